From an optimization exercise on the open Yosys and OpenROAD flow, aimed at small area, a short achievable clock period and few clock cycles; shortcuts taken in it are not production practice. RTL that was checked went through simulation tests only; none was proved equivalent to the original. Order is by start time. A run may have started before the one above it ended, and the first run may already hold edits. Not every run is shown, and edits may drop behaviour that the tests do not exercise. For runs 1, 4, 5 and 24, only the layout was checked, not whether the RTL still works. No activity file was given, so power comes from the tool's default toggle rates.

**flow/config.mk**
```make
export PLATFORM = sky130hd
export DESIGN_NAME = wisc_cache
export DESIGN_NICKNAME = wisc_cache
export VERILOG_FILES = /design/flow/design.v
export SDC_FILE = /design/flow/constraint.sdc
export NUM_CORES = 4
export LEC_CHECK = 0
export CAP_MARGIN = 20
export CORE_MARGIN = 2
export CORE_UTILIZATION = 40
export PLACE_DENSITY = 0.6
export SLEW_MARGIN = 20
```
**flow/constraint.sdc**
```tcl
create_clock -name core_clock -period 12.0 [get_ports {clk}]
set_input_delay 2.4000 -clock core_clock [delete_from_list [all_inputs] [get_ports {clk}]]
set_output_delay 2.4000 -clock core_clock [all_outputs]
set_load 0.01 [all_outputs]
```
**flow/design.v**
```verilog
module wisc_cache (
   input         clk,
   input         rst,
   input  [15:0] Addr,
   input  [15:0] DataIn,
   input         Rd,
   input         Wr,
   output [15:0] DataOut,
   output        Done,
   output        Stall,
   output        CacheHit,
   output        err,
   output [51:0] bank_addr,     
   output [63:0] bank_wdata,    
   output [3:0]  bank_we,       
   input  [63:0] bank_rdata     
);
   wire [15:0] M_addr, M_data_in, M_data_out;
   wire M_wr, M_rd, M_stall, M_err;
   wire [3:0] M_busy;
   mem_system #(1) cache0 (
      .DataOut(DataOut), .Done(Done), .Stall(Stall), .CacheHit(CacheHit), .err(err),
      .Addr(Addr), .DataIn(DataIn), .Rd(Rd), .Wr(Wr), .createdump(1'b0),
      .clk(clk), .rst(rst),
      .M_addr(M_addr), .M_data_in(M_data_in), .M_wr(M_wr), .M_rd(M_rd),
      .M_data_out(M_data_out), .M_stall(M_stall), .M_busy(M_busy), .err_mem(M_err));
   wisc_fbm mem (
      .clk(clk), .rst(rst), .addr(M_addr), .data_in(M_data_in), .wr(M_wr), .rd(M_rd),
      .data_out(M_data_out), .stall(M_stall), .busy(M_busy), .err(M_err),
      .bank_addr(bank_addr), .bank_wdata(bank_wdata), .bank_we(bank_we),
      .bank_rdata(bank_rdata));
endmodule
module wisc_fbm (
   input         clk,
   input         rst,
   input  [15:0] addr,
   input  [15:0] data_in,
   input         wr,
   input         rd,
   output [15:0] data_out,
   output        stall,
   output [3:0]  busy,
   output        err,
   output [51:0] bank_addr,
   output [63:0] bank_wdata,
   output [3:0]  bank_we,
   input  [63:0] bank_rdata
);
   wire [3:0] sel;
   assign sel[0] = (addr[2:1] == 2'd0);
   assign sel[1] = (addr[2:1] == 2'd1);
   assign sel[2] = (addr[2:1] == 2'd2);
   assign sel[3] = (addr[2:1] == 2'd3);
   wire [3:0] en = sel & ~busy & {4{wr | rd}};
   assign stall = (wr | rd) & ~rst & (|(sel & busy));
   wire [15:0] d0, d1, d2, d3;
   wire [3:0] berr;
   wisc_bank m0 (.clk(clk), .rst(rst), .data_in(data_in), .addr(addr[15:3]), .wr(wr), .rd(rd), .enable(en[0]),
                 .data_out(d0), .err(berr[0]), .st_addr(bank_addr[12:0]), .st_wdata(bank_wdata[15:0]),
                 .st_we(bank_we[0]), .st_rdata(bank_rdata[15:0]));
   wisc_bank m1 (.clk(clk), .rst(rst), .data_in(data_in), .addr(addr[15:3]), .wr(wr), .rd(rd), .enable(en[1]),
                 .data_out(d1), .err(berr[1]), .st_addr(bank_addr[25:13]), .st_wdata(bank_wdata[31:16]),
                 .st_we(bank_we[1]), .st_rdata(bank_rdata[31:16]));
   wisc_bank m2 (.clk(clk), .rst(rst), .data_in(data_in), .addr(addr[15:3]), .wr(wr), .rd(rd), .enable(en[2]),
                 .data_out(d2), .err(berr[2]), .st_addr(bank_addr[38:26]), .st_wdata(bank_wdata[47:32]),
                 .st_we(bank_we[2]), .st_rdata(bank_rdata[47:32]));
   wisc_bank m3 (.clk(clk), .rst(rst), .data_in(data_in), .addr(addr[15:3]), .wr(wr), .rd(rd), .enable(en[3]),
                 .data_out(d3), .err(berr[3]), .st_addr(bank_addr[51:39]), .st_wdata(bank_wdata[63:48]),
                 .st_we(bank_we[3]), .st_rdata(bank_rdata[63:48]));
   assign data_out = d0 | d1 | d2 | d3;
   assign err = (wr | rd) & ((|berr) | addr[0]);
   reg [3:0] bsy0, bsy1, bsy2;
   always @(posedge clk) begin
      bsy0 <= rst ? 4'd0 : en;
      bsy1 <= rst ? 4'd0 : bsy0;
      bsy2 <= rst ? 4'd0 : bsy1;
   end
   assign busy = bsy0 | bsy1 | bsy2;
endmodule
module wisc_bank (
   input         clk,
   input         rst,
   input  [15:0] data_in,
   input  [12:0] addr,
   input         wr,
   input         rd,
   input         enable,
   output [15:0] data_out,
   output        err,
   output [12:0] st_addr,
   output [15:0] st_wdata,
   output        st_we,
   input  [15:0] st_rdata
);
   wire rd0 = rd & ~wr & enable & ~rst;
   wire wr0 = ~rd & wr & enable & ~rst;
   reg rd1, wr1, rd2, wr2, rd3, wr3;
   reg [12:0] addr_1c;
   reg [15:0] data_in_1c, dout;
   always @(posedge clk) begin
      rd1 <= rst ? 1'b0 : rd0;
      wr1 <= rst ? 1'b0 : wr0;
      rd2 <= rst ? 1'b0 : rd1;
      wr2 <= rst ? 1'b0 : wr1;
      rd3 <= rst ? 1'b0 : rd2;
      wr3 <= rst ? 1'b0 : wr2;
      addr_1c <= rst ? 13'd0 : addr;
      data_in_1c <= rst ? 16'd0 : data_in;
      dout <= rst ? 16'd0 : (rd1 ? st_rdata : 16'd0);
   end
   wire busy = rd1 | rd2 | rd3 | wr1 | wr2 | wr3;
   assign err = ((rd0 | wr0) & busy) | (rd & wr & enable & ~rst);
   assign data_out = dout;
   assign st_addr = addr_1c;
   assign st_wdata = data_in_1c;
   assign st_we = wr1 & ~rst;
endmodule

module mem_system(
   output [15:0] DataOut,
   output        Done,
   output        Stall,
   output        CacheHit,
   output        err,
   input  [15:0] Addr,
   input  [15:0] DataIn,
   input         Rd,
   input         Wr,
   input         createdump,
   input         clk,
   input         rst,
   output [15:0] M_addr,
   output [15:0] M_data_in,
   output        M_wr,
   output        M_rd,
   input  [15:0] M_data_out,
   input         M_stall,
   input  [3:0]  M_busy,
   input         err_mem
   );
   parameter memtype = 0;
   reg rd1, rd2;      
   reg wait_q;        
   wire bank_free = ~M_busy[Addr[2:1]];
   assign M_rd = Rd & bank_free & ~rd1 & ~rd2;
   assign M_wr = Wr & bank_free;
   assign M_addr = Addr;
   assign M_data_in = DataIn;
   assign Done = rd2 | M_wr;
   assign DataOut = M_data_out;
   assign CacheHit = Done & ~wait_q;
   assign Stall = Rd | Wr;
   assign err = err_mem | Addr[0];
   always @(posedge clk) begin
      rd1 <= rst ? 1'b0 : M_rd;
      rd2 <= rst ? 1'b0 : rd1;
      wait_q <= rst ? 1'b0 : (Rd | Wr) & ~Done;
   end
endmodule
```
**flow/run.sh**
```bash
#!/bin/bash
# synth_recipe.tcl (not shown) runs the flow's synth.tcl, then flattens the netlist and writes it again
# the make line also repeats each setting of config.mk as NAME=value (left out here)
make -C /OpenROAD-flow-scripts/flow DESIGN_CONFIG=/design/flow/config.mk WORK_HOME=/design/flow/orfs CLKGATE_MAP_FILE= SYNTH_SCRIPT=/design/flow/synth_recipe.tcl finish
```
==> impl_metrics.ini, run 1 <==
[sta]
worst_pin_slew_ns = 0.737
rsz0062_at_grt = false
setup_viol = 0
hold_ws_ns = 0.464
slew_headroom_pct = 50.4
max_freq_ghz = 0.140
fin_crit_sh_pct = 59.4
min_period_ns = 7.13
slew_violations = 0
tns_ns = 0
skew_ns = 0.0109
hold_violations = 0
worst_slack_ns = 4.87

[setup_path]
cp-end-kind = output port
ff2ff_setup_slack_ns = 10.41
cp.arrival_ns = 4.73
crit_type = in -> out
critPathSlowestCell = nor4_1
critPathTopFamily = buffers and inverters
crit_buf_inv = 2
critPathMaxFanout = 5
slowest_delay_ns = 0.70
required_ns = 9.60
reg2reg_depth = 5
r2r-end = cache0.wait_q
startpoint = Addr[2]
r2r-start = mem.bsy2[1]
path_cells = clkdlybuf4s50_1 -> nor4_1 -> o21ai_0 -> o21ai_0 -> a21o_1 -> nor2b_1 -> clkdlybuf4s50_1
startpoint_type = primary input

[logic_synthesis]
synth_seq_cells = 132
netlist_area_um2 = 4540
avgSynthCellArea_um2 = 10.8
synth_top_area_cell = dfxtp_1
synthArstFlopShare_pct = 0
synth_area_leaders = dfxtp_1 58%, buf_4 15%, and2_1 8.8%
ys_types = 26
synth_ff_type = dfxtp_1
synth_edf_count = 0
yosysTopAreaCellShare_pct = 58.2
seq_area_frac_synth_pct = 58.2
synthesis.instances = 422
synth_fp_nets = 522
yosysWarnings = 3

[placement]
place_ws_ns = 4.88
hpwl_mm = 7.99
gp_congestion = 0.835
port_buffers = 239

[drt]
met2_length_mm = 5.38
wire_per_inst_um = 14.5
maxUsedRoutingLayer = met4
firstDrtPassIters = 4
drc = 0
m1WireLength_mm = 4.21
routed_wl_mm = 10.7
drt_iter0_drc = 71
wl_met3_um = 927
ant_nets = 0
vias = 3209
vias_per_cell = 4.35

[pwr]
powerDensity_nw_per_um2 = 154
p_clk_share_pct = 48.2
internal_power_uw = 867
vdd_drop_max_mv = 0.100
switching_share_pct = 19.9
p_leak_uw = 0.00285
comb_power_share_pct = 9.9
totalPowerFinal_uw = 1080
switchingPower_uw = 215
p_seq_share_pct = 42.0

[floorplan]
fp.dieH_um = 111
rows = 38
dieArea_um2 = 12200
die_x_um = 111
pin_count = 240
core_area_um2 = 10900
start_util_pct = 41.5

[cts]
path_clk_slew_ns = 0.05
clock-sinks = 132
cts_resized = 0
clk_path_buf_depth = 2
clk_latency_ns = 0.40
htree_levels = 4
root_buffer = clkbuf_16
cts_setup_buffers = 0
cts_tree = yes
postCtsHoldBufs = 0
numCtsBuffers = 17

[global_route]
grt_max_degree = 63
grt_overflow = 0
track_usage_pct = 17.2
grt_antenna_before_repair = 1
grt_pass1_wl_mm = 16.4
grt_pass1_vias = 3091

[status]
status = no timing/DRC/antenna violations

[layout]
final_common_cell = clkdlybuf4s50_1
drive_gt1_share_pct = 6.53
layout_common_cells = 238 x clkdlybuf4s50_1, 132 x dfxtp_1, 64 x and2_1
area_growth_pct = 55.0
nNetsFinal = 684

[run]
drv_cap = 0

[min_path]
hold_depth = 1
min_to = cache0.rd2
hold_start = cache0.rd1
hp-class = reg -> reg
## worst max path at each step
| stage | endpoint | cells after the start |
|---|---|---|
| final | CacheHit | 7 |
| after global routing | CacheHit | 7 |
| after CTS | CacheHit | 7 |
| after detailed placement | CacheHit | 7 |
| after global placement | CacheHit | 7 |
| after floorplan | CacheHit | 5 |
## area by class of cell
cell class / count / area (um2)
flip-flops and latches: 132 / 2640
clock inverters: 9 / 125
multi-input cells: 189 / 1180
fillers: 908 / 3900
repair buffers: 244 / 2420
well taps: 140 / 175
clock buffers: 23 / 488
diodes: 1 / 2.50
## state kept, by name, summed over array words and instances (netlist names), 13 cells and up
| signal | flops |
|---|---|
| mem.m0.dout | 16 |
| mem.m1.addr_1c | 13 |
| mem.m3.dout | 16 |
| mem.m1.dout | 16 |
| mem.m1.data_in_1c | 16 |
| mem.m2.dout | 16 |
## power groups by stage
stage / clock network [uW] / logic [uW] / registers, uW
after floorplan: 0 / 45.9 / 465
after global placement: 0 / 108 / 463
after detailed placement: 0 / 108 / 464
after CTS: 534 / 108 / 454
after global routing: 554 / 113 / 455
final: 522 / 107 / 454
## cells by family after synthesis
logic type | share of synthesized area (%)
flip-flops | 58.2
AO/OA/AOI/OAI | 1.85
multiplexers | 0.221
buffers and inverters | 15.9
AND/OR/NAND/NOR | 23.8
## worst register-to-register path, stage by stage (launching register included)
cell,delay [ns]
dfxtp_1,0.29
nor4_1,0.65
o21ai_0,0.15
o21ai_0,0.13
a21o_1,0.18
nor3b_1,0.05
## routing by layer
metal / up-vias / track usage [%]
met5: - / 0
met4: 0 / 5.67
met3: 10 / 7.35
met2: 140 / 29.9
met1: 1483 / 18.8
li1: 1576 / -
## Yosys cell counts (all sizes together), types with 2 or more instances
master and number:
dfxtp 132, buf 91, and2 64, nor2b 60, or4 18, nor2 17
clkbuf 10, nand2 4, a21oi 3, nor4 3, o21ai 3, nand2b 2
nor3 2, nor3b 2, o31ai 2
## per-stage QoR
step	std cells	cell area [um2]	util, %
6_report	738	7030	64.3
5_1_grt	738	7030	64.3
4_1_cts	737	7030	64.3
3_5_place_dp	705	6420	58.7
3_3_place_gp	705	6420	58.7
2_1_floorplan	422	4540	-
==> run 2, diff against run 1 <==
--- a/flow/design.v
+++ b/flow/design.v
@@ -139,21 +139,30 @@
    input         err_mem
    );
    parameter memtype = 0;
-   reg rd1, rd2;      
-   reg wait_q;        
+   reg [1:0] st;
    wire bank_free = ~M_busy[Addr[2:1]];
-   assign M_rd = Rd & bank_free & ~rd1 & ~rd2;
+   wire can_send = ~(st[1] ^ st[0]);
+   assign M_rd = Rd & bank_free & can_send;
    assign M_wr = Wr & bank_free;
    assign M_addr = Addr;
    assign M_data_in = DataIn;
-   assign Done = rd2 | M_wr;
+   assign Done = (st == 2'b10) | M_wr;
    assign DataOut = M_data_out;
-   assign CacheHit = Done & ~wait_q;
+   assign CacheHit = M_wr & ~st[0];
    assign Stall = Rd | Wr;
-   assign err = err_mem | Addr[0];
+   assign err = Addr[0] | (Rd & Wr);
    always @(posedge clk) begin
-      rd1 <= rst ? 1'b0 : M_rd;
-      rd2 <= rst ? 1'b0 : rd1;
-      wait_q <= rst ? 1'b0 : (Rd | Wr) & ~Done;
+      if (rst)
+         st <= 2'b00;
+      else if (st == 2'b01)
+         st <= 2'b10;
+      else if (st == 2'b10)
+         st <= 2'b00;
+      else if (M_rd)
+         st <= 2'b01;
+      else if ((Rd | Wr) & ~Done)
+         st <= 2'b11;
+      else
+         st <= 2'b00;
    end
 endmodule
==> flow/flow/run.sh (new file) <==
#!/bin/bash
# The standard layout, with the port buffers made of buf_1 cells instead of
# the resizer's default choice (clkdlybuf4s50_1).
cp standard.sh standard_sh_copy.txt
export BUFFER_PORTS_ARGS="-buffer_cell sky130_fd_sc_hd__buf_1"
bash standard.sh > standard.log 2>&1
==> flow/standard.sh (new file) <==
#!/bin/bash
# synth_recipe.tcl (not shown) runs the flow's synth.tcl, then flattens the netlist and writes it again
# the make line also repeats each setting of config.mk as NAME=value (left out here)
make -C /OpenROAD-flow-scripts/flow DESIGN_CONFIG=/design/flow/config.mk WORK_HOME=/design/flow/orfs CLKGATE_MAP_FILE= SYNTH_SCRIPT=/design/flow/synth_recipe.tcl "${@:-finish}"
removed: flow/run.sh
==> run 2 against run 1 <==
- still clean on timing, DRC and antenna
- clock power is 7.9% lower
- area after synthesis is 10% lower
- worst hold slack worse by 0.0059 ns
- global-route usage is 2.6 points lower
- die area is 9.9% lower
- combinational power is 39% lower
- setup slack better by 1.3 ns
- critical endpoint is now Done
- highest routed layer unchanged
==> impl_metrics.ini, run 2 <==
[status]
status = no timing/DRC/antenna violations

[layout]
num-fill-cells = 965
layout_common_cells = 238 x buf_1, 115 x dfxtp_1, 64 x and2_1
final_common_cell = buf_1
nNetsFinal = 648
drive_gt1_share_pct = 6.63
final_util_pct = 51.1
area_growth_pct = 23.3
antenna_cells = 0

[sta]
hold_ws_ns = 0.459
skew_ns = 0.0166
max_freq_ghz = 0.171
slew_violations = 0
worst_pin_slew_ns = 0.971
fin_crit_sh_pct = 48.9
slew_headroom_pct = 35.2
setup_viol = 0
tns_ns = 0
min_period_ns = 5.86
rsz0062_at_grt = false
hold_violations = 0

[cts]
cts_tree = yes
path_clk_slew_ns = 0.05
root_buffer = clkbuf_8
htree_levels = 4
clock-sinks = 115
cts_setup_buffers = 0
postCtsHoldBufs = 0
cts_resized = 0
numCtsBuffers = 17
clk_path_buf_depth = 2
clk_latency_ns = 0.51

[floorplan]
rows = 36
core_area_um2 = 9820
pin_count = 240
start_util_pct = 41.5
fp.dieH_um = 105
dieArea_um2 = 11000
die_x_um = 105

[logic_synthesis]
synth_edf_count = 0
synth_ff_type = dfxtp_1
synth_commonest_cells = 115 x dfxtp_1, 91 x buf_4, 64 x and2_1
avgSynthCellArea_um2 = 10.6
seq_area_frac_synth_pct = 56.5
synth_top_area_cell = dfxtp_1
ys_types = 21
yosysWarnings = 3
synth_fp_nets = 487
synthesis.instances = 385
netlist_area_um2 = 4070
yosysTopAreaCellShare_pct = 56.5
yosysMostFrequentCell = dfxtp_1
synth_area_leaders = dfxtp_1 57%, buf_4 17%, and2_1 9.8%
synthArstFlopShare_pct = 0
synth_seq_cells = 115

[drt]
vias_per_cell = 4.21
drt_iter0_drc = 119
vias = 2908
wl_met3_um = 615
drc = 0
maxUsedRoutingLayer = met4
firstDrtPassIters = 4
wire_per_inst_um = 11.8
m1WireLength_mm = 3.14
routed_wl_mm = 8.13
met2_length_mm = 4.25
ant_nets = 0

[global_route]
grt_overflow = 0
grt_max_degree = 51
grt_antenna_before_repair = 0
grt_pass1_wl_mm = 12.4
grt_pass1_vias = 2618
track_usage_pct = 14.6

[setup_path]
r2r-end = cache0.st[0]
r2r-start = mem.bsy0[3]
reg2reg_depth = 4
required_ns = 9.60
crit_buf_inv = 2
crit_top_cell = buf_1
critPathMaxFanout = 7
cp.arrival_ns = 3.46
critPathTopFamily = multiplexers
cp-end-kind = output port
critPathSlowestCell = mux4_2
slowest_delay_ns = 0.60
startpoint_type = primary input
ff2ff_setup_slack_ns = 10.24
path_cells = buf_1 -> mux4_2 -> nand2_1 -> nand2b_1 -> buf_1
crit_type = in -> out

[min_path]
hold_depth = 1
hold_start = mem.bsy0[0]
hp-class = reg -> reg
min_to = mem.bsy1[0]

[placement]
port_buffers = 239
hpwl_mm = 5.77
gp_congestion = 0.765

[pwr]
vdd_drop_max_mv = 0.0900
p_leak_uw = 0.00203
powerDensity_nw_per_um2 = 188

[run]
drv_cap = 0
## run 2: cell types whose count changed in the layout (fill, tap and decap cells not counted), moves of 3 or more
cell             previous run  this run
nor2b_1                    60        45
inv_1                       0         5
inv_6                       0         3
a21oi_1                     3         0
clkinv_2                    4         1
clkdlybuf4s50_1           238         0
dfxtp_1                   132       115
clkinv_4                    0         3
buf_1                       0       238
nor4_1                      3         0
## run 2: worst reg2reg max path, cell delays in order, from the launching register on
cell       delay [ns]
dfxtp_1          0.34
nor3_1           0.07
mux4_2           0.54
a211o_1          0.35
a2111oi_2        0.36
## run 2: through the flow
step,total power [uW],instance area [um2],cells,worst slack (ns)
global placement,472,4440,660,6.16
global route,987,5020,691,6.06
detailed placement,473,4440,660,6.13
floorplan,461,4070,385,6.44
finish,946,5020,691,6.14
CTS,960,5020,691,6.13
## run 2: metal layers
metal | vias up | GRT usage, %
met5 | - | 0
met4 | 0 | 6.19
met3 | 10 | 4.80
met2 | 141 | 26.4
met1 | 1309 | 15.4
li1 | 1448 | -
## run 2: worst max-delay path by stage
stage,from,endpoint,slack (ns),depth (start not counted)
6_report,Addr[1],Done,6.14,5
5_1_grt,rst,bank_we[3],6.06,3
4_1_cts,Addr[1],Done,6.13,5
3_5_place_dp,Addr[1],Done,6.13,5
3_3_place_gp,Addr[1],Done,6.16,5
2_1_floorplan,rst,bank_we[0],6.44,4
## run 2: where the power goes
| group | switching [uW] | leakage, uW | total, uW | internal, uW |
|---|---|---|---|---|
| Clock | 178 | 0.000276 | 481 | 303 |
| Combinational | 38.5 | 0.000816 | 65.6 | 27.1 |
| Sequential | 6.72 | 0.000936 | 399 | 392 |
| Total | 224 | 0.00203 | 946 | 722 |
## run 2: cells by family (layout without fill, tap and decap cells)
group | Yosys count | count (layout) | synth area share (%)
AOI/OAI and AO/OA | 5 | 5 | 1.11
and+or+nand+nor | 157 | 157 | 23.1
adders and majority gates | 2 | 2 | 0.614
buffers and inverters | 105 | 278 | 18.1
DFF | 115 | 115 | 56.5
muxes | 1 | 1 | 0.553
## run 2: area by class of cell
| cell class | count | area [um2] | share of cell area (%) |
|---|---|---|---|
| flip-flops and latches | 115 | 2300 | 45.8 |
| repair buffers | 242 | 921 | 18.3 |
| clock buffers | 18 | 428 | 8.52 |
| multi-input cells | 165 | 1030 | 20.6 |
| well taps | 133 | 166 | 3.31 |
| clock inverters | 13 | 151 | 3.01 |
| inverters | 5 | 18.8 | 0.374 |
Testbench counts for the RTL of run 2, summed over its fixed seeds: cycles 54,679.
==> run 3, diff against run 2 <==
==> flow/flow/run.sh (replaced) <==
#!/bin/bash
# The standard layout, with the port buffers made of buf_1 cells instead of
# the resizer's default choice (clkdlybuf4s50_1), and timing repair aiming
# for more setup slack than the standard flow.
export BUFFER_PORTS_ARGS="-buffer_cell sky130_fd_sc_hd__buf_1"
export SETUP_SLACK_MARGIN=6.6
bash standard.sh > standard.log 2>&1
--- a/flow/config.mk
+++ b/flow/config.mk
@@ -5,8 +5,12 @@
 export SDC_FILE = /design/flow/constraint.sdc
 export NUM_CORES = 4
 export LEC_CHECK = 0
+export ABC_CLOCK_PERIOD_IN_PS = 1000
 export CAP_MARGIN = 20
 export CORE_MARGIN = 2
 export CORE_UTILIZATION = 40
+export CTS_BUF_LIST = sky130_fd_sc_hd__clkbuf_8
+export CTS_CLUSTER_DIAMETER = 60
+export CTS_CLUSTER_SIZE = 30
 export PLACE_DENSITY = 0.6
 export SLEW_MARGIN = 20
==> run 3 against run 2 <==
- still clean
- sequential share of layout area up 0.057 points
- flip-flop and latch count is the same
- critical path depth stayed put
- core utilization shrank 0.064 points
- synthesized cell count unchanged
- critical path type unchanged
- largest cell class unchanged
- largest power group is now sequential cells
==> impl_metrics.ini, run 3 <==
[logic_synthesis]
yosysMostFrequentCell = dfxtp_1
synthesis.instances = 385
yosysTopAreaCellShare_pct = 56.5
seq_area_frac_synth_pct = 56.5
synth_area_leaders = dfxtp_1 57%, buf_4 17%, and2_1 9.8%
synth_commonest_cells = 115 x dfxtp_1, 91 x buf_4, 64 x and2_1
synth_edf_count = 0
synth_top_area_cell = dfxtp_1
synth_ff_type = dfxtp_1
synth_fp_nets = 487
netlist_area_um2 = 4070
synth_seq_cells = 115
avgSynthCellArea_um2 = 10.6
yosysWarnings = 3
synthArstFlopShare_pct = 0
ys_types = 21

[floorplan]
core_area_um2 = 9820
rows = 36
die_x_um = 105
start_util_pct = 41.5
pin_count = 240
fp.dieH_um = 105
dieArea_um2 = 11000

[cts]
path_clk_slew_ns = 0.07
clk_path_buf_depth = 2
htree_levels = 4
clk_latency_ns = 0.41
clock-sinks = 115
postCtsHoldBufs = 0
root_buffer = clkbuf_8
numCtsBuffers = 17
cts_tree = yes

[sta]
rsz0062_at_grt = true
hold_violations = 0
worst_pin_slew_ns = 0.658
skew_ns = 0.00775
setup_viol = 0
max_freq_ghz = 0.177
slew_headroom_pct = 55.9
min_period_ns = 5.64
tns_ns = 0
fin_crit_sh_pct = 47.0
slew_violations = 0

[drt]
vias_per_cell = 4.19
firstDrtPassIters = 4
drt_iter0_drc = 58
routed_wl_mm = 8.69
vias = 2931
ant_nets = 0
drc = 0
wire_per_inst_um = 12.4

[global_route]
grt_overflow = 0
track_usage_pct = 14.8
grt_antenna_before_repair = 0
grt_max_degree = 51
grt_pass1_wl_mm = 12.5
grt_pass1_vias = 2655

[placement]
port_buffers = 239
place_area_um2 = 4450
gp_congestion = 0.791
dp_cells = 660
hpwl_mm = 6.05

[setup_path]
slowest_delay_ns = 0.51
required_ns = 9.60
critPathSlowestCell = mux4_2
path_cells = buf_8 -> mux4_2 -> nand2_2 -> nand2b_1 -> buf_2
critPathMaxFanout = 2
crit_type = in -> out
crit_buf_inv = 2
cp.arrival_ns = 3.24
startpoint_type = primary input
cp-end-kind = output port
critPathTopFamily = multiplexers

[layout]
nNetsFinal = 656
layout_common_cells = 231 x buf_1, 115 x dfxtp_1, 64 x and2_1
area_growth_pct = 23.2
antenna_cells = 0
design_area_um2 = 5020
fin_cells = 700
drive_gt1_share_pct = 9.88
final_util_pct = 51.1
final_common_cell = buf_1

[pwr]
p_leak_uw = 0.00205
powerDensity_nw_per_um2 = 170
vdd_drop_max_mv = 0.0595

[min_path]
hp-class = reg -> reg

[run]
drv_cap = 0

[status]
status = no timing/DRC/antenna violations
-- run 3: cell count changes in the layout (fill, tap and decap cells not counted), moves of 3 or more --
| cell | previous run | this run |
|---|---|---|
| clkbuf_8 | 2 | 18 |
| clkbuf_16 | 16 | 2 |
| buf_1 | 238 | 231 |
| buf_4 | 3 | 8 |
| buf_2 | 0 | 3 |
| nor2b_1 | 45 | 42 |
| nor2b_2 | 0 | 3 |
-- run 3: power by group --
part,total (uW),switching [uW],internal [uW]
Combinational,71.9,40.2,31.7
Clock,384,153,231
Sequential,398,6.62,392
-- run 3: path summary, 6_finish.rpt --
path | from | end | slack (ns) | depth (start not counted)
worst max-delay path | Addr[1] | Done | 6.36 | 5
worst min-delay path | mem.bsy0[0] | mem.bsy1[0] | 0.46 | 1
worst max register to register | mem.bsy0[2] | cache0.st[0] | 10.05 | 6
worst min register to register | mem.bsy0[0] | mem.bsy1[0] | 0.46 | 1
-- run 3: layer usage --
metal	share of wire [%]	routed length [um]	up-vias	global-route usage [%]
li1	-	-	1459	-
met1	39	3350	1308	15.3
met2	51	4450	152	26.1
met3	8.6	744	12	5.86
met4	1.6	143	0	7.05
met5	0	0	-	0
-- run 3: kinds of logic (layout without fill, tap and decap cells) --
| logic type | count (synthesis) | count (layout) | synth area share [%] |
|---|---|---|---|
| AO/OA/AOI/OAI | 5 | 5 | 1.11 |
| adder cells (fa/ha/maj) | 2 | 2 | 0.614 |
| buffers and inverters | 105 | 287 | 18.1 |
| flip-flops | 115 | 115 | 56.5 |
| multiplexers | 1 | 1 | 0.553 |
| AND/OR/NAND/NOR | 157 | 157 | 23.1 |
-- run 3: timing repair --
item | CTS | global route
setup endpoints to repair | 6 | 6
setup buffers | 2 | 4
pin swaps | 1 | 0
resized for setup | 10 | 8
gates cloned | 0 | 2
-- run 3: metrics by stage --
| stage | power, uW | setup slack (ns) | hold WS [ns] |
|---|---|---|---|
| 5_1_grt | 892 | 6.34 | 0.481 |
| 6_report | 854 | 6.36 | 0.458 |
| 4_1_cts | 862 | 6.35 | 0.459 |
| 3_5_place_dp | 473 | 6.15 | 0.458 |
| 2_1_floorplan | 461 | 6.47 | 0.439 |
| 3_3_place_gp | 473 | 6.17 | 0.451 |
-- run 3: area by class of cell --
type | instances | area, um2
clock buffer | 18 | 248
clock inverter | 14 | 186
fill | 935 | 4800
inverter | 5 | 18.8
multi-input combinational | 165 | 1040
sequential | 115 | 2300
tap | 133 | 166
timing repair buffer | 250 | 1050
==> run 4, diff against run 3 <==
--- a/flow/design.v
+++ b/flow/design.v
@@ -140,7 +140,9 @@
    );
    parameter memtype = 0;
    reg [1:0] st;
-   wire bank_free = ~M_busy[Addr[2:1]];
+   wire free01 = Addr[1] ? ~M_busy[1] : ~M_busy[0];
+   wire free23 = Addr[1] ? ~M_busy[3] : ~M_busy[2];
+   wire bank_free = Addr[2] ? free23 : free01;
    wire can_send = ~(st[1] ^ st[0]);
    assign M_rd = Rd & bank_free & can_send;
    assign M_wr = Wr & bank_free;
==> flow/flow/run.sh (replaced) <==
#!/bin/bash
# The standard layout, with the port buffers made of buf_1 cells instead of
# the resizer's default choice (clkdlybuf4s50_1).
cp standard.sh standard_sh_copy.txt
export BUFFER_PORTS_ARGS="-buffer_cell sky130_fd_sc_hd__buf_1"
bash standard.sh > standard.log 2>&1
==> run 4 against run 3 <==
- core utilization decreased by 2.1 points
- worst hold slack got worse by 0.0050 ns
- cell count down 1.4%
==> impl_metrics.ini, run 4 <==
[status]
status = no timing/DRC/antenna violations

[setup_path]
critPathSlowestCell = mux4_2
crit_type = in -> out
crit_top_cell = buf_1
cp.arrival_ns = 3.47
cp-end-kind = output port
slowest_delay_ns = 0.60
critPathMaxFanout = 7
required_ns = 9.60
ff2ff_setup_slack_ns = 10.24
startpoint_type = primary input
path_cells = buf_1 -> mux4_2 -> nand2_1 -> nand2b_1 -> buf_1

[sta]
skew_ns = 0.0116
worst_slack_ns = 6.13
hold_violations = 0
min_period_ns = 5.87
slew_violations = 0
worst_pin_slew_ns = 0.978
setup_viol = 0
rsz0062_at_grt = false
max_freq_ghz = 0.170
slew_headroom_pct = 34.8
fin_crit_sh_pct = 48.9
tns_ns = 0

[placement]
hpwl_mm = 6.12
port_buffers = 239
gp_congestion = 0.730
place_ws_ns = 6.13
place_area_um2 = 4440
dp_cells = 658

[logic_synthesis]
synth_commonest_cells = 115 x dfxtp_1, 91 x buf_4, 64 x and2_1
synthesis.instances = 385
synth_area_leaders = dfxtp_1 57%, buf_4 17%, and2_1 9.8%
avgSynthCellArea_um2 = 10.6
synth_top_area_cell = dfxtp_1
yosysTopAreaCellShare_pct = 56.5
seq_area_frac_synth_pct = 56.5
netlist_area_um2 = 4070
ys_types = 21
synthArstFlopShare_pct = 0
synth_fp_nets = 487
synth_ff_type = dfxtp_1
synth_edf_count = 0
yosysMostFrequentCell = dfxtp_1
synth_seq_cells = 115
yosysWarnings = 3

[layout]
area_growth_pct = 18.1
nNetsFinal = 646
antenna_cells = 0
drive_gt1_share_pct = 6.64
layout_common_cells = 238 x buf_1, 115 x dfxtp_1, 64 x and2_1
num-fill-cells = 977
design_area_um2 = 4810
fin_cells = 690
final_common_cell = buf_1

[global_route]
grt_pass1_vias = 2758
grt_pass1_wl_mm = 12.8
grt_antenna_before_repair = 0
grt_overflow = 0
grt_max_degree = 51
track_usage_pct = 15.0

[floorplan]
rows = 36
fp.dieH_um = 105
pin_count = 240
core_area_um2 = 9820
die_x_um = 105
start_util_pct = 41.5
dieArea_um2 = 11000

[drt]
routed_wl_mm = 8.16
drt_iter0_drc = 48
ant_nets = 0
firstDrtPassIters = 4
vias_per_cell = 4.23
drc = 0
vias = 2918
wire_per_inst_um = 11.8

[cts]
clk_latency_ns = 0.41
root_buffer = clkbuf_8
cts_tree = yes
numCtsBuffers = 17
clock-sinks = 115
clk_path_buf_depth = 2
cts_resized = 0
path_clk_slew_ns = 0.07
postCtsHoldBufs = 0
htree_levels = 4
cts_setup_buffers = 0

[min_path]
hp-class = reg -> reg

[pwr]
p_leak_uw = 0.00194
vdd_drop_max_mv = 0.0639
powerDensity_nw_per_um2 = 165

[run]
drv_cap = 0
## run 4: final cells by class
type                       count  area (um2)  area share (%)
timing repair buffer         240         906            18.8
clock inverter                11        86.3            1.79
sequential                   115        2300            47.9
clock buffer                  21         289            6.01
multi-input combinational    165        1040            21.7
tap                          133         166            3.46
inverter                       5        18.8           0.390
## run 4: logic make-up (layout without fill, tap and decap cells)
family,after synthesis,in the layout,share of synthesized area (%)
simple gates,157,157,23.1
flops,115,115,56.5
buf+inv,105,277,18.1
compound gates,5,5,1.11
fa+ha+maj,2,2,0.614
mux,1,1,0.553
## run 4: worst paths after layout
check	end	cells past startpoint	from
hold / removal	mem.bsy1[3]	1	mem.bsy0[3]
setup reg to reg	cache0.st[0]	4	mem.bsy1[3]
hold reg to reg	mem.bsy1[3]	1	mem.bsy0[3]
setup / recovery	Done	5	Addr[1]
## run 4: report_power, final
part | switching (uW) | internal [uW]
clock network | 146 | 183
logic | 38.6 | 27.0
registers | 6.31 | 392
## run 4: metrics by stage
stage	hold slack, ns	util [%]	total power (uW)
global placement	0.451	45.1	472
floorplan	0.439	-	461
global route	0.463	49.0	834
detailed placement	0.461	45.2	473
finish	0.453	49.0	792
CTS	0.453	49.0	805
## run 4: worst max-delay path: cells and delay by family
family | cells | cell delay, ns
buffers and inverters | 2 | 0.29
multiplexers | 1 | 0.60
AND/OR/NAND/NOR | 2 | 0.18
## run 4: metal layers
layer	routed length (um)	up-vias	global-route usage [%]
li1	-	1439	-
met1	3170	1333	16.1
met2	4290	134	26.5
met3	585	12	5.05
met4	119	0	6.95
met5	0	-	0
==> run 5, diff against run 4 <==
--- a/flow/design.v
+++ b/flow/design.v
@@ -140,9 +140,8 @@
    );
    parameter memtype = 0;
    reg [1:0] st;
-   wire free01 = Addr[1] ? ~M_busy[1] : ~M_busy[0];
-   wire free23 = Addr[1] ? ~M_busy[3] : ~M_busy[2];
-   wire bank_free = Addr[2] ? free23 : free01;
+   wire [3:0] sel = {Addr[2] & Addr[1], Addr[2] & ~Addr[1], ~Addr[2] & Addr[1], ~Addr[2] & ~Addr[1]};
+   wire bank_free = |(sel & ~M_busy);
    wire can_send = ~(st[1] ^ st[0]);
    assign M_rd = Rd & bank_free & can_send;
    assign M_wr = Wr & bank_free;
==> run 5 against run 4 <==
- sequential power about the same
- design area increased by 0.70%
- critical path depth unchanged
- still clean
- clock power up 5%
- area after synthesis is essentially flat
- critical path type unchanged
- via count shrank 2.7%
- sequential share of layout area is 0.33 points lower
- total power grew 1.7%
- register-to-register slack improved by 0.43 ns
- synthesized cell count down 0.26%
==> impl_metrics.ini, run 5 <==
[layout]
final_common_cell = buf_1
nNetsFinal = 648
num-fill-cells = 956
multi_input_area_um2 = 1030
antenna_cells = 0
register_area_um2 = 2300
fin_cells = 692
drive_gt1_share_pct = 7.51
area_growth_pct = 18.9
layout_common_cells = 238 x buf_1, 115 x dfxtp_1, 64 x and2_1

[floorplan]
pin_count = 240
start_util_pct = 41.5
dieArea_um2 = 11000
fp.dieH_um = 105
core_area_um2 = 9820
rows = 36
die_x_um = 105

[drt]
vias = 2838
firstDrtPassIters = 4
routed_wl_mm = 8.29
drc = 0
drt_iter0_drc = 57
wire_per_inst_um = 12.0
vias_per_cell = 4.10
ant_nets = 0

[logic_synthesis]
synth_fp_nets = 486
synth_edf_count = 0
synth_seq_cells = 115
synthArstFlopShare_pct = 0
synth_area_leaders = dfxtp_1 57%, buf_4 17%, and2_1 9.8%
ys_types = 25
yosysMostFrequentCell = dfxtp_1
synth_commonest_cells = 115 x dfxtp_1, 91 x buf_4, 64 x and2_1
avgSynthCellArea_um2 = 10.6
synth_top_area_cell = dfxtp_1
netlist_area_um2 = 4070
synthesis.instances = 384
synth_ff_type = dfxtp_1
yosysTopAreaCellShare_pct = 56.5
seq_area_frac_synth_pct = 56.5
yosysWarnings = 3

[global_route]
grt_max_degree = 49
grt_overflow = 0
grt_pass1_wl_mm = 12.5
grt_pass1_vias = 2639
grt_antenna_before_repair = 0
track_usage_pct = 14.9

[setup_path]
critPathMaxFanout = 4
cp.arrival_ns = 3.58
r2r-end = mem.bsy0[3]
r2r-start = cache0.st[0]
reg2reg_depth = 5
crit_type = in -> out
required_ns = 9.60
ff2ff_setup_slack_ns = 10.67
cp-end-kind = output port
startpoint_type = primary input

[sta]
tns_ns = 0
min_period_ns = 5.98
hold_ws_ns = 0.465
max_freq_ghz = 0.167
setup_viol = 0
worst_pin_slew_ns = 0.934
fin_crit_sh_pct = 49.8
slew_headroom_pct = 37.8
rsz0062_at_grt = false
skew_ns = 0.0107
slew_violations = 0
hold_violations = 0

[pwr]
powerDensity_nw_per_um2 = 166
vdd_drop_max_mv = 0.112
p_leak_uw = 0.00195

[cts]
numCtsBuffers = 17
cts_resized = 0
clk_latency_ns = 0.41
clock-sinks = 115
htree_levels = 4
root_buffer = clkbuf_8
path_clk_slew_ns = 0.08
postCtsHoldBufs = 0
clk_path_buf_depth = 2
cts_tree = yes
cts_setup_buffers = 0

[placement]
dp_cells = 660
gp_congestion = 0.781
port_buffers = 239
hpwl_mm = 6.09

[min_path]
hp-class = reg -> reg
hold_start = mem.bsy0[2]
hold_depth = 1
min_to = mem.bsy1[2]

[run]
drv_cap = 0

[status]
status = no timing/DRC/antenna violations
-- run 5: layout make-up --
class	instances	share of cell area [%]
Clock buffer	17	4.83
Clock inverter	15	3.31
Inverter	5	0.387
Multi-Input combinational cell	164	21.4
Sequential cell	115	47.5
Tap cell	133	3.43
Timing Repair Buffer	243	19.2
-- run 5: worst max path at each step --
stage               slack (ns)    start       end  depth (start not counted)
floorplan                 6.32  Addr[1]  CacheHit                          3
global placement          6.06  Addr[1]  CacheHit                          5
detailed placement        6.02  Addr[1]  CacheHit                          5
CTS                       6.02  Addr[1]  CacheHit                          5
global route              5.95  Addr[2]  CacheHit                          6
finish                    6.02  Addr[1]  CacheHit                          5
-- run 5: where the power goes --
group          switching (uW)  internal (uW)  leakage [uW]  total [uW]
combinational            36.1           26.1      0.000826        62.2
sequential               6.21            391      0.000936         397
clock                     160            186      0.000190         346
-- run 5: worst max-delay path: stages --
cell and delay, ns:
buf_1 0.11, or4_4 0.58, nand4_2 0.16, and3_1 0.17, buf_1 0.15
-- run 5: metal layers --
| metal | vias to the layer above | GRT usage (%) | share of wire (%) |
|---|---|---|---|
| met5 | - | 0 | 0 |
| met4 | 0 | 7.05 | 1.4 |
| met3 | 10 | 5.24 | 6.8 |
| met2 | 120 | 25.5 | 51 |
| met1 | 1263 | 16.4 | 41 |
| li1 | 1445 | - | - |
-- run 5: logic make-up (layout without fill, tap and decap cells) --
| logic type | count (synthesis) | count (layout) | share of synthesized area, % |
|---|---|---|---|
| compound gates | 8 | 8 | 1.44 |
| fa+ha+maj | 2 | 2 | 0.614 |
| buf+inv | 105 | 280 | 18.1 |
| flops | 115 | 115 | 56.5 |
| simple gates | 154 | 154 | 23.3 |
-- run 5: metrics by stage --
step / setup WS [ns] / instance area, um2 / power [uW] / util [%]
6_report: 6.02 / 4840 / 806 / 49.3
5_1_grt: 5.95 / 4840 / 844 / 49.3
4_1_cts: 6.02 / 4840 / 817 / 49.3
3_5_place_dp: 6.02 / 4450 / 469 / 45.3
3_3_place_gp: 6.06 / 4450 / 468 / 45.3
2_1_floorplan: 6.32 / 4070 / 457 / -
==> run 6, diff against run 5 <==
--- a/flow/design.v
+++ b/flow/design.v
@@ -140,8 +140,7 @@
    );
    parameter memtype = 0;
    reg [1:0] st;
-   wire [3:0] sel = {Addr[2] & Addr[1], Addr[2] & ~Addr[1], ~Addr[2] & Addr[1], ~Addr[2] & ~Addr[1]};
-   wire bank_free = |(sel & ~M_busy);
+   wire bank_free = ~M_busy[Addr[2:1]];
    wire can_send = ~(st[1] ^ st[0]);
    assign M_rd = Rd & bank_free & can_send;
    assign M_wr = Wr & bank_free;
--- a/flow/config.mk
+++ b/flow/config.mk
@@ -5,7 +5,7 @@
 export SDC_FILE = /design/flow/constraint.sdc
 export NUM_CORES = 4
 export LEC_CHECK = 0
-export ABC_CLOCK_PERIOD_IN_PS = 1000
+export ABC_CLOCK_PERIOD_IN_PS = 10
 export CAP_MARGIN = 20
 export CORE_MARGIN = 2
 export CORE_UTILIZATION = 40
==> run 6 against run 5 <==
- largest cell class unchanged
- clock-buffer cell count grew 1
- via count grew 1.6%
- non-clock buffer count shrank 1
- core utilization is essentially flat
- global-route usage shrank 0.81 points
- synthesized cell count grew 0.26%
- worst hold slack gained 0.00086 ns
==> impl_metrics.ini, run 6 <==
[setup_path]
critPathSlowestCell = mux4_2
cp.arrival_ns = 3.47
slowest_delay_ns = 0.60
crit_type = in -> out
cp-end-kind = output port
required_ns = 9.60
startpoint_type = primary input
crit_top_cell = buf_1
path_cells = buf_1 -> mux4_2 -> nand2_1 -> nand2b_1 -> buf_1
critPathMaxFanout = 7

[cts]
cts_resized = 0
clock-sinks = 115
root_buffer = clkbuf_8
cts_setup_buffers = 0
numCtsBuffers = 17
path_clk_slew_ns = 0.08
htree_levels = 4
clk_latency_ns = 0.41
postCtsHoldBufs = 0
cts_tree = yes
clk_path_buf_depth = 2

[sta]
hold_ws_ns = 0.466
tns_ns = 0
setup_viol = 0
min_period_ns = 5.87
slew_headroom_pct = 33.9
fin_crit_sh_pct = 48.9
max_freq_ghz = 0.170
rsz0062_at_grt = false
hold_violations = 0
worst_pin_slew_ns = 0.990
worst_slack_ns = 6.13
slew_violations = 0
skew_ns = 0.0119

[logic_synthesis]
synthArstFlopShare_pct = 0
ys_types = 21
seq_area_frac_synth_pct = 56.5
synthesis.instances = 385
synth_edf_count = 0
synth_ff_type = dfxtp_1
yosysTopAreaCellShare_pct = 56.5
synth_seq_cells = 115
yosysMostFrequentCell = dfxtp_1
synth_commonest_cells = 115 x dfxtp_1, 91 x buf_4, 64 x and2_1
netlist_area_um2 = 4070
avgSynthCellArea_um2 = 10.6
yosysWarnings = 3
synth_area_leaders = dfxtp_1 57%, buf_4 17%, and2_1 9.8%
synth_top_area_cell = dfxtp_1
synth_fp_nets = 487

[layout]
nNetsFinal = 648
layout_common_cells = 238 x buf_1, 115 x dfxtp_1, 64 x and2_1
final_util_pct = 49.3
multi_input_area_um2 = 1030
num-fill-cells = 978
register_area_um2 = 2300
area_growth_pct = 18.9
final_common_cell = buf_1
fin_cells = 691
antenna_cells = 0
drive_gt1_share_pct = 6.63

[drt]
wire_per_inst_um = 11.6
vias = 2884
wl_met3_um = 616
routed_wl_mm = 8.02
firstDrtPassIters = 4
maxUsedRoutingLayer = met4
vias_per_cell = 4.17
m1WireLength_mm = 3.09
drc = 0
drt_iter0_drc = 84
met2_length_mm = 4.23
ant_nets = 0

[placement]
hpwl_mm = 5.77
dp_cells = 660
gp_congestion = 0.765
port_buffers = 239
place_ws_ns = 6.13

[pwr]
vdd_drop_max_mv = 0.0665
p_leak_uw = 0.00195
powerDensity_nw_per_um2 = 169

[floorplan]
die_x_um = 105
start_util_pct = 41.5
fp.dieH_um = 105
rows = 36
core_area_um2 = 9820
pin_count = 240
dieArea_um2 = 11000

[min_path]
hp-class = reg -> reg

[global_route]
grt_pass1_vias = 2607
grt_max_degree = 51
grt_antenna_before_repair = 0
grt_overflow = 0
track_usage_pct = 14.1
grt_pass1_wl_mm = 12.1

[status]
status = no timing/DRC/antenna violations

[run]
drv_cap = 0
[run 6: changes by cell type after synthesis, sizes merged, moves of 2 or more]
cell,change
a21o,-2
a21oi,-2
nand3,+3
nand4,-2
nor2,+3
nor3,+3
or2,-2
or4,-2
[run 6: layout make-up]
type | count | share of cell area (%)
Clock buffer | 18 | 5.12
Sequential cell | 115 | 47.5
Timing Repair Buffer | 242 | 19.0
Tap cell | 133 | 3.44
Inverter | 5 | 0.388
Multi-Input combinational cell | 165 | 21.4
Clock inverter | 13 | 3.13
[run 6: cell families after synthesis]
kind of cell / after synthesis / share of synthesized area (%)
buffers and inverters: 105 / 18.1
AOI/OAI and AO/OA: 5 / 1.11
DFF: 115 / 56.5
muxes: 1 / 0.553
adders and majority gates: 2 / 0.614
and+or+nand+nor: 157 / 23.1
[run 6: report_power, final]
group | leakage (uW) | internal, uW | switching [uW] | total, uW
clock | 0.000194 | 193 | 160 | 353
combinational | 0.000816 | 27.1 | 38.3 | 65.4
sequential | 0.000936 | 391 | 6.67 | 398
total | 0.00195 | 611 | 205 | 817
[run 6: final timing paths]
kind	startpoint	to	slack, ns	depth (start not counted)
worst min-delay path	mem.bsy0[2]	mem.bsy1[2]	0.47	1
worst min register to register	mem.bsy0[2]	mem.bsy1[2]	0.47	1
worst max register to register	mem.bsy0[3]	cache0.st[0]	10.24	4
worst max-delay path	Addr[1]	Done	6.13	5
[run 6: through the flow]
stage,instance area (um2),power [uW]
after detailed placement,4440,473
after global placement,4440,472
after global routing,4840,854
final,4840,817
after floorplan,4070,461
after CTS,4840,831
[run 6: layer usage]
metal / vias to the layer above / global-route usage, %
li1: 1446 / -
met1: 1293 / 15.0
met2: 137 / 25.8
met3: 8 / 4.43
met4: 0 / 5.33
met5: - / 0
[run 6: critical path: cells and delay by family]
family | cells | cell delay (ns)
mux | 1 | 0.60
buf+inv | 2 | 0.29
simple gates | 2 | 0.18
Testbench counts for the RTL of run 6, summed over its fixed seeds: cycles 54,679.
==> run 7, diff against run 6 <==
--- a/flow/config.mk
+++ b/flow/config.mk
@@ -5,7 +5,7 @@
 export SDC_FILE = /design/flow/constraint.sdc
 export NUM_CORES = 4
 export LEC_CHECK = 0
-export ABC_CLOCK_PERIOD_IN_PS = 10
+export ABC_AREA = 1
 export CAP_MARGIN = 20
 export CORE_MARGIN = 2
 export CORE_UTILIZATION = 40
==> run 7 against run 6 <==
- total power up 3.3%
- sequential share of layout area down 2.2 points
- via count up 16%
- clock skew about the same
==> impl_metrics.ini, run 7 <==
[sta]
worst_pin_slew_ns = 0.866
max_freq_ghz = 0.174
hold_violations = 0
slew_violations = 0
hold_ws_ns = 0.426
worst_slack_ns = 6.25
skew_ns = 0.0114
tns_ns = 0
slew_headroom_pct = 42.2
rsz0062_at_grt = false
setup_viol = 0
min_period_ns = 5.75
fin_crit_sh_pct = 47.9

[logic_synthesis]
ys_types = 21
synthArstFlopShare_pct = 0
avgSynthCellArea_um2 = 8.49
synth_area_leaders = dfxtp_1 53%, buf_4 16%, nor2_1 10%
synthesis.instances = 509
synth_ff_type = dfxtp_1
yosysWarnings = 3
synth_commonest_cells = 117 x nor2_1, 115 x dfxtp_1, 114 x inv_1
synth_seq_cells = 115
netlist_area_um2 = 4320
synth_fp_nets = 611
yosysMostFrequentCell = nor2_1
synth_top_area_cell = dfxtp_1
yosysTopAreaCellShare_pct = 53.3
synth_edf_count = 0
seq_area_frac_synth_pct = 53.3

[setup_path]
cp.arrival_ns = 3.35
crit_type = in -> out
ff2ff_setup_slack_ns = 10.67
slowest_delay_ns = 0.64
startpoint = rst
crit_end = bank_we[1]
r2r-start = cache0.st[0]
reg2reg_depth = 8
required_ns = 9.60
path_cells = clkbuf_2 -> nor2_1 -> buf_1
critPathSlowestCell = clkbuf_2
r2r-end = mem.bsy0[2]
startpoint_type = primary input
critPathMaxFanout = 43
cp-end-kind = output port

[floorplan]
rows = 37
dieArea_um2 = 11600
start_util_pct = 41.5
core_area_um2 = 10400
die_x_um = 108
fp.dieH_um = 108
pin_count = 240

[placement]
gp_congestion = 0.756
place_ws_ns = 6.22
place_area_um2 = 4660
port_buffers = 239
hpwl_mm = 6.64

[pwr]
internal_power_uw = 626
powerDensity_nw_per_um2 = 166
p_seq_share_pct = 47.2
totalPowerFinal_uw = 843
comb_power_share_pct = 9.0
vdd_drop_max_mv = 0.0779
p_leak_uw = 0.00247
switching_share_pct = 25.7
p_clk_share_pct = 43.8
switchingPower_uw = 217

[cts]
path_clk_slew_ns = 0.06
htree_levels = 4
cts_setup_buffers = 0
cts_resized = 0
clock-sinks = 115
clk_path_buf_depth = 2
postCtsHoldBufs = 0
cts_tree = yes
root_buffer = clkbuf_8
numCtsBuffers = 17
clk_latency_ns = 0.41

[global_route]
grt_pass1_wl_mm = 13.6
grt_max_degree = 44
grt_antenna_before_repair = 0
track_usage_pct = 15.3
grt_overflow = 0
grt_pass1_vias = 3109

[layout]
design_area_um2 = 5080
layout_common_cells = 238 x buf_1, 117 x nor2_1, 115 x inv_1, 115 x dfxtp_1, 17 x clkbuf_8
drive_gt1_share_pct = 8.09
antenna_cells = 0
area_growth_pct = 17.6
nNetsFinal = 769
final_common_cell = buf_1

[status]
status = no timing/DRC/antenna violations

[drt]
drc = 0
ant_nets = 0
drt_iter0_drc = 137
vias = 3332
routed_wl_mm = 8.82
vias_per_cell = 4.08
firstDrtPassIters = 4
wire_per_inst_um = 10.8

[min_path]
hp-class = reg -> reg

[run]
drv_cap = 0
## run 7: cell count changes after synthesis, sizes merged, moves of 2 or more
| cell | before | now |
|---|---|---|
| a21oi | 0 | 2 |
| nand2 | 4 | 21 |
| nor2b | 45 | 0 |
| inv | 5 | 117 |
| and2 | 64 | 0 |
| nor3 | 4 | 0 |
| clkbuf | 9 | 4 |
| buf | 91 | 96 |
| nand4 | 0 | 5 |
| nor2 | 18 | 126 |
## run 7: how the worst min path moves through the flow
| stage | start | endpoint | cells past startpoint |
|---|---|---|---|
| finish | mem.bsy0[2] | mem.bsy1[2] | 2 |
| global route | mem.bsy0[2] | mem.bsy1[2] | 2 |
| CTS | mem.bsy0[2] | mem.bsy1[2] | 2 |
| detailed placement | mem.bsy1[3] | mem.bsy2[3] | 2 |
| global placement | mem.bsy1[3] | mem.bsy2[3] | 2 |
| floorplan | mem.bsy0[2] | mem.bsy1[2] | 2 |
## run 7: power by group through the flow
stage                     sequential [uW]  combinational, uW  clock (uW)
after floorplan                       408               61.0           0
after global placement                406               77.3           0
after detailed placement              407               77.0           0
after CTS                             398               77.4         380
after global routing                  399               86.7         397
final                                 398               76.0         370
## run 7: metal layers
layer / global-route usage (%) / routed length (um) / up-vias
li1: - / - / 1693
met1: 16.0 / 3460 / 1495
met2: 27.7 / 4720 / 134
met3: 5.33 / 500 / 10
met4: 6.78 / 132 / 0
met5: 0 / 0 / -
## run 7: cells by family after synthesis
logic type / synth area share (%)
buffers and inverters: 26.9
AND/OR/NAND/NOR: 18.7
flip-flops: 53.3
AO/OA/AOI/OAI: 0.492
adder cells (fa/ha/maj): 0.579
## run 7: worst max-delay path, delay by kind of cell
family	cells	cell delay (ns)
simple gates	1	0.13
buf+inv	2	0.80
## run 7: final cells by class
type | instances | area (um2)
Inverter | 117 | 439
Fill cell | 1056 | 5340
Clock inverter | 15 | 181
Timing Repair Buffer | 239 | 898
Multi-Input combinational cell | 177 | 855
Sequential cell | 115 | 2300
Clock buffer | 17 | 234
Tap cell | 136 | 170
## run 7: stage by stage
step | util (%) | std cells
6_report | 48.8 | 816
5_1_grt | 48.8 | 816
4_1_cts | 48.8 | 816
3_5_place_dp | 44.8 | 784
3_3_place_gp | 44.8 | 784
2_1_floorplan | - | 509
==> run 8, diff against run 7 <==
--- a/flow/config.mk
+++ b/flow/config.mk
@@ -5,7 +5,7 @@
 export SDC_FILE = /design/flow/constraint.sdc
 export NUM_CORES = 4
 export LEC_CHECK = 0
-export ABC_AREA = 1
+export ABC_CLOCK_PERIOD_IN_PS = 1000
 export CAP_MARGIN = 20
 export CORE_MARGIN = 2
 export CORE_UTILIZATION = 40
==> run 8 against run 7 <==
- still clean
- flip-flop and latch count stayed put
- setup slack worse by 0.12 ns
- core utilization is 0.54 points higher
- critical path depth is 2 higher
- die area is 5.5% lower
==> impl_metrics.ini, run 8 <==
[global_route]
grt_pass1_vias = 2607
grt_max_degree = 51
grt_antenna_before_repair = 0
grt_overflow = 0
grt_pass1_wl_mm = 12.1
track_usage_pct = 14.1

[min_path]
hold_depth = 1
hp-class = reg -> reg

[layout]
final_util_pct = 49.3
register_area_um2 = 2300
antenna_cells = 0
drive_gt1_share_pct = 6.63
area_growth_pct = 18.9
fin_cells = 691
num-fill-cells = 978
final_common_cell = buf_1
layout_common_cells = 238 x buf_1, 115 x dfxtp_1, 64 x and2_1
nNetsFinal = 648
multi_input_area_um2 = 1030

[cts]
htree_levels = 4
postCtsHoldBufs = 0
clk_latency_ns = 0.41
clk_path_buf_depth = 2
cts_resized = 0
cts_tree = yes
cts_setup_buffers = 0
root_buffer = clkbuf_8
path_clk_slew_ns = 0.08
clock-sinks = 115
numCtsBuffers = 17

[drt]
wire_per_inst_um = 11.6
drt_iter0_drc = 84
routed_wl_mm = 8.02
vias = 2884
firstDrtPassIters = 4
ant_nets = 0
vias_per_cell = 4.17
drc = 0

[logic_synthesis]
avgSynthCellArea_um2 = 10.6
ys_types = 21
netlist_area_um2 = 4070
seq_area_frac_synth_pct = 56.5
synth_top_area_cell = dfxtp_1
synth_seq_cells = 115
synthArstFlopShare_pct = 0
synth_commonest_cells = 115 x dfxtp_1, 91 x buf_4, 64 x and2_1
synth_fp_nets = 487
synth_area_leaders = dfxtp_1 57%, buf_4 17%, and2_1 9.8%
yosysMostFrequentCell = dfxtp_1
yosysTopAreaCellShare_pct = 56.5
synth_edf_count = 0
synth_ff_type = dfxtp_1
synthesis.instances = 385
yosysWarnings = 3

[setup_path]
crit_type = in -> out
startpoint_type = primary input
r2r-start = mem.bsy0[3]
critPathMaxFanout = 7
cp.arrival_ns = 3.47
r2r-end = cache0.st[0]
ff2ff_setup_slack_ns = 10.24
crit_end = Done
cp-end-kind = output port
startpoint = Addr[1]
required_ns = 9.60
reg2reg_depth = 4

[floorplan]
die_x_um = 105
fp.dieH_um = 105
dieArea_um2 = 11000
pin_count = 240
start_util_pct = 41.5
core_area_um2 = 9820
rows = 36

[pwr]
totalPowerFinal_uw = 817
powerDensity_nw_per_um2 = 169
vdd_drop_max_mv = 0.0665
p_leak_uw = 0.00195

[sta]
fin_crit_sh_pct = 48.9
rsz0062_at_grt = false
tns_ns = 0
hold_ws_ns = 0.466
max_freq_ghz = 0.170
slew_violations = 0
min_period_ns = 5.87
slew_headroom_pct = 33.9
hold_violations = 0
setup_viol = 0
worst_pin_slew_ns = 0.990
skew_ns = 0.0119

[placement]
hpwl_mm = 5.77
dp_cells = 660
gp_congestion = 0.765
port_buffers = 239

[run]
drv_cap = 0

[status]
status = no timing/DRC/antenna violations
==> run 8: cell types whose count changed in the layout (fill, tap and decap cells not counted), moves of 4 or more <==
cell | previous run | this run
nor2_1 | 117 | 18
nor3_1 | 0 | 4
inv_1 | 115 | 5
and2_1 | 0 | 64
nand2_1 | 14 | 4
nor2b_1 | 0 | 45
nor2_2 | 8 | 0
nand4_1 | 4 | 0
nand2_2 | 4 | 0
==> run 8: final cells by class <==
type,count,share of cell area (%)
repair buffers,242,19.0
well taps,133,3.44
inverters,5,0.388
clock buffers,18,5.12
clock inverters,13,3.13
flip-flops and latches,115,47.5
multi-input cells,165,21.4
==> run 8: critical path, stage by stage <==
cell and delay, ns:
buf_1 0.17, mux4_2 0.60, nand2_1 0.12, nand2b_1 0.06, buf_1 0.12
==> run 8: worst min-delay path by stage <==
stage | startpoint | endpoint | slack, ns
final | mem.bsy0[2] | mem.bsy1[2] | 0.47
after global routing | mem.bsy0[2] | mem.bsy1[2] | 0.48
after CTS | mem.bsy0[2] | mem.bsy1[2] | 0.46
after detailed placement | mem.bsy1[3] | mem.bsy2[3] | 0.45
after global placement | mem.bsy0[0] | mem.bsy1[0] | 0.45
after floorplan | mem.bsy1[1] | mem.bsy2[1] | 0.44
==> run 8: layer usage <==
layer | up-vias | GRT usage [%] | wire [um]
met5 | - | 0 | 0
met4 | 0 | 5.33 | 87
met3 | 8 | 4.43 | 616
met2 | 137 | 25.8 | 4230
met1 | 1293 | 15.0 | 3090
li1 | 1446 | - | -
==> run 8: stage by stage <==
stage / cell area [um2] / setup slack [ns]
2_1_floorplan: 4070 / 6.44
3_3_place_gp: 4440 / 6.16
3_5_place_dp: 4440 / 6.13
4_1_cts: 4840 / 6.13
5_1_grt: 4840 / 6.06
6_report: 4840 / 6.13
==> run 8: cells by family after synthesis <==
| family | share of synthesized area (%) |
|---|---|
| compound gates | 1.11 |
| simple gates | 23.1 |
| flops | 56.5 |
| fa+ha+maj | 0.614 |
| buf+inv | 18.1 |
| mux | 0.553 |
==> run 8: power breakdown <==
| part | internal (uW) | leakage, uW | total (uW) | switching, uW |
|---|---|---|---|---|
| clock | 193 | 0.000194 | 353 | 160 |
| sequential | 391 | 0.000936 | 398 | 6.67 |
| combinational | 27.1 | 0.000816 | 65.4 | 38.3 |
==> run 9, diff against run 8 <==
==> flow/flow/run.sh (replaced) <==
#!/bin/bash
# The standard layout, with the port buffers made of buf_1 cells instead of
# the resizer's default choice (clkdlybuf4s50_1), and larger clock-tree sink
# clusters.
export BUFFER_PORTS_ARGS="-buffer_cell sky130_fd_sc_hd__buf_1"
export CTS_ARGS="-sink_clustering_enable -repair_clock_nets -sink_clustering_size 40 -sink_clustering_max_diameter 200 -buf_list sky130_fd_sc_hd__clkbuf_8"
bash standard.sh > standard.log 2>&1
==> run 9 against run 8 <==
- still clean
- routed wire length stayed put
- clock-buffer cell count did not move
- synthesized cell count stayed put
- area after synthesis did not move
- total power did not move
- sequential power about the same
- global-route usage unchanged
- setup slack unchanged
- die area stayed put
- cell count did not move
- highest routed layer unchanged
==> impl_metrics.ini, run 9 <==
[sta]
skew_ns = 0.0119
fin_crit_sh_pct = 48.9
setup_viol = 0
rsz0062_at_grt = false
max_freq_ghz = 0.170
slew_headroom_pct = 33.9
tns_ns = 0
worst_pin_slew_ns = 0.990
slew_violations = 0
min_period_ns = 5.87
hold_violations = 0

[logic_synthesis]
synth_edf_count = 0
synth_fp_nets = 487
synthesis.instances = 385
synthArstFlopShare_pct = 0
synth_area_leaders = dfxtp_1 57%, buf_4 17%, and2_1 9.8%
netlist_area_um2 = 4070
synth_commonest_cells = 115 x dfxtp_1, 91 x buf_4, 64 x and2_1
synth_ff_type = dfxtp_1
avgSynthCellArea_um2 = 10.6
synth_top_area_cell = dfxtp_1
yosysTopAreaCellShare_pct = 56.5
yosysMostFrequentCell = dfxtp_1
synth_seq_cells = 115
seq_area_frac_synth_pct = 56.5
ys_types = 21
yosysWarnings = 3

[min_path]
hold_depth = 1
hold_start = mem.bsy0[2]
hp-class = reg -> reg
min_to = mem.bsy1[2]

[floorplan]
pin_count = 240
fp.dieH_um = 105
rows = 36
core_area_um2 = 9820
dieArea_um2 = 11000
die_x_um = 105
start_util_pct = 41.5

[pwr]
p_seq_share_pct = 48.8
comb_power_share_pct = 8.0
vdd_drop_max_mv = 0.0665
switching_share_pct = 25.2
internal_power_uw = 611
powerDensity_nw_per_um2 = 169
p_leak_uw = 0.00195
switchingPower_uw = 205
p_clk_share_pct = 43.2

[drt]
wire_per_inst_um = 11.6
drt_iter0_drc = 84
vias = 2884
drc = 0
ant_nets = 0
firstDrtPassIters = 4
routed_wl_mm = 8.02
vias_per_cell = 4.17

[cts]
root_buffer = clkbuf_8
clk_path_buf_depth = 2
cts_setup_buffers = 0
numCtsBuffers = 17
path_clk_slew_ns = 0.08
clock-sinks = 115
htree_levels = 4
cts_tree = yes
postCtsHoldBufs = 0
clk_latency_ns = 0.41
cts_resized = 0

[run]
drv_cap = 0

[setup_path]
startpoint_type = primary input
r2r-start = mem.bsy0[3]
required_ns = 9.60
cp-end-kind = output port
ff2ff_setup_slack_ns = 10.24
critPathTopFamily = multiplexers
reg2reg_depth = 4
crit_top_cell = buf_1
slowest_delay_ns = 0.60
path_cells = buf_1 -> mux4_2 -> nand2_1 -> nand2b_1 -> buf_1
cp.arrival_ns = 3.47
startpoint = Addr[1]
r2r-end = cache0.st[0]
critPathSlowestCell = mux4_2
crit_buf_inv = 2
crit_type = in -> out
cp.depth = 5
critPathMaxFanout = 7

[global_route]
grt_pass1_wl_mm = 12.1
track_usage_pct = 14.1
grt_max_degree = 51
grt_overflow = 0
grt_antenna_before_repair = 0
grt_pass1_vias = 2607

[layout]
area_growth_pct = 18.9
final_common_cell = buf_1
design_area_um2 = 4840
nNetsFinal = 648
layout_common_cells = 238 x buf_1, 115 x dfxtp_1, 64 x and2_1
drive_gt1_share_pct = 6.63
antenna_cells = 0

[placement]
port_buffers = 239
place_area_um2 = 4440
hpwl_mm = 5.77
gp_congestion = 0.765

[status]
status = no timing/DRC/antenna violations
[run 9: cell counts after synthesis]
No cell type changed its count.
[run 9: power by group through the flow]
stage	logic, uW	registers [uW]	clock network [uW]
2_1_floorplan	52.3	408	0
3_3_place_gp	65.9	406	0
3_5_place_dp	66.2	407	0
4_1_cts	66.5	398	366
5_1_grt	72.6	399	382
6_report	65.4	398	353
[run 9: kinds of logic (layout without fill, tap and decap cells)]
logic type	Yosys count	in the layout	synth area share [%]
AO/OA/AOI/OAI	5	5	1.11
AND/OR/NAND/NOR	157	157	23.1
multiplexers	1	1	0.553
buffers and inverters	105	278	18.1
adder cells (fa/ha/maj)	2	2	0.614
flip-flops	115	115	56.5
[run 9: area by class of cell]
class	count	area, um2
clock buffer	18	248
inverter	5	18.8
sequential	115	2300
clock inverter	13	151
multi-input combinational	165	1030
tap	133	166
timing repair buffer	242	921
fill	978	4980
[run 9: how the worst max path moves through the flow]
| stage | endpoint | slack, ns |
|---|---|---|
| 2_1_floorplan | bank_we[0] | 6.44 |
| 3_3_place_gp | Done | 6.16 |
| 3_5_place_dp | Done | 6.13 |
| 4_1_cts | Done | 6.13 |
| 5_1_grt | bank_we[3] | 6.06 |
| 6_report | Done | 6.13 |
[run 9: per-layer routing]
| metal | wire, um | vias to the layer above | part of all wire [%] | track usage, % |
|---|---|---|---|---|
| met5 | 0 | - | 0 | 0 |
| met4 | 87 | 0 | 1.1 | 5.33 |
| met3 | 616 | 8 | 7.7 | 4.43 |
| met2 | 4230 | 137 | 53 | 25.8 |
| met1 | 3090 | 1293 | 39 | 15.0 |
| li1 | - | 1446 | - | - |
[run 9: metrics by stage]
step	utilization [%]	instances	power, uW	worst slack (ns)	hold slack [ns]
global placement	45.2	660	472	6.16	0.450
detailed placement	45.2	660	473	6.13	0.454
floorplan	-	385	461	6.44	0.439
finish	49.3	691	817	6.13	0.466
global route	49.3	691	854	6.06	0.475
CTS	49.3	691	831	6.13	0.461
==> run 10, diff against run 9 <==
==> flow/flow/run.sh (replaced) <==
#!/bin/bash
# The standard layout, with the port buffers made of buf_1 cells instead of
# the resizer's default choice (clkdlybuf4s50_1), and timing repair aiming
# for more setup slack than the standard flow.
export BUFFER_PORTS_ARGS="-buffer_cell sky130_fd_sc_hd__buf_1"
export SETUP_SLACK_MARGIN=7.0
bash standard.sh > standard.log 2>&1
==> run 10 against run 9 <==
- routed wire length grew 9.2%
- sequential power is essentially flat
- sequential share of layout area fell by 1.4 points
- clock-buffer cell count did not move
- design area grew 3.1%
- die area did not move
- largest cell class unchanged
- critical path depth did not move
- cell count up 1.6%
- maximum frequency increased by 3.6%
- clock skew increased by 0.0021 ns
- highest routed layer unchanged
- core utilization rose by 1.5 points
- register-to-register slack worse by 0.25 ns
==> impl_metrics.ini, run 10 <==
[logic_synthesis]
ys_types = 21
synth_top_area_cell = dfxtp_1
synth_edf_count = 0
seq_area_frac_synth_pct = 56.5
synth_commonest_cells = 115 x dfxtp_1, 91 x buf_4, 64 x and2_1
synth_fp_nets = 487
yosysWarnings = 3
synthesis.instances = 385
synth_ff_type = dfxtp_1
synth_area_leaders = dfxtp_1 57%, buf_4 17%, and2_1 9.8%
netlist_area_um2 = 4070
avgSynthCellArea_um2 = 10.6
synthArstFlopShare_pct = 0
synth_seq_cells = 115
yosysTopAreaCellShare_pct = 56.5
yosysMostFrequentCell = dfxtp_1

[sta]
rsz0062_at_grt = true
min_period_ns = 5.66
hold_violations = 0
slew_violations = 0
setup_viol = 0
hold_ws_ns = 0.466
fin_crit_sh_pct = 47.2
tns_ns = 0
max_freq_ghz = 0.177
worst_pin_slew_ns = 0.507
slew_headroom_pct = 65.8
skew_ns = 0.0140

[drt]
drt_iter0_drc = 110
wire_per_inst_um = 12.5
firstDrtPassIters = 4
ant_nets = 0
drc = 0
routed_wl_mm = 8.75
vias = 2922
vias_per_cell = 4.16

[status]
status = no timing/DRC/antenna violations

[placement]
hpwl_mm = 6.06
place_area_um2 = 4450
port_buffers = 239
gp_congestion = 0.754

[setup_path]
required_ns = 9.60
startpoint_type = primary input
cp-end-kind = output port
cp.arrival_ns = 3.26
slowest_delay_ns = 0.51
critPathSlowestCell = mux4_2
crit_type = in -> out
path_cells = buf_8 -> mux4_2 -> nand2_2 -> nand2b_1 -> buf_2
critPathMaxFanout = 2

[global_route]
grt_max_degree = 26
grt_pass1_vias = 2669
track_usage_pct = 15.8
grt_pass1_wl_mm = 13.1
grt_overflow = 0
grt_antenna_before_repair = 0

[layout]
area_growth_pct = 22.6
num-fill-cells = 969
design_area_um2 = 4990
antenna_cells = 0
layout_common_cells = 227 x buf_1, 115 x dfxtp_1, 64 x and2_1
drive_gt1_share_pct = 10.9
nNetsFinal = 658
final_common_cell = buf_1

[floorplan]
rows = 36
core_area_um2 = 9820
fp.dieH_um = 105
dieArea_um2 = 11000
pin_count = 240
die_x_um = 105
start_util_pct = 41.5

[cts]
path_clk_slew_ns = 0.06
htree_levels = 4
cts_tree = yes
clk_latency_ns = 0.41
postCtsHoldBufs = 0
numCtsBuffers = 17
clk_path_buf_depth = 2
clock-sinks = 115
root_buffer = clkbuf_8

[pwr]
powerDensity_nw_per_um2 = 160
p_leak_uw = 0.00204
vdd_drop_max_mv = 0.0719

[min_path]
hp-class = reg -> reg

[run]
drv_cap = 0
-- run 10: cell counts after synthesis --
No cell type changed its count.
-- run 10: final cells by class --
class / instances / area [um2] / area share [%]
inverter: 5 / 18.8 / 0.376
tap: 133 / 166 / 3.33
sequential: 115 / 2300 / 46.1
timing repair buffer: 252 / 1080 / 21.7
clock inverter: 14 / 130 / 2.61
multi-input combinational: 165 / 1040 / 20.9
clock buffer: 18 / 248 / 4.96
-- run 10: worst max-delay path: cells and delay by family --
kind | cells | cell delay [ns]
mux | 1 | 0.51
buf+inv | 2 | 0.21
simple gates | 2 | 0.14
-- run 10: power by group --
part	switching, uW	total, uW	internal [uW]
Sequential	6.77	398	392
Clock	159	330	171
Combinational	40.1	72.6	32.5
-- run 10: per-stage QoR --
step           instances  power [uW]  utilization (%)  setup slack (ns)
2_1_floorplan        385         462                -              6.47
3_3_place_gp         661         474             45.3              6.15
3_5_place_dp         661         473             45.3              6.13
4_1_cts              699         812             50.4              6.33
5_1_grt              702         839             50.9              6.30
6_report             702         801             50.9              6.34
-- run 10: routing by layer --
| metal | track usage (%) | share of wire, % |
|---|---|---|
| met5 | 0 | 0 |
| met4 | 6.48 | 1.4 |
| met3 | 6.05 | 7.5 |
| met2 | 26.9 | 49 |
| met1 | 17.6 | 42 |
-- run 10: path summary, 6_finish.rpt --
kind,from,endpoint,depth (start not counted),slack (ns)
min reg2reg,mem.bsy1[0],mem.bsy2[0],1,0.47
max,Addr[1],Done,5,6.34
min,mem.bsy1[0],mem.bsy2[0],1,0.47
max reg2reg,mem.bsy1[3],cache0.st[0],6,9.99
-- run 10: what timing repair did --
item                       CTS  global route
gates cloned                 2             0
buffers inserted             4             3
gates resized for setup     23             6
setup endpoints to repair    8             8
pin swaps                    1             1
-- run 10: cell families after synthesis --
| kind of cell | Yosys count | share of synthesized area (%) |
|---|---|---|
| AOI/OAI and AO/OA | 5 | 1.11 |
| adders and majority gates | 2 | 0.614 |
| buffers and inverters | 105 | 18.1 |
| DFF | 115 | 56.5 |
| muxes | 1 | 0.553 |
| and+or+nand+nor | 157 | 23.1 |
==> run 11, diff against run 10 <==
==> flow/flow/run.sh (replaced) <==
#!/bin/bash
# The standard layout, with the port buffers made of buf_1 cells instead of
# the resizer's default choice (clkdlybuf4s50_1), and timing repair aiming
# for more setup slack than the standard flow.
export BUFFER_PORTS_ARGS="-buffer_cell sky130_fd_sc_hd__buf_1"
export SETUP_SLACK_MARGIN=6.4
bash standard.sh > standard.log 2>&1
==> run 11 against run 10 <==
- worst hold slack about the same
- non-clock buffer count is 8 lower
- design area fell by 2.4%
- setup slack better by 0.023 ns
- core utilization shrank 1.2 points
- critical path depth is the same
- critical endpoint unchanged
- highest routed layer unchanged
==> impl_metrics.ini, run 11 <==
[min_path]
hp-class = reg -> reg
min_to = mem.bsy1[2]
hold_depth = 1
hold_start = mem.bsy0[2]

[cts]
cts_tree = yes
postCtsHoldBufs = 0
clock-sinks = 115
numCtsBuffers = 17
clk_path_buf_depth = 2
htree_levels = 4
root_buffer = clkbuf_8
path_clk_slew_ns = 0.08
clk_latency_ns = 0.41

[logic_synthesis]
avgSynthCellArea_um2 = 10.6
netlist_area_um2 = 4070
synthArstFlopShare_pct = 0
seq_area_frac_synth_pct = 56.5
synth_commonest_cells = 115 x dfxtp_1, 91 x buf_4, 64 x and2_1
synth_edf_count = 0
ys_types = 21
synth_ff_type = dfxtp_1
synthesis.instances = 385
synth_area_leaders = dfxtp_1 57%, buf_4 17%, and2_1 9.8%
yosysMostFrequentCell = dfxtp_1
synth_seq_cells = 115
synth_fp_nets = 487
yosysWarnings = 3
yosysTopAreaCellShare_pct = 56.5
synth_top_area_cell = dfxtp_1

[drt]
vias_per_cell = 4.17
drt_iter0_drc = 98
vias = 2892
firstDrtPassIters = 4
ant_nets = 0
routed_wl_mm = 8.05
drc = 0
wire_per_inst_um = 11.6

[run]
drv_cap = 0

[placement]
gp_congestion = 0.765
port_buffers = 239
place_ws_ns = 6.13
hpwl_mm = 5.77

[setup_path]
cp-end-kind = output port
reg2reg_depth = 5
startpoint_type = primary input
slowest_delay_ns = 0.51
r2r-start = mem.bsy0[3]
crit_type = in -> out
required_ns = 9.60
critPathTopFamily = multiplexers
path_cells = buf_8 -> mux4_2 -> nand2_2 -> nand2b_1 -> clkbuf_2
crit_buf_inv = 2
r2r-end = cache0.st[0]
cp.arrival_ns = 3.24
critPathSlowestCell = mux4_2
critPathMaxFanout = 2
ff2ff_setup_slack_ns = 10.17
cp.depth = 5

[pwr]
p_leak_uw = 0.00197
vdd_drop_max_mv = 0.0665
powerDensity_nw_per_um2 = 168

[sta]
fin_crit_sh_pct = 47.0
setup_viol = 0
rsz0062_at_grt = true
tns_ns = 0
worst_slack_ns = 6.36
slew_violations = 0
max_freq_ghz = 0.177
skew_ns = 0.0119
worst_pin_slew_ns = 0.984
hold_violations = 0
min_period_ns = 5.64
slew_headroom_pct = 34.2

[layout]
layout_common_cells = 235 x buf_1, 115 x dfxtp_1, 64 x and2_1
final_util_pct = 49.7
antenna_cells = 0
drive_gt1_share_pct = 7.68
nNetsFinal = 650
final_common_cell = buf_1
num-fill-cells = 978
area_growth_pct = 19.7

[global_route]
grt_antenna_before_repair = 0
grt_max_degree = 51
grt_pass1_wl_mm = 12.2
track_usage_pct = 14.2
grt_overflow = 0
grt_pass1_vias = 2626

[floorplan]
die_x_um = 105
core_area_um2 = 9820
start_util_pct = 41.5
pin_count = 240
rows = 36
fp.dieH_um = 105
dieArea_um2 = 11000

[status]
status = no timing/DRC/antenna violations
-- run 11: cell counts after synthesis --
Identical to the previous run, type by type.
-- run 11: cells by family after synthesis --
family	share of synthesized area [%]
simple gates	23.1
mux	0.553
buf+inv	18.1
flops	56.5
fa+ha+maj	0.614
compound gates	1.11
-- run 11: power by group --
| part | switching [uW] | internal, uW | leakage [uW] |
|---|---|---|---|
| combinational | 38.6 | 28.6 | 0.000838 |
| sequential | 6.69 | 391 | 0.000936 |
| clock | 160 | 193 | 0.000194 |
| total | 206 | 613 | 0.00197 |
-- run 11: final cells by class --
| class | count | area, um2 | area share, % |
|---|---|---|---|
| Clock buffer | 18 | 248 | 5.08 |
| Clock inverter | 13 | 151 | 3.10 |
| Inverter | 5 | 18.8 | 0.385 |
| Multi-Input combinational cell | 165 | 1040 | 21.3 |
| Sequential cell | 115 | 2300 | 47.2 |
| Tap cell | 133 | 166 | 3.41 |
| Timing Repair Buffer | 244 | 952 | 19.5 |
-- run 11: worst register-to-register path, delay by kind of cell, from the launching register on --
kind	cells	cell delay, ns
DFF	1	0.33
buffers and inverters	1	0.17
and+or+nand+nor	1	0.06
AOI/OAI and AO/OA	2	0.68
muxes	1	0.49
-- run 11: worst max-delay path by stage --
| stage | startpoint | endpoint | slack, ns |
|---|---|---|---|
| 6_report | Addr[1] | Done | 6.36 |
| 4_1_cts | Addr[1] | Done | 6.35 |
| 5_1_grt | Addr[1] | Done | 6.32 |
| 3_3_place_gp | Addr[1] | Done | 6.16 |
| 2_1_floorplan | rst | bank_we[0] | 6.44 |
| 3_5_place_dp | Addr[1] | Done | 6.13 |
-- run 11: per-stage QoR --
stage | total power, uW | hold slack (ns) | area [um2] | instances
final | 818 | 0.466 | 4880 | 693
after global routing | 856 | 0.475 | 4880 | 693
after CTS | 832 | 0.461 | 4870 | 693
after detailed placement | 473 | 0.454 | 4440 | 660
after global placement | 472 | 0.450 | 4440 | 660
after floorplan | 461 | 0.439 | 4070 | 385
-- run 11: per-layer routing --
metal | up-vias | routed length (um) | global-route usage [%]
li1 | 1449 | - | -
met1 | 1299 | 3090 | 15.0
met2 | 136 | 4260 | 26.0
met3 | 8 | 609 | 4.43
met4 | 0 | 87 | 5.33
met5 | - | 0 | 0
-- run 11: timing repair --
| action | in CTS | in global routing |
|---|---|---|
| setup buffers | 2 | 0 |
| gates resized for setup | 7 | 2 |
| setup endpoints to repair | 6 | 3 |
| pin swaps | 2 | 1 |
==> run 12, diff against run 11 <==
==> flow/config.mk (replaced) <==
export PLATFORM = sky130hd
export DESIGN_NAME = wisc_cache
export DESIGN_NICKNAME = wisc_cache
export VERILOG_FILES = /design/flow/design.v
export SDC_FILE = /design/flow/constraint.sdc
export NUM_CORES = 4
export LEC_CHECK = 0
export ABC_CLOCK_PERIOD_IN_PS = 1000
export CAP_MARGIN = 0
export CORE_MARGIN = 2
export CORE_UTILIZATION = 40
export CTS_BUF_LIST = sky130_fd_sc_hd__clkbuf_4
export PLACE_DENSITY = 0.6
export SLEW_MARGIN = 0
==> run 12 against run 11 <==
- non-clock buffer count stayed put
- maximum frequency is essentially flat
- clock power down 22%
- critical path depth stayed put
- clock-buffer cell count fell by 1
- first-iteration DRC count fell by 32%
- critical endpoint unchanged
==> impl_metrics.ini, run 12 <==
[sta]
slew_headroom_pct = 34.3
slew_violations = 0
hold_violations = 0
tns_ns = 0
worst_pin_slew_ns = 0.983
skew_ns = 0.0176
max_freq_ghz = 0.177
fin_crit_sh_pct = 47.0
min_period_ns = 5.64
rsz0062_at_grt = true
setup_viol = 0

[layout]
drive_gt1_share_pct = 7.50
nNetsFinal = 650
design_area_um2 = 4760
final_common_cell = buf_1
area_growth_pct = 16.9
layout_common_cells = 235 x buf_1, 115 x dfxtp_1, 64 x and2_1
antenna_cells = 0

[setup_path]
r2r-start = mem.bsy0[3]
ff2ff_setup_slack_ns = 10.15
r2r-end = cache0.st[0]
required_ns = 9.60
startpoint_type = primary input
cp-end-kind = output port
crit_type = in -> out
reg2reg_depth = 5
cp.arrival_ns = 3.24
critPathMaxFanout = 2

[logic_synthesis]
synth_ff_type = dfxtp_1
avgSynthCellArea_um2 = 10.6
synth_top_area_cell = dfxtp_1
yosysMostFrequentCell = dfxtp_1
synthArstFlopShare_pct = 0
synth_commonest_cells = 115 x dfxtp_1, 91 x buf_4, 64 x and2_1
netlist_area_um2 = 4070
synth_seq_cells = 115
synth_area_leaders = dfxtp_1 57%, buf_4 17%, and2_1 9.8%
yosysWarnings = 3
ys_types = 21
synth_edf_count = 0
seq_area_frac_synth_pct = 56.5
synth_fp_nets = 487
synthesis.instances = 385
yosysTopAreaCellShare_pct = 56.5

[pwr]
p_leak_uw = 0.00192
powerDensity_nw_per_um2 = 156
vdd_drop_max_mv = 0.0571

[cts]
clk_latency_ns = 0.47
clock-sinks = 115
numCtsBuffers = 17
path_clk_slew_ns = 0.11
htree_levels = 4
root_buffer = clkbuf_4
clk_path_buf_depth = 2
cts_tree = yes

[floorplan]
start_util_pct = 41.5
rows = 36
die_x_um = 105
fp.dieH_um = 105
dieArea_um2 = 11000
pin_count = 240
core_area_um2 = 9820

[global_route]
grt_max_degree = 51
grt_antenna_before_repair = 0
grt_overflow = 0
grt_pass1_wl_mm = 12.2
grt_pass1_vias = 2628
track_usage_pct = 14.2

[drt]
firstDrtPassIters = 4
drt_iter0_drc = 67
vias = 2891
routed_wl_mm = 8.01
wire_per_inst_um = 11.6
drc = 0
vias_per_cell = 4.17
ant_nets = 0

[min_path]
hold_start = mem.bsy0[2]
hold_depth = 1
hp-class = reg -> reg
min_to = mem.bsy1[2]

[placement]
port_buffers = 239
place_area_um2 = 4440
hpwl_mm = 5.77
gp_congestion = 0.765

[status]
status = no timing/DRC/antenna violations

[run]
drv_cap = 0
run 12: cell counts after synthesis:
No cell type changed its count.
run 12: cells by family after synthesis:
logic type      after synthesis  share of synthesized area, %
simple gates                157                          23.1
buf+inv                     105                          18.1
mux                           1                         0.553
flops                       115                          56.5
compound gates                5                          1.11
fa+ha+maj                     2                         0.614
run 12: how the worst max path moves through the flow:
stage                       start          to  slack, ns
after floorplan               rst  bank_we[0]       6.44
after global placement    Addr[1]        Done       6.16
after detailed placement  Addr[1]        Done       6.13
after CTS                 Addr[1]        Done       6.35
after global routing      Addr[1]        Done       6.32
final                     Addr[1]        Done       6.36
run 12: timing repair:
| item | 4_1_cts | 5_1_grt |
|---|---|---|
| hold endpoints to repair | 0 | 0 |
| pin swaps | 2 | 1 |
| buffers inserted | 2 | 0 |
| hold buffers | 0 | 0 |
| resized for setup | 7 | 2 |
| endpoints found under the setup margin | 6 | 3 |
run 12: metrics by stage:
stage               total power, uW  setup WS (ns)  instances  utilization (%)  hold slack [ns]
finish                          741           6.36        693             48.5            0.468
floorplan                       461           6.44        385                -            0.439
CTS                             756           6.35        693             48.5            0.462
global placement                472           6.16        660             45.2            0.450
detailed placement              473           6.13        660             45.2            0.454
global route                    779           6.32        693             48.5            0.477
run 12: per-layer routing:
metal,share of wire (%),up-vias,track usage (%)
met5,0,-,0
li1,-,1452,-
met3,7.4,4,4.43
met4,0.75,0,5.90
met2,53,139,25.8
met1,39,1296,15.1
run 12: power by group:
group | total, uW | switching (uW) | internal (uW)
clock network | 275 | 150 | 126
registers | 398 | 6.74 | 391
logic | 67.2 | 38.6 | 28.6
run 12: area by class of cell:
type / count / area [um2]
Clock buffer: 17 / 128
Clock inverter: 14 / 155
Fill cell: 1001 / 5060
Inverter: 5 / 18.8
Multi-Input combinational cell: 165 / 1040
Sequential cell: 115 / 2300
Tap cell: 133 / 166
Timing Repair Buffer: 244 / 952
run 12: critical path: stages:
cell	delay, ns
buf_8	0.07
mux4_2	0.51
nand2_2	0.08
nand2b_1	0.06
clkbuf_2	0.12
==> run 13, diff against run 12 <==
--- a/flow/config.mk
+++ b/flow/config.mk
@@ -6,9 +6,9 @@
 export NUM_CORES = 4
 export LEC_CHECK = 0
 export ABC_CLOCK_PERIOD_IN_PS = 1000
-export CAP_MARGIN = 0
+export CAP_MARGIN = 20
 export CORE_MARGIN = 2
 export CORE_UTILIZATION = 40
 export CTS_BUF_LIST = sky130_fd_sc_hd__clkbuf_4
 export PLACE_DENSITY = 0.6
-export SLEW_MARGIN = 0
+export SLEW_MARGIN = 20
==> run 13 against run 12 <==
- critical endpoint unchanged
- critical path type unchanged
- sequential share of layout area unchanged
- sequential power about the same
- largest cell class unchanged
- clock skew unchanged
- cell count unchanged
- non-clock buffer count unchanged
==> impl_metrics.ini, run 13 <==
[status]
status = no timing/DRC/antenna violations

[cts]
path_clk_slew_ns = 0.11
cts_tree = yes
clk_path_buf_depth = 2
root_buffer = clkbuf_4
numCtsBuffers = 17
clk_latency_ns = 0.47
htree_levels = 4
clock-sinks = 115
postCtsHoldBufs = 0

[floorplan]
dieArea_um2 = 11000
fp.dieH_um = 105
core_area_um2 = 9820
die_x_um = 105
pin_count = 240
rows = 36
start_util_pct = 41.5

[sta]
slew_violations = 0
fin_crit_sh_pct = 47.0
skew_ns = 0.0176
hold_ws_ns = 0.468
tns_ns = 0
rsz0062_at_grt = true
setup_viol = 0
worst_pin_slew_ns = 0.983
max_freq_ghz = 0.177
slew_headroom_pct = 34.3
hold_violations = 0
min_period_ns = 5.64

[logic_synthesis]
synthesis.instances = 385
synthArstFlopShare_pct = 0
synth_area_leaders = dfxtp_1 57%, buf_4 17%, and2_1 9.8%
synth_ff_type = dfxtp_1
yosysTopAreaCellShare_pct = 56.5
netlist_area_um2 = 4070
yosysWarnings = 3
synth_top_area_cell = dfxtp_1
synth_edf_count = 0
synth_commonest_cells = 115 x dfxtp_1, 91 x buf_4, 64 x and2_1
yosysMostFrequentCell = dfxtp_1
avgSynthCellArea_um2 = 10.6
synth_fp_nets = 487
synth_seq_cells = 115
seq_area_frac_synth_pct = 56.5
ys_types = 21

[setup_path]
reg2reg_depth = 5
critPathMaxFanout = 2
r2r-end = cache0.st[0]
startpoint_type = primary input
path_cells = buf_8 -> mux4_2 -> nand2_2 -> nand2b_1 -> clkbuf_2
critPathSlowestCell = mux4_2
cp.arrival_ns = 3.24
r2r-start = mem.bsy0[3]
slowest_delay_ns = 0.51
startpoint = Addr[1]
cp-end-kind = output port
critPathTopFamily = multiplexers
required_ns = 9.60
ff2ff_setup_slack_ns = 10.15
crit_buf_inv = 2
crit_type = in -> out
cp.depth = 5
crit_end = Done

[drt]
routed_wl_mm = 8.01
wire_per_inst_um = 11.6
drt_iter0_drc = 67
firstDrtPassIters = 4
vias = 2891
drc = 0
ant_nets = 0
vias_per_cell = 4.17

[global_route]
grt_pass1_vias = 2628
grt_overflow = 0
grt_antenna_before_repair = 0
grt_max_degree = 51
grt_pass1_wl_mm = 12.2
track_usage_pct = 14.2

[pwr]
vdd_drop_max_mv = 0.0571
p_seq_share_pct = 53.8
internal_power_uw = 546
switching_share_pct = 26.3
p_leak_uw = 0.00192
switchingPower_uw = 195
p_clk_share_pct = 37.2
powerDensity_nw_per_um2 = 156
comb_power_share_pct = 9.1

[layout]
design_area_um2 = 4760
num-fill-cells = 1001
antenna_cells = 0
area_growth_pct = 16.9
drive_gt1_share_pct = 7.50
layout_common_cells = 235 x buf_1, 115 x dfxtp_1, 64 x and2_1
final_util_pct = 48.5
final_common_cell = buf_1
nNetsFinal = 650

[min_path]
hp-class = reg -> reg
hold_depth = 1

[placement]
place_area_um2 = 4440
hpwl_mm = 5.77
port_buffers = 239
gp_congestion = 0.765

[run]
drv_cap = 0
[run 13: per-stage QoR]
step / setup WS [ns] / power, uW / std cells
after floorplan: 6.44 / 461 / 385
after global placement: 6.16 / 472 / 660
after detailed placement: 6.13 / 473 / 660
after CTS: 6.35 / 756 / 693
after global routing: 6.32 / 779 / 693
final: 6.36 / 741 / 693
[run 13: cell families (layout without fill, tap and decap cells)]
kind of cell | count (synthesis) | count (layout) | synth area share [%]
DFF | 115 | 115 | 56.5
muxes | 1 | 1 | 0.553
buffers and inverters | 105 | 280 | 18.1
and+or+nand+nor | 157 | 157 | 23.1
adders and majority gates | 2 | 2 | 0.614
AOI/OAI and AO/OA | 5 | 5 | 1.11
[run 13: layout make-up]
type / count / area [um2] / share of cell area [%]
clock buffer: 17 / 128 / 2.68
sequential: 115 / 2300 / 48.4
clock inverter: 14 / 155 / 3.26
inverter: 5 / 18.8 / 0.394
multi-input combinational: 165 / 1040 / 21.8
tap: 133 / 166 / 3.50
timing repair buffer: 244 / 952 / 20.0
[run 13: timing repair]
item | CTS | global route
resized for setup | 7 | 2
pin swaps | 2 | 1
setup endpoints to repair | 6 | 3
hold endpoints to repair | 0 | 0
buffers inserted | 2 | 0
[run 13: power by group through the flow]
stage	clock, uW	sequential, uW	combinational, uW
2_1_floorplan	0	408	52.3
3_3_place_gp	0	406	65.9
3_5_place_dp	0	407	66.2
4_1_cts	289	398	68.0
5_1_grt	305	400	74.3
6_report	275	398	67.2
[run 13: worst min-delay path by stage]
stage,start,to,slack [ns]
2_1_floorplan,mem.bsy1[1],mem.bsy2[1],0.44
3_3_place_gp,mem.bsy0[0],mem.bsy1[0],0.45
5_1_grt,mem.bsy0[2],mem.bsy1[2],0.48
4_1_cts,mem.bsy0[2],mem.bsy1[2],0.46
6_report,mem.bsy0[2],mem.bsy1[2],0.47
3_5_place_dp,mem.bsy1[3],mem.bsy2[3],0.45
[run 13: layer usage]
layer,wire [um],GRT usage (%),vias up
li1,-,-,1452
met1,3100,15.1,1296
met2,4250,25.8,139
met3,595,4.43,4
met4,60,5.90,0
met5,0,0,-
==> run 14, diff against run 13 <==
--- a/flow/design.v
+++ b/flow/design.v
@@ -139,30 +139,61 @@
    input         err_mem
    );
    parameter memtype = 0;
-   reg [1:0] st;
-   wire bank_free = ~M_busy[Addr[2:1]];
+   reg         line_v;           
+   reg  [15:3] line_tag;
+   reg  [3:0]  word_v;           
+   reg  [15:0] w0, w1, w2, w3;
+   reg  [1:0]  st;
+   wire [1:0] wd = Addr[2:1];
+   wire tag_hit = line_v & (line_tag == Addr[15:3]);
+   wire [15:0] cword = wd[1] ? (wd[0] ? w3 : w2) : (wd[0] ? w1 : w0);
+   wire bank_free = ~M_busy[wd];
    wire can_send = ~(st[1] ^ st[0]);
-   assign M_rd = Rd & bank_free & can_send;
+   wire rd_hit = Rd & tag_hit & word_v[wd] & can_send;
+   wire rd_arr = (st == 2'b10);
+   assign M_rd = Rd & ~rd_hit & bank_free & can_send;
    assign M_wr = Wr & bank_free;
    assign M_addr = Addr;
    assign M_data_in = DataIn;
-   assign Done = (st == 2'b10) | M_wr;
-   assign DataOut = M_data_out;
-   assign CacheHit = M_wr & ~st[0];
+   assign Done = rd_hit | rd_arr | M_wr;
+   assign DataOut = rd_arr ? M_data_out : cword;
+   assign CacheHit = (rd_hit | M_wr) & ~st[0];
    assign Stall = Rd | Wr;
    assign err = Addr[0] | (Rd & Wr);
+   wire put = (M_wr & tag_hit) | rd_arr;
+   wire [15:0] put_d = rd_arr ? M_data_out : DataIn;
    always @(posedge clk) begin
-      if (rst)
+      if (rst) begin
          st <= 2'b00;
-      else if (st == 2'b01)
-         st <= 2'b10;
-      else if (st == 2'b10)
-         st <= 2'b00;
-      else if (M_rd)
-         st <= 2'b01;
-      else if ((Rd | Wr) & ~Done)
-         st <= 2'b11;
-      else
-         st <= 2'b00;
+         line_v <= 1'b0;
+         word_v <= 4'b0000;
+      end else begin
+         if (st == 2'b01)
+            st <= 2'b10;
+         else if (st == 2'b10)
+            st <= 2'b00;
+         else if (M_rd)
+            st <= 2'b01;
+         else if ((Rd | Wr) & ~Done)
+            st <= 2'b11;
+         else
+            st <= 2'b00;
+         if (M_rd & ~tag_hit) begin
+            line_v <= 1'b1;
+            word_v <= 4'b0000;
+         end else if (put) begin
+            word_v[wd] <= 1'b1;
+         end
+      end
+      if (M_rd & ~tag_hit)
+         line_tag <= Addr[15:3];
+      if (put) begin
+         case (wd)
+            2'd0: w0 <= put_d;
+            2'd1: w1 <= put_d;
+            2'd2: w2 <= put_d;
+            2'd3: w3 <= put_d;
+         endcase
+      end
    end
 endmodule
--- a/flow/config.mk
+++ b/flow/config.mk
@@ -9,6 +9,8 @@
 export CAP_MARGIN = 20
 export CORE_MARGIN = 2
 export CORE_UTILIZATION = 40
-export CTS_BUF_LIST = sky130_fd_sc_hd__clkbuf_4
+export CTS_BUF_LIST = sky130_fd_sc_hd__clkbuf_8
+export CTS_CLUSTER_DIAMETER = 60
+export CTS_CLUSTER_SIZE = 30
 export PLACE_DENSITY = 0.6
 export SLEW_MARGIN = 20
==> run 14 against run 13 <==
- total power rose by 86%
- area after synthesis rose by 85%
- synthesized cell count rose by 54%
- worst hold slack got worse by 0.0032 ns
- setup slack got worse by 0.55 ns
- clock-buffer cell count did not move
- via count rose by 60%
- critical endpoint is now CacheHit
- largest cell class unchanged
==> impl_metrics.ini, run 14 <==
[setup_path]
crit_end = CacheHit
path_cells = clkbuf_2 -> xnor2_1 -> nand4_1 -> or4_4 -> o21ai_4 -> and2_4 -> buf_6
required_ns = 9.60
critPathMaxFanout = 3
startpoint = Addr[11]
r2r-start = cache0.line_tag[12]
ff2ff_setup_slack_ns = 9.10
cp.arrival_ns = 3.80
cp-end-kind = output port
slowest_delay_ns = 0.54
r2r-end = cache0.w0[14]
critPathSlowestCell = or4_4
reg2reg_depth = 7
crit_type = in -> out
startpoint_type = primary input

[sta]
min_period_ns = 6.20
slew_violations = 0
rsz0062_at_grt = true
hold_ws_ns = 0.465
worst_pin_slew_ns = 1.02
hold_violations = 0
setup_viol = 0
skew_ns = 0.0143
tns_ns = 0
slew_headroom_pct = 31.2
max_freq_ghz = 0.161
fin_crit_sh_pct = 51.6

[logic_synthesis]
synth_fp_nets = 694
synth_commonest_cells = 120 x dfxtp_1, 91 x buf_4, 77 x edfxtp_1
yosys.area_share.simple_pct = 15.0
synthesis.instances = 592
avgSynthCellArea_um2 = 12.8
netlist_area_um2 = 7550
synth_top_family_by_area = simple AND/OR/NAND/NOR gates
synthMuxAreaShare_pct = 5.07
synth_xor_area_share_pct = 1.51
synthArstFlopShare_pct = 0
yosysWarnings = 3
synthAdderAreaFrac_pct = 0.332
synth_seq_cells = 197
synth_top_area_cell = dfxtp_1
synth_area_leaders = dfxtp_1 32%, edfxtp_1 31%, buf_4 9.1%
synth_ff_type = dfxtp_1
seq_area_frac_synth_pct = 62.5
yosysTopAreaCellShare_pct = 31.8
ys_types = 39
synth-compound-area-share_pct = 5.11
synth_edf_count = 77
yosysMostFrequentCell = dfxtp_1

[floorplan]
start_util_pct = 40.6
rows = 50
dieArea_um2 = 20000
pin_count = 240
die_x_um = 141
fp.dieH_um = 141
core_area_um2 = 18600

[layout]
final_util_pct = 47.2
antenna_cells = 0
layout_common_cells = 213 x buf_1, 120 x dfxtp_1, 77 x edfxtp_1
area_growth_pct = 16.2
final_common_cell = buf_1
drive_gt1_share_pct = 15.1
nNetsFinal = 856
fin_cells = 1001

[cts]
postCtsHoldBufs = 0
path_clk_slew_ns = 0.10
root_buffer = clkbuf_8
numCtsBuffers = 17
clock-sinks = 197
cts_tree = yes
clk_latency_ns = 0.47
htree_levels = 4
clk_path_buf_depth = 2

[drt]
drc = 0
vias = 4623
routed_wl_mm = 15.7
drt_iter0_drc = 177
firstDrtPassIters = 4
vias_per_cell = 4.62
wire_per_inst_um = 15.7
ant_nets = 0

[pwr]
vdd_drop_max_mv = 0.0708
p_leak_uw = 0.00312
powerDensity_nw_per_um2 = 157

[min_path]
hp-class = reg -> reg

[global_route]
grt_antenna_before_repair = 0
track_usage_pct = 16.0
grt_max_degree = 57
grt_pass1_vias = 4666
grt_pass1_wl_mm = 24.2
grt_overflow = 0

[placement]
port_buffers = 239
dp_cells = 957
hpwl_mm = 10.5
gp_congestion = 0.771

[run]
drv_cap = 0

[status]
status = no timing/DRC/antenna violations
==> run 14: cell types whose count changed after synthesis, sizes merged, moves of 9 or more <==
cell	before	now
or4	16	2
mux4	1	17
edfxtp	0	77
xnor2	0	13
nand2	4	18
a21oi	0	13
nor4	0	17
o21a	0	30
buf	91	100
==> run 14: how the worst min path moves through the flow <==
stage	endpoint	cells past startpoint	start	slack, ns
2_1_floorplan	cache0.line_v	2	cache0.line_v	0.43
3_3_place_gp	cache0.line_v	2	cache0.line_v	0.44
4_1_cts	mem.bsy1[0]	1	mem.bsy0[0]	0.47
6_report	cache0.line_v	2	cache0.line_v	0.46
3_5_place_dp	mem.bsy1[0]	1	mem.bsy0[0]	0.45
5_1_grt	mem.bsy1[0]	1	mem.bsy0[0]	0.47
==> run 14: timing repair <==
item | CTS | global route
gates resized for setup | 28 | 20
gates cloned | 3 | 0
setup endpoints to repair | 22 | 18
pin swaps | 6 | 11
setup buffers | 8 | 1
==> run 14: cell type report <==
cell class / instances / area, um2
clock buffer: 17 / 234
inverter: 4 / 15.0
timing repair buffer: 257 / 1200
fill: 1705 / 9810
multi-input combinational: 277 / 2130
sequential: 197 / 4710
clock inverter: 15 / 184
tap: 234 / 293
==> run 14: routing by layer <==
layer / wire, um / up-vias / track usage [%]
li1: - / 2274 / -
met1: 6940 / 2174 / 20.3
met2: 7710 / 157 / 26.6
met3: 807 / 18 / 3.68
met4: 288 / 0 / 6.47
met5: 0 / - / 0
==> run 14: logic make-up after synthesis <==
| group | after synthesis |
|---|---|
| AO/OA/AOI/OAI | 53 |
| XOR/XNOR | 13 |
| adder cells (fa/ha/maj) | 2 |
| buffers and inverters | 118 |
| flip-flops | 197 |
| multiplexers | 17 |
| AND/OR/NAND/NOR | 192 |
==> run 14: critical path, delay by kind of cell <==
family | cells | cell delay (ns)
compound gates | 1 | 0.16
buf+inv | 2 | 0.20
xor+xnor | 1 | 0.18
simple gates | 3 | 0.86
==> run 14: stage by stage <==
step / setup WS, ns / instance area, um2 / power (uW)
2_1_floorplan: 6.10 / 7670 / 901
3_3_place_gp: 5.23 / 8070 / 939
3_5_place_dp: 5.14 / 8070 / 944
4_1_cts: 5.77 / 8710 / 1390
5_1_grt: 5.74 / 8770 / 1440
6_report: 5.80 / 8770 / 1380
==> run 14: report_power, final <==
part           switching (uW)  total, uW  leakage [uW]  internal [uW]
clock network             256        435      0.000211            178
logic                     111        195       0.00123           83.6
registers                11.6        747       0.00168            736
Testbench counts for the RTL of run 14, summed over its fixed seeds: cycles 54,441.
==> run 15, diff against run 14 <==
--- a/flow/design.v
+++ b/flow/design.v
@@ -139,61 +139,30 @@
    input         err_mem
    );
    parameter memtype = 0;
-   reg         line_v;           
-   reg  [15:3] line_tag;
-   reg  [3:0]  word_v;           
-   reg  [15:0] w0, w1, w2, w3;
-   reg  [1:0]  st;
-   wire [1:0] wd = Addr[2:1];
-   wire tag_hit = line_v & (line_tag == Addr[15:3]);
-   wire [15:0] cword = wd[1] ? (wd[0] ? w3 : w2) : (wd[0] ? w1 : w0);
-   wire bank_free = ~M_busy[wd];
+   reg [1:0] st;
+   wire bank_free = ~M_busy[Addr[2:1]];
    wire can_send = ~(st[1] ^ st[0]);
-   wire rd_hit = Rd & tag_hit & word_v[wd] & can_send;
-   wire rd_arr = (st == 2'b10);
-   assign M_rd = Rd & ~rd_hit & bank_free & can_send;
+   assign M_rd = Rd & bank_free & can_send;
    assign M_wr = Wr & bank_free;
    assign M_addr = Addr;
    assign M_data_in = DataIn;
-   assign Done = rd_hit | rd_arr | M_wr;
-   assign DataOut = rd_arr ? M_data_out : cword;
-   assign CacheHit = (rd_hit | M_wr) & ~st[0];
+   assign Done = (st == 2'b10) | M_wr;
+   assign DataOut = M_data_out;
+   assign CacheHit = M_wr & ~st[0];
    assign Stall = Rd | Wr;
    assign err = Addr[0] | (Rd & Wr);
-   wire put = (M_wr & tag_hit) | rd_arr;
-   wire [15:0] put_d = rd_arr ? M_data_out : DataIn;
    always @(posedge clk) begin
-      if (rst) begin
+      if (rst)
          st <= 2'b00;
-         line_v <= 1'b0;
-         word_v <= 4'b0000;
-      end else begin
-         if (st == 2'b01)
-            st <= 2'b10;
-         else if (st == 2'b10)
-            st <= 2'b00;
-         else if (M_rd)
-            st <= 2'b01;
-         else if ((Rd | Wr) & ~Done)
-            st <= 2'b11;
-         else
-            st <= 2'b00;
-         if (M_rd & ~tag_hit) begin
-            line_v <= 1'b1;
-            word_v <= 4'b0000;
-         end else if (put) begin
-            word_v[wd] <= 1'b1;
-         end
-      end
-      if (M_rd & ~tag_hit)
-         line_tag <= Addr[15:3];
-      if (put) begin
-         case (wd)
-            2'd0: w0 <= put_d;
-            2'd1: w1 <= put_d;
-            2'd2: w2 <= put_d;
-            2'd3: w3 <= put_d;
-         endcase
-      end
+      else if (st == 2'b01)
+         st <= 2'b10;
+      else if (st == 2'b10)
+         st <= 2'b00;
+      else if (M_rd)
+         st <= 2'b01;
+      else if ((Rd | Wr) & ~Done)
+         st <= 2'b11;
+      else
+         st <= 2'b00;
    end
 endmodule
==> flow/flow/run.sh (replaced) <==
#!/bin/bash
# The standard layout with three changes:
#  - the port buffers are buf_1 cells instead of the resizer's default
#    choice (clkdlybuf4s50_1);
#  - timing repair aims for more setup slack than the standard flow;
#  - after the standard synthesis, each mux4 cell is rebuilt from NAND gates
#    (flow/eco.tcl), which is faster from its select inputs.
set -euo pipefail
export BUFFER_PORTS_ARGS="-buffer_cell sky130_fd_sc_hd__buf_1"
export SETUP_SLACK_MARGIN=6.7
bash standard.sh synth > synth.log 2>&1
R=$PWD/orfs/results/$FLOW_PLATFORM/wisc_cache/base
cat > eco_run.tcl <<EOT
read_db $R/1_synth.odb
source $PWD/flow/eco.tcl
write_db $R/1_synth.odb
EOT
openroad -no_init -exit eco_run.tcl > eco.log 2>&1
touch $R/1_synth.sdc
bash standard.sh > standard.log 2>&1
==> flow/flow/eco.tcl (new file) <==
# Replace each mux4 cell of the synthesized netlist with the same function
# built from NAND gates (two inverters, four nand3, one nand4), which is
# faster from the select inputs.
set db [ord::get_db]
set block [ord::get_db_block]
proc master {name} {
  set m [[ord::get_db] findMaster $name]
  if {$m eq "NULL" || $m eq ""} { error "no master $name" }
  return $m
}
proc pin_net {inst pin} { return [[$inst findITerm $pin] getNet] }
set n 0
foreach inst [$block getInsts] {
  set mname [[$inst getMaster] getName]
  if {![string match sky130_fd_sc_hd__mux4_* $mname]} { continue }
  set name [$inst getName]
  set a0 [pin_net $inst A0]; set a1 [pin_net $inst A1]
  set a2 [pin_net $inst A2]; set a3 [pin_net $inst A3]
  set s0 [pin_net $inst S0]; set s1 [pin_net $inst S1]
  set x  [pin_net $inst X]
  foreach it [$inst getITerms] { $it disconnect }
  odb::dbInst_destroy $inst
  set s0n [odb::dbNet_create $block ${name}_eco_s0n]
  set s1n [odb::dbNet_create $block ${name}_eco_s1n]
  set i0 [odb::dbInst_create $block [master sky130_fd_sc_hd__inv_1] ${name}_eco_i0]
  [$i0 findITerm A] connect $s0; [$i0 findITerm Y] connect $s0n
  set i1 [odb::dbInst_create $block [master sky130_fd_sc_hd__inv_1] ${name}_eco_i1]
  [$i1 findITerm A] connect $s1; [$i1 findITerm Y] connect $s1n
  set ts {}
  foreach {k sa sb d} [list 0 $s1n $s0n $a0 1 $s1n $s0 $a1 2 $s1 $s0n $a2 3 $s1 $s0 $a3] {
    set t [odb::dbNet_create $block ${name}_eco_t$k]
    set g [odb::dbInst_create $block [master sky130_fd_sc_hd__nand3_1] ${name}_eco_g$k]
    [$g findITerm A] connect $sa; [$g findITerm B] connect $sb; [$g findITerm C] connect $d
    [$g findITerm Y] connect $t
    lappend ts $t
  }
  set o [odb::dbInst_create $block [master sky130_fd_sc_hd__nand4_1] ${name}_eco_o]
  foreach p {A B C D} t $ts { [$o findITerm $p] connect $t }
  [$o findITerm Y] connect $x
  incr n
}
puts "ECO replaced $n mux4 cells"
--- a/flow/config.mk
+++ b/flow/config.mk
@@ -9,8 +9,6 @@
 export CAP_MARGIN = 20
 export CORE_MARGIN = 2
 export CORE_UTILIZATION = 40
-export CTS_BUF_LIST = sky130_fd_sc_hd__clkbuf_8
-export CTS_CLUSTER_DIAMETER = 60
-export CTS_CLUSTER_SIZE = 30
+export CTS_BUF_LIST = sky130_fd_sc_hd__clkbuf_4
 export PLACE_DENSITY = 0.6
 export SLEW_MARGIN = 20
==> run 15 against run 14 <==
- highest routed layer unchanged
- register-to-register slack improved by 1.3 ns
- first-iteration DRC count decreased by 72%
- sequential power decreased by 47%
- clock skew increased by 0.0066 ns
- still clean
- routed wire length decreased by 44%
- non-clock buffer count decreased by 6
- setup slack improved by 0.74 ns
- sequential share of layout area decreased by 7.2 points
==> impl_metrics.ini, run 15 <==
[status]
status = no timing/DRC/antenna violations

[drt]
routed_wl_mm = 8.77
ant_nets = 0
drt_iter0_drc = 49
firstDrtPassIters = 4
wire_per_inst_um = 12.4
vias_per_cell = 4.15
drc = 0
vias = 2937

[placement]
place_ws_ns = 5.99
port_buffers = 239
hpwl_mm = 6.15
gp_congestion = 0.795

[global_route]
grt_pass1_vias = 2721
track_usage_pct = 16.2
grt_max_degree = 26
grt_pass1_wl_mm = 13.5
grt_antenna_before_repair = 1
grt_overflow = 0

[cts]
numCtsBuffers = 17
clock-sinks = 115
cts_tree = yes
clk_latency_ns = 0.50
root_buffer = clkbuf_4
htree_levels = 4
postCtsHoldBufs = 0
clk_path_buf_depth = 2
path_clk_slew_ns = 0.11

[floorplan]
start_util_pct = 41.4
dieArea_um2 = 11000
fp.dieH_um = 105
die_x_um = 105
rows = 36
pin_count = 240
core_area_um2 = 9860

[setup_path]
critPathMaxFanout = 4
cp.arrival_ns = 3.06
crit_type = in -> out
cp-end-kind = output port
required_ns = 9.60
startpoint_type = primary input

[sta]
skew_ns = 0.0209
worst_pin_slew_ns = 0.711
rsz0062_at_grt = true
tns_ns = 0
setup_viol = 0
slew_violations = 0
fin_crit_sh_pct = 45.5
worst_slack_ns = 6.54
min_period_ns = 5.46
slew_headroom_pct = 52.4
max_freq_ghz = 0.183
hold_violations = 0

[min_path]
hp-class = reg -> reg

[layout]
nNetsFinal = 663
final_common_cell = buf_1
drive_gt1_share_pct = 11.1
area_growth_pct = 21.1
layout_common_cells = 229 x buf_1, 115 x dfxtp_1, 64 x and2_1

[logic_synthesis]
avgSynthCellArea_um2 = 10.4
netlist_area_um2 = 4080
yosysWarnings = 3
synth_fp_nets = 493
synthesis.instances = 391

[pwr]
p_leak_uw = 0.00203
vdd_drop_max_mv = 0.0564
powerDensity_nw_per_um2 = 146

[run]
drv_cap = 0
## run 15: area by class of cell
| type | instances | area (um2) |
|---|---|---|
| diodes | 1 | 2.50 |
| repair buffers | 251 | 1100 |
| flip-flops and latches | 115 | 2300 |
| multi-input cells | 169 | 1070 |
| clock inverters | 15 | 134 |
| inverters | 7 | 43.8 |
| well taps | 133 | 166 |
| clock buffers | 17 | 128 |
| fillers | 979 | 4920 |
## run 15: path summary, 6_finish.rpt
check | slack, ns | from | to | cells past startpoint
worst max register to register | 10.36 | mem.bsy1[3] | cache0.st[0] | 6
worst min-delay path | 0.47 | mem.bsy0[3] | mem.bsy1[3] | 1
worst min register to register | 0.47 | mem.bsy0[3] | mem.bsy1[3] | 1
worst max-delay path | 6.54 | Addr[2] | CacheHit | 7
## run 15: power by group
group          leakage (uW)  internal (uW)  switching [uW]
clock network      0.000139            104             151
logic              0.000960           32.8            39.9
registers          0.000935            391            6.33
## run 15: stage by stage
step / std cells / cell area, um2 / hold slack, ns / total power, uW / util, %
global route: 708 / 4940 / 0.479 / 764 / 50.1
finish: 708 / 4940 / 0.472 / 724 / 50.1
floorplan: 391 / 4140 / 0.439 / 459 / -
global placement: 667 / 4500 / 0.450 / 471 / 45.6
detailed placement: 667 / 4500 / 0.458 / 471 / 45.6
CTS: 706 / 4930 / 0.472 / 736 / 50.0
## run 15: repair_timing
| item | 4_1_cts | 5_1_grt |
|---|---|---|
| gates resized for setup | 23 | 2 |
| pin swaps | 3 | 1 |
| buffers inserted | 5 | 1 |
| setup endpoints to repair | 8 | 6 |
| cloned | 2 | 0 |
| hold endpoints to repair | 0 | 0 |
## run 15: routing by layer
| metal | global-route usage (%) | vias up | part of all wire (%) |
|---|---|---|---|
| met4 | 8.00 | 0 | 1.8 |
| met2 | 26.9 | 122 | 51 |
| li1 | - | 1484 | - |
| met1 | 18.5 | 1318 | 41 |
| met3 | 5.43 | 13 | 6.3 |
| met5 | 0 | - | 0 |
## run 15: worst max-delay path, cell delays in order
cell     delay [ns]
buf_12         0.12
inv_12         0.04
nand3_2        0.06
nand4_1        0.16
nand2_2        0.08
nor2_2         0.07
buf_2          0.12
Testbench counts for the RTL of run 15, summed over its fixed seeds: cycles 54,679.
==> run 16, diff against run 15 <==
--- a/flow/flow/run.sh
+++ b/flow/flow/run.sh
@@ -7,7 +7,7 @@
 #    (flow/eco.tcl), which is faster from its select inputs.
 set -euo pipefail
 export BUFFER_PORTS_ARGS="-buffer_cell sky130_fd_sc_hd__buf_1"
-export SETUP_SLACK_MARGIN=6.7
+export SETUP_SLACK_MARGIN=6.55
 bash standard.sh synth > synth.log 2>&1
 R=$PWD/orfs/results/$FLOW_PLATFORM/wisc_cache/base
 cat > eco_run.tcl <<EOT
==> run 16 against run 15 <==
- first-iteration DRC count up 110%
- total power increased by 7.2%
- area after synthesis unchanged
- cell count is 0.85% lower
- largest cell class unchanged
- design area decreased by 1.6%
- clock skew is 0.0043 ns lower
- worst hold slack got worse by 0.0056 ns
- non-clock buffer count fell by 5
- setup slack got worse by 0.012 ns
- synthesized cell count stayed put
- core utilization fell by 0.79 points
- flip-flop and latch count did not move
==> impl_metrics.ini, run 16 <==
[status]
status = no timing/DRC/antenna violations

[drt]
vias_per_cell = 4.21
drc = 0
firstDrtPassIters = 4
ant_nets = 0
wire_per_inst_um = 12.5
vias = 2956
routed_wl_mm = 8.80
drt_iter0_drc = 102

[setup_path]
startpoint_type = primary input
required_ns = 9.60
path_cells = buf_8 -> inv_4 -> nand3_2 -> nand4_1 -> nand2_2 -> nor2_1 -> buf_2
r2r-end = cache0.st[0]
startpoint = Addr[2]
critPathSlowestCell = nand4_1
cp.arrival_ns = 3.07
r2r-start = mem.bsy0[3]
ff2ff_setup_slack_ns = 10.41
cp-end-kind = output port
crit_end = CacheHit
reg2reg_depth = 6
slowest_delay_ns = 0.14
critPathMaxFanout = 4
crit_type = in -> out

[cts]
root_buffer = clkbuf_4
clock-sinks = 115
clk_latency_ns = 0.48
path_clk_slew_ns = 0.12
htree_levels = 4
numCtsBuffers = 17
clk_path_buf_depth = 2
cts_tree = yes

[layout]
nNetsFinal = 658
num-fill-cells = 956
final_util_pct = 49.3
layout_common_cells = 234 x buf_1, 115 x dfxtp_1, 64 x and2_1
area_growth_pct = 19.2
drive_gt1_share_pct = 8.96
fin_cells = 702
final_common_cell = buf_1
antenna_cells = 0

[sta]
rsz0062_at_grt = true
max_freq_ghz = 0.183
tns_ns = 0
slew_violations = 0
hold_violations = 0
setup_viol = 0
worst_pin_slew_ns = 0.456
min_period_ns = 5.47
fin_crit_sh_pct = 45.6
skew_ns = 0.0166
slew_headroom_pct = 69.3

[global_route]
grt.busiest_layer = met2
grt_util_met2_pct = 28.1
grt_antenna_before_repair = 0
track_usage_pct = 15.9
grtUsageMet1_pct = 17.0
grt_pass1_wl_mm = 13.4
grt_overflow = 0
grt_max_degree = 51
grt_use_met3_pct = 6.92
grt_pass1_vias = 2728

[placement]
hpwl_mm = 6.51
gp_congestion = 0.765
dp_cells = 668
port_buffers = 239

[floorplan]
start_util_pct = 41.4
dieArea_um2 = 11000
fp.dieH_um = 105
core_area_um2 = 9860
die_x_um = 105
pin_count = 240
rows = 36

[pwr]
powerDensity_nw_per_um2 = 160
p_leak_uw = 0.00198
vdd_drop_max_mv = 0.0931

[logic_synthesis]
yosysWarnings = 3
avgSynthCellArea_um2 = 10.4
synthesis.instances = 391
synth_fp_nets = 493
netlist_area_um2 = 4080

[min_path]
hp-class = reg -> reg
hold_depth = 1

[run]
drv_cap = 0
-- run 16: per-stage QoR --
stage / hold slack, ns / worst slack (ns) / power (uW) / cell area [um2]
floorplan: 0.439 / 6.63 / 458 / 4090
global placement: 0.452 / 6.25 / 470 / 4470
detailed placement: 0.459 / 6.19 / 471 / 4470
CTS: 0.461 / 6.50 / 787 / 4850
global route: 0.470 / 6.48 / 814 / 4870
finish: 0.467 / 6.53 / 776 / 4870
-- run 16: power by group --
group	switching, uW	total, uW	internal (uW)
combinational	38.9	67.4	28.4
sequential	6.66	397	391
clock	161	312	151
-- run 16: worst min-delay path by stage --
stage / slack, ns / from / end
global placement: 0.45 / mem.bsy1[1] / mem.bsy2[1]
floorplan: 0.44 / mem.bsy1[1] / mem.bsy2[1]
global route: 0.47 / mem.bsy0[1] / mem.bsy1[1]
finish: 0.47 / mem.bsy1[2] / mem.bsy2[2]
CTS: 0.46 / mem.bsy1[3] / mem.bsy2[3]
detailed placement: 0.46 / mem.bsy0[3] / mem.bsy1[3]
-- run 16: what timing repair did --
action,CTS,global route
buffers inserted,2,0
endpoints found under the setup margin,6,6
gates resized for setup,18,3
hold buffers,0,0
cloned,0,0
pin swaps,4,3
-- run 16: critical path, delay by kind of cell --
| kind | cells | cell delay (ns) |
|---|---|---|
| simple gates | 4 | 0.37 |
| buf+inv | 3 | 0.30 |
-- run 16: layout make-up --
| class | instances | area, um2 | area share, % |
|---|---|---|---|
| inverters | 7 | 31.3 | 0.643 |
| clock inverters | 15 | 195 | 4.01 |
| repair buffers | 246 | 988 | 20.3 |
| flip-flops and latches | 115 | 2300 | 47.3 |
| multi-input cells | 169 | 1060 | 21.7 |
| clock buffers | 17 | 128 | 2.62 |
| well taps | 133 | 166 | 3.42 |
-- run 16: layer usage --
metal | vias to the layer above | share of wire [%]
met1 | 1331 | 38
met2 | 147 | 52
met5 | - | 0
met4 | 0 | 0.77
li1 | 1472 | -
met3 | 6 | 8.7
==> run 17, diff against run 16 <==
--- a/flow/flow/run.sh
+++ b/flow/flow/run.sh
@@ -7,7 +7,7 @@
 #    (flow/eco.tcl), which is faster from its select inputs.
 set -euo pipefail
 export BUFFER_PORTS_ARGS="-buffer_cell sky130_fd_sc_hd__buf_1"
-export SETUP_SLACK_MARGIN=6.55
+export SETUP_SLACK_MARGIN=6.3
 bash standard.sh synth > synth.log 2>&1
 R=$PWD/orfs/results/$FLOW_PLATFORM/wisc_cache/base
 cat > eco_run.tcl <<EOT
==> run 17 against run 16 <==
- still clean on timing, DRC and antenna
- sequential power hardly changed
- register-to-register slack lost 0.02 ns
- clock power fell by 25%
- flip-flop and latch count unchanged
- synthesized cell count unchanged
- global-route usage down 0.72 points
- sequential share of layout area increased by 1.4 points
- total power shrank 11%
- setup slack got worse by 0.096 ns
- critical path type unchanged
- critical endpoint unchanged
- highest routed layer unchanged
==> impl_metrics.ini, run 17 <==
[sta]
fin_crit_sh_pct = 46.4
worst_slack_ns = 6.44
rsz0062_at_grt = false
skew_ns = 0.0162
slew_headroom_pct = 65.2
slew_violations = 0
setup_viol = 0
worst_pin_slew_ns = 0.517
max_freq_ghz = 0.180
hold_violations = 0
min_period_ns = 5.56
tns_ns = 0

[placement]
hpwl_mm = 6.17
gp_congestion = 0.709
port_buffers = 239
place_area_um2 = 4470
dp_cells = 668
place_ws_ns = 6.18

[setup_path]
startpoint = Addr[2]
critPathTopFamily = simple AND/OR/NAND/NOR gates
crit_buf_inv = 3
startpoint_type = primary input
ff2ff_setup_slack_ns = 10.39
crit_end = CacheHit
cp.depth = 7
crit_type = in -> out
r2r-end = cache0.st[0]
slowest_delay_ns = 0.14
critPathSlowestCell = buf_2
crit_top_cell = buf_2
cp.arrival_ns = 3.16
required_ns = 9.60
cp-end-kind = output port
critPathMaxFanout = 7
r2r-start = mem.bsy0[2]
reg2reg_depth = 6
path_cells = buf_2 -> inv_1 -> nand3_1 -> nand4_1 -> nand2_1 -> nor2_1 -> buf_2

[floorplan]
dieArea_um2 = 11000
pin_count = 240
fp.dieH_um = 105
rows = 36
die_x_um = 105
core_area_um2 = 9860
start_util_pct = 41.4

[layout]
num-fill-cells = 1003
fin_cells = 702
final_common_cell = buf_1
register_area_um2 = 2300
drive_gt1_share_pct = 7.92
design_area_um2 = 4730
nNetsFinal = 657
final_util_pct = 47.9
area_growth_pct = 15.7
multi_input_area_um2 = 1040
layout_common_cells = 235 x buf_1, 115 x dfxtp_1, 64 x and2_1

[global_route]
track_usage_pct = 15.2
grt_antenna_before_repair = 0
grt_pass1_vias = 2665
grt_pass1_wl_mm = 12.7
grt_overflow = 0
grt_max_degree = 51

[logic_synthesis]
netlist_area_um2 = 4080
synth_fp_nets = 493
synthesis.instances = 391
yosysWarnings = 3
avgSynthCellArea_um2 = 10.4

[drt]
drt_iter0_drc = 72
vias_per_cell = 4.14
drc = 0
routed_wl_mm = 8.34
firstDrtPassIters = 4
wire_per_inst_um = 11.9
ant_nets = 0
vias = 2904

[pwr]
p_leak_uw = 0.00191
vdd_drop_max_mv = 0.0568
powerDensity_nw_per_um2 = 147

[cts]
clk_latency_ns = 0.50
clk_path_buf_depth = 2
root_buffer = clkbuf_4
clock-sinks = 115
cts_tree = yes
path_clk_slew_ns = 0.10
htree_levels = 4
numCtsBuffers = 17

[min_path]
hp-class = reg -> reg

[run]
drv_cap = 0

[status]
status = no timing/DRC/antenna violations
run 17: cell types whose count changed in the layout (fill, tap and decap cells not counted), moves of 2 or more:
cell        delta
buf_8          -2
bufinv_16      -3
clkinv_2       +4
clkinvlp_4     +3
inv_4          -2
inv_6          -4
nand3_1        +2
nand3_2        -2
run 17: per-layer routing:
layer,GRT usage (%),wire length (um),up-vias,share of wire [%]
met5,0,0,-,0
met3,6.67,606,11,7.3
met1,16.8,3480,1289,42
met2,25.4,4120,128,49
met4,6.38,129,0,1.5
li1,-,-,1476,-
run 17: worst min-delay path by stage:
stage | startpoint | endpoint | depth (start not counted) | slack (ns)
floorplan | mem.bsy1[1] | mem.bsy2[1] | 1 | 0.44
global placement | mem.bsy0[3] | mem.bsy1[3] | 1 | 0.45
detailed placement | mem.bsy0[3] | mem.bsy1[3] | 1 | 0.46
CTS | mem.bsy0[3] | mem.bsy1[3] | 1 | 0.47
global route | mem.bsy0[2] | mem.bsy1[2] | 1 | 0.48
finish | mem.bsy1[3] | mem.bsy2[3] | 1 | 0.47
run 17: per-stage QoR:
stage / hold slack (ns) / total power, uW
2_1_floorplan: 0.439 / 458
6_report: 0.468 / 694
5_1_grt: 0.480 / 735
3_5_place_dp: 0.456 / 470
4_1_cts: 0.465 / 705
3_3_place_gp: 0.448 / 470
run 17: layout make-up:
class / count / area share [%]
Clock buffer: 17 / 2.70
Clock inverter: 15 / 2.33
Inverter: 7 / 0.556
Sequential cell: 115 / 48.7
Multi-Input combinational cell: 169 / 22.1
Timing Repair Buffer: 245 / 20.0
Antenna cell: 1 / 0.0530
Tap cell: 133 / 3.52
run 17: report_power, final:
group | leakage, uW | total [uW] | switching, uW | internal [uW]
registers | 0.000935 | 397 | 6.56 | 390
logic | 0.000852 | 64.4 | 37.9 | 26.5
clock network | 0.000121 | 233 | 150 | 82.6
run 17: what timing repair did:
action | 4_1_cts | 5_1_grt
endpoints found under the setup margin | 2 | 2
hold buffers | 0 | 0
gates cloned | 0 | 0
buffers inserted | 1 | 0
hold endpoints to repair | 0 | 0
resized for setup | 0 | 8
pin swaps | 1 | 3
==> run 18, diff against run 17 <==
--- a/flow/flow/run.sh
+++ b/flow/flow/run.sh
@@ -7,7 +7,7 @@
 #    (flow/eco.tcl), which is faster from its select inputs.
 set -euo pipefail
 export BUFFER_PORTS_ARGS="-buffer_cell sky130_fd_sc_hd__buf_1"
-export SETUP_SLACK_MARGIN=6.3
+export SETUP_SLACK_MARGIN=6.0
 bash standard.sh synth > synth.log 2>&1
 R=$PWD/orfs/results/$FLOW_PLATFORM/wisc_cache/base
 cat > eco_run.tcl <<EOT
==> run 18 against run 17 <==
- still clean
- area after synthesis stayed put
- clock power hardly changed
- highest routed layer unchanged
- total power hardly changed
- critical endpoint is now Done
- global-route usage is 0.053 points lower
==> impl_metrics.ini, run 18 <==
[status]
status = no timing/DRC/antenna violations

[sta]
rsz0062_at_grt = false
setup_viol = 0
slew_headroom_pct = 65.0
max_freq_ghz = 0.175
hold_violations = 0
min_period_ns = 5.71
fin_crit_sh_pct = 47.6
worst_pin_slew_ns = 0.519
slew_violations = 0
tns_ns = 0
skew_ns = 0.0173

[floorplan]
start_util_pct = 41.4
core_area_um2 = 9860
fp.dieH_um = 105
die_x_um = 105
rows = 36
dieArea_um2 = 11000
pin_count = 240

[setup_path]
cp-end-kind = output port
crit_type = in -> out
critPathMaxFanout = 6
cp.arrival_ns = 3.31
crit_buf_inv = 3
critPathSlowestCell = nand4_1
path_cells = buf_1 -> inv_1 -> nand3_1 -> nand4_1 -> nand2_1 -> nand2b_1 -> buf_1
startpoint_type = primary input
critPathTopFamily = simple AND/OR/NAND/NOR gates
required_ns = 9.60
crit_top_cell = buf_1
slowest_delay_ns = 0.20

[layout]
final_util_pct = 47.9
design_area_um2 = 4720
drive_gt1_share_pct = 7.21
area_growth_pct = 15.7
nNetsFinal = 658
layout_common_cells = 238 x buf_1, 115 x dfxtp_1, 64 x and2_1
final_common_cell = buf_1

[global_route]
track_usage_pct = 15.1
grt_antenna_before_repair = 0
grt_overflow = 0
grt_max_degree = 51
grt_pass1_wl_mm = 12.7
grt_pass1_vias = 2666

[cts]
numCtsBuffers = 17
clk_path_buf_depth = 2
cts_resized = 0
clock-sinks = 115
cts_tree = yes
path_clk_slew_ns = 0.10
clk_latency_ns = 0.50
root_buffer = clkbuf_4
htree_levels = 4

[logic_synthesis]
yosysWarnings = 3
synthesis.instances = 391
netlist_area_um2 = 4080
synth_fp_nets = 493
avgSynthCellArea_um2 = 10.4

[drt]
drc = 0
routed_wl_mm = 8.34
ant_nets = 0
vias_per_cell = 4.13
firstDrtPassIters = 4
vias = 2904
drt_iter0_drc = 55
wire_per_inst_um = 11.9

[run]
drv_cap = 0

[pwr]
p_leak_uw = 0.00190
vdd_drop_max_mv = 0.0569
powerDensity_nw_per_um2 = 147

[placement]
hpwl_mm = 6.17
gp_congestion = 0.709
port_buffers = 239
place_area_um2 = 4470

[min_path]
hp-class = reg -> reg
run 18: cell type report:
| type | count | area (um2) |
|---|---|---|
| diodes | 1 | 2.50 |
| clock buffers | 17 | 128 |
| clock inverters | 15 | 110 |
| fillers | 1000 | 5140 |
| inverters | 7 | 26.3 |
| multi-input cells | 169 | 1040 |
| flip-flops and latches | 115 | 2300 |
| well taps | 133 | 166 |
| repair buffers | 246 | 951 |
run 18: metal layers:
layer | vias to the layer above | share of wire (%) | GRT usage [%]
li1 | 1475 | - | -
met1 | 1295 | 41 | 16.6
met2 | 122 | 50 | 25.4
met3 | 12 | 7.3 | 6.67
met4 | 0 | 1.6 | 6.38
met5 | - | 0 | 0
run 18: final timing paths:
kind	startpoint	endpoint	slack, ns	depth (start not counted)
setup / recovery	Addr[1]	Done	6.29	7
hold / removal	mem.bsy0[3]	mem.bsy1[3]	0.47	1
setup reg to reg	mem.bsy0[1]	cache0.st[0]	10.33	6
hold reg to reg	mem.bsy0[3]	mem.bsy1[3]	0.47	1
run 18: where the power goes:
part | total (uW) | switching (uW) | internal [uW]
clock network | 233 | 150 | 82.6
logic | 64.5 | 37.8 | 26.7
registers | 397 | 6.52 | 390
total | 694 | 195 | 500
run 18: worst reg2reg max path, cell delays in order (launching register included):
cell	delay, ns
dfxtp_1	0.34
nor3_1	0.07
nand3_1	0.08
nand4_1	0.20
buf_4	0.21
a211o_1	0.33
a2111oi_2	0.35
run 18: stage by stage:
stage | hold slack (ns) | worst slack [ns] | cells | total power, uW
global route | 0.480 | 6.11 | 702 | 735
CTS | 0.465 | 6.17 | 700 | 704
detailed placement | 0.456 | 6.18 | 668 | 470
global placement | 0.448 | 6.23 | 668 | 470
floorplan | 0.439 | 6.44 | 391 | 458
finish | 0.468 | 6.29 | 703 | 694
run 18: what timing repair did:
item                       in CTS  in global routing
setup buffers                   0                  2
hold buffers                    0                  0
setup endpoints to repair       0                  2
==> run 19, diff against run 18 <==
--- a/flow/flow/run.sh
+++ b/flow/flow/run.sh
@@ -7,7 +7,7 @@
 #    (flow/eco.tcl), which is faster from its select inputs.
 set -euo pipefail
 export BUFFER_PORTS_ARGS="-buffer_cell sky130_fd_sc_hd__buf_1"
-export SETUP_SLACK_MARGIN=6.0
+export SETUP_SLACK_MARGIN=6.4
 bash standard.sh synth > synth.log 2>&1
 R=$PWD/orfs/results/$FLOW_PLATFORM/wisc_cache/base
 cat > eco_run.tcl <<EOT
==> run 19 against run 18 <==
- clock-buffer cell count unchanged
- core utilization up 0.20 points
- die area unchanged
- clock power about the same
- non-clock buffer count down 1
- sequential power about the same
- maximum frequency up 3.9%
- still clean on timing, DRC and antenna
- setup slack better by 0.21 ns
- routed wire length about the same
- area after synthesis unchanged
==> impl_metrics.ini, run 19 <==
[status]
status = no timing/DRC/antenna violations

[sta]
hold_violations = 0
setup_viol = 0
max_freq_ghz = 0.182
fin_crit_sh_pct = 45.8
hold_ws_ns = 0.469
slew_headroom_pct = 65.2
worst_pin_slew_ns = 0.517
min_period_ns = 5.50
rsz0062_at_grt = true
tns_ns = 0
skew_ns = 0.0161
slew_violations = 0

[setup_path]
crit_type = in -> out
critPathMaxFanout = 7
crit_end = CacheHit
r2r-start = mem.bsy0[2]
cp.arrival_ns = 3.10
slowest_delay_ns = 0.14
r2r-end = cache0.st[0]
startpoint = Addr[2]
reg2reg_depth = 6
startpoint_type = primary input
path_cells = buf_6 -> inv_2 -> nand3_1 -> nand4_1 -> nand2_1 -> nor2_1 -> buf_2
cp-end-kind = output port
required_ns = 9.60
ff2ff_setup_slack_ns = 10.39
critPathSlowestCell = nand4_1

[placement]
place_area_um2 = 4470
gp_congestion = 0.709
port_buffers = 239
hpwl_mm = 6.17

[logic_synthesis]
synth_fp_nets = 493
synthesis.instances = 391
avgSynthCellArea_um2 = 10.4
netlist_area_um2 = 4080
yosysWarnings = 3

[global_route]
grt_pass1_vias = 2665
track_usage_pct = 15.2
grt.busiest_layer = met2
grt_antenna_before_repair = 0
grt_util_met2_pct = 25.4
grt_max_degree = 51
grtUsageMet1_pct = 16.8
grt_pass1_wl_mm = 12.7
grt_overflow = 0
grt_use_met3_pct = 6.67

[cts]
htree_levels = 4
clk_latency_ns = 0.50
postCtsHoldBufs = 0
clk_path_buf_depth = 2
clock-sinks = 115
numCtsBuffers = 17
root_buffer = clkbuf_4
path_clk_slew_ns = 0.10
cts_tree = yes

[layout]
layout_common_cells = 235 x buf_1, 115 x dfxtp_1, 64 x and2_1
design_area_um2 = 4740
drive_gt1_share_pct = 8.10
num-fill-cells = 1005
final_common_cell = buf_1
final_util_pct = 48.1
multi_input_area_um2 = 1040
area_growth_pct = 16.2
nNetsFinal = 657
register_area_um2 = 2300

[floorplan]
dieArea_um2 = 11000
start_util_pct = 41.4
die_x_um = 105
rows = 36
fp.dieH_um = 105
core_area_um2 = 9860
pin_count = 240

[min_path]
hp-class = reg -> reg
hold_start = mem.bsy1[3]

[pwr]
powerDensity_nw_per_um2 = 146
switching_share_pct = 28.0
vdd_drop_max_mv = 0.0568
p_seq_share_pct = 57.2
internal_power_uw = 500
p_clk_share_pct = 33.5
comb_power_share_pct = 9.4
p_leak_uw = 0.00191
switchingPower_uw = 195

[drt]
vias = 2915
vias_per_cell = 4.15
drt_iter0_drc = 58
routed_wl_mm = 8.35
drc = 0
firstDrtPassIters = 4
wire_per_inst_um = 11.9
ant_nets = 0

[run]
drv_cap = 0
run 19: stage by stage:
stage | power, uW | instances | setup WS (ns)
5_1_grt | 736 | 701 | 6.38
2_1_floorplan | 458 | 391 | 6.44
4_1_cts | 705 | 701 | 6.41
3_3_place_gp | 470 | 668 | 6.23
6_report | 695 | 702 | 6.50
3_5_place_dp | 470 | 668 | 6.18
run 19: worst max-delay path, delay by kind of cell:
| family | cells | cell delay, ns |
|---|---|---|
| simple gates | 4 | 0.40 |
| buf+inv | 3 | 0.30 |
run 19: worst min path at each step:
stage / endpoint / cells after the start / slack, ns
after floorplan: mem.bsy2[1] / 1 / 0.44
after global placement: mem.bsy1[3] / 1 / 0.45
after detailed placement: mem.bsy1[3] / 1 / 0.46
after CTS: mem.bsy1[3] / 1 / 0.47
after global routing: mem.bsy1[2] / 1 / 0.48
final: mem.bsy2[3] / 1 / 0.47
run 19: layout make-up:
cell class / count / area share, %
Sequential cell: 115 / 48.5
Multi-Input combinational cell: 169 / 22.0
Timing Repair Buffer: 245 / 20.3
Tap cell: 133 / 3.51
Clock buffer: 17 / 2.69
Clock inverter: 15 / 2.32
Inverter: 7 / 0.607
Antenna cell: 1 / 0.0527
run 19: repair_timing:
action	4_1_cts	5_1_grt
pin swaps	1	4
resized for setup	3	10
setup endpoints to repair	2	6
buffers inserted	1	0
run 19: routing by layer:
| layer | wire length [um] | part of all wire, % | vias to the layer above |
|---|---|---|---|
| met1 | 3480 | 42 | 1296 |
| met5 | 0 | 0 | - |
| li1 | - | - | 1478 |
| met4 | 131 | 1.6 | 0 |
| met2 | 4130 | 49 | 128 |
| met3 | 614 | 7.4 | 13 |
run 19: power groups by stage:
stage,registers [uW],logic [uW],clock network [uW]
4_1_cts,397,65.4,242
3_5_place_dp,406,64.2,0
5_1_grt,399,72.9,264
2_1_floorplan,407,50.3,0
3_3_place_gp,406,64.2,0
6_report,397,65.1,233
==> run 20, diff against run 19 <==
--- a/flow/config.mk
+++ b/flow/config.mk
@@ -8,7 +8,7 @@
 export ABC_CLOCK_PERIOD_IN_PS = 1000
 export CAP_MARGIN = 20
 export CORE_MARGIN = 2
-export CORE_UTILIZATION = 40
+export CORE_UTILIZATION = 80
 export CTS_BUF_LIST = sky130_fd_sc_hd__clkbuf_4
-export PLACE_DENSITY = 0.6
+export PLACE_DENSITY = 0.9
 export SLEW_MARGIN = 20
==> run 20 against run 19 <==
- the run now fails in 5_1_grt
- synthesized cell count did not move
- area after synthesis did not move
==> impl_metrics.ini, run 20 <==
[floorplan]
rows = 26
fp.dieH_um = 75.5
die_x_um = 75.5
pin_count = 240
start_util_pct = 81.5

[sta]
grt_worst_setup_endpoint = bank_we[3]
worstEndpointType = top-level output

[status]
haltStage = 5_1_grt
status = aborted with a tool error
toolErrorMsg = [ERROR DPL-0033] detailed placement checks failed during check placement.

[cts]
numCtsBuffers = 17
postCtsHoldBufs = 0
htree_levels = 4
clk_path_buf_depth = 2
root_buffer = clkbuf_4
clock-sinks = 115

[global_route]
grt_max_degree = 51
grt_antenna_before_repair = 0

[logic_synthesis]
yosysWarnings = 3
netlist_area_um2 = 4080
avgSynthCellArea_um2 = 10.4
synthesis.instances = 391
synth_fp_nets = 493

[placement]
gp_congestion = 0.806
hpwl_mm = 6.51
port_buffers = 239
[run 20: through the flow]
stage	setup slack [ns]	instances	hold slack [ns]	instance area (um2)	utilization, %
2_1_floorplan	6.44	391	0.439	4080	-
3_3_place_gp	6.24	600	0.446	4350	86.9
3_5_place_dp	6.17	600	0.460	4350	86.9
4_1_cts	6.41	633	0.462	4650	92.8
[run 20: power by group through the flow]
stage          sequential (uW)  clock, uW  combinational [uW]
4_1_cts                    397        281                66.7
3_5_place_dp               406          0                63.5
3_3_place_gp               405          0                62.4
2_1_floorplan              407          0                50.3
[run 20: what timing repair did]
action	in CTS
endpoints found under the setup margin	6
endpoints found under the hold margin	0
gates resized for setup	4
buffers inserted	1
pin swaps	1
[run 20: worst min path at each step]
stage,slack (ns),endpoint
2_1_floorplan,0.44,mem.bsy2[1]
3_5_place_dp,0.46,mem.bsy1[0]
4_1_cts,0.46,mem.bsy1[0]
3_3_place_gp,0.45,mem.bsy2[2]
==> run 21, diff against run 20 <==
--- a/flow/config.mk
+++ b/flow/config.mk
@@ -8,7 +8,7 @@
 export ABC_CLOCK_PERIOD_IN_PS = 1000
 export CAP_MARGIN = 20
 export CORE_MARGIN = 2
-export CORE_UTILIZATION = 80
+export CORE_UTILIZATION = 65
 export CTS_BUF_LIST = sky130_fd_sc_hd__clkbuf_4
-export PLACE_DENSITY = 0.9
+export PLACE_DENSITY = 0.75
 export SLEW_MARGIN = 20
==> run 21 against run 20 <==
- area after synthesis unchanged
- now clean on timing, DRC and antenna
- synthesized cell count unchanged
==> impl_metrics.ini, run 21 <==
[sta]
min_period_ns = 5.55
skew_ns = 0.0142
worst_pin_slew_ns = 1.01
hold_violations = 0
max_freq_ghz = 0.180
slew_headroom_pct = 32.3
setup_viol = 0
tns_ns = 0
slew_violations = 0
rsz0062_at_grt = true
hold_ws_ns = 0.463
fin_crit_sh_pct = 46.2

[floorplan]
dieArea_um2 = 6930
start_util_pct = 68.2
rows = 28
die_x_um = 83.3
core_area_um2 = 5990
fp.dieH_um = 83.3
pin_count = 240

[layout]
layout_common_cells = 234 x buf_1, 115 x dfxtp_1, 64 x and2_1
final_common_cell = buf_1
multi_input_area_um2 = 1060
antenna_cells = 0
drive_gt1_share_pct = 7.64
num-fill-cells = 443
nNetsFinal = 652
area_growth_pct = 14.9
register_area_um2 = 2300

[setup_path]
cp-end-kind = output port
critPathMaxFanout = 6
startpoint_type = primary input
crit_type = in -> out
reg2reg_depth = 6
r2r-start = mem.bsy1[2]
cp.arrival_ns = 3.15
required_ns = 9.60
ff2ff_setup_slack_ns = 10.38
r2r-end = cache0.st[0]

[placement]
port_buffers = 239
hpwl_mm = 5.77
gp_congestion = 0.743

[drt]
ant_nets = 0
vias_per_cell = 4.56
vias = 2907
routed_wl_mm = 7.76
drc = 0
wire_per_inst_um = 12.2
drt_iter0_drc = 105
firstDrtPassIters = 4

[global_route]
grt_pass1_wl_mm = 11.9
grt_use_met3_pct = 7.95
grt_util_met2_pct = 36.8
grtUsageMet1_pct = 25.0
grt_max_degree = 51
grt_antenna_before_repair = 0
grt_overflow = 0
track_usage_pct = 21.9
grt_pass1_vias = 2553
grt.busiest_layer = met2

[min_path]
hp-class = reg -> reg
hold_start = mem.bsy1[0]
hold_depth = 1
min_to = mem.bsy2[0]

[cts]
clk_latency_ns = 0.47
postCtsHoldBufs = 0
path_clk_slew_ns = 0.09
root_buffer = clkbuf_4
numCtsBuffers = 17
htree_levels = 4
cts_tree = yes
clock-sinks = 115
clk_path_buf_depth = 2

[pwr]
vdd_drop_max_mv = 0.0902
switching_share_pct = 23.7
p_leak_uw = 0.00192
comb_power_share_pct = 9.0
switchingPower_uw = 174
p_seq_share_pct = 54.0
internal_power_uw = 560
p_clk_share_pct = 37.0
powerDensity_nw_per_um2 = 156

[logic_synthesis]
synthesis.instances = 391
avgSynthCellArea_um2 = 10.4
synth_fp_nets = 493
netlist_area_um2 = 4080
yosysWarnings = 3

[status]
status = no timing/DRC/antenna violations

[run]
drv_cap = 0
-- run 21: per-stage QoR --
step / util (%) / total power (uW) / setup WS [ns] / area, um2 / std cells
2_1_floorplan: - / 458 / 6.44 / 4080 / 391
3_3_place_gp: 72.8 / 468 / 6.23 / 4360 / 605
3_5_place_dp: 72.8 / 469 / 6.18 / 4360 / 605
4_1_cts: 77.7 / 739 / 6.42 / 4650 / 638
5_1_grt: 78.3 / 766 / 6.39 / 4690 / 638
6_report: 78.3 / 734 / 6.45 / 4690 / 638
-- run 21: what timing repair did --
item                                    in CTS  in global routing
endpoints found under the setup margin       6                  4
pin swaps                                    1                  3
setup buffers                                1                  0
gates resized for setup                      4                 15
-- run 21: worst max-delay path: stages --
cell and delay, ns:
buf_6 0.11, inv_2 0.06, nand3_2 0.07, nand4_1 0.17
nand2_2 0.09, nor2_2 0.11, buf_2 0.13
-- run 21: layer usage --
metal,part of all wire [%],routed length (um),vias to the layer above
met5,0,0,-
met4,1.4,109,0
met3,8.2,636,10
met2,51,3960,132
met1,39,3060,1294
li1,-,-,1471
-- run 21: worst max-delay path by stage --
stage | from | slack [ns] | end
CTS | Addr[1] | 6.42 | CacheHit
global placement | rst | 6.23 | bank_we[1]
floorplan | rst | 6.44 | bank_we[0]
global route | Addr[1] | 6.39 | CacheHit
finish | Addr[1] | 6.45 | CacheHit
detailed placement | rst | 6.18 | bank_we[0]
-- run 21: power by group through the flow --
| stage | clock (uW) | combinational (uW) | sequential (uW) |
|---|---|---|---|
| 2_1_floorplan | 0 | 50.3 | 407 |
| 3_3_place_gp | 0 | 62.8 | 405 |
| 3_5_place_dp | 0 | 63.4 | 405 |
| 4_1_cts | 278 | 64.7 | 396 |
| 5_1_grt | 296 | 72.9 | 398 |
| 6_report | 271 | 66.0 | 396 |
-- run 21: cell type report --
class | count | share of cell area, %
well taps | 75 | 2.00
flip-flops and latches | 115 | 49.1
multi-input cells | 169 | 22.7
clock buffers | 18 | 2.88
inverters | 7 | 0.613
repair buffers | 240 | 19.7
clock inverters | 14 | 3.07
==> run 22, diff against run 21 <==
--- a/flow/flow/run.sh
+++ b/flow/flow/run.sh
@@ -3,11 +3,13 @@
 #  - the port buffers are buf_1 cells instead of the resizer's default
 #    choice (clkdlybuf4s50_1);
 #  - timing repair aims for more setup slack than the standard flow;
+#  - clock tree synthesis adds no dummy loads;
 #  - after the standard synthesis, each mux4 cell is rebuilt from NAND gates
 #    (flow/eco.tcl), which is faster from its select inputs.
 set -euo pipefail
 export BUFFER_PORTS_ARGS="-buffer_cell sky130_fd_sc_hd__buf_1"
 export SETUP_SLACK_MARGIN=6.4
+export CTS_ARGS="-sink_clustering_enable -repair_clock_nets -buf_list sky130_fd_sc_hd__clkbuf_4 -dont_use_dummy_load"
 bash standard.sh synth > synth.log 2>&1
 R=$PWD/orfs/results/$FLOW_PLATFORM/wisc_cache/base
 cat > eco_run.tcl <<EOT
--- a/flow/config.mk
+++ b/flow/config.mk
@@ -8,7 +8,7 @@
 export ABC_CLOCK_PERIOD_IN_PS = 1000
 export CAP_MARGIN = 20
 export CORE_MARGIN = 2
-export CORE_UTILIZATION = 65
+export CORE_UTILIZATION = 40
 export CTS_BUF_LIST = sky130_fd_sc_hd__clkbuf_4
-export PLACE_DENSITY = 0.75
+export PLACE_DENSITY = 0.6
 export SLEW_MARGIN = 20
==> run 22 against run 21 <==
- clock skew up 0.028 ns
- sequential power hardly changed
- clock-buffer cell count is 1 lower
- critical path depth unchanged
- die area up 59%
- sequential share of layout area grew 0.65 points
- routed wire length grew 6.6%
- area after synthesis unchanged
- worst hold slack lost 0.014 ns
- critical path type unchanged
- critical endpoint unchanged
- largest cell class unchanged
==> impl_metrics.ini, run 22 <==
[logic_synthesis]
avgSynthCellArea_um2 = 10.4
synthesis.instances = 391
yosysWarnings = 3
netlist_area_um2 = 4080
synth_fp_nets = 493

[cts]
htree_levels = 4
path_clk_slew_ns = 0.07
numCtsBuffers = 17
clock-sinks = 115
postCtsHoldBufs = 0
cts_tree = yes
clk_latency_ns = 0.47
clk_path_buf_depth = 2
root_buffer = clkbuf_4

[drt]
vias_per_cell = 4.22
wire_per_inst_um = 12.1
drt_iter0_drc = 55
ant_nets = 0
firstDrtPassIters = 6
vias = 2898
routed_wl_mm = 8.27
drc = 0

[floorplan]
rows = 36
pin_count = 240
start_util_pct = 41.4
dieArea_um2 = 11000
die_x_um = 105
core_area_um2 = 9860
fp.dieH_um = 105

[setup_path]
critPathMaxFanout = 7
crit_type = in -> out
critPathSlowestCell = nand4_1
cp-end-kind = output port
reg2reg_depth = 6
required_ns = 9.60
critPathTopFamily = simple AND/OR/NAND/NOR gates
startpoint_type = primary input
path_cells = buf_6 -> inv_2 -> nand3_1 -> nand4_1 -> nand2_1 -> nor2_1 -> buf_2
cp.depth = 7
cp.arrival_ns = 3.09
crit_buf_inv = 3
slowest_delay_ns = 0.14

[sta]
rsz0062_at_grt = true
min_period_ns = 5.49
setup_viol = 0
worst_pin_slew_ns = 0.542
slew_headroom_pct = 63.5
tns_ns = 0
worst_slack_ns = 6.51
fin_crit_sh_pct = 45.8
hold_violations = 0
slew_violations = 0
skew_ns = 0.0421
max_freq_ghz = 0.182

[min_path]
hp-class = reg -> reg
hold_depth = 1

[global_route]
grt_pass1_vias = 2629
grt_pass1_wl_mm = 12.6
grt_max_degree = 51
grt_antenna_before_repair = 0
grt_overflow = 0
track_usage_pct = 14.9

[placement]
port_buffers = 239
gp_congestion = 0.709
place_area_um2 = 4470
hpwl_mm = 6.17
place_ws_ns = 6.18

[pwr]
vdd_drop_max_mv = 0.0689
powerDensity_nw_per_um2 = 137
p_leak_uw = 0.00187

[layout]
nNetsFinal = 657
design_area_um2 = 4630
final_common_cell = buf_1
antenna_cells = 0
drive_gt1_share_pct = 5.61
layout_common_cells = 235 x buf_1, 115 x dfxtp_1, 64 x and2_1
area_growth_pct = 13.4

[run]
drv_cap = 0

[status]
status = no timing/DRC/antenna violations
run 22: area by class of cell:
cell class,count,area [um2]
tap,133,166
multi-input combinational,169,1040
timing repair buffer,245,963
inverter,7,28.8
fill,1006,5230
sequential,115,2300
clock buffer,17,128
run 22: worst reg2reg max path, cell delays in order (launching register included):
cell	delay [ns]
dfxtp_1	0.34
nor3_1	0.07
nand3_1	0.08
nand4_1	0.14
buf_4	0.20
a211o_1	0.33
a2111oi_2	0.34
run 22: what timing repair did:
item,in CTS,in global routing
pin swaps,1,4
endpoints found under the setup margin,2,6
setup buffers,1,0
gates resized for setup,3,10
run 22: per-stage QoR:
| step | hold slack [ns] | total power [uW] | std cells | utilization (%) |
|---|---|---|---|---|
| detailed placement | 0.456 | 470 | 668 | 45.3 |
| CTS | 0.452 | 645 | 686 | 46.7 |
| global route | 0.464 | 674 | 686 | 47.0 |
| floorplan | 0.439 | 458 | 391 | - |
| global placement | 0.448 | 470 | 668 | 45.3 |
| finish | 0.449 | 635 | 686 | 47.0 |
run 22: final timing paths:
path / from / end / slack, ns
max: Addr[2] / CacheHit / 6.51
min: mem.bsy0[3] / mem.bsy1[3] / 0.45
max reg2reg: mem.bsy0[1] / cache0.st[0] / 10.39
min reg2reg: mem.bsy0[3] / mem.bsy1[3] / 0.45
run 22: layer usage:
metal / GRT usage [%] / wire length [um] / part of all wire [%]
met2: 25.3 / 4120 / 50
met1: 16.6 / 3440 / 42
met3: 6.30 / 599 / 7.2
met4: 5.52 / 108 / 1.3
met5: 0 / 0 / 0
run 22: power by group:
| part | internal [uW] | switching (uW) |
|---|---|---|
| Clock | 64.8 | 108 |
| Sequential | 390 | 6.53 |
| Combinational | 27.1 | 38.1 |
==> run 23, diff against run 22 <==
--- a/flow/flow/run.sh
+++ b/flow/flow/run.sh
@@ -1,5 +1,5 @@
 #!/bin/bash
-# The standard layout with three changes:
+# The standard layout with four changes:
 #  - the port buffers are buf_1 cells instead of the resizer's default
 #    choice (clkdlybuf4s50_1);
 #  - timing repair aims for more setup slack than the standard flow;
==> run 23 against run 22 <==
- routed wire length unchanged
- clock power hardly changed
- core utilization stayed put
- sequential power about the same
- combinational power about the same
- die area is the same
- cell count unchanged
- maximum frequency is the same
- design area unchanged
- setup slack is the same
==> impl_metrics.ini, run 23 <==
[placement]
gp_congestion = 0.709
port_buffers = 239
hpwl_mm = 6.17
dp_cells = 668

[layout]
fin_cells = 686
final_util_pct = 47.0
area_growth_pct = 13.4
drive_gt1_share_pct = 5.61
multi_input_area_um2 = 1040
register_area_um2 = 2300
final_common_cell = buf_1
num-fill-cells = 1006
antenna_cells = 0
layout_common_cells = 235 x buf_1, 115 x dfxtp_1, 64 x and2_1
nNetsFinal = 657

[cts]
numCtsBuffers = 17
root_buffer = clkbuf_4
cts_tree = yes
clock-sinks = 115
clk_latency_ns = 0.47
clk_path_buf_depth = 2
path_clk_slew_ns = 0.07
postCtsHoldBufs = 0
htree_levels = 4

[setup_path]
cp.arrival_ns = 3.09
startpoint_type = primary input
critPathMaxFanout = 7
required_ns = 9.60
cp-end-kind = output port
crit_type = in -> out

[sta]
min_period_ns = 5.49
fin_crit_sh_pct = 45.8
rsz0062_at_grt = true
setup_viol = 0
hold_violations = 0
slew_violations = 0
slew_headroom_pct = 63.5
max_freq_ghz = 0.182
tns_ns = 0
worst_pin_slew_ns = 0.542
skew_ns = 0.0421

[floorplan]
start_util_pct = 41.4
pin_count = 240
core_area_um2 = 9860
rows = 36
fp.dieH_um = 105
dieArea_um2 = 11000
die_x_um = 105

[pwr]
totalPowerFinal_uw = 635
p_leak_uw = 0.00187
vdd_drop_max_mv = 0.0689
powerDensity_nw_per_um2 = 137

[logic_synthesis]
netlist_area_um2 = 4080
yosysWarnings = 3
synth_fp_nets = 493
avgSynthCellArea_um2 = 10.4
synthesis.instances = 391

[drt]
routed_wl_mm = 8.27
wire_per_inst_um = 12.1
drt_iter0_drc = 55
firstDrtPassIters = 6
drc = 0
vias_per_cell = 4.22
ant_nets = 0
vias = 2898

[global_route]
grt_max_degree = 51
grt_antenna_before_repair = 0
grt_overflow = 0
track_usage_pct = 14.9
grt_pass1_wl_mm = 12.6
grt_pass1_vias = 2629

[run]
drv_cap = 0

[status]
status = no timing/DRC/antenna violations

[min_path]
hp-class = reg -> reg
[run 23: worst paths after layout]
path	from	slack, ns	cells after the start	endpoint
max	Addr[2]	6.51	7	CacheHit
min	mem.bsy0[3]	0.45	1	mem.bsy1[3]
max reg2reg	mem.bsy0[1]	10.39	6	cache0.st[0]
min reg2reg	mem.bsy0[3]	0.45	1	mem.bsy1[3]
[run 23: worst max-delay path, cell delays in order]
cell     delay (ns)
buf_6          0.11
inv_2          0.05
nand3_1        0.06
nand4_1        0.14
nand2_1        0.08
nor2_1         0.12
buf_2          0.14
[run 23: layout make-up]
cell class / instances / area share [%]
inverters: 7 / 0.621
repair buffers: 245 / 20.8
flip-flops and latches: 115 / 49.7
well taps: 133 / 3.59
multi-input cells: 169 / 22.5
clock buffers: 17 / 2.76
[run 23: report_power, final]
| part | switching (uW) | internal [uW] | total, uW |
|---|---|---|---|
| logic | 38.1 | 27.1 | 65.2 |
| clock network | 108 | 64.8 | 173 |
| registers | 6.53 | 390 | 397 |
[run 23: per-layer routing]
| metal | GRT usage, % | routed length, um | up-vias |
|---|---|---|---|
| li1 | - | - | 1458 |
| met1 | 16.6 | 3440 | 1302 |
| met2 | 25.3 | 4120 | 127 |
| met3 | 6.30 | 599 | 11 |
| met4 | 5.52 | 108 | 0 |
| met5 | 0 | 0 | - |
[run 23: through the flow]
step / hold WS (ns) / cell area, um2 / setup WS, ns
floorplan: 0.439 / 4080 / 6.44
global placement: 0.448 / 4470 / 6.23
detailed placement: 0.456 / 4470 / 6.18
CTS: 0.452 / 4610 / 6.41
global route: 0.464 / 4630 / 6.38
finish: 0.449 / 4630 / 6.51
[run 23: timing repair]
item,CTS,global route
setup buffers,1,0
resized for setup,3,10
hold endpoints to repair,0,0
pin swaps,1,4
setup endpoints to repair,2,6
==> run 24, diff against run 23 <==
--- a/flow/design.v
+++ b/flow/design.v
@@ -141,12 +141,11 @@
    parameter memtype = 0;
    reg [1:0] st;
    wire bank_free = ~M_busy[Addr[2:1]];
-   wire can_send = ~(st[1] ^ st[0]);
-   assign M_rd = Rd & bank_free & can_send;
+   assign M_rd = Rd & bank_free & ~st[1];
    assign M_wr = Wr & bank_free;
    assign M_addr = Addr;
    assign M_data_in = DataIn;
-   assign Done = (st == 2'b10) | M_wr;
+   assign Done = (st[1] & st[0]) | M_wr;
    assign DataOut = M_data_out;
    assign CacheHit = M_wr & ~st[0];
    assign Stall = Rd | Wr;
@@ -154,14 +153,14 @@
    always @(posedge clk) begin
       if (rst)
          st <= 2'b00;
-      else if (st == 2'b01)
-         st <= 2'b10;
       else if (st == 2'b10)
+         st <= 2'b11;
+      else if (st == 2'b11)
          st <= 2'b00;
       else if (M_rd)
+         st <= 2'b10;
+      else if ((Rd | Wr) & ~M_wr)
          st <= 2'b01;
-      else if ((Rd | Wr) & ~Done)
-         st <= 2'b11;
       else
          st <= 2'b00;
    end
==> run 24 against run 23 <==
- synthesized cell count is 2.3% lower
- sequential power barely moved
- combinational power fell by 4.4%
- non-clock buffer count up 5
- largest power group unchanged
==> impl_metrics.ini, run 24 <==
[layout]
area_growth_pct = 14.6
layout_common_cells = 234 x buf_1, 115 x dfxtp_1, 64 x and2_1
drive_gt1_share_pct = 7.66
final_util_pct = 47.5
design_area_um2 = 4680
fin_cells = 681
final_common_cell = buf_1
num-fill-cells = 965
antenna_cells = 0
nNetsFinal = 650

[drt]
vias = 2900
vias_per_cell = 4.26
wire_per_inst_um = 12.9
routed_wl_mm = 8.79
drt_iter0_drc = 67
firstDrtPassIters = 4
drc = 0
ant_nets = 0

[floorplan]
rows = 36
dieArea_um2 = 11000
fp.dieH_um = 105
core_area_um2 = 9860
start_util_pct = 41.5
die_x_um = 105
pin_count = 240

[global_route]
grt_antenna_before_repair = 0
track_usage_pct = 15.8
grt_pass1_wl_mm = 13.3
grt_max_degree = 55
grt_overflow = 0
grt_pass1_vias = 2733

[logic_synthesis]
synthesis.instances = 382
yosys.area_share.simple_pct = 24.6
ys_types = 24
synth-compound-area-share_pct = 1.41
synth_xor_area_share_pct = 0
synth_top_family_by_area = simple AND/OR/NAND/NOR gates
avgSynthCellArea_um2 = 10.7
seq_area_frac_synth_pct = 56.3
synthArstFlopShare_pct = 0
synth_area_leaders = dfxtp_1 56%, buf_4 17%, and2_1 9.8%
yosysMostFrequentCell = dfxtp_1
synth_top_area_cell = dfxtp_1
synth_seq_cells = 115
synth_fp_nets = 482
yosysTopAreaCellShare_pct = 56.3
synth_ff_type = dfxtp_1
synth_edf_count = 0
netlist_area_um2 = 4090
synthAdderAreaFrac_pct = 0
yosysWarnings = 3
synth_commonest_cells = 115 x dfxtp_1, 91 x buf_4, 64 x and2_1
synthMuxAreaShare_pct = 0

[setup_path]
startpoint = Addr[2]
cp-end-kind = output port
r2r-start = mem.bsy2[0]
r2r-end = mem.m2.wr1
startpoint_type = primary input
cp.arrival_ns = 3.46
critPathMaxFanout = 4
crit_end = CacheHit
crit_type = in -> out
ff2ff_setup_slack_ns = 10.21
required_ns = 9.60
reg2reg_depth = 6

[cts]
clk_latency_ns = 0.46
path_clk_slew_ns = 0.09
numCtsBuffers = 17
cts_tree = yes
htree_levels = 4
postCtsHoldBufs = 0
clock-sinks = 115
root_buffer = clkbuf_4
clk_path_buf_depth = 2

[placement]
dp_cells = 658
hpwl_mm = 6.54
place_area_um2 = 4480
gp_congestion = 0.785
port_buffers = 239

[sta]
slew_headroom_pct = 69.1
slew_violations = 0
hold_violations = 0
skew_ns = 0.0370
max_freq_ghz = 0.171
worst_pin_slew_ns = 0.464
hold_ws_ns = 0.471
min_period_ns = 5.86
tns_ns = 0
fin_crit_sh_pct = 48.9
setup_viol = 0
rsz0062_at_grt = true

[pwr]
p_leak_uw = 0.00187
vdd_drop_max_mv = 0.0667
powerDensity_nw_per_um2 = 135

[status]
status = no timing/DRC/antenna violations

[run]
drv_cap = 0

[min_path]
hp-class = reg -> reg
[run 24: changes by cell type in the layout (fill, tap and decap cells not counted), sizes merged, moves of 4 or more]
cell   change
buf        +4
nor2       -9
nand3      -6
inv        -7
[run 24: routing by layer]
metal / share of wire, % / wire [um] / global-route usage, %
met1: 38 / 3350 / 16.8
met2: 54 / 4730 / 28.8
met3: 7.2 / 629 / 5.86
met4: 0.93 / 82 / 5.24
met5: 0 / 0 / 0
[run 24: final cells by class]
cell class	instances	area (um2)	share of cell area [%]
Sequential cell	115	2300	49.1
Multi-Input combinational cell	166	1090	23.2
Timing Repair Buffer	250	1000	21.3
Tap cell	133	166	3.55
Clock buffer	17	128	2.72
[run 24: timing repair]
item	4_1_cts	5_1_grt
pin swaps	3	2
resized for setup	6	2
setup endpoints to repair	5	2
buffers inserted	3	3
[run 24: kinds of logic after synthesis]
kind of cell | after synthesis
and+or+nand+nor | 161
buffers and inverters | 101
DFF | 115
AOI/OAI and AO/OA | 5
[run 24: through the flow]
stage | worst slack (ns) | power [uW]
global route | 6.10 | 668
global placement | 5.97 | 465
finish | 6.14 | 634
detailed placement | 5.94 | 466
floorplan | 6.28 | 455
CTS | 6.15 | 644
[run 24: worst min-delay path by stage]
stage           startpoint          end  slack, ns  cells past startpoint
6_report       mem.bsy0[3]  mem.bsy1[3]       0.47                      1
5_1_grt        mem.bsy1[3]  mem.bsy2[3]       0.48                      1
4_1_cts        mem.bsy1[3]  mem.bsy2[3]       0.47                      1
3_5_place_dp   mem.bsy0[3]  mem.bsy1[3]       0.46                      1
3_3_place_gp   mem.bsy1[3]  mem.bsy2[3]       0.45                      1
2_1_floorplan  mem.bsy1[3]  mem.bsy2[3]       0.44                      1
[run 24: power breakdown]
part	leakage, uW	switching [uW]	internal [uW]
Sequential	0.000936	6.96	390
Clock	0.0000782	110	64.6
Combinational	0.000857	34.9	27.5
Total	0.00187	151	482
[run 24: worst max-delay path: stages]
cell	delay, ns
buf_8	0.10
or4_4	0.43
a21oi_4	0.21
o31ai_4	0.09
nor2_2	0.10
buf_2	0.13
==> run 25, diff against run 24 <==
--- a/flow/design.v
+++ b/flow/design.v
@@ -139,29 +139,61 @@
    input         err_mem
    );
    parameter memtype = 0;
-   reg [1:0] st;
-   wire bank_free = ~M_busy[Addr[2:1]];
-   assign M_rd = Rd & bank_free & ~st[1];
+   reg         line_v;           
+   reg  [15:3] line_tag;
+   reg  [3:0]  word_v;           
+   reg  [15:0] w0, w1, w2, w3;
+   reg  [1:0]  st;
+   wire [1:0] wd = Addr[2:1];
+   wire tag_hit = line_v & (line_tag == Addr[15:3]);
+   wire [15:0] cword = wd[1] ? (wd[0] ? w3 : w2) : (wd[0] ? w1 : w0);
+   wire bank_free = ~M_busy[wd];
+   wire can_send = ~(st[1] ^ st[0]);
+   wire rd_hit = Rd & tag_hit & word_v[wd] & can_send;
+   wire rd_arr = (st == 2'b10);
+   assign M_rd = Rd & ~rd_hit & bank_free & can_send;
    assign M_wr = Wr & bank_free;
    assign M_addr = Addr;
    assign M_data_in = DataIn;
-   assign Done = (st[1] & st[0]) | M_wr;
-   assign DataOut = M_data_out;
-   assign CacheHit = M_wr & ~st[0];
+   assign Done = rd_hit | rd_arr | M_wr;
+   assign DataOut = rd_arr ? M_data_out : cword;
+   assign CacheHit = (rd_hit | M_wr) & ~st[0];
    assign Stall = Rd | Wr;
    assign err = Addr[0] | (Rd & Wr);
+   wire put = (M_wr & tag_hit) | rd_arr;
+   wire [15:0] put_d = rd_arr ? M_data_out : DataIn;
    always @(posedge clk) begin
-      if (rst)
+      if (rst) begin
          st <= 2'b00;
-      else if (st == 2'b10)
-         st <= 2'b11;
-      else if (st == 2'b11)
-         st <= 2'b00;
-      else if (M_rd)
-         st <= 2'b10;
-      else if ((Rd | Wr) & ~M_wr)
-         st <= 2'b01;
-      else
-         st <= 2'b00;
+         line_v <= 1'b0;
+         word_v <= 4'b0000;
+      end else begin
+         if (st == 2'b01)
+            st <= 2'b10;
+         else if (st == 2'b10)
+            st <= 2'b00;
+         else if (M_rd)
+            st <= 2'b01;
+         else if ((Rd | Wr) & ~Done)
+            st <= 2'b11;
+         else
+            st <= 2'b00;
+         if (M_rd & ~tag_hit) begin
+            line_v <= 1'b1;
+            word_v <= 4'b0000;
+         end else if (put) begin
+            word_v[wd] <= 1'b1;
+         end
+      end
+      if (M_rd & ~tag_hit)
+         line_tag <= Addr[15:3];
+      if (put) begin
+         case (wd)
+            2'd0: w0 <= put_d;
+            2'd1: w1 <= put_d;
+            2'd2: w2 <= put_d;
+            2'd3: w3 <= put_d;
+         endcase
+      end
    end
 endmodule
--- a/flow/flow/run.sh
+++ b/flow/flow/run.sh
@@ -9,7 +9,7 @@
 set -euo pipefail
 export BUFFER_PORTS_ARGS="-buffer_cell sky130_fd_sc_hd__buf_1"
 export SETUP_SLACK_MARGIN=6.4
-export CTS_ARGS="-sink_clustering_enable -repair_clock_nets -buf_list sky130_fd_sc_hd__clkbuf_4 -dont_use_dummy_load"
+export CTS_ARGS="-sink_clustering_enable -repair_clock_nets -buf_list sky130_fd_sc_hd__clkbuf_8 -dont_use_dummy_load"
 bash standard.sh synth > synth.log 2>&1
 R=$PWD/orfs/results/$FLOW_PLATFORM/wisc_cache/base
 cat > eco_run.tcl <<EOT
--- a/flow/config.mk
+++ b/flow/config.mk
@@ -9,6 +9,6 @@
 export CAP_MARGIN = 20
 export CORE_MARGIN = 2
 export CORE_UTILIZATION = 40
-export CTS_BUF_LIST = sky130_fd_sc_hd__clkbuf_4
+export CTS_BUF_LIST = sky130_fd_sc_hd__clkbuf_8
 export PLACE_DENSITY = 0.6
 export SLEW_MARGIN = 20
==> run 25 against run 24 <==
- still clean on timing, DRC and antenna
- combinational power rose to 3.7 times the previous value
- maximum frequency fell by 5.3%
- non-clock buffer count rose by 18
- critical path type unchanged
- critical endpoint unchanged
- largest power group unchanged
==> impl_metrics.ini, run 25 <==
[status]
status = no timing/DRC/antenna violations

[logic_synthesis]
avgSynthCellArea_um2 = 11.2
synthesis.instances = 694
synth_fp_nets = 796
yosysWarnings = 3
netlist_area_um2 = 7740

[setup_path]
required_ns = 9.60
r2r-end = cache0.w0[8]
cp.arrival_ns = 3.79
cp-end-kind = output port
critPathMaxFanout = 3
r2r-start = cache0.st[0]
crit_end = CacheHit
ff2ff_setup_slack_ns = 9.14
crit_type = in -> out
startpoint_type = primary input
reg2reg_depth = 6
startpoint = Addr[10]

[drt]
wire_per_inst_um = 15.2
vias_per_cell = 4.67
drc = 0
drt_iter0_drc = 192
routed_wl_mm = 17.1
firstDrtPassIters = 4
vias = 5250
ant_nets = 0

[cts]
numCtsBuffers = 17
clk_latency_ns = 0.46
clock-sinks = 197
path_clk_slew_ns = 0.07
cts_tree = yes
clk_path_buf_depth = 2
root_buffer = clkbuf_8
htree_levels = 4

[layout]
final_common_cell = buf_1
layout_common_cells = 208 x buf_1, 120 x dfxtp_1, 77 x edfxtp_1
antenna_cells = 0
final_util_pct = 50.1
fin_cells = 1125
nNetsFinal = 969
drive_gt1_share_pct = 19.8
area_growth_pct = 22.0
num-fill-cells = 1683

[sta]
setup_viol = 0
min_period_ns = 6.19
skew_ns = 0.0419
slew_violations = 0
fin_crit_sh_pct = 51.6
slew_headroom_pct = 27.9
rsz0062_at_grt = true
hold_ws_ns = 0.461
hold_violations = 0
max_freq_ghz = 0.162
tns_ns = 0
worst_pin_slew_ns = 1.08

[placement]
port_buffers = 239
hpwl_mm = 10.8
dp_cells = 1086
gp_congestion = 0.766

[pwr]
comb_power_share_pct = 17.7
p_seq_share_pct = 57.6
internal_power_uw = 961
p_leak_uw = 0.00346
switching_share_pct = 26.1
powerDensity_nw_per_um2 = 138
p_clk_share_pct = 24.7
vdd_drop_max_mv = 0.0661
switchingPower_uw = 340

[floorplan]
die_x_um = 143
rows = 50
fp.dieH_um = 143
pin_count = 240
start_util_pct = 41.1
dieArea_um2 = 20500
core_area_um2 = 18800

[run]
drv_cap = 0

[global_route]
grt_antenna_before_repair = 0
grt_pass1_vias = 4890
track_usage_pct = 16.7
grt_pass1_wl_mm = 25.7
grt_overflow = 0
grt_max_degree = 55

[min_path]
hp-class = reg -> reg
## run 25: power by group through the flow
stage	combinational (uW)	clock (uW)	sequential, uW
floorplan	143	0	764
detailed placement	192	0	764
CTS	227	331	750
global placement	190	0	763
global route	252	357	753
finish	230	321	750
## run 25: stage by stage
step,instance area (um2),power (uW),setup slack (ns)
after floorplan,7990,907,6.11
after global placement,8420,953,5.17
after detailed placement,8420,955,5.10
after CTS,9340,1310,5.81
after global routing,9440,1360,5.75
final,9440,1300,5.81
## run 25: critical path, cell delays in order
cell and delay (ns):
buf_8 0.10, xnor2_2 0.11, nand4_1 0.16, or4_4 0.60, o21ai_4 0.16, and2_4 0.16
buf_6 0.09
## run 25: what timing repair did
action / in CTS / in global routing
hold endpoints to repair: 0 / 0
gates cloned: 9 / 0
gates resized for setup: 114 / 24
hold buffers: 0 / 0
pin swaps: 38 / 14
setup buffers: 8 / 5
endpoints found under the setup margin: 22 / 20
## run 25: cell type report
class	count	area, um2	area share (%)
multi-input combinational	345	2440	25.9
sequential	197	4710	49.9
inverter	38	195	2.07
timing repair buffer	268	1530	16.2
clock buffer	17	234	2.48
tap	260	325	3.45
## run 25: routing by layer
metal | track usage (%) | vias to the layer above | part of all wire, %
li1 | - | 2603 | -
met1 | 22.3 | 2420 | 46
met2 | 26.3 | 204 | 46
met3 | 4.06 | 23 | 6.1
met4 | 6.51 | 0 | 1.9
met5 | 0 | - | 0
## run 25: how the worst min path moves through the flow
| stage | startpoint | end | slack (ns) | depth (start not counted) |
|---|---|---|---|---|
| 4_1_cts | mem.bsy1[2] | mem.bsy2[2] | 0.46 | 1 |
| 2_1_floorplan | cache0.line_v | cache0.line_v | 0.43 | 2 |
| 3_5_place_dp | mem.bsy1[1] | mem.bsy2[1] | 0.45 | 1 |
| 3_3_place_gp | mem.bsy1[2] | mem.bsy2[2] | 0.44 | 1 |
| 6_report | cache0.line_v | cache0.line_v | 0.46 | 2 |
| 5_1_grt | mem.bsy1[2] | mem.bsy2[2] | 0.47 | 1 |
Testbench counts for the RTL of run 25, summed over its fixed seeds: cycles 54,441.

port drivers added, routing unchanged:
No port has a modelled driver above. Below, the same layouts with a new extraction and two added sets of constraints. Step 1: set_driving_cell puts a clkbuf_16 on clk and a buf_2 on each other input, an assumption about the parent block. Step 2 also shifts input and output timing later by t, the mid clock arrival at the registers, as if the neighbouring blocks saw the same clock. Slacks: ideal / step 1 / step 2; pairs: ideal / step 1.
| run | t (ns) | setup slack, ns | worst setup path after step 2 | worst slew at a driven data input, ns | pins driven straight from the clock port |
|---|---|---|---|---|---|
| run 1 | 0.423 | 4.868 / 4.846 / 4.846 | input to output | 0.08 | 1 |
| run 2 | 0.524 | 6.136 / 6.108 / 6.108 | input to output | 0.05 | 1 |
| run 3 | 0.439 | 6.356 / 6.296 / 6.296 | input to output | 0.06 | 1 |
| run 4 | 0.428 | 6.130 / 6.101 / 6.101 | input to output | 0.06 | 1 |
| run 5 | 0.432 | 6.019 / 5.992 / 5.992 | input to output | 0.06 | 1 |
| run 6 | 0.430 | 6.134 / 6.106 / 6.106 | input to output | 0.05 | 1 |
| run 7 | 0.438 | 6.253 / 6.233 / 6.233 | input to output | 0.04 | 1 |
| run 8 | 0.430 | 6.134 / 6.106 / 6.106 | input to output | 0.05 | 1 |
| run 9 | 0.430 | 6.134 / 6.106 / 6.106 | input to output | 0.05 | 1 |
| run 10 | 0.438 | 6.337 / 6.272 / 6.272 | input to output | 0.13 | 1 |
| run 11 | 0.430 | 6.360 / 6.305 / 6.305 | input to output | 0.05 | 1 |
| run 12 | 0.488 | 6.356 / 6.302 / 6.302 | input to output | 0.05 | 1 |
| run 13 | 0.488 | 6.356 / 6.302 / 6.302 | input to output | 0.05 | 1 |
| run 14 | 0.495 | 5.804 / 5.753 / 5.753 | input to output | 0.19 | 1 |
| run 15 | 0.518 | 6.544 / 6.486 / 6.486 | input to output | 0.06 | 1 |
| run 16 | 0.504 | 6.532 / 6.492 / 6.492 | input to output | 0.06 | 1 |
| run 17 | 0.518 | 6.436 / 6.407 / 6.407 | input to output | 0.06 | 1 |
| run 18 | 0.519 | 6.287 / 6.257 / 6.257 | input to output | 0.06 | 1 |
| run 19 | 0.517 | 6.502 / 6.463 / 6.463 | input to output | 0.06 | 1 |
| run 21 | 0.493 | 6.451 / 6.409 / 6.409 | input to output | 0.06 | 1 |
| run 22 | 0.480 | 6.506 / 6.468 / 6.468 | input to output | 0.06 | 1 |
| run 23 | 0.480 | 6.506 / 6.468 / 6.468 | input to output | 0.06 | 1 |
| run 24 | 0.482 | 6.136 / 6.094 / 6.094 | input to output | 0.05 | 1 |
| run 25 | 0.480 | 5.810 / 5.769 / 5.769 | input to output | 0.06 | 1 |
After both steps setup and hold are still met in every run listed. For run 10, which loses most, drivers alone change the setup slack by -0.065 ns; drivers and shift together by -0.065 ns.
